Background: an optimization exercise with open tools, aiming at small area, a short achievable clock period and few clock cycles. Do not read the settings as production practice.
RTL that was checked went through simulation tests only; none was proved equivalent to the original.
Runs are listed by start time; runs that overlapped did not see each other's results, and the first one shown may already differ from the original design.
Some runs may be left out. An edit can pass the tests and still lose a function that they never use.
The RTL of runs 2 to 8 was laid out without a check of its function.
The clock port is modelled as an ideal driver, which makes a skipped or thinned clock tree look cheaper than it is; a real chip needs a root buffer or a tree.

## design/flow/design.v

```verilog
`timescale 1ns / 1ps
module matriscarpici #(parameter M=8)(
    input clk,
    input rst,
    input [M-1:0] matris_veri,
    input matris_gecerli,
    output reg [2*M+1:0] carpim_veri,  
    output reg carpim_gecerli
    );
    reg [M-1:0] A_matrisi [7:0];
    reg [M-1:0] B_matrisi [7:0];
    reg [2*M+1:0] carpim_veri_sonraki;
    reg carpim_gecerli_sonraki;
    reg [4:0] sayac;
    reg [4:0] sayac_sonraki;
    reg [1:0] sayac2;
    reg [1:0] sayac2_sonraki;
    always @* begin
        sayac_sonraki = sayac;
        sayac2_sonraki = sayac2;
        carpim_veri_sonraki = 0;
        carpim_gecerli_sonraki = 0;
        if(matris_gecerli && sayac < 16) begin
            sayac_sonraki = sayac + 1;
        end
        if(sayac == 16) begin  
            sayac2_sonraki = sayac2 + 1;
            case(sayac2)
                2'b00: begin
                    carpim_veri_sonraki = A_matrisi[0]*B_matrisi[0] + A_matrisi[1]*B_matrisi[2] 
                                        + A_matrisi[2]*B_matrisi[4] + A_matrisi[3]*B_matrisi[6];
                    carpim_gecerli_sonraki = 1;
                end
                2'b01: begin
                    carpim_veri_sonraki = A_matrisi[0]*B_matrisi[1] + A_matrisi[1]*B_matrisi[3] 
                                        + A_matrisi[2]*B_matrisi[5] + A_matrisi[3]*B_matrisi[7];
                    carpim_gecerli_sonraki = 1;
                end
                2'b10: begin
                    carpim_veri_sonraki = A_matrisi[4]*B_matrisi[0] + A_matrisi[5]*B_matrisi[2] 
                                        + A_matrisi[6]*B_matrisi[4] + A_matrisi[7]*B_matrisi[6];
                    carpim_gecerli_sonraki = 1;
                end
                2'b11: begin
                    carpim_veri_sonraki = A_matrisi[4]*B_matrisi[1] + A_matrisi[5]*B_matrisi[3] 
                                        + A_matrisi[6]*B_matrisi[5] + A_matrisi[7]*B_matrisi[7];
                    carpim_gecerli_sonraki = 1;
                    sayac_sonraki = 0;
                    sayac2_sonraki = 0;
                end
            endcase
        end
    end
    always @(posedge clk) begin
        if(rst) begin
            sayac <= 0;
            sayac2 <= 0;
            carpim_veri <= 0;
            carpim_gecerli <= 0;
        end
        else begin
            if(matris_gecerli && sayac < 16) begin  
                if(sayac[3] == 0) begin
                    A_matrisi[sayac[2:0]] = matris_veri;
                end
                else begin
                    B_matrisi[sayac[2:0]] = matris_veri;
                end
            end
            sayac <= sayac_sonraki;
            sayac2 <= sayac2_sonraki;
            carpim_veri <= carpim_veri_sonraki;
            carpim_gecerli <= carpim_gecerli_sonraki;
        end
    end
endmodule
```

## design/flow/run.sh

```bash
#!/bin/bash
# synth_recipe.tcl (not shown) runs the flow's synth.tcl, then flattens the netlist and writes it again
# the make line also repeats each setting of config.mk as NAME=value (left out here)
make -C /OpenROAD-flow-scripts/flow DESIGN_CONFIG=/design/flow/config.mk WORK_HOME=/design/flow/orfs CLKGATE_MAP_FILE= SYNTH_SCRIPT=/design/flow/synth_recipe.tcl finish
```

## design/flow/config.mk

```make
export PLATFORM = sky130hd
export DESIGN_NAME = matriscarpici
export DESIGN_NICKNAME = matriscarpici
export VERILOG_FILES = /design/flow/design.v
export SDC_FILE = /design/flow/constraint.sdc
export NUM_CORES = 4
export LEC_CHECK = 0
export CAP_MARGIN = 20
export CORE_MARGIN = 2
export CORE_UTILIZATION = 40
export PLACE_DENSITY = 0.6
export SLEW_MARGIN = 20
```

## design/flow/constraint.sdc

```tcl
create_clock -name core_clock -period 9.0 [get_ports {clk}]
set_input_delay 1.8000 -clock core_clock [delete_from_list [all_inputs] [get_ports {clk}]]
set_output_delay 1.8000 -clock core_clock [all_outputs]
set_load 0.01 [all_outputs]
```

==> results.toml, run 1 <==
[die]
die_area_mm2 = 0.107
core_mm2 = 0.103
ios = 30
dieWidth_um = 327
num_rows = 118
fp.dieH_um = 327
start_util = 0.404

[final_layout]
final_area_mm2 = 0.0440
syn2layout_area_growth_pct = 5.43
nets = 5686
drive_above_1_share = 0.0176
fillCellCount = 10200

[logic_synthesis]
synth_top_area_frac = 0.429
synthFlopType = "edfxtp_1"
synthMuxAreaShare = 0.000240
yosys.area_share.simple = 0.146
synth_edf_count = 128
synth-xor-area-share = 0.0134
synth_common_cells = "inv_1 (1227), fa_1 (896), and2_1 (638)"
synth_compound_area_frac = 0.0266
ys_seq_area_frac = 0.104
synth.most_common_cell = "inv_1"
synth_cell_types = 61
ys_top_cells_by_area = "fa_1 (43%), ha_1 (16%), inv_1 (11%)"
avgSynthCellArea_um2 = 9.66
synth_seq_cells = 154
syn-num-nets = 5752
async_reset_ff_frac = 0
synth_adder_area_share = 0.586
syn_inst = 4323
synth_top_family_by_area = "adder cells"
ys_warn_count = 1
synth_area_mm2 = 0.0418
synth_largest_area_cell = "fa_1"

[drt]
postRouteAntennaNets = 0
first_iter_violations = 1820
routedWlPerCell_um = 21.8
via_count = 28100
viasPerCell = 4.96
drc = 0
drt_wl_total_mm = 123
firstDrtPassIters = 5

[placed_design]
dpl_cell_area_mm2 = 0.0435
dp_hpwl_mm = 103
gp_congestion = 0.927
portBuffers = 29

[clocking]
cts_setup_buffers = 0
holdBufCountCts = 0
cts_made_buffers = 17
clk_path_buf_depth = 2
clk_pin_slew_ns = 0.09
root_buffer = "clkbuf_16"
cts_tree = "done"
cts_resized = 0
h-tree-depth = 4
clkLatencyLatePin_ns = 0.51
cts_sinks = 154

[timing]
finalSetupViolations = 0
tns_ns = 0
holdWs_ns = 0.517
maxSlewHeadroom = 0.300
finalCriticalPeriod_ns = 7.84
slew_violations = 0
tightest_slew_ns = 1.05
timing.final.crit_share = 0.871
hold_viol = 0
finalClockSkew_ns = 0.0214
max_freq_mhz = 128
rsz0062_at_grt = "false"

[worst_setup_path]
cp.required_ns = 9.34
critPathKind = "register to register"
cp.arrival_ns = 8.18
crit_top_cell = "fa_1"
cpMaxStageDelayCell = "edfxtp_1"
cp-end-kind = "register"
max_stage_delay_ns = 0.89
worstPathMaxFanout = 17
crit_chain = "nand2_1 > fa_1 > inv_1 > fa_1 > inv_1 > fa_1 > inv_1 > fa_1 > fa_1 > inv_1 > fa_1 > inv_1 > fa_1 > inv_1 > fa_1 > inv_1 > ha_1 > a21o_1 > a2111oi_1 > o31ai_1 > a21o_1 > a21oi_1 > xor2_1 > a221oi_1"
critPathLaunchType = "register"

[outcome]
outcome = "timing/DRC/antenna clean"

[global_route]
grt_pass1_vias = 30700
antenna_found_initial = 5
grt_max_degree = 37
grt.total_usage = 0.238
grt_overflow_total = 0
grt_first_pass_wirelength_mm = 185

[worst_hold_path]
worst_hold_path_type = "register to register"

[flow_run]
max_cap_viol_count = 0
[cell type report]
class                   count  area [um^2]  share of cell area
diodes                      7         17.5            0.000398
clock inverters            14          136             0.00310
flip-flops and latches    154         4360              0.0991
inverters                1227         4610               0.105
repair buffers             57          480              0.0109
clock buffers              18          429             0.00975
multi-input cells        2800        32300               0.733
well taps                1380         1730              0.0392
[logic make-up (layout without fill, tap and decap cells)]
family	count (synthesis)	in the layout
DFF	154	154
and+or+nand+nor	1166	1166
AOI/OAI and AO/OA	151	151
other	0	7
muxes	1	1
buffers and inverters	1369	1316
xor gates and xnor gates	64	64
adders and majority gates	1418	1418
[final timing paths]
check | from | end | slack (ns) | depth (start not counted)
setup / recovery | B_matrisi[6][2] | carpim_veri[16] | 1.16 | 24
hold reg to reg | sayac[1] | sayac[1] | 0.52 | 2
setup reg to reg | B_matrisi[6][2] | carpim_veri[16] | 1.16 | 24
hold / removal | sayac[1] | sayac[1] | 0.52 | 2
[placed cells by master, fill, tap and decap left out, drive strengths merged, types with 6 or more instances in the layout]
cell type / count
ha: 522
nand2: 413
nor3: 14
dfxtp: 26
fa: 896
nand3: 10
nor2: 57
xnor2: 46
clkbuf: 18
clkdlybuf4s50: 25
inv: 1233
buf: 32
a221oi: 10
and2: 638
o21a: 6
nand2b: 6
o21ai: 13
a211oi: 11
a21o: 18
a222oi: 7
xor2: 18
edfxtp: 128
diode: 7
nor2b: 10
a21oi: 43
[stage by stage]
step	util	cells	worst slack, ns
floorplan	-	4323	2.06
global placement	0.420	5618	1.26
detailed placement	0.420	5618	1.30
CTS	0.425	5650	1.24
global route	0.425	5650	0.784
finish	0.425	5657	1.16
[worst max-delay path, delay by kind of cell (launching register included)]
kind / cells / cell delay (ns)
simple gates: 1 / 0.16
buf+inv: 7 / 0.37
xor+xnor: 1 / 0.37
flops: 1 / 0.89
compound gates: 6 / 1.46
fa+ha+maj: 9 / 4.42
[per-layer routing]
metal  up-vias  GRT usage  part of all wire
li1      12500          -                 -
met1     14700      0.284              0.38
met2       671      0.427              0.52
met3       221     0.0183             0.038
met4         0      0.125             0.058
met5         -          0                 0
Testbench counts, summed over its fixed seeds: cycles 10,248.
Power of run 1 is not shown: the default activity estimate is doubtful for this run.
==> run 2, diff against run 1 <==
==> design/flow/design.v (replaced) <==
`timescale 1ns / 1ps
module matriscarpici #(parameter M=8)(
    input clk,
    input rst,
    input [M-1:0] matris_veri,
    input matris_gecerli,
    output reg [2*M+1:0] carpim_veri,
    output reg carpim_gecerli
    );
    reg [M-1:0] a_zincir [7:0];    
    reg [M-1:0] b_reg;             
    reg         b_gecerli;         
    reg [4:0]   sayac;             
    reg [2*M+1:0] r0a;             
    reg [2*M+1:0] r1a, r1b;        
    wire al = matris_gecerli && !sayac[4];
    wire k0 = (sayac == 5'd9) || (sayac == 5'd10);
    wire k3 = (sayac == 5'd15) || (sayac == 5'd16);
    wire j1 = !sayac[0];
    wire kaydir = (al && !sayac[3]) || (b_gecerli && j1);
    wire [2*M+1:0] mac0 = (k0 ? {(2*M+2){1'b0}} : r0a) + a_zincir[0] * b_reg;
    wire [2*M+1:0] mac1 = (k0 ? {(2*M+2){1'b0}} : r1a) + a_zincir[4] * b_reg;
    wire kuyruk1 = (sayac == 5'd17);
    wire kuyruk2 = (sayac == 5'd18);
    integer i;
    always @(posedge clk) begin
        b_reg <= matris_veri;
        if (kaydir) begin
            for (i = 0; i < 7; i = i + 1) a_zincir[i] <= a_zincir[i+1];
            a_zincir[7] <= matris_veri;
        end
        if (b_gecerli) begin
            carpim_veri <= mac0;
            r0a <= carpim_veri;
            r1b <= mac1;
            r1a <= r1b;
        end else if (kuyruk1) begin
            carpim_veri <= r1a;
            r1a <= r1b;
        end else if (kuyruk2) begin
            carpim_veri <= r1a;
        end
        if (rst) begin
            sayac <= 5'd0;
            b_gecerli <= 1'b0;
            carpim_gecerli <= 1'b0;
        end else begin
            b_gecerli <= al && sayac[3];
            carpim_gecerli <= (b_gecerli && k3) || kuyruk1 || kuyruk2;
            if (kuyruk2)
                sayac <= 5'd0;
            else if (sayac[4] || al)
                sayac <= sayac + 5'd1;
        end
    end
endmodule
==> run 2 against run 1 <==
Compared with the run above: still clean; via count shrank 78%; worst setup slack gained 2.4 ns; design area shrank 74%; clock-buffer cell count shrank 1; synthesized area shrank 75%; hold slack lost 0.10 ns; global-route usage shrank 7.8 points; critical path depth shrank 6; non-clock buffer count shrank 25.
==> results.toml, run 2 <==
[outcome]
outcome = "timing/DRC/antenna clean"

[timing]
maxSlewHeadroom = 0.411
hold_viol = 0
finalCriticalPeriod_ns = 5.45
max_freq_mhz = 184
finalSetupViolations = 0
rsz0062_at_grt = "false"
tightest_slew_ns = 0.881
timing.final.crit_share = 0.605
slew_violations = 0
tns_ns = 0
finalClockSkew_ns = 0.0130

[drt]
drt_wl_total_mm = 19.8
firstDrtPassIters = 4
first_iter_violations = 393
via_count = 6037
viasPerCell = 4.76
drc = 0
routedWlPerCell_um = 15.6
postRouteAntennaNets = 0

[logic_synthesis]
synth_common_cells = "inv_1 (176), edfxtp_1 (136), fa_1 (100), nand2_1 (100), and2_1 (94)"
synth_cell_types = 56
synthFlopType = "edfxtp_1"
ys_warn_count = 2
synth_seq_cells = 151
synth_adder_area_share = 0.296
async_reset_ff_frac = 0
ys_top_cells_by_area = "edfxtp_1 (40%), fa_1 (19%), ha_1 (10%)"
synth_largest_area_cell = "edfxtp_1"
synth_compound_area_frac = 0.0603
syn-num-nets = 1086
synth-xor-area-share = 0.0170
synth.most_common_cell = "inv_1"
synth_top_family_by_area = "adder cells"
synth_edf_count = 136
yosys.area_share.simple = 0.118
synth_area_mm2 = 0.0103
synth_top_area_frac = 0.396
avgSynthCellArea_um2 = 11.6
ys_seq_area_frac = 0.425
syn_inst = 891
synthMuxAreaShare = 0.0108

[worst_setup_path]
cp-end-kind = "register"
critPathKind = "register to register"
crit_chain = "inv_1 > ha_1 > nor2_1 > or4_1 > buf_4 > nand2_1 > fa_1 > inv_1 > fa_1 > fa_1 > inv_1 > fa_1 > inv_1 > ha_1 > nand4_1 > a211o_2 > a211oi_1 > o311ai_0"
worstReg2RegEnd = "carpim_veri[16]"
cp.required_ns = 9.16
rr_worst_depth = 18
cpMaxStageDelayCell = "fa_1"
r2r_setup_slack_ns = 3.55
max_stage_delay_ns = 0.55
critPathBufInv = 5
worstPathMaxFanout = 35
cp.arrival_ns = 5.61
critPathLaunchType = "register"
reg2reg_from = "sayac[0]"
cp.depth = 18
cp_top_family = "adder cells"

[clocking]
clkLatencyLatePin_ns = 0.43
clk_pin_slew_ns = 0.07
h-tree-depth = 4
holdBufCountCts = 0
cts_sinks = 151
root_buffer = "clkbuf_16"
cts_made_buffers = 17
cts_tree = "done"
cts_setup_buffers = 0
clk_path_buf_depth = 2
cts_resized = 0

[placed_design]
gp_congestion = 0.789
portBuffers = 29
dp_hpwl_mm = 14.7

[flow_run]
max_cap_viol_count = 0

[final_layout]
antenna_cells = 0
multi_input_area_mm2 = 0.00519
register_area_mm2 = 0.00439
syn2layout_area_growth_pct = 11.9
final_cell_mix = "inv_1 (176), edfxtp_1 (136), nand2_1 (100), fa_1 (100), and2_1 (94)"
largest_reg_flops = 64
regMostFlops = "a_zincir"
fillCellCount = 2348
nets = 1119
drive_above_1_share = 0.0598
final_common_cell = "inv_1"

[die]
start_util = 0.408
fp.dieH_um = 165
core_mm2 = 0.0253
num_rows = 58
dieWidth_um = 165
ios = 30
die_area_mm2 = 0.0271

[global_route]
grt.total_usage = 0.160
antenna_found_initial = 0
grt_pass1_vias = 6303
grt_max_degree = 65
grt_overflow_total = 0
grt_first_pass_wirelength_mm = 33.2

[worst_hold_path]
hold_end = "a_zincir[6][2]"
hold_depth = 0
worst_hold_path_type = "register to register"
min_from = "a_zincir[7][2]"
-- run 2: how the worst max path moves through the flow --
stage	start	end	slack (ns)
floorplan	matris_gecerli	a_zincir[0][0]	3.46
global placement	sayac[0]	r1b[17]	3.65
detailed placement	sayac[0]	r1b[17]	3.52
CTS	sayac[0]	carpim_veri[16]	3.51
global route	sayac[0]	r1b[17]	3.13
finish	sayac[0]	carpim_veri[16]	3.55
-- run 2: logic make-up after synthesis --
group           count (synthesis)
flops                         151
fa+ha+maj                     184
mux                            10
xor+xnor                       20
compound gates                 90
simple gates                  241
buf+inv                       195
-- run 2: layer usage --
layer / track usage / vias up / routed length [um]
met5: 0 / - / 0
met4: 0.0498 / 0 / 295
met3: 0.0264 / 23 / 674
met2: 0.257 / 101 / 9430
met1: 0.224 / 2969 / 9400
li1: - / 2944 / -
-- run 2: worst reg2reg max path, stage by stage (launching register included) --
cell	delay, ns
dfxtp_1	0.44
inv_1	0.13
ha_1	0.24
nor2_1	0.14
or4_1	0.12
buf_4	0.36
nand2_1	0.15
fa_1	0.54
inv_1	0.06
fa_1	0.48
fa_1	0.55
inv_1	0.05
fa_1	0.53
inv_1	0.05
ha_1	0.35
nand4_1	0.12
a211o_2	0.39
a211oi_1	0.30
o311ai_0	0.17
-- run 2: layout make-up --
type,instances,area share
clock buffers,17,0.0368
clock inverters,15,0.0135
inverters,177,0.0575
multi-input cells,545,0.449
flip-flops and latches,151,0.380
well taps,330,0.0358
repair buffers,32,0.0271
-- run 2: metrics by stage --
step	setup slack, ns	hold slack, ns	utilization	std cells	cell area [um^2]
2_1_floorplan	3.46	0.400	-	891	10300
3_3_place_gp	3.65	0.400	0.434	1235	11000
3_5_place_dp	3.52	0.405	0.434	1235	11000
4_1_cts	3.51	0.415	0.457	1267	11500
5_1_grt	3.13	0.425	0.457	1267	11500
6_report	3.55	0.415	0.457	1267	11500
Power of run 2 is not shown: the default activity estimate is doubtful for this run.
==> run 3, diff against run 2 <==
--- a/design/flow/config.mk
+++ b/design/flow/config.mk
@@ -7,2 +7,3 @@
 export LEC_CHECK = 0
+export ABC_CLOCK_PERIOD_IN_PS = 2000
 export CAP_MARGIN = 20
@@ -11,2 +12,3 @@
 export PLACE_DENSITY = 0.6
+export SETUP_SLACK_MARGIN = 5
 export SLEW_MARGIN = 20
==> run 3 against run 2 <==
Compared with the run above: via count increased by 4.9%; final cell count grew 2.0%; design area increased by 6.0%; clock-buffer cell count rose by 2; synthesized area did not move; routed wire length increased by 11%; critical path depth is 4 higher; die area did not move; first-iteration DRC count rose by 0.25%; global-route usage is 1.3 points higher; non-clock buffer count is 25 higher; hold slack about the same; critical path type unchanged.
==> results.toml, run 3 <==
[outcome]
outcome = "timing/DRC/antenna clean"

[clocking]
clk_pin_slew_ns = 0.07
h-tree-depth = 4
root_buffer = "clkbuf_16"
clkLatencyLatePin_ns = 0.43
cts_sinks = 151
clk_path_buf_depth = 2
cts_tree = "done"
holdBufCountCts = 0
cts_made_buffers = 17

[global_route]
grt.total_usage = 0.173
grt_first_pass_wirelength_mm = 35.5
grt_max_degree = 65
grt_pass1_vias = 6711
grt_overflow_total = 0
antenna_found_initial = 0

[logic_synthesis]
ys_warn_count = 2
synth_common_cells = "inv_1 (176), edfxtp_1 (136), fa_1 (100), nand2_1 (100), and2_1 (94)"
synth_cell_types = 56
synth_area_mm2 = 0.0103
ys_seq_area_frac = 0.425
async_reset_ff_frac = 0
syn-num-nets = 1086
syn_inst = 891
synth_largest_area_cell = "edfxtp_1"
synth_edf_count = 136
synth_top_area_frac = 0.396
avgSynthCellArea_um2 = 11.6
synth_seq_cells = 151
synthFlopType = "edfxtp_1"
synth.most_common_cell = "inv_1"
ys_top_cells_by_area = "edfxtp_1 (40%), fa_1 (19%), ha_1 (10%)"

[worst_setup_path]
crit_chain = "inv_4 > ha_4 > nor2_2 > or4_4 > buf_12 > nand2_2 > fa_1 > inv_1 > ha_4 > ha_1 > inv_2 > fa_1 > inv_1 > ha_2 > inv_1 > fa_2 > nor2b_1 > o21a_1 > o211ai_4 > a211o_4 > a2111oi_2 > nand3b_1"
cp.arrival_ns = 5.23
worstSetupStartpoint = "sayac[1]"
worstReg2RegEnd = "carpim_veri[15]"
critPathLaunchType = "register"
cpMaxStageDelayCell = "or4_4"
rr_worst_depth = 22
cp.required_ns = 9.29
crit_top_cell = "inv_1"
reg2reg_from = "sayac[1]"
critPathKind = "register to register"
max_stage_delay_ns = 0.49
worstPathMaxFanout = 6
r2r_setup_slack_ns = 4.06
cp-end-kind = "register"

[drt]
drc = 0
viasPerCell = 4.90
drt_wl_total_mm = 21.9
routedWlPerCell_um = 16.9
first_iter_violations = 394
firstDrtPassIters = 4
via_count = 6335
postRouteAntennaNets = 0

[flow_run]
max_cap_viol_count = 0

[die]
die_area_mm2 = 0.0271
fp.dieH_um = 165
core_mm2 = 0.0253
dieWidth_um = 165
num_rows = 58
start_util = 0.408
ios = 30

[timing]
finalCriticalPeriod_ns = 4.94
max_freq_mhz = 203
slew_violations = 0
tns_ns = 0
finalClockSkew_ns = 0.0155
hold_viol = 0
maxSlewHeadroom = 0.300
tightest_slew_ns = 1.05
finalSetupViolations = 0
timing.final.crit_share = 0.549
rsz0062_at_grt = "true"

[final_layout]
fillCellCount = 2273
nets = 1144
antenna_cells = 0
largest_reg_flops = 64
final_common_cell = "inv_1"
regMostFlops = "a_zincir"
syn2layout_area_growth_pct = 18.7
drive_above_1_share = 0.167
final_cell_mix = "inv_1 (159), edfxtp_1 (136), fa_1 (96)"

[worst_hold_path]
worst_hold_path_type = "register to register"
hold_end = "a_zincir[5][1]"
min_from = "a_zincir[6][1]"
hold_depth = 0

[placed_design]
dp_hpwl_mm = 15.5
portBuffers = 29
gp_congestion = 0.777
[run 3: cell counts after synthesis]
No cell type changed its count.
[run 3: critical path: cells and delay by family (launching register included)]
family	cells	cell delay (ns)
simple gates	5	0.87
flops	1	0.37
buf+inv	6	0.52
compound gates	4	1.01
fa+ha+maj	7	2.02
[run 3: kinds of logic after synthesis]
| group | count (synthesis) | share of synthesized area |
|---|---|---|
| AO/OA/AOI/OAI | 90 | 0.0603 |
| XOR/XNOR | 20 | 0.0170 |
| adder cells (fa/ha/maj) | 184 | 0.296 |
| buffers and inverters | 195 | 0.0731 |
| flip-flops | 151 | 0.425 |
| multiplexers | 10 | 0.0108 |
| AND/OR/NAND/NOR | 241 | 0.118 |
[run 3: repair_timing]
action | in CTS | in global routing
cloned | 2 | 0
pin swaps | 23 | 27
endpoints found under the setup margin | 27 | 28
resized for setup | 34 | 41
setup buffers | 16 | 7
[run 3: worst max path at each step]
stage | to | slack (ns) | cells past startpoint
2_1_floorplan | carpim_veri[14] | 4.28 | 20
3_3_place_gp | carpim_veri[12] | 3.96 | 19
3_5_place_dp | carpim_veri[12] | 3.85 | 20
4_1_cts | carpim_veri[16] | 4.07 | 19
5_1_grt | carpim_veri[15] | 3.87 | 22
6_report | carpim_veri[15] | 4.06 | 22
[run 3: final cells by class]
| class | count | area (um^2) | area share |
|---|---|---|---|
| Multi-Input combinational cell | 545 | 5600 | 0.457 |
| Clock buffer | 19 | 443 | 0.0362 |
| Timing Repair Buffer | 57 | 589 | 0.0481 |
| Clock inverter | 13 | 136 | 0.0111 |
| Tap cell | 330 | 413 | 0.0337 |
| Inverter | 177 | 669 | 0.0547 |
| Sequential cell | 151 | 4390 | 0.359 |
[run 3: per-stage QoR]
| stage | worst slack, ns | area [um^2] | util | std cells | hold slack (ns) |
|---|---|---|---|---|---|
| after floorplan | 4.28 | 10500 | - | 891 | 0.400 |
| final | 4.06 | 12200 | 0.485 | 1292 | 0.415 |
| after global placement | 3.96 | 11100 | 0.441 | 1235 | 0.401 |
| after detailed placement | 3.85 | 11100 | 0.441 | 1235 | 0.405 |
| after CTS | 4.07 | 12000 | 0.476 | 1285 | 0.417 |
| after global routing | 3.87 | 12200 | 0.485 | 1292 | 0.423 |
[run 3: metal layers]
| metal | vias to the layer above | global-route usage | wire length [um] |
|---|---|---|---|
| li1 | 3009 | - | - |
| met5 | - | 0 | 0 |
| met2 | 83 | 0.285 | 10800 |
| met3 | 25 | 0.0271 | 507 |
| met4 | 0 | 0.0478 | 266 |
| met1 | 3218 | 0.240 | 10300 |
Power of run 3 is not shown: the default activity estimate is doubtful for this run.
==> run 4, diff against run 3 <==
==> design/flow/design.v (replaced) <==
`timescale 1ns / 1ps
module matriscarpici #(parameter M=8)(
    input clk,
    input rst,
    input [M-1:0] matris_veri,
    input matris_gecerli,
    output reg [2*M+1:0] carpim_veri,
    output reg carpim_gecerli
    );
    localparam [17:0] BASLA = 18'd88064;    
    reg [7:0]   a_zincir [7:0];    
    reg [4:0]   sayac;             
    reg [3:0]   b_one, b_two, b_neg;    
    reg         b_b7;
    reg         p_v, p_k0, p_k3, p_j1, p_t1, p_t2;
    reg [17:0]  r0a, r1a, r1b;
    wire al   = matris_gecerli && !sayac[4];
    wire al_b = al && sayac[3];
    wire [9:0] bb = {1'b0, matris_veri, 1'b0};
    wire [3:0] e_one, e_two, e_neg;
    genvar g;
    generate for (g = 0; g < 4; g = g + 1) begin : enc
        assign e_one[g] = bb[2*g+1] ^ bb[2*g];
        assign e_two[g] = (bb[2*g+2] & ~bb[2*g+1] & ~bb[2*g]) | (~bb[2*g+2] & bb[2*g+1] & bb[2*g]);
        assign e_neg[g] = bb[2*g+2];
    end endgenerate
    wire [3:0] nn = {4{p_v}} & ~b_neg;
    wire [17:0] acc0 = p_k0 ? BASLA : p_v ? r0a : (p_t1 || p_t2) ? r1a : carpim_veri;
    wire [17:0] acc1 = p_k0 ? BASLA : p_v ? r1a : r1b;
    wire [17:0] mac0, mac1;
    matriscarpici_mac u0 (.a(a_zincir[0]), .one(b_one), .two(b_two), .neg(b_neg), .nn(nn),
                          .b7(b_b7), .acc(acc0), .y(mac0));
    matriscarpici_mac u1 (.a(a_zincir[4]), .one(b_one), .two(b_two), .neg(b_neg), .nn(nn),
                          .b7(b_b7), .acc(acc1), .y(mac1));
    wire kaydir = (al && !sayac[3]) || (p_v && p_j1);
    integer i;
    always @(posedge clk) begin
        if (kaydir) begin
            for (i = 0; i < 7; i = i + 1) a_zincir[i] <= a_zincir[i+1];
            a_zincir[7] <= matris_veri;
        end
        carpim_veri <= mac0;
        r1b <= mac1;
        if (p_v) r0a <= carpim_veri;
        if (p_v || p_t1) r1a <= r1b;
        if (rst) begin
            sayac <= 5'd0;
            b_one <= 4'd0; b_two <= 4'd0; b_neg <= 4'd0; b_b7 <= 1'b0;
            p_v <= 1'b0; p_k0 <= 1'b0; p_k3 <= 1'b0; p_j1 <= 1'b0;
            p_t1 <= 1'b0; p_t2 <= 1'b0;
            carpim_gecerli <= 1'b0;
        end else begin
            b_one <= al_b ? e_one : 4'd0;
            b_two <= al_b ? e_two : 4'd0;
            b_neg <= al_b ? e_neg : 4'd0;
            b_b7  <= al_b & matris_veri[7];
            p_v  <= al_b;
            p_k0 <= al_b && (sayac[2:1] == 2'd0);
            p_k3 <= al_b && (sayac[2:1] == 2'd3);
            p_j1 <= al_b && sayac[0];
            p_t1 <= (sayac == 5'd16);
            p_t2 <= (sayac == 5'd17);
            carpim_gecerli <= (p_v && p_k3) || p_t1 || p_t2;
            if (sayac == 5'd18)
                sayac <= 5'd0;
            else if (sayac[4] || al)
                sayac <= sayac + 5'd1;
        end
    end
endmodule
module matriscarpici_mac (
    input  [7:0] a,
    input  [3:0] one, two, neg, nn,
    input        b7,
    input  [17:0] acc,
    output [17:0] y
);
    wire x0_0 = ((one[0] & a[0])) ^ neg[0];
    wire x0_1 = ((one[0] & a[1]) | (two[0] & a[0])) ^ neg[0];
    wire x0_2 = ((one[0] & a[2]) | (two[0] & a[1])) ^ neg[0];
    wire x0_3 = ((one[0] & a[3]) | (two[0] & a[2])) ^ neg[0];
    wire x0_4 = ((one[0] & a[4]) | (two[0] & a[3])) ^ neg[0];
    wire x0_5 = ((one[0] & a[5]) | (two[0] & a[4])) ^ neg[0];
    wire x0_6 = ((one[0] & a[6]) | (two[0] & a[5])) ^ neg[0];
    wire x0_7 = ((one[0] & a[7]) | (two[0] & a[6])) ^ neg[0];
    wire x0_8 = ((two[0] & a[7])) ^ neg[0];
    wire x1_0 = ((one[1] & a[0])) ^ neg[1];
    wire x1_1 = ((one[1] & a[1]) | (two[1] & a[0])) ^ neg[1];
    wire x1_2 = ((one[1] & a[2]) | (two[1] & a[1])) ^ neg[1];
    wire x1_3 = ((one[1] & a[3]) | (two[1] & a[2])) ^ neg[1];
    wire x1_4 = ((one[1] & a[4]) | (two[1] & a[3])) ^ neg[1];
    wire x1_5 = ((one[1] & a[5]) | (two[1] & a[4])) ^ neg[1];
    wire x1_6 = ((one[1] & a[6]) | (two[1] & a[5])) ^ neg[1];
    wire x1_7 = ((one[1] & a[7]) | (two[1] & a[6])) ^ neg[1];
    wire x1_8 = ((two[1] & a[7])) ^ neg[1];
    wire x2_0 = ((one[2] & a[0])) ^ neg[2];
    wire x2_1 = ((one[2] & a[1]) | (two[2] & a[0])) ^ neg[2];
    wire x2_2 = ((one[2] & a[2]) | (two[2] & a[1])) ^ neg[2];
    wire x2_3 = ((one[2] & a[3]) | (two[2] & a[2])) ^ neg[2];
    wire x2_4 = ((one[2] & a[4]) | (two[2] & a[3])) ^ neg[2];
    wire x2_5 = ((one[2] & a[5]) | (two[2] & a[4])) ^ neg[2];
    wire x2_6 = ((one[2] & a[6]) | (two[2] & a[5])) ^ neg[2];
    wire x2_7 = ((one[2] & a[7]) | (two[2] & a[6])) ^ neg[2];
    wire x2_8 = ((two[2] & a[7])) ^ neg[2];
    wire x3_0 = ((one[3] & a[0])) ^ neg[3];
    wire x3_1 = ((one[3] & a[1]) | (two[3] & a[0])) ^ neg[3];
    wire x3_2 = ((one[3] & a[2]) | (two[3] & a[1])) ^ neg[3];
    wire x3_3 = ((one[3] & a[3]) | (two[3] & a[2])) ^ neg[3];
    wire x3_4 = ((one[3] & a[4]) | (two[3] & a[3])) ^ neg[3];
    wire x3_5 = ((one[3] & a[5]) | (two[3] & a[4])) ^ neg[3];
    wire x3_6 = ((one[3] & a[6]) | (two[3] & a[5])) ^ neg[3];
    wire x3_7 = ((one[3] & a[7]) | (two[3] & a[6])) ^ neg[3];
    wire x3_8 = ((two[3] & a[7])) ^ neg[3];
    wire y_0 = b7 & a[0];
    wire y_1 = b7 & a[1];
    wire y_2 = b7 & a[2];
    wire y_3 = b7 & a[3];
    wire y_4 = b7 & a[4];
    wire y_5 = b7 & a[5];
    wire y_6 = b7 & a[6];
    wire y_7 = b7 & a[7];
    wire t1 = neg[0] ^ acc[0] ^ x0_0;
    wire t2 = (neg[0] & acc[0]) | (neg[0] & x0_0) | (acc[0] & x0_0);
    wire t3 = neg[1] ^ acc[2] ^ x0_2;
    wire t4 = (neg[1] & acc[2]) | (neg[1] & x0_2) | (acc[2] & x0_2);
    wire t5 = acc[3] ^ x0_3 ^ x1_1;
    wire t6 = (acc[3] & x0_3) | (acc[3] & x1_1) | (x0_3 & x1_1);
    wire t7 = neg[2] ^ acc[4] ^ x0_4;
    wire t8 = (neg[2] & acc[4]) | (neg[2] & x0_4) | (acc[4] & x0_4);
    wire t9 = acc[5] ^ x0_5 ^ x1_3;
    wire t10 = (acc[5] & x0_5) | (acc[5] & x1_3) | (x0_5 & x1_3);
    wire t11 = neg[3] ^ acc[6] ^ x0_6;
    wire t12 = (neg[3] & acc[6]) | (neg[3] & x0_6) | (acc[6] & x0_6);
    wire t13 = x1_4 ^ x2_2 ^ x3_0;
    wire t14 = (x1_4 & x2_2) | (x1_4 & x3_0) | (x2_2 & x3_0);
    wire t15 = acc[7] ^ x0_7 ^ x1_5;
    wire t16 = (acc[7] & x0_7) | (acc[7] & x1_5) | (x0_7 & x1_5);
    wire t17 = y_0 ^ acc[8] ^ x0_8;
    wire t18 = (y_0 & acc[8]) | (y_0 & x0_8) | (acc[8] & x0_8);
    wire t19 = x1_6 ^ x2_4 ^ x3_2;
    wire t20 = (x1_6 & x2_4) | (x1_6 & x3_2) | (x2_4 & x3_2);
    wire t21 = nn[0] ^ y_1 ^ acc[9];
    wire t22 = (nn[0] & y_1) | (nn[0] & acc[9]) | (y_1 & acc[9]);
    wire t23 = x1_7 ^ x2_5 ^ x3_3;
    wire t24 = (x1_7 & x2_5) | (x1_7 & x3_3) | (x2_5 & x3_3);
    wire t25 = y_2 ^ acc[10] ^ x1_8;
    wire t26 = (y_2 & acc[10]) | (y_2 & x1_8) | (acc[10] & x1_8);
    wire t27 = nn[1] ^ y_3 ^ acc[11];
    wire t28 = (nn[1] & y_3) | (nn[1] & acc[11]) | (y_3 & acc[11]);
    wire t29 = y_4 ^ acc[12] ^ x2_8;
    wire t30 = (y_4 & acc[12]) | (y_4 & x2_8) | (acc[12] & x2_8);
    wire t31 = nn[2] ^ y_5 ^ acc[13];
    wire t32 = (nn[2] & y_5) | (nn[2] & acc[13]) | (y_5 & acc[13]);
    wire t33 = y_6 ^ acc[14] ^ x3_8;
    wire t34 = (y_6 & acc[14]) | (y_6 & x3_8) | (acc[14] & x3_8);
    wire t35 = nn[3] ^ y_7 ^ acc[15];
    wire t36 = (nn[3] & y_7) | (nn[3] & acc[15]) | (y_7 & acc[15]);
    wire t37 = acc[1] ^ x0_1 ^ t2;
    wire t38 = (acc[1] & x0_1) | (acc[1] & t2) | (x0_1 & t2);
    wire t39 = x1_2 ^ x2_0 ^ t6;
    wire t40 = (x1_2 & x2_0) | (x1_2 & t6) | (x2_0 & t6);
    wire t41 = x2_1 ^ t8 ^ t9;
    wire t42 = (x2_1 & t8) | (x2_1 & t9) | (t8 & t9);
    wire t43 = t10 ^ t11 ^ t13;
    wire t44 = (t10 & t11) | (t10 & t13) | (t11 & t13);
    wire t45 = x2_3 ^ x3_1 ^ t12;
    wire t46 = (x2_3 & x3_1) | (x2_3 & t12) | (x3_1 & t12);
    wire t47 = t16 ^ t17 ^ t19;
    wire t48 = (t16 & t17) | (t16 & t19) | (t17 & t19);
    wire t49 = t18 ^ t20 ^ t21;
    wire t50 = (t18 & t20) | (t18 & t21) | (t20 & t21);
    wire t51 = x2_6 ^ x3_4 ^ t22;
    wire t52 = (x2_6 & x3_4) | (x2_6 & t22) | (x3_4 & t22);
    wire t53 = x2_7 ^ x3_5 ^ t26;
    wire t54 = (x2_7 & x3_5) | (x2_7 & t26) | (x3_5 & t26);
    wire t55 = x3_6 ^ t28 ^ t29;
    wire t56 = (x3_6 & t28) | (x3_6 & t29) | (t28 & t29);
    wire t57 = x3_7 ^ t30 ^ t31;
    wire t58 = (x3_7 & t30) | (x3_7 & t31) | (t30 & t31);
    wire t59 = x1_0 ^ t3 ^ t38;
    wire t60 = (x1_0 & t3) | (x1_0 & t38) | (t3 & t38);
    wire t61 = t14 ^ t15 ^ t44;
    wire t62 = (t14 & t15) | (t14 & t44) | (t15 & t44);
    wire t63 = t23 ^ t48 ^ t49;
    wire t64 = (t23 & t48) | (t23 & t49) | (t48 & t49);
    wire t65 = t24 ^ t25 ^ t50;
    wire t66 = (t24 & t25) | (t24 & t50) | (t25 & t50);
    wire t67 = t27 ^ t52 ^ t53;
    wire t68 = (t27 & t52) | (t27 & t53) | (t52 & t53);
    wire t69 = t32 ^ t33 ^ t58;
    wire t70 = (t32 & t33) | (t32 & t58) | (t33 & t58);
    wire t71 = t4 ^ t5 ^ t60;
    wire t72 = (t4 & t5) | (t4 & t60) | (t5 & t60);
    wire t73 = t46 ^ t47 ^ t62;
    wire t74 = (t46 & t47) | (t46 & t62) | (t47 & t62);
    wire t75 = t51 ^ t64 ^ t65;
    wire t76 = (t51 & t64) | (t51 & t65) | (t64 & t65);
    wire t77 = t54 ^ t55 ^ t68;
    wire t78 = (t54 & t55) | (t54 & t68) | (t55 & t68);
    wire t79 = t34 ^ t35 ^ t70;
    wire t80 = (t34 & t35) | (t34 & t70) | (t35 & t70);
    wire t81 = t7 ^ t39 ^ t72;
    wire t82 = (t7 & t39) | (t7 & t72) | (t39 & t72);
    wire t83 = t66 ^ t67 ^ t76;
    wire t84 = (t66 & t67) | (t66 & t76) | (t67 & t76);
    wire t85 = t56 ^ t57 ^ t78;
    wire t86 = (t56 & t57) | (t56 & t78) | (t57 & t78);
    wire t87 = acc[16] ^ t36 ^ t80;
    wire t88 = (acc[16] & t36) | (acc[16] & t80) | (t36 & t80);
    wire t89 = t40 ^ t41 ^ t82;
    wire t90 = (t40 & t41) | (t40 & t82) | (t41 & t82);
    wire t91 = t42 ^ t43 ^ t90;
    wire t92 = (t42 & t43) | (t42 & t90) | (t43 & t90);
    wire t93 = t45 ^ t61 ^ t92;
    wire t94 = (t45 & t61) | (t45 & t92) | (t61 & t92);
    wire [17:0] ra = {acc[17], t87, t79, t69, t85, t77, t83, t75, t63, t94, t93, t91, t89, t81, t71, t59, t37, t1};
    wire [17:0] rb = {t88, 1'b0, 1'b0, t86, 1'b0, t84, 1'b0, 1'b0, t74, t73, 1'b0, 1'b0, 1'b0, 1'b0, 1'b0, 1'b0, 1'b0, 1'b0};
    assign y = ra + rb;
endmodule
--- a/design/flow/config.mk
+++ b/design/flow/config.mk
@@ -7,3 +7,2 @@
 export LEC_CHECK = 0
-export ABC_CLOCK_PERIOD_IN_PS = 2000
 export CAP_MARGIN = 20
@@ -12,3 +11,2 @@
 export PLACE_DENSITY = 0.6
-export SETUP_SLACK_MARGIN = 5
 export SLEW_MARGIN = 20
==> run 4 against run 3 <==
Compared with the run above: flip-flop and latch count is 10 higher; utilization is 3.3 points lower; synthesized cell count is 12% lower; synthesized area is 9.1% lower; clock-buffer cell count is 2 lower; design area is 14% lower; sequential share of layout area is 4.3 points higher; critical path type unchanged; highest routed layer unchanged.
==> results.toml, run 4 <==
[outcome]
outcome = "timing/DRC/antenna clean"

[flow_run]
max_cap_viol_count = 0

[die]
fp.dieH_um = 157
num_rows = 56
die_area_mm2 = 0.0247
start_util = 0.403
core_mm2 = 0.0233
ios = 30
dieWidth_um = 157

[logic_synthesis]
synth_common_cells = "edfxtp_1 (100), fa_1 (94), inv_1 (79)"
ys_seq_area_frac = 0.450
synth_cell_types = 44
synthFlopType = "edfxtp_1"
synth_largest_area_cell = "edfxtp_1"
synth.most_common_cell = "edfxtp_1"
synth_area_mm2 = 0.00938
ys_top_cells_by_area = "edfxtp_1 (32%), fa_1 (20%), dfxtp_1 (13%)"
ys_warn_count = 3
syn_inst = 781
synth_top_area_frac = 0.320
synth_edf_count = 100
syn-num-nets = 898
async_reset_ff_frac = 0
synth_seq_cells = 161
avgSynthCellArea_um2 = 12.0

[final_layout]
syn2layout_area_growth_pct = 12.0
nets = 896
largest_reg_flops = 64
final_cell_mix = "edfxtp_1 (100), fa_1 (94), inv_1 (79)"
final_cells = 1111
regMostFlops = "a_zincir"
antenna_cells = 0
drive_above_1_share = 0.0795
final_common_cell = "edfxtp_1"

[drt]
firstDrtPassIters = 5
drt_wl_total_mm = 18.9
first_iter_violations = 314
drc = 0
via_count = 5399
viasPerCell = 4.86
postRouteAntennaNets = 0
routedWlPerCell_um = 17.0

[placed_design]
dp_hpwl_mm = 13.3
portBuffers = 29
dp.cells = 1079
gp_congestion = 0.795

[clocking]
clk_pin_slew_ns = 0.07
clkLatencyLatePin_ns = 0.44
clk_path_buf_depth = 2
cts_setup_buffers = 0
cts_sinks = 161
cts_made_buffers = 17
holdBufCountCts = 0
root_buffer = "clkbuf_16"
cts_resized = 0
cts_tree = "done"
h-tree-depth = 4

[global_route]
antenna_found_initial = 0
grt_overflow_total = 0
grt.total_usage = 0.167
grt_first_pass_wirelength_mm = 31.1
grt_pass1_vias = 5761
grt_max_degree = 65

[worst_setup_path]
r2r_setup_slack_ns = 2.78
cpMaxStageDelayCell = "dfxtp_2"
critPathKind = "register to register"
crit_chain = "inv_2 > nor2_1 > a311oi_1 > mux2_2 > fa_1 > fa_1 > inv_1 > fa_1 > inv_1 > fa_1 > fa_1 > fa_1 > fa_1 > ha_1 > fa_1 > a41oi_1 > o21ai_0 > xnor2_1"
cp.required_ns = 9.33
cp.arrival_ns = 6.55
critPathLaunchType = "register"
max_stage_delay_ns = 0.70
worstPathMaxFanout = 35
cp-end-kind = "register"
crit_top_cell = "fa_1"

[timing]
tns_ns = 0
rsz0062_at_grt = "false"
slew_violations = 0
maxSlewHeadroom = 0.313
timing.final.crit_share = 0.692
finalCriticalPeriod_ns = 6.22
finalClockSkew_ns = 0.0115
max_freq_mhz = 161
hold_viol = 0
tightest_slew_ns = 1.03
finalSetupViolations = 0

[worst_hold_path]
worst_hold_path_type = "register to register"
## run 4: changes by cell type after synthesis, moves of 13 or more
cell      change
ha_1         -72
edfxtp_1     -36
xnor2_1      +62
clkbuf_1     +24
and2_1       -76
xor2_1       +13
inv_1        -97
a21o_1       -16
dfxtp_1      +46
nand2_1      -44
nor2_1       +21
mux2i_1      +17
a22oi_1      +55
## run 4: cell families (layout without fill, tap and decap cells)
| kind of cell | after synthesis | count (layout) | share of synthesized area |
|---|---|---|---|
| XOR/XNOR | 95 | 95 | 0.0887 |
| AO/OA/AOI/OAI | 111 | 111 | 0.0848 |
| buffers and inverters | 136 | 147 | 0.0571 |
| flip-flops | 161 | 161 | 0.450 |
| adder cells (fa/ha/maj) | 106 | 106 | 0.217 |
| AND/OR/NAND/NOR | 147 | 147 | 0.0747 |
| multiplexers | 25 | 25 | 0.0276 |
## run 4: final timing paths
check / cells past startpoint / endpoint / from
worst max-delay path: 18 / carpim_veri[16] / p_v
worst min-delay path: 0 / a_zincir[1][0] / a_zincir[2][0]
worst max register to register: 18 / carpim_veri[16] / p_v
worst min register to register: 0 / a_zincir[1][0] / a_zincir[2][0]
## run 4: cell type report
cell class / instances / area (um^2)
multi-input combinational: 484 / 4630
sequential: 161 / 4230
tap: 319 / 399
fill: 2177 / 12800
clock inverter: 15 / 189
inverter: 81 / 307
timing repair buffer: 34 / 328
clock buffer: 17 / 425
## run 4: critical path: cells and delay by family (launching register included)
| family | cells | cell delay, ns |
|---|---|---|
| buf+inv | 3 | 0.60 |
| xor+xnor | 1 | 0.14 |
| fa+ha+maj | 9 | 3.64 |
| compound gates | 3 | 0.49 |
| simple gates | 1 | 0.19 |
| mux | 1 | 0.34 |
| flops | 1 | 0.70 |
## run 4: per-stage QoR
stage	setup slack, ns	utilization	hold slack, ns	cell area [um^2]
4_1_cts	2.71	0.452	0.420	10500
5_1_grt	2.36	0.452	0.426	10500
3_5_place_dp	2.75	0.425	0.405	9890
6_report	2.78	0.452	0.419	10500
3_3_place_gp	2.80	0.425	0.400	9890
2_1_floorplan	2.07	-	0.400	9380
## run 4: routing by layer
metal / share of wire / global-route usage
met5: 0 / 0
met4: 0.018 / 0.0597
met3: 0.042 / 0.0292
met2: 0.45 / 0.258
met1: 0.49 / 0.238
Power of run 4 is not shown: the default activity estimate is doubtful for this run.
==> run 5, diff against run 4 <==
==> design/flow/design.v (replaced) <==
`timescale 1ns / 1ps
module matriscarpici #(parameter M=8)(
    input clk,
    input rst,
    input [M-1:0] matris_veri,
    input matris_gecerli,
    output reg [2*M+1:0] carpim_veri,
    output reg carpim_gecerli
    );
    localparam [17:0] BASLA = 18'd88064;    
    reg [7:0]   a_zincir [7:0];    
    reg [4:0]   sayac;             
    reg [3:0]   b_one, b_two, b_neg;    
    reg         b_b7;
    reg         p_v, p_k3, p_j1, p_t1, p_t2;
    reg [17:0]  r0a, r1a, r1b;
    wire al   = matris_gecerli && !sayac[4];
    wire al_b = al && sayac[3];
    wire [9:0] bb = {1'b0, matris_veri, 1'b0};
    wire [3:0] e_one, e_two, e_neg;
    genvar g;
    generate for (g = 0; g < 4; g = g + 1) begin : enc
        assign e_one[g] = bb[2*g+1] ^ bb[2*g];
        assign e_two[g] = (bb[2*g+2] & ~bb[2*g+1] & ~bb[2*g]) | (~bb[2*g+2] & bb[2*g+1] & bb[2*g]);
        assign e_neg[g] = bb[2*g+2];
    end endgenerate
    wire [3:0] nn = {4{p_v}} & ~b_neg;
    reg q_c, q_p, q_t, q_h0, q_h1;
    wire [17:0] acc0 = ({18{q_c}} & BASLA) | ({18{q_p}} & r0a) | ({18{q_t}} & r1a) | ({18{q_h0}} & carpim_veri);
    wire [17:0] acc1 = ({18{q_c}} & BASLA) | ({18{q_p}} & r1a) | ({18{q_h1}} & r1b);
    wire [17:0] mac0, mac1;
    matriscarpici_mac u0 (.a(a_zincir[0]), .one(b_one), .two(b_two), .neg(b_neg), .nn(nn),
                          .b7(b_b7), .acc(acc0), .y(mac0));
    matriscarpici_mac u1 (.a(a_zincir[4]), .one(b_one), .two(b_two), .neg(b_neg), .nn(nn),
                          .b7(b_b7), .acc(acc1), .y(mac1));
    wire kaydir = (al && !sayac[3]) || (p_v && p_j1);
    integer i;
    always @(posedge clk) begin
        if (kaydir) begin
            for (i = 0; i < 7; i = i + 1) a_zincir[i] <= a_zincir[i+1];
            a_zincir[7] <= matris_veri;
        end
        carpim_veri <= mac0;
        r1b <= mac1;
        if (p_v) r0a <= carpim_veri;
        if (p_v || p_t1) r1a <= r1b;
        if (rst) begin
            sayac <= 5'd0;
            b_one <= 4'd0; b_two <= 4'd0; b_neg <= 4'd0; b_b7 <= 1'b0;
            p_v <= 1'b0; p_k3 <= 1'b0; p_j1 <= 1'b0;
            p_t1 <= 1'b0; p_t2 <= 1'b0;
            q_c <= 1'b0; q_p <= 1'b0; q_t <= 1'b0; q_h0 <= 1'b0; q_h1 <= 1'b0;
            carpim_gecerli <= 1'b0;
        end else begin
            b_one <= al_b ? e_one : 4'd0;
            b_two <= al_b ? e_two : 4'd0;
            b_neg <= al_b ? e_neg : 4'd0;
            b_b7  <= al_b & matris_veri[7];
            p_v  <= al_b;
            p_k3 <= al_b && (sayac[2:1] == 2'd3);
            p_j1 <= al_b && sayac[0];
            p_t1 <= (sayac == 5'd16);
            p_t2 <= (sayac == 5'd17);
            q_c  <= al_b && (sayac[2:1] == 2'd0);
            q_p  <= al_b && (sayac[2:1] != 2'd0);
            q_t  <= (sayac == 5'd16) || (sayac == 5'd17);
            q_h0 <= !al_b && !((sayac == 5'd16) || (sayac == 5'd17));
            q_h1 <= !al_b;
            carpim_gecerli <= (p_v && p_k3) || p_t1 || p_t2;
            if (sayac == 5'd18)
                sayac <= 5'd0;
            else if (sayac[4] || al)
                sayac <= sayac + 5'd1;
        end
    end
endmodule
module matriscarpici_mac (
    input  [7:0] a,
    input  [3:0] one, two, neg, nn,
    input        b7,
    input  [17:0] acc,
    output [17:0] y
);
    wire x0_0 = ((one[0] & a[0])) ^ neg[0];
    wire x0_1 = ((one[0] & a[1]) | (two[0] & a[0])) ^ neg[0];
    wire x0_2 = ((one[0] & a[2]) | (two[0] & a[1])) ^ neg[0];
    wire x0_3 = ((one[0] & a[3]) | (two[0] & a[2])) ^ neg[0];
    wire x0_4 = ((one[0] & a[4]) | (two[0] & a[3])) ^ neg[0];
    wire x0_5 = ((one[0] & a[5]) | (two[0] & a[4])) ^ neg[0];
    wire x0_6 = ((one[0] & a[6]) | (two[0] & a[5])) ^ neg[0];
    wire x0_7 = ((one[0] & a[7]) | (two[0] & a[6])) ^ neg[0];
    wire x0_8 = ((two[0] & a[7])) ^ neg[0];
    wire x1_0 = ((one[1] & a[0])) ^ neg[1];
    wire x1_1 = ((one[1] & a[1]) | (two[1] & a[0])) ^ neg[1];
    wire x1_2 = ((one[1] & a[2]) | (two[1] & a[1])) ^ neg[1];
    wire x1_3 = ((one[1] & a[3]) | (two[1] & a[2])) ^ neg[1];
    wire x1_4 = ((one[1] & a[4]) | (two[1] & a[3])) ^ neg[1];
    wire x1_5 = ((one[1] & a[5]) | (two[1] & a[4])) ^ neg[1];
    wire x1_6 = ((one[1] & a[6]) | (two[1] & a[5])) ^ neg[1];
    wire x1_7 = ((one[1] & a[7]) | (two[1] & a[6])) ^ neg[1];
    wire x1_8 = ((two[1] & a[7])) ^ neg[1];
    wire x2_0 = ((one[2] & a[0])) ^ neg[2];
    wire x2_1 = ((one[2] & a[1]) | (two[2] & a[0])) ^ neg[2];
    wire x2_2 = ((one[2] & a[2]) | (two[2] & a[1])) ^ neg[2];
    wire x2_3 = ((one[2] & a[3]) | (two[2] & a[2])) ^ neg[2];
    wire x2_4 = ((one[2] & a[4]) | (two[2] & a[3])) ^ neg[2];
    wire x2_5 = ((one[2] & a[5]) | (two[2] & a[4])) ^ neg[2];
    wire x2_6 = ((one[2] & a[6]) | (two[2] & a[5])) ^ neg[2];
    wire x2_7 = ((one[2] & a[7]) | (two[2] & a[6])) ^ neg[2];
    wire x2_8 = ((two[2] & a[7])) ^ neg[2];
    wire x3_0 = ((one[3] & a[0])) ^ neg[3];
    wire x3_1 = ((one[3] & a[1]) | (two[3] & a[0])) ^ neg[3];
    wire x3_2 = ((one[3] & a[2]) | (two[3] & a[1])) ^ neg[3];
    wire x3_3 = ((one[3] & a[3]) | (two[3] & a[2])) ^ neg[3];
    wire x3_4 = ((one[3] & a[4]) | (two[3] & a[3])) ^ neg[3];
    wire x3_5 = ((one[3] & a[5]) | (two[3] & a[4])) ^ neg[3];
    wire x3_6 = ((one[3] & a[6]) | (two[3] & a[5])) ^ neg[3];
    wire x3_7 = ((one[3] & a[7]) | (two[3] & a[6])) ^ neg[3];
    wire x3_8 = ((two[3] & a[7])) ^ neg[3];
    wire y_0 = b7 & a[0];
    wire y_1 = b7 & a[1];
    wire y_2 = b7 & a[2];
    wire y_3 = b7 & a[3];
    wire y_4 = b7 & a[4];
    wire y_5 = b7 & a[5];
    wire y_6 = b7 & a[6];
    wire y_7 = b7 & a[7];
    wire t1 = neg[2] ^ x0_4;
    wire t2 = neg[2] & x0_4;
    wire t3 = x0_5 ^ x1_3;
    wire t4 = x0_5 & x1_3;
    wire t5 = neg[3] ^ x0_6 ^ x1_4;
    wire t6 = (neg[3] & x0_6) | (neg[3] & x1_4) | (x0_6 & x1_4);
    wire t7 = x2_2 ^ x3_0;
    wire t8 = x2_2 & x3_0;
    wire t9 = x0_7 ^ x1_5 ^ x2_3;
    wire t10 = (x0_7 & x1_5) | (x0_7 & x2_3) | (x1_5 & x2_3);
    wire t11 = x3_1 ^ acc[7];
    wire t12 = x3_1 & acc[7];
    wire t13 = y_0 ^ x0_8 ^ x1_6;
    wire t14 = (y_0 & x0_8) | (y_0 & x1_6) | (x0_8 & x1_6);
    wire t15 = x2_4 ^ x3_2 ^ acc[8];
    wire t16 = (x2_4 & x3_2) | (x2_4 & acc[8]) | (x3_2 & acc[8]);
    wire t17 = nn[0] ^ y_1 ^ x1_7;
    wire t18 = (nn[0] & y_1) | (nn[0] & x1_7) | (y_1 & x1_7);
    wire t19 = x2_5 ^ x3_3 ^ acc[9];
    wire t20 = (x2_5 & x3_3) | (x2_5 & acc[9]) | (x3_3 & acc[9]);
    wire t21 = y_2 ^ x1_8 ^ x2_6;
    wire t22 = (y_2 & x1_8) | (y_2 & x2_6) | (x1_8 & x2_6);
    wire t23 = x3_4 ^ acc[10];
    wire t24 = x3_4 & acc[10];
    wire t25 = nn[1] ^ y_3 ^ x2_7;
    wire t26 = (nn[1] & y_3) | (nn[1] & x2_7) | (y_3 & x2_7);
    wire t27 = x3_5 ^ acc[11];
    wire t28 = x3_5 & acc[11];
    wire t29 = y_4 ^ x2_8 ^ x3_6;
    wire t30 = (y_4 & x2_8) | (y_4 & x3_6) | (x2_8 & x3_6);
    wire t31 = nn[2] ^ y_5;
    wire t32 = nn[2] & y_5;
    wire t33 = neg[1] ^ x0_2;
    wire t34 = neg[1] & x0_2;
    wire t35 = x0_3 ^ x1_1;
    wire t36 = x0_3 & x1_1;
    wire t37 = x1_2 ^ x2_0 ^ t1;
    wire t38 = (x1_2 & x2_0) | (x1_2 & t1) | (x2_0 & t1);
    wire t39 = x2_1 ^ t2 ^ t3;
    wire t40 = (x2_1 & t2) | (x2_1 & t3) | (t2 & t3);
    wire t41 = t4 ^ t7 ^ t5;
    wire t42 = (t4 & t7) | (t4 & t5) | (t7 & t5);
    wire t43 = t8 ^ t6 ^ t9;
    wire t44 = (t8 & t6) | (t8 & t9) | (t6 & t9);
    wire t45 = t10 ^ t13 ^ t12;
    wire t46 = (t10 & t13) | (t10 & t12) | (t13 & t12);
    wire t47 = t14 ^ t17 ^ t16;
    wire t48 = (t14 & t17) | (t14 & t16) | (t17 & t16);
    wire t49 = t18 ^ t21 ^ t23;
    wire t50 = (t18 & t21) | (t18 & t23) | (t21 & t23);
    wire t51 = t22 ^ t25 ^ t24;
    wire t52 = (t22 & t25) | (t22 & t24) | (t25 & t24);
    wire t53 = t26 ^ t29 ^ acc[12];
    wire t54 = (t26 & t29) | (t26 & acc[12]) | (t29 & acc[12]);
    wire t55 = x3_7 ^ t31 ^ t30;
    wire t56 = (x3_7 & t31) | (x3_7 & t30) | (t31 & t30);
    wire t57 = y_6 ^ t32 ^ x3_8;
    wire t58 = (y_6 & t32) | (y_6 & x3_8) | (t32 & x3_8);
    wire t59 = nn[3] ^ y_7;
    wire t60 = nn[3] & y_7;
    wire t61 = neg[0] ^ x0_0;
    wire t62 = neg[0] & x0_0;
    wire t63 = x0_1 ^ acc[1];
    wire t64 = x0_1 & acc[1];
    wire t65 = x1_0 ^ t33 ^ acc[2];
    wire t66 = (x1_0 & t33) | (x1_0 & acc[2]) | (t33 & acc[2]);
    wire t67 = t34 ^ t35 ^ acc[3];
    wire t68 = (t34 & t35) | (t34 & acc[3]) | (t35 & acc[3]);
    wire t69 = t36 ^ acc[4] ^ t37;
    wire t70 = (t36 & acc[4]) | (t36 & t37) | (acc[4] & t37);
    wire t71 = acc[5] ^ t38 ^ t39;
    wire t72 = (acc[5] & t38) | (acc[5] & t39) | (t38 & t39);
    wire t73 = acc[6] ^ t40 ^ t41;
    wire t74 = (acc[6] & t40) | (acc[6] & t41) | (t40 & t41);
    wire t75 = t11 ^ t42 ^ t43;
    wire t76 = (t11 & t42) | (t11 & t43) | (t42 & t43);
    wire t77 = t44 ^ t15 ^ t45;
    wire t78 = (t44 & t15) | (t44 & t45) | (t15 & t45);
    wire t79 = t19 ^ t46 ^ t47;
    wire t80 = (t19 & t46) | (t19 & t47) | (t46 & t47);
    wire t81 = t20 ^ t49 ^ t48;
    wire t82 = (t20 & t49) | (t20 & t48) | (t49 & t48);
    wire t83 = t27 ^ t50 ^ t51;
    wire t84 = (t27 & t50) | (t27 & t51) | (t50 & t51);
    wire t85 = t28 ^ t53 ^ t52;
    wire t86 = (t28 & t53) | (t28 & t52) | (t53 & t52);
    wire t87 = acc[13] ^ t54 ^ t55;
    wire t88 = (acc[13] & t54) | (acc[13] & t55) | (t54 & t55);
    wire t89 = t57 ^ acc[14] ^ t56;
    wire t90 = (t57 & acc[14]) | (t57 & t56) | (acc[14] & t56);
    wire t91 = t59 ^ t58 ^ acc[15];
    wire t92 = (t59 & t58) | (t59 & acc[15]) | (t58 & acc[15]);
    wire t93 = t60 ^ acc[16];
    wire t94 = t60 & acc[16];
    wire [17:0] ra = {t94, t92, t90, t88, t86, t84, t82, t80, t78, t76, t74, t72, t70, t68, t66, t64, t62, t61};
    wire [17:0] rb = {acc[17], t93, t91, t89, t87, t85, t83, t81, t79, t77, t75, t73, t71, t69, t67, t65, t63, acc[0]};
    assign y = ra + rb;
endmodule
--- a/design/flow/config.mk
+++ b/design/flow/config.mk
@@ -7,2 +7,3 @@
 export LEC_CHECK = 0
+export ABC_CLOCK_PERIOD_IN_PS = 2000
 export CAP_MARGIN = 20
@@ -11,2 +12,3 @@
 export PLACE_DENSITY = 0.6
+export SETUP_SLACK_MARGIN = 5
 export SLEW_MARGIN = 20
==> run 5 against run 4 <==
Compared with the run above: still clean on timing, DRC and antenna; global-route usage grew 2.5 points; first-iteration DRC count grew 130%; worst setup slack gained 2.2 ns; design area grew 16%; routed wire length grew 31%; register-to-register slack gained 2.2 ns; largest cell class unchanged.
==> results.toml, run 5 <==
[die]
fp.dieH_um = 164
core_mm2 = 0.0251
num_rows = 58
ios = 30
start_util = 0.407
dieWidth_um = 164
die_area_mm2 = 0.0269

[timing]
finalCriticalPeriod_ns = 4.02
finalSetupViolations = 0
max_freq_mhz = 249
timing.final.crit_share = 0.446
maxSlewHeadroom = 0.487
tightest_slew_ns = 0.770
setup_ws_ns = 4.98
finalClockSkew_ns = 0.0219
slew_violations = 0
rsz0062_at_grt = "true"
hold_viol = 0
holdWs_ns = 0.405
tns_ns = 0

[placed_design]
dp_hpwl_mm = 17.4
dpl_cell_area_mm2 = 0.0107
gp_congestion = 0.885
dp_worst_setup_slack_ns = 4.44
portBuffers = 29

[logic_synthesis]
synth.most_common_cell = "edfxtp_1"
synth_edf_count = 100
synth_cell_types = 60
syn-num-nets = 1046
synth_seq_cells = 165
synth_top_area_frac = 0.294
ys_top_cells_by_area = "edfxtp_1 (29%), fa_1 (14%), dfxtp_1 (13%)"
synth_area_mm2 = 0.0102
synth_largest_area_cell = "edfxtp_1"
ys_warn_count = 3
synth_common_cells = "edfxtp_1 (100), inv_1 (82), xnor2_1 (79)"
async_reset_ff_frac = 0
syn_inst = 901
avgSynthCellArea_um2 = 11.3
synthFlopType = "edfxtp_1"
ys_seq_area_frac = 0.421

[final_layout]
drive_above_1_share = 0.195
final_area_mm2 = 0.0122
largest_reg_flops = 64
final_cell_mix = "edfxtp_1 (100), inv_1 (81), xnor2_1 (75)"
final_common_cell = "edfxtp_1"
regMostFlops = "a_zincir"
antenna_cells = 0
nets = 1085
syn2layout_area_growth_pct = 19.5

[drt]
viasPerCell = 5.41
via_count = 6941
wl_met3_mm = 1.64
drc = 0
maxUsedRoutingLayer = "met4"
firstDrtPassIters = 6
met1Wirelength_mm = 10.6
first_iter_violations = 718
postRouteAntennaNets = 0
drt_wl_total_mm = 24.8
wl_met2_mm = 12.0
routedWlPerCell_um = 19.3

[clocking]
holdBufCountCts = 0
h-tree-depth = 4
cts_tree = "done"
clk_path_buf_depth = 2
clkLatencyLatePin_ns = 0.44
cts_made_buffers = 17
clk_pin_slew_ns = 0.09
root_buffer = "clkbuf_16"
cts_sinks = 165

[worst_setup_path]
cp.required_ns = 9.36
cp-end-kind = "register"
critPathLaunchType = "register"
worstPathMaxFanout = 7
critPathKind = "register to register"
cp.arrival_ns = 4.38

[global_route]
grt_max_degree = 65
grt.total_usage = 0.192
grt_pass1_vias = 7079
grt_overflow_total = 0
antenna_found_initial = 0
grt_first_pass_wirelength_mm = 38.8

[flow_run]
max_cap_viol_count = 0

[worst_hold_path]
worst_hold_path_type = "register to register"

[outcome]
outcome = "timing/DRC/antenna clean"
## run 5: what timing repair did
item | 4_1_cts | 5_1_grt
buffers inserted | 26 | 20
cloned | 0 | 0
gates resized for setup | 44 | 72
endpoints found under the setup margin | 19 | 18
pin swaps | 7 | 24
## run 5: layout make-up
class | count | area (um^2)
clock buffer | 17 | 425
clock inverter | 15 | 201
fill | 2258 | 12900
inverter | 85 | 322
multi-input combinational | 591 | 5820
sequential | 165 | 4330
tap | 330 | 413
timing repair buffer | 80 | 703
## run 5: cells by family after synthesis
group,share of synthesized area
AOI/OAI and AO/OA,0.140
DFF,0.421
and+or+nand+nor,0.0745
buffers and inverters,0.0552
adders and majority gates,0.215
xor gates and xnor gates,0.0934
muxes,0.000979
## run 5: worst paths after layout
path	from	end	slack (ns)	cells past startpoint
setup reg to reg	a_zincir[0][5]	carpim_veri[17]	4.98	15
hold reg to reg	a_zincir[2][7]	a_zincir[1][7]	0.41	0
hold / removal	a_zincir[2][7]	a_zincir[1][7]	0.41	0
setup / recovery	a_zincir[0][5]	carpim_veri[17]	4.98	15
## run 5: metrics by stage
| stage | instances | util |
|---|---|---|
| floorplan | 901 | - |
| global placement | 1205 | 0.427 |
| detailed placement | 1205 | 0.427 |
| CTS | 1263 | 0.467 |
| global route | 1283 | 0.486 |
| finish | 1283 | 0.486 |
## run 5: worst max-delay path, stage by stage (launching register included)
cell	delay [ns]
edfxtp_1	0.37
buf_4	0.18
buf_4	0.15
a22oi_2	0.17
xor2_1	0.23
fa_1	0.46
fa_1	0.51
inv_1	0.05
fa_1	0.49
ha_4	0.21
a21oi_4	0.16
o221ai_2	0.11
a21o_1	0.18
a221o_1	0.33
a31oi_1	0.18
xnor2_1	0.14
## run 5: layer usage
| layer | vias up | GRT usage |
|---|---|---|
| met4 | 0 | 0.0738 |
| met3 | 42 | 0.0308 |
| met5 | - | 0 |
| li1 | 3238 | - |
| met2 | 224 | 0.320 |
| met1 | 3437 | 0.251 |
Power of run 5 is not shown: the default activity estimate is doubtful for this run.
==> run 6, diff against run 5 <==
--- a/design/flow/config.mk
+++ b/design/flow/config.mk
@@ -7,3 +7,2 @@
 export LEC_CHECK = 0
-export ABC_CLOCK_PERIOD_IN_PS = 2000
 export CAP_MARGIN = 20
@@ -12,3 +11,2 @@
 export PLACE_DENSITY = 0.6
-export SETUP_SLACK_MARGIN = 5
 export SLEW_MARGIN = 20
==> run 6 against run 5 <==
Compared with the run above: fmax decreased by 15%; die area unchanged; highest routed layer unchanged; largest cell class unchanged; still clean on timing, DRC and antenna; worst setup slack got worse by 0.72 ns.
==> results.toml, run 6 <==
[die]
fp.dieH_um = 164
ios = 30
dieWidth_um = 164
die_area_mm2 = 0.0269
num_rows = 58
start_util = 0.407
core_mm2 = 0.0251

[logic_synthesis]
synthFlopType = "edfxtp_1"
ys_warn_count = 3
ys_top_cells_by_area = "edfxtp_1 (29%), fa_1 (14%), dfxtp_1 (13%)"
synth_cell_types = 60
synth_top_area_frac = 0.294
synth_largest_area_cell = "edfxtp_1"
synth_edf_count = 100
syn-num-nets = 1046
async_reset_ff_frac = 0
syn_inst = 901
avgSynthCellArea_um2 = 11.3
synth.most_common_cell = "edfxtp_1"
ys_seq_area_frac = 0.421
synth_seq_cells = 165
synth_area_mm2 = 0.0102
synth_common_cells = "edfxtp_1 (100), inv_1 (82), xnor2_1 (79)"

[final_layout]
drive_above_1_share = 0.0583
final_cell_mix = "edfxtp_1 (100), inv_1 (82), xnor2_1 (79)"
nets = 1041
antenna_cells = 0
register_area_mm2 = 0.00430
largest_reg_flops = 64
fillCellCount = 2380
syn2layout_area_growth_pct = 10.9
multi_input_area_mm2 = 0.00537
regMostFlops = "a_zincir"
final_common_cell = "edfxtp_1"

[worst_setup_path]
worstPathMaxFanout = 16
critPathKind = "register to register"
crit_chain = "a22oi_1 > xnor2_1 > fa_1 > inv_1 > fa_1 > fa_1 > inv_1 > ha_1 > a211oi_1 > o211ai_1 > a41oi_2 > o21bai_1 > a21o_1 > xor2_1"
cp.required_ns = 9.32
max_stage_delay_ns = 0.82
cpMaxStageDelayCell = "dfxtp_1"
cp.arrival_ns = 5.05
cp-end-kind = "register"
crit_top_cell = "fa_1"
critPathLaunchType = "register"
critPathBufInv = 2
cp_top_family = "adder cells"

[clocking]
cts_setup_buffers = 0
cts_sinks = 165
cts_made_buffers = 17
clk_pin_slew_ns = 0.08
cts_tree = "done"
holdBufCountCts = 0
clk_path_buf_depth = 2
h-tree-depth = 4
root_buffer = "clkbuf_16"
cts_resized = 0
clkLatencyLatePin_ns = 0.44

[timing]
finalCriticalPeriod_ns = 4.74
tightest_slew_ns = 0.868
max_freq_mhz = 211
timing.final.crit_share = 0.526
hold_viol = 0
slew_violations = 0
finalClockSkew_ns = 0.0121
rsz0062_at_grt = "false"
maxSlewHeadroom = 0.420
finalSetupViolations = 0
tns_ns = 0

[global_route]
grt_overflow_total = 0
grt_pass1_vias = 6844
grt_first_pass_wirelength_mm = 38.2
grt_max_degree = 65
grt.total_usage = 0.189
antenna_found_initial = 0

[drt]
postRouteAntennaNets = 0
viasPerCell = 5.42
drt_wl_total_mm = 24.0
drc = 0
via_count = 6715
firstDrtPassIters = 6
routedWlPerCell_um = 19.4
first_iter_violations = 555

[placed_design]
gp_congestion = 0.861
dp_hpwl_mm = 17.3
portBuffers = 29

[worst_hold_path]
worst_hold_path_type = "register to register"

[outcome]
outcome = "timing/DRC/antenna clean"

[flow_run]
max_cap_viol_count = 0
run 6: cell families after synthesis:
family                     count (synthesis)  share of synthesized area
AOI/OAI and AO/OA                        193                      0.140
xor gates and xnor gates                 109                     0.0934
adders and majority gates                134                      0.215
buffers and inverters                    145                     0.0552
DFF                                      165                      0.421
muxes                                      1                   0.000979
and+or+nand+nor                          154                     0.0745
run 6: final timing paths:
path | slack (ns) | cells past startpoint | endpoint | start
worst min register to register | 0.42 | 0 | a_zincir[2][6] | a_zincir[3][6]
worst min-delay path | 0.42 | 0 | a_zincir[2][6] | a_zincir[3][6]
worst max register to register | 4.26 | 14 | carpim_veri[12] | b_two[2]
worst max-delay path | 4.26 | 14 | carpim_veri[12] | b_two[2]
run 6: stage by stage:
step | instance area [um^2] | utilization | worst slack, ns | hold WS, ns | instances
floorplan | 10200 | - | 1.86 | 0.400 | 901
global placement | 10700 | 0.428 | 4.33 | 0.400 | 1207
detailed placement | 10700 | 0.428 | 4.31 | 0.405 | 1207
CTS | 11300 | 0.452 | 4.30 | 0.414 | 1239
global route | 11300 | 0.452 | 4.02 | 0.417 | 1239
finish | 11300 | 0.452 | 4.26 | 0.416 | 1239
run 6: layout make-up:
cell class              instances  area share
multi-input cells             591       0.474
flip-flops and latches        165       0.380
clock buffers                  18      0.0379
well taps                     330      0.0364
repair buffers                 36      0.0302
inverters                      85      0.0281
clock inverters                14      0.0142
run 6: metal layers:
layer / global-route usage / share of wire
met1: 0.257 / 0.44
met4: 0.0606 / 0.016
met5: 0 / 0
met2: 0.308 / 0.48
met3: 0.0323 / 0.057
Power of run 6 is not shown: the default activity estimate is doubtful for this run.
==> run 7, diff against run 6 <==
==> design/flow/design.v (replaced) <==
`timescale 1ns / 1ps
module matriscarpici #(parameter M=8)(
    input clk,
    input rst,
    input [M-1:0] matris_veri,
    input matris_gecerli,
    output reg [2*M+1:0] carpim_veri,
    output reg carpim_gecerli
    );
    localparam [17:0] BASLA = 18'd88064;    
    reg [7:0]   a_zincir [7:0];    
    reg [4:0]   sayac;             
    reg [3:0]   b_one, b_two, b_neg;    
    reg         b_b7;
    reg         p_v, p_k0, p_k3, p_j1;      
    reg         c_k3;                       
    reg         q_c, q_p, q_t, q_h0, q_h1, q_r1a, q_r0a;    
    reg [17:0]  s0a, s0b, s1a, s1b;        
    reg [17:0]  r0a, r1a, r1b;
    wire al   = matris_gecerli && !sayac[4];
    wire al_b = al && sayac[3];
    wire [9:0] bb = {1'b0, matris_veri, 1'b0};
    wire [3:0] e_one, e_two, e_neg;
    genvar g;
    generate for (g = 0; g < 4; g = g + 1) begin : enc
        assign e_one[g] = bb[2*g+1] ^ bb[2*g];
        assign e_two[g] = (bb[2*g+2] & ~bb[2*g+1] & ~bb[2*g]) | (~bb[2*g+2] & bb[2*g+1] & bb[2*g]);
        assign e_neg[g] = bb[2*g+2];
    end endgenerate
    wire [3:0] nn = {4{p_v}} & ~b_neg;
    wire [17:0] t0a, t0b, t1a, t1b;
    matriscarpici_pp u0 (.a(a_zincir[0]), .one(b_one), .two(b_two), .neg(b_neg), .nn(nn),
                         .b7(b_b7), .ra(t0a), .rb(t0b));
    matriscarpici_pp u1 (.a(a_zincir[4]), .one(b_one), .two(b_two), .neg(b_neg), .nn(nn),
                         .b7(b_b7), .ra(t1a), .rb(t1b));
    wire [17:0] acc0 = ({18{q_c}} & BASLA) | ({18{q_p}} & r0a) | ({18{q_t}} & r1a) | ({18{q_h0}} & carpim_veri);
    wire [17:0] acc1 = ({18{q_c}} & BASLA) | ({18{q_p}} & r1a) | ({18{q_h1}} & r1b);
    wire [17:0] mac0, mac1;
    matriscarpici_add3 w0 (.x(acc0), .y(s0a), .z(s0b), .s(mac0));
    matriscarpici_add3 w1 (.x(acc1), .y(s1a), .z(s1b), .s(mac1));
    wire kaydir = (al && !sayac[3]) || (p_v && p_j1);
    integer i;
    always @(posedge clk) begin
        if (kaydir) begin
            for (i = 0; i < 7; i = i + 1) a_zincir[i] <= a_zincir[i+1];
            a_zincir[7] <= matris_veri;
        end
        s0a <= t0a; s0b <= t0b; s1a <= t1a; s1b <= t1b;
        carpim_veri <= mac0;
        r1b <= mac1;
        if (q_r0a) r0a <= carpim_veri;
        if (q_r1a) r1a <= r1b;
        if (rst) begin
            sayac <= 5'd0;
            b_one <= 4'd0; b_two <= 4'd0; b_neg <= 4'd0; b_b7 <= 1'b0;
            p_v <= 1'b0; p_k0 <= 1'b0; p_k3 <= 1'b0; p_j1 <= 1'b0;
            c_k3 <= 1'b0;
            q_c <= 1'b0; q_p <= 1'b0; q_t <= 1'b0; q_h0 <= 1'b0; q_h1 <= 1'b0;
            q_r1a <= 1'b0; q_r0a <= 1'b0;
            carpim_gecerli <= 1'b0;
        end else begin
            b_one <= al_b ? e_one : 4'd0;
            b_two <= al_b ? e_two : 4'd0;
            b_neg <= al_b ? e_neg : 4'd0;
            b_b7  <= al_b & matris_veri[7];
            p_v  <= al_b;
            p_k0 <= al_b && (sayac[2:1] == 2'd0);
            p_k3 <= al_b && (sayac[2:1] == 2'd3);
            p_j1 <= al_b && sayac[0];
            c_k3 <= p_v && p_k3;
            q_c  <= p_v && p_k0;
            q_p  <= p_v && !p_k0;
            q_t  <= (sayac == 5'd17) || (sayac == 5'd18);
            q_h0 <= !p_v && !((sayac == 5'd17) || (sayac == 5'd18));
            q_h1 <= !p_v;
            q_r0a <= p_v;
            q_r1a <= p_v || (sayac == 5'd17);
            carpim_gecerli <= c_k3 || q_t;
            if (sayac == 5'd19)
                sayac <= 5'd0;
            else if (sayac[4] || al)
                sayac <= sayac + 5'd1;
        end
    end
endmodule
module matriscarpici_pp (
    input  [7:0] a,
    input  [3:0] one, two, neg, nn,
    input        b7,
    output [17:0] ra,
    output [17:0] rb
);
    wire x0_0 = ((one[0] & a[0])) ^ neg[0];
    wire x0_1 = ((one[0] & a[1]) | (two[0] & a[0])) ^ neg[0];
    wire x0_2 = ((one[0] & a[2]) | (two[0] & a[1])) ^ neg[0];
    wire x0_3 = ((one[0] & a[3]) | (two[0] & a[2])) ^ neg[0];
    wire x0_4 = ((one[0] & a[4]) | (two[0] & a[3])) ^ neg[0];
    wire x0_5 = ((one[0] & a[5]) | (two[0] & a[4])) ^ neg[0];
    wire x0_6 = ((one[0] & a[6]) | (two[0] & a[5])) ^ neg[0];
    wire x0_7 = ((one[0] & a[7]) | (two[0] & a[6])) ^ neg[0];
    wire x0_8 = ((two[0] & a[7])) ^ neg[0];
    wire x1_0 = ((one[1] & a[0])) ^ neg[1];
    wire x1_1 = ((one[1] & a[1]) | (two[1] & a[0])) ^ neg[1];
    wire x1_2 = ((one[1] & a[2]) | (two[1] & a[1])) ^ neg[1];
    wire x1_3 = ((one[1] & a[3]) | (two[1] & a[2])) ^ neg[1];
    wire x1_4 = ((one[1] & a[4]) | (two[1] & a[3])) ^ neg[1];
    wire x1_5 = ((one[1] & a[5]) | (two[1] & a[4])) ^ neg[1];
    wire x1_6 = ((one[1] & a[6]) | (two[1] & a[5])) ^ neg[1];
    wire x1_7 = ((one[1] & a[7]) | (two[1] & a[6])) ^ neg[1];
    wire x1_8 = ((two[1] & a[7])) ^ neg[1];
    wire x2_0 = ((one[2] & a[0])) ^ neg[2];
    wire x2_1 = ((one[2] & a[1]) | (two[2] & a[0])) ^ neg[2];
    wire x2_2 = ((one[2] & a[2]) | (two[2] & a[1])) ^ neg[2];
    wire x2_3 = ((one[2] & a[3]) | (two[2] & a[2])) ^ neg[2];
    wire x2_4 = ((one[2] & a[4]) | (two[2] & a[3])) ^ neg[2];
    wire x2_5 = ((one[2] & a[5]) | (two[2] & a[4])) ^ neg[2];
    wire x2_6 = ((one[2] & a[6]) | (two[2] & a[5])) ^ neg[2];
    wire x2_7 = ((one[2] & a[7]) | (two[2] & a[6])) ^ neg[2];
    wire x2_8 = ((two[2] & a[7])) ^ neg[2];
    wire x3_0 = ((one[3] & a[0])) ^ neg[3];
    wire x3_1 = ((one[3] & a[1]) | (two[3] & a[0])) ^ neg[3];
    wire x3_2 = ((one[3] & a[2]) | (two[3] & a[1])) ^ neg[3];
    wire x3_3 = ((one[3] & a[3]) | (two[3] & a[2])) ^ neg[3];
    wire x3_4 = ((one[3] & a[4]) | (two[3] & a[3])) ^ neg[3];
    wire x3_5 = ((one[3] & a[5]) | (two[3] & a[4])) ^ neg[3];
    wire x3_6 = ((one[3] & a[6]) | (two[3] & a[5])) ^ neg[3];
    wire x3_7 = ((one[3] & a[7]) | (two[3] & a[6])) ^ neg[3];
    wire x3_8 = ((two[3] & a[7])) ^ neg[3];
    wire y_0 = b7 & a[0];
    wire y_1 = b7 & a[1];
    wire y_2 = b7 & a[2];
    wire y_3 = b7 & a[3];
    wire y_4 = b7 & a[4];
    wire y_5 = b7 & a[5];
    wire y_6 = b7 & a[6];
    wire y_7 = b7 & a[7];
    wire t1 = neg[3] ^ x0_6;
    wire t2 = neg[3] & x0_6;
    wire t3 = x0_7 ^ x1_5;
    wire t4 = x0_7 & x1_5;
    wire t5 = y_0 ^ x0_8 ^ x1_6;
    wire t6 = (y_0 & x0_8) | (y_0 & x1_6) | (x0_8 & x1_6);
    wire t7 = nn[0] ^ y_1 ^ x1_7;
    wire t8 = (nn[0] & y_1) | (nn[0] & x1_7) | (y_1 & x1_7);
    wire t9 = y_2 ^ x1_8;
    wire t10 = y_2 & x1_8;
    wire t11 = nn[1] ^ y_3;
    wire t12 = nn[1] & y_3;
    wire t13 = neg[2] ^ x0_4;
    wire t14 = neg[2] & x0_4;
    wire t15 = x0_5 ^ x1_3;
    wire t16 = x0_5 & x1_3;
    wire t17 = x1_4 ^ x2_2 ^ x3_0;
    wire t18 = (x1_4 & x2_2) | (x1_4 & x3_0) | (x2_2 & x3_0);
    wire t19 = x2_3 ^ x3_1 ^ t2;
    wire t20 = (x2_3 & x3_1) | (x2_3 & t2) | (x3_1 & t2);
    wire t21 = x2_4 ^ x3_2 ^ t4;
    wire t22 = (x2_4 & x3_2) | (x2_4 & t4) | (x3_2 & t4);
    wire t23 = x2_5 ^ x3_3 ^ t6;
    wire t24 = (x2_5 & x3_3) | (x2_5 & t6) | (x3_3 & t6);
    wire t25 = x2_6 ^ x3_4 ^ t9;
    wire t26 = (x2_6 & x3_4) | (x2_6 & t9) | (x3_4 & t9);
    wire t27 = x2_7 ^ x3_5 ^ t11;
    wire t28 = (x2_7 & x3_5) | (x2_7 & t11) | (x3_5 & t11);
    wire t29 = y_4 ^ t12 ^ x2_8;
    wire t30 = (y_4 & t12) | (y_4 & x2_8) | (t12 & x2_8);
    wire t31 = nn[2] ^ y_5;
    wire t32 = nn[2] & y_5;
    wire t33 = neg[1] ^ x0_2;
    wire t34 = neg[1] & x0_2;
    wire t35 = x0_3 ^ x1_1;
    wire t36 = x0_3 & x1_1;
    wire t37 = x1_2 ^ x2_0 ^ t13;
    wire t38 = (x1_2 & x2_0) | (x1_2 & t13) | (x2_0 & t13);
    wire t39 = x2_1 ^ t14 ^ t15;
    wire t40 = (x2_1 & t14) | (x2_1 & t15) | (t14 & t15);
    wire t41 = t16 ^ t1 ^ t17;
    wire t42 = (t16 & t1) | (t16 & t17) | (t1 & t17);
    wire t43 = t3 ^ t18 ^ t19;
    wire t44 = (t3 & t18) | (t3 & t19) | (t18 & t19);
    wire t45 = t5 ^ t20 ^ t21;
    wire t46 = (t5 & t20) | (t5 & t21) | (t20 & t21);
    wire t47 = t7 ^ t22 ^ t23;
    wire t48 = (t7 & t22) | (t7 & t23) | (t22 & t23);
    wire t49 = t8 ^ t25 ^ t24;
    wire t50 = (t8 & t25) | (t8 & t24) | (t25 & t24);
    wire t51 = t10 ^ t27 ^ t26;
    wire t52 = (t10 & t27) | (t10 & t26) | (t27 & t26);
    wire t53 = x3_6 ^ t28 ^ t29;
    wire t54 = (x3_6 & t28) | (x3_6 & t29) | (t28 & t29);
    wire t55 = x3_7 ^ t31 ^ t30;
    wire t56 = (x3_7 & t31) | (x3_7 & t30) | (t31 & t30);
    wire t57 = y_6 ^ t32 ^ x3_8;
    wire t58 = (y_6 & t32) | (y_6 & x3_8) | (t32 & x3_8);
    wire t59 = nn[3] ^ y_7;
    wire t60 = nn[3] & y_7;
    assign ra = {1'b0, t60, t58, t56, t54, t52, t50, t48, t46, t44, t42, t40, t38, t36, t34, t33, x0_1, neg[0]};
    assign rb = {1'b0, 1'b0, t59, t57, t55, t53, t51, t49, t47, t45, t43, t41, t39, t37, t35, x1_0, 1'b0, x0_0};
endmodule
module matriscarpici_add3 (
    input  [17:0] x, y, z,
    output [17:0] s
);
    wire [17:0] u = x ^ y ^ z;
    wire [17:0] v = (x & y) | (x & z) | (y & z);
    assign s = u + {v[16:0], 1'b0};
endmodule
--- a/design/flow/config.mk
+++ b/design/flow/config.mk
@@ -7,2 +7,3 @@
 export LEC_CHECK = 0
+export ABC_CLOCK_PERIOD_IN_PS = 2000
 export CAP_MARGIN = 20
@@ -11,2 +12,3 @@
 export PLACE_DENSITY = 0.6
+export SETUP_SLACK_MARGIN = 5
 export SLEW_MARGIN = 20
==> run 7 against run 6 <==
Compared with the run above: clock skew decreased by 0.0031 ns; global-route usage down 3.9 points; highest routed layer unchanged; worst setup slack gained 1.2 ns; first-iteration DRC count shrank 22%.
==> results.toml, run 7 <==
[die]
die_area_mm2 = 0.0304
ios = 30
start_util = 0.405
fp.dieH_um = 174
num_rows = 62
core_mm2 = 0.0286
dieWidth_um = 174

[logic_synthesis]
syn-num-nets = 1145
synth_area_mm2 = 0.0116
synth.most_common_cell = "inv_1"
synth_adder_area_share = 0.188
ys_top_cells_by_area = "edfxtp_1 (26%), dfxtp_1 (22%), fa_1 (12%)"
syn_inst = 1003
synth_compound_area_frac = 0.126
synth_top_family_by_area = "adder cells"
async_reset_ff_frac = 0
avgSynthCellArea_um2 = 11.6
synth_seq_cells = 230
yosys.area_share.simple = 0.0512
synthFlopType = "dfxtp_1"
ys_warn_count = 3
synth_cell_types = 57
synth-xor-area-share = 0.0793
ys_seq_area_frac = 0.484
synth_largest_area_cell = "edfxtp_1"
synth_top_area_frac = 0.259
synthMuxAreaShare = 0
synth_edf_count = 100
synth_common_cells = "inv_1 (163), dfxtp_1 (130), edfxtp_1 (100)"

[timing]
maxSlewHeadroom = 0.425
finalSetupViolations = 0
tightest_slew_ns = 0.861
hold_viol = 0
slew_violations = 0
timing.final.crit_share = 0.391
finalCriticalPeriod_ns = 3.52
finalClockSkew_ns = 0.00900
max_freq_mhz = 284
tns_ns = 0
rsz0062_at_grt = "false"
holdWs_ns = 0.404

[global_route]
antenna_found_initial = 0
grt_overflow_total = 0
grt.total_usage = 0.150
grt_max_degree = 65
grt_pass1_vias = 7115
grt_first_pass_wirelength_mm = 36.8

[final_layout]
largest_reg_flops = 64
register_area_mm2 = 0.00561
final_cell_mix = "inv_1 (163), dfxtp_1 (130), edfxtp_1 (100)"
fillCellCount = 2547
nets = 1152
drive_above_1_share = 0.0680
multi_input_area_mm2 = 0.00515
final_common_cell = "inv_1"
syn2layout_area_growth_pct = 12.9
utilization = 0.457
antenna_cells = 0
regMostFlops = "a_zincir"

[clocking]
h-tree-depth = 1
cts_resized = 0
clkLatencyLatePin_ns = 0.52
root_buffer = "clkbuf_16"
cts_sinks = 230
cts_setup_buffers = 0
cts_tree = "done"
holdBufCountCts = 0
clk_path_buf_depth = 3
clk_pin_slew_ns = 0.06
cts_made_buffers = 27

[drt]
drc = 0
via_count = 6968
routedWlPerCell_um = 15.8
firstDrtPassIters = 5
first_iter_violations = 434
drt_wl_total_mm = 22.3
viasPerCell = 4.93
postRouteAntennaNets = 0

[worst_setup_path]
crit_chain = "a222oi_1 > inv_1 > fa_1 > ha_1 > fa_1 > a211oi_2 > o21ai_2 > o221a_2 > a31oi_1 > a31oi_1 > xnor2_1"
cp.required_ns = 9.41
worstSetupStartpoint = "q_t"
worstPathMaxFanout = 19
critPathLaunchType = "register"
r2r_setup_slack_ns = 5.48
cp.arrival_ns = 3.93
reg2reg_from = "q_t"
critPathKind = "register to register"
max_stage_delay_ns = 0.54
cpMaxStageDelayCell = "dfxtp_1"
cp-end-kind = "register"

[worst_hold_path]
worst_hold_path_type = "register to register"
min_from = "p_k0"

[placed_design]
dp_hpwl_mm = 15.6
portBuffers = 29
gp_congestion = 0.854

[flow_run]
max_cap_viol_count = 0

[outcome]
outcome = "timing/DRC/antenna clean"
## run 7: layout make-up
type | count | share of cell area
clock inverters | 18 | 0.0141
clock buffers | 31 | 0.0551
well taps | 384 | 0.0367
inverters | 163 | 0.0467
repair buffers | 35 | 0.0256
multi-input cells | 553 | 0.394
flip-flops and latches | 230 | 0.428
## run 7: final timing paths
| kind | endpoint | cells after the start |
|---|---|---|
| setup / recovery | carpim_veri[17] | 11 |
| hold / removal | q_p | 1 |
| setup reg to reg | carpim_veri[17] | 11 |
| hold reg to reg | q_p | 1 |
## run 7: cell families (layout without fill, tap and decap cells)
logic type / count (synthesis) / in the layout
buffers and inverters: 220 / 247
xor gates and xnor gates: 105 / 105
and+or+nand+nor: 122 / 122
adders and majority gates: 131 / 131
AOI/OAI and AO/OA: 195 / 195
DFF: 230 / 230
## run 7: layer usage
| layer | GRT usage | wire length [um] | vias to the layer above |
|---|---|---|---|
| li1 | - | - | 3377 |
| met1 | 0.204 | 10500 | 3374 |
| met2 | 0.246 | 10100 | 170 |
| met3 | 0.0210 | 1110 | 47 |
| met4 | 0.0522 | 580 | 0 |
| met5 | 0 | 0 | - |
## run 7: critical path: cells and delay by family (launching register included)
family / cells / cell delay [ns]
flip-flops: 1 / 0.54
buffers and inverters: 1 / 0.10
AO/OA/AOI/OAI: 6 / 1.49
XOR/XNOR: 1 / 0.15
adder cells (fa/ha/maj): 3 / 1.12
## run 7: per-stage QoR
| step | area (um^2) | instances | worst slack, ns |
|---|---|---|---|
| floorplan | 11600 | 1003 | 5.05 |
| global placement | 12200 | 1365 | 5.28 |
| detailed placement | 12200 | 1365 | 5.22 |
| CTS | 13100 | 1414 | 5.49 |
| global route | 13100 | 1414 | 5.25 |
| finish | 13100 | 1414 | 5.48 |
Power of run 7 is not shown: the default activity estimate is doubtful for this run.
==> run 8, diff against run 7 <==
--- a/design/flow/config.mk
+++ b/design/flow/config.mk
@@ -7,3 +7,2 @@
 export LEC_CHECK = 0
-export ABC_CLOCK_PERIOD_IN_PS = 2000
 export CAP_MARGIN = 20
@@ -12,3 +11,2 @@
 export PLACE_DENSITY = 0.6
-export SETUP_SLACK_MARGIN = 5
 export SLEW_MARGIN = 20
==> run 8 against run 7 <==
Compared with the run above: synthesized cell count is the same; routed wire length is the same; via count unchanged; critical endpoint unchanged; fmax unchanged; clock skew unchanged; global-route usage is the same; hold slack stayed put; non-clock buffer count unchanged; first-iteration DRC count stayed put; worst setup slack is the same; still clean on timing, DRC and antenna; register-to-register slack barely moved; sequential share of layout area did not move.
==> results.toml, run 8 <==
[outcome]
outcome = "timing/DRC/antenna clean"

[logic_synthesis]
ys_warn_count = 3
avgSynthCellArea_um2 = 11.6
syn-num-nets = 1145
synth_common_cells = "inv_1 (163), dfxtp_1 (130), edfxtp_1 (100)"
synth_edf_count = 100
synth_cell_types = 57
synth_seq_cells = 230
ys_seq_area_frac = 0.484
synth_top_area_frac = 0.259
synth_largest_area_cell = "edfxtp_1"
synth_area_mm2 = 0.0116
ys_top_cells_by_area = "edfxtp_1 (26%), dfxtp_1 (22%), fa_1 (12%)"
syn_inst = 1003
synth.most_common_cell = "inv_1"
async_reset_ff_frac = 0
synthFlopType = "dfxtp_1"

[drt]
drc = 0
drt_wl_total_mm = 22.3
via_count = 6968
postRouteAntennaNets = 0
routedWlPerCell_um = 15.8
firstDrtPassIters = 5
viasPerCell = 4.93
first_iter_violations = 434

[final_layout]
syn2layout_area_growth_pct = 12.9
final_cell_mix = "inv_1 (163), dfxtp_1 (130), edfxtp_1 (100)"
fillCellCount = 2547
regMostFlops = "a_zincir"
nets = 1152
final_common_cell = "inv_1"
largest_reg_flops = 64
drive_above_1_share = 0.0680
antenna_cells = 0

[die]
ios = 30
fp.dieH_um = 174
core_mm2 = 0.0286
num_rows = 62
start_util = 0.405
die_area_mm2 = 0.0304
dieWidth_um = 174

[timing]
timing.final.crit_share = 0.391
maxSlewHeadroom = 0.425
tns_ns = 0
rsz0062_at_grt = "false"
finalClockSkew_ns = 0.00900
finalSetupViolations = 0
slew_violations = 0
tightest_slew_ns = 0.861
finalCriticalPeriod_ns = 3.52
max_freq_mhz = 284
hold_viol = 0

[clocking]
cts_resized = 0
h-tree-depth = 1
cts_tree = "done"
clk_path_buf_depth = 3
root_buffer = "clkbuf_16"
cts_made_buffers = 27
clk_pin_slew_ns = 0.06
clkLatencyLatePin_ns = 0.52
holdBufCountCts = 0
cts_sinks = 230
cts_setup_buffers = 0

[worst_setup_path]
cp.required_ns = 9.41
critPathKind = "register to register"
cp-end-kind = "register"
endpoint = "carpim_veri[17]"
cp_top_family = "compound AO/OA/AOI/OAI gates"
worstPathMaxFanout = 19
crit_chain = "a222oi_1 > inv_1 > fa_1 > ha_1 > fa_1 > a211oi_2 > o21ai_2 > o221a_2 > a31oi_1 > a31oi_1 > xnor2_1"
worstSetupStartpoint = "q_t"
r2r_setup_slack_ns = 5.48
rr_worst_depth = 11
cpMaxStageDelayCell = "dfxtp_1"
cp.depth = 11
critPathLaunchType = "register"
max_stage_delay_ns = 0.54
critPathBufInv = 1
cp.arrival_ns = 3.93
reg2reg_from = "q_t"
worstReg2RegEnd = "carpim_veri[17]"

[placed_design]
gp_congestion = 0.854
portBuffers = 29
dp_hpwl_mm = 15.6

[global_route]
grt_pass1_vias = 7115
grt_overflow_total = 0
grt_first_pass_wirelength_mm = 36.8
grt.total_usage = 0.150
grt_max_degree = 65
antenna_found_initial = 0

[worst_hold_path]
worst_hold_path_type = "register to register"

[flow_run]
max_cap_viol_count = 0
[run 8: cell counts in the layout (fill, tap and decap cells not counted)]
Identical to the previous run, type by type.
[run 8: worst register-to-register path, cell delays in order, from the launching register on]
cell and delay (ns):
dfxtp_1 0.54, a222oi_1 0.43, inv_1 0.10, fa_1 0.37, ha_1 0.25, fa_1 0.50, a211oi_2 0.23, o21ai_2 0.11
o221a_2 0.33, a31oi_1 0.26, a31oi_1 0.14, xnor2_1 0.15
[run 8: layout make-up]
cell class | instances | area [um^2] | share of cell area
Sequential cell | 230 | 5610 | 0.428
Multi-Input combinational cell | 553 | 5150 | 0.394
Clock buffer | 31 | 721 | 0.0551
Inverter | 163 | 612 | 0.0467
Tap cell | 384 | 480 | 0.0367
Timing Repair Buffer | 35 | 335 | 0.0256
Clock inverter | 18 | 185 | 0.0141
[run 8: worst min-delay path by stage]
stage / slack [ns] / startpoint / cells past startpoint / to
2_1_floorplan: 0.33 / b_neg[0] / 0 / s1a[0]
3_3_place_gp: 0.39 / p_k0 / 1 / q_p
3_5_place_dp: 0.40 / p_k0 / 1 / q_p
4_1_cts: 0.40 / p_k0 / 1 / q_p
5_1_grt: 0.42 / p_k0 / 1 / q_p
6_report: 0.40 / p_k0 / 1 / q_p
[run 8: per-layer routing]
layer	part of all wire	wire, um	track usage	vias to the layer above
met5	0	0	0	-
met4	0.026	580	0.0522	0
met3	0.050	1110	0.0210	47
met2	0.45	10100	0.246	170
met1	0.47	10500	0.204	3374
li1	-	-	-	3377
[run 8: cells by family (layout without fill, tap and decap cells)]
logic type	count (synthesis)	after routing	share of synthesized area
fa+ha+maj	131	131	0.188
simple gates	122	122	0.0512
compound gates	195	195	0.126
flops	230	230	0.484
buf+inv	220	247	0.0720
xor+xnor	105	105	0.0793
[run 8: metrics by stage]
stage | worst slack (ns) | instances | area [um^2] | hold WS, ns | util
global placement | 5.28 | 1365 | 12200 | 0.394 | 0.426
detailed placement | 5.22 | 1365 | 12200 | 0.397 | 0.426
finish | 5.48 | 1414 | 13100 | 0.404 | 0.457
global route | 5.25 | 1414 | 13100 | 0.418 | 0.457
floorplan | 5.05 | 1003 | 11600 | 0.329 | -
CTS | 5.49 | 1414 | 13100 | 0.404 | 0.457
Power of run 8 is not shown: the default activity estimate is doubtful for this run.
==> run 9, diff against run 8 <==
--- a/design/flow/design.v
+++ b/design/flow/design.v
@@ -13,6 +13,5 @@
     reg [3:0]   b_one, b_two, b_neg;    
-    reg         b_b7;
-    reg         p_v, p_k0, p_k3, p_j1;      
-    reg         c_k3;                       
-    reg         q_c, q_p, q_t, q_h0, q_h1, q_r1a, q_r0a;    
+    reg         p_a, p_v, p_k0, p_k3, p_j1;      
+    reg         c_v, c_ilk, c_k3, c_son;          
+    reg         t1, t2, yukle;
     reg [17:0]  s0a, s0b, s1a, s1b;        
@@ -20,3 +19,2 @@
     wire al   = matris_gecerli && !sayac[4];
-    wire al_b = al && sayac[3];
     wire [9:0] bb = {1'b0, matris_veri, 1'b0};
@@ -29,14 +27,22 @@
     end endgenerate
+    wire [7:0] geri;
+    assign geri[0] = b_one[0];
+    assign geri[1] = b_neg[0];
+    assign geri[2] = b_one[1] ^ b_neg[0];
+    assign geri[3] = b_neg[1];
+    assign geri[4] = b_one[2] ^ b_neg[1];
+    assign geri[5] = b_neg[2];
+    assign geri[6] = b_one[3] ^ b_neg[2];
+    assign geri[7] = b_neg[3];
     wire [3:0] nn = {4{p_v}} & ~b_neg;
+    wire       b7 = p_v & b_neg[3];
     wire [17:0] t0a, t0b, t1a, t1b;
     matriscarpici_pp u0 (.a(a_zincir[0]), .one(b_one), .two(b_two), .neg(b_neg), .nn(nn),
-                         .b7(b_b7), .ra(t0a), .rb(t0b));
+                         .b7(b7), .ra(t0a), .rb(t0b));
     matriscarpici_pp u1 (.a(a_zincir[4]), .one(b_one), .two(b_two), .neg(b_neg), .nn(nn),
-                         .b7(b_b7), .ra(t1a), .rb(t1b));
-    wire [17:0] acc0 = ({18{q_c}} & BASLA) | ({18{q_p}} & r0a) | ({18{q_t}} & r1a) | ({18{q_h0}} & carpim_veri);
-    wire [17:0] acc1 = ({18{q_c}} & BASLA) | ({18{q_p}} & r1a) | ({18{q_h1}} & r1b);
+                         .b7(b7), .ra(t1a), .rb(t1b));
     wire [17:0] mac0, mac1;
-    matriscarpici_add3 w0 (.x(acc0), .y(s0a), .z(s0b), .s(mac0));
-    matriscarpici_add3 w1 (.x(acc1), .y(s1a), .z(s1b), .s(mac1));
-    wire kaydir = (al && !sayac[3]) || (p_v && p_j1);
+    matriscarpici_add3 w0 (.x(r0a), .y(s0a), .z(s0b), .s(mac0));
+    matriscarpici_add3 w1 (.x(r1a), .y(s1a), .z(s1b), .s(mac1));
+    wire kaydir = p_a || (p_v && p_j1);
     integer i;
@@ -45,35 +51,40 @@
             for (i = 0; i < 7; i = i + 1) a_zincir[i] <= a_zincir[i+1];
-            a_zincir[7] <= matris_veri;
+            a_zincir[7] <= geri;
         end
         s0a <= t0a; s0b <= t0b; s1a <= t1a; s1b <= t1b;
-        carpim_veri <= mac0;
-        r1b <= mac1;
-        if (q_r0a) r0a <= carpim_veri;
-        if (q_r1a) r1a <= r1b;
+        if (c_v || t1 || t2) carpim_veri <= mac0;
+        if (c_v) r1b <= mac1;
+        if (c_son || t1)
+            r0a <= r1b;
+        else if (c_v && !c_ilk)
+            r0a <= carpim_veri;
+        else if (c_v || yukle)
+            r0a <= BASLA;
+        if (c_v && !c_ilk)
+            r1a <= r1b;
+        else if (c_v || yukle)
+            r1a <= BASLA;
+        b_one <= al ? e_one : 4'd0;
+        b_two <= al ? e_two : 4'd0;
+        b_neg <= al ? e_neg : 4'd0;
         if (rst) begin
             sayac <= 5'd0;
-            b_one <= 4'd0; b_two <= 4'd0; b_neg <= 4'd0; b_b7 <= 1'b0;
-            p_v <= 1'b0; p_k0 <= 1'b0; p_k3 <= 1'b0; p_j1 <= 1'b0;
-            c_k3 <= 1'b0;
-            q_c <= 1'b0; q_p <= 1'b0; q_t <= 1'b0; q_h0 <= 1'b0; q_h1 <= 1'b0;
-            q_r1a <= 1'b0; q_r0a <= 1'b0;
+            p_a <= 1'b0; p_v <= 1'b0; p_k0 <= 1'b0; p_k3 <= 1'b0; p_j1 <= 1'b0;
+            c_v <= 1'b0; c_ilk <= 1'b0; c_k3 <= 1'b0; c_son <= 1'b0;
+            t1 <= 1'b0; t2 <= 1'b0; yukle <= 1'b0;
             carpim_gecerli <= 1'b0;
         end else begin
-            b_one <= al_b ? e_one : 4'd0;
-            b_two <= al_b ? e_two : 4'd0;
-            b_neg <= al_b ? e_neg : 4'd0;
-            b_b7  <= al_b & matris_veri[7];
-            p_v  <= al_b;
-            p_k0 <= al_b && (sayac[2:1] == 2'd0);
-            p_k3 <= al_b && (sayac[2:1] == 2'd3);
-            p_j1 <= al_b && sayac[0];
-            c_k3 <= p_v && p_k3;
-            q_c  <= p_v && p_k0;
-            q_p  <= p_v && !p_k0;
-            q_t  <= (sayac == 5'd17) || (sayac == 5'd18);
-            q_h0 <= !p_v && !((sayac == 5'd17) || (sayac == 5'd18));
-            q_h1 <= !p_v;
-            q_r0a <= p_v;
-            q_r1a <= p_v || (sayac == 5'd17);
-            carpim_gecerli <= c_k3 || q_t;
+            p_a  <= al && !sayac[3];
+            p_v  <= al && sayac[3];
+            p_k0 <= sayac[2:1] == 2'd0;
+            p_k3 <= sayac[2:1] == 2'd3;
+            p_j1 <= sayac[0];
+            c_v   <= p_v;
+            c_ilk <= p_v && p_k0 && !p_j1;
+            c_k3  <= p_v && p_k3;
+            c_son <= p_v && p_k3 && p_j1;
+            t1 <= (sayac == 5'd17);
+            t2 <= (sayac == 5'd18);
+            yukle <= (sayac[4:3] == 2'd0);
+            carpim_gecerli <= c_k3 || t1 || t2;
             if (sayac == 5'd19)
==> run 9 against run 8 <==
Compared with the run above: fmax is 7.7% higher; routed wire length shrank 0.88%; hold slack improved by 0.0012 ns; final cell count fell by 8.3%; design area shrank 1.9%; via count decreased by 6.3%; synthesized area is 1.1% lower; critical path depth shrank 10; clock skew is 0.0072 ns higher; first-iteration DRC count fell by 24%; synthesized cell count shrank 11%; worst setup slack better by 0.25 ns.
==> results.toml, run 9 <==
[outcome]
outcome = "timing/DRC/antenna clean"

[worst_setup_path]
critPathLaunchType = "register"
worstPathMaxFanout = 2
critPathBufInv = 1
critPathKind = "register to output port"
max_stage_delay_ns = 0.56
cp.arrival_ns = 1.47
cp.required_ns = 7.20
cp-end-kind = "output port"
r2r_setup_slack_ns = 5.89
crit_chain = "clkdlybuf4s50_1"
cpMaxStageDelayCell = "clkdlybuf4s50_1"
rr_worst_depth = 12
reg2reg_from = "s1a[0]"
worstReg2RegEnd = "r1b[15]"
cp_top_family = "buffers and inverters"

[flow_run]
max_cap_viol_count = 0

[drt]
firstDrtPassIters = 5
via_count = 6532
routedWlPerCell_um = 17.1
first_iter_violations = 329
drc = 0
viasPerCell = 5.04
drt_wl_total_mm = 22.1
postRouteAntennaNets = 0

[timing]
hold_viol = 0
finalClockSkew_ns = 0.0161
tightest_slew_ns = 0.945
finalSetupViolations = 0
slew_violations = 0
max_freq_mhz = 306
maxSlewHeadroom = 0.369
tns_ns = 0
finalCriticalPeriod_ns = 3.27
rsz0062_at_grt = "false"
timing.final.crit_share = 0.364

[clocking]
clkLatencyLatePin_ns = 0.52
clk_pin_slew_ns = 0.06
cts_sinks = 229
h-tree-depth = 1
cts_tree = "done"
holdBufCountCts = 0
root_buffer = "clkbuf_16"
cts_setup_buffers = 0
clk_path_buf_depth = 3
cts_made_buffers = 25
cts_resized = 0

[logic_synthesis]
ys_seq_area_frac = 0.519
synth_seq_cells = 229
synth_common_cells = "edfxtp_1 (136), dfxtp_1 (93), fa_1 (72)"
synth_area_mm2 = 0.0115
syn-num-nets = 1031
syn_inst = 889
synth_cell_types = 50
synth.most_common_cell = "edfxtp_1"
ys_top_cells_by_area = "edfxtp_1 (36%), dfxtp_1 (16%), fa_1 (13%)"
async_reset_ff_frac = 0
avgSynthCellArea_um2 = 12.9
synth_top_area_frac = 0.356
ys_warn_count = 3
synth_edf_count = 136
synthFlopType = "edfxtp_1"
synth_largest_area_cell = "edfxtp_1"

[die]
num_rows = 61
ios = 30
start_util = 0.409
fp.dieH_um = 173
die_area_mm2 = 0.0300
core_mm2 = 0.0280
dieWidth_um = 173

[worst_hold_path]
hold_end = "a_zincir[1][7]"
min_from = "a_zincir[2][7]"
worst_hold_path_type = "register to register"
hold_depth = 0

[global_route]
grt_first_pass_wirelength_mm = 36.1
grt.total_usage = 0.150
grt_pass1_vias = 6584
grt_overflow_total = 0
antenna_found_initial = 0
grt_max_degree = 65

[placed_design]
dpl_cell_area_mm2 = 0.0121
gp_congestion = 0.816
portBuffers = 29
dp_hpwl_mm = 15.5

[final_layout]
syn2layout_area_growth_pct = 12.1
final_area_mm2 = 0.0128
fillCellCount = 2545
final_cell_mix = "edfxtp_1 (136), dfxtp_1 (93), fa_1 (72)"
largest_reg_flops = 64
drive_above_1_share = 0.0654
regMostFlops = "a_zincir"
final_common_cell = "edfxtp_1"
antenna_cells = 0
nets = 1042
## run 9: changes by cell type after synthesis, sizes merged, moves of 5 or more
cell    before  now
edfxtp     100  136
a211oi      15    9
nand2b       3    9
inv        163   50
a222oi      14    0
dfxtp      130   93
a22o         6   14
nor2        32   27
and3         2   16
buf          7    1
o21a         8    2
a22oi       71   56
a21oi       25   30
and2        18   24
## run 9: per-stage QoR
step / util / setup WS (ns) / instances / hold WS (ns)
floorplan: - / 6.20 / 889 / 0.359
global placement: 0.431 / 5.91 / 1251 / 0.401
detailed placement: 0.431 / 5.90 / 1251 / 0.405
CTS: 0.459 / 5.69 / 1296 / 0.410
global route: 0.459 / 5.67 / 1296 / 0.422
finish: 0.459 / 5.73 / 1296 / 0.405
## run 9: logic make-up (layout without fill, tap and decap cells)
family | Yosys count | in the layout | synth area share
fa+ha+maj | 131 | 131 | 0.190
mux | 1 | 1 | 0.000874
simple gates | 151 | 151 | 0.0696
buf+inv | 103 | 132 | 0.0339
xor+xnor | 111 | 111 | 0.0848
compound gates | 163 | 163 | 0.102
flops | 229 | 229 | 0.519
## run 9: area by class of cell
cell class / count / area (um^2) / area share
multi-input combinational: 557 / 5130 / 0.399
timing repair buffer: 37 / 350 / 0.0273
inverter: 50 / 188 / 0.0146
sequential: 229 / 5950 / 0.463
clock inverter: 7 / 35.0 / 0.00273
tap: 378 / 473 / 0.0368
clock buffer: 38 / 726 / 0.0565
## run 9: worst max path at each step
stage | start | end | cells past startpoint
after global placement | matris_gecerli | sayac[4] | 5
after CTS | carpim_veri[2] | carpim_veri[2] | 1
after floorplan | s1a[0] | r1b[15] | 12
after detailed placement | matris_gecerli | sayac[4] | 5
final | carpim_veri[15] | carpim_veri[15] | 1
after global routing | s1a[0] | r1b[15] | 12
## run 9: routing by layer
layer,global-route usage,up-vias,part of all wire
li1,-,3142,-
met1,0.221,3239,0.50
met2,0.234,122,0.44
met3,0.0232,29,0.040
met4,0.0318,0,0.017
met5,0,-,0
Testbench counts for the RTL of run 9, summed over its fixed seeds: cycles 10,248.
Power of run 9 is not shown: the default activity estimate is doubtful for this run.
==> run 10, diff against run 9 <==
==> design/flow/flow/run.sh (new file) <==
#!/bin/bash
set -euo pipefail
bash standard.sh SETUP_SLACK_MARGIN=6.3 finish > standard.log 2>&1
==> design/flow/standard.sh (new file) <==
#!/bin/bash
# synth_recipe.tcl (not shown) runs the flow's synth.tcl, then flattens the netlist and writes it again
# the make line also repeats each setting of config.mk as NAME=value (left out here)
make -C /OpenROAD-flow-scripts/flow DESIGN_CONFIG=/design/flow/config.mk WORK_HOME=/design/flow/orfs CLKGATE_MAP_FILE= SYNTH_SCRIPT=/design/flow/synth_recipe.tcl "${@:-finish}"
removed: design/flow/run.sh
==> run 10 against run 9 <==
Compared with the run above: still clean; clock-buffer cell count shrank 1; non-clock buffer count increased by 33; global-route usage up 0.63 points; first-iteration DRC count is 13% higher; synthesized cell count unchanged; critical path depth unchanged; clock skew fell by 0.0045 ns; worst setup slack better by 0.35 ns; hold slack gained 0.012 ns; routed wire length rose by 4.2%; critical path type unchanged; critical endpoint is now carpim_veri[2]; highest routed layer unchanged.
==> results.toml, run 10 <==
[logic_synthesis]
synth_area_mm2 = 0.0115
synthFlopType = "edfxtp_1"
ys_seq_area_frac = 0.519
synth_largest_area_cell = "edfxtp_1"
synth.most_common_cell = "edfxtp_1"
ys_top_cells_by_area = "edfxtp_1 (36%), dfxtp_1 (16%), fa_1 (13%)"
syn_inst = 889
async_reset_ff_frac = 0
avgSynthCellArea_um2 = 12.9
syn-num-nets = 1031
synth_adder_area_share = 0.190
ys_warn_count = 3
synth_top_area_frac = 0.356
synth-xor-area-share = 0.0848
synth_top_family_by_area = "adder cells"
yosys.area_share.simple = 0.0696
synth_compound_area_frac = 0.102
synth_seq_cells = 229
synth_common_cells = "edfxtp_1 (136), dfxtp_1 (93), fa_1 (72)"
synthMuxAreaShare = 0.000874
synth_edf_count = 136
synth_cell_types = 50

[worst_setup_path]
cp.required_ns = 7.20
max_stage_delay_ns = 0.43
worstPathMaxFanout = 2
cp.arrival_ns = 1.12
critPathBufInv = 1
cp_top_family = "flip-flops"
critPathKind = "register to output port"
crit_chain = "buf_2"
critPathLaunchType = "register"
cp-end-kind = "output port"
cpMaxStageDelayCell = "edfxtp_1"

[global_route]
grt_overflow_total = 0
grt_first_pass_wirelength_mm = 37.8
grt.total_usage = 0.156
antenna_found_initial = 0
grt_max_degree = 65
grt_pass1_vias = 7079

[placed_design]
dp.cells = 1251
dp_hpwl_mm = 15.7
dpl_cell_area_mm2 = 0.0121
portBuffers = 29
gp_congestion = 0.820

[timing]
timing.final.crit_share = 0.325
hold_viol = 0
max_freq_mhz = 342
finalSetupViolations = 0
finalCriticalPeriod_ns = 2.92
maxSlewHeadroom = 0.369
holdWs_ns = 0.417
slew_violations = 0
finalClockSkew_ns = 0.0116
tns_ns = 0
rsz0062_at_grt = "true"
tightest_slew_ns = 0.945

[clocking]
cts_tree = "done"
root_buffer = "clkbuf_16"
h-tree-depth = 1
cts_made_buffers = 26
cts_sinks = 229
clkLatencyLatePin_ns = 0.53
clk_path_buf_depth = 3
clk_pin_slew_ns = 0.06
holdBufCountCts = 0

[die]
dieWidth_um = 173
num_rows = 61
start_util = 0.409
die_area_mm2 = 0.0300
ios = 30
fp.dieH_um = 173
core_mm2 = 0.0280

[drt]
routedWlPerCell_um = 17.3
via_count = 6748
drc = 0
postRouteAntennaNets = 0
first_iter_violations = 371
viasPerCell = 5.07
firstDrtPassIters = 4
drt_wl_total_mm = 23.1

[final_layout]
final_cell_mix = "edfxtp_1 (136), dfxtp_1 (90), xnor2_1 (69), fa_1 (69), a22oi_1 (56)"
drive_above_1_share = 0.156
syn2layout_area_growth_pct = 16.0
final_common_cell = "edfxtp_1"
antenna_cells = 0
final_cells = 1332
regMostFlops = "a_zincir"
final_area_mm2 = 0.0133
largest_reg_flops = 64
nets = 1076

[worst_hold_path]
worst_hold_path_type = "register to register"

[outcome]
outcome = "timing/DRC/antenna clean"

[flow_run]
max_cap_viol_count = 0
[run 10: cell types whose count changed in the layout (fill, tap and decap cells not counted), moves of 5 or more]
cell	previous run	this run
a211oi_2	1	6
buf_4	8	40
ha_1	59	52
a211oi_1	8	3
buf_2	0	19
clkdlybuf4s50_1	29	10
[run 10: final timing paths]
kind	from	to	cells after the start	slack [ns]
worst max-delay path	carpim_veri[2]	carpim_veri[2]	1	6.08
worst min-delay path	a_zincir[6][3]	a_zincir[5][3]	0	0.42
worst min register to register	a_zincir[6][3]	a_zincir[5][3]	0	0.42
worst max register to register	r1a[2]	r1b[16]	8	6.28
[run 10: cell type report]
cell class,instances,area (um^2)
Clock buffer,37,763
Clock inverter,11,126
Fill cell,2564,14700
Inverter,50,188
Multi-Input combinational cell,557,5280
Sequential cell,229,5950
Tap cell,378,473
Timing Repair Buffer,70,510
[run 10: layer usage]
metal / up-vias / routed length (um) / global-route usage
li1: 3208 / - / -
met1: 3370 / 11300 / 0.221
met2: 130 / 10400 / 0.253
met3: 40 / 931 / 0.0230
met4: 0 / 518 / 0.0392
met5: - / 0 / 0
[run 10: cells by family (layout without fill, tap and decap cells)]
| family | Yosys count | in the layout |
|---|---|---|
| AOI/OAI and AO/OA | 163 | 163 |
| buffers and inverters | 103 | 168 |
| and+or+nand+nor | 151 | 151 |
| DFF | 229 | 229 |
| muxes | 1 | 1 |
| xor gates and xnor gates | 111 | 111 |
| adders and majority gates | 131 | 131 |
[run 10: what timing repair did]
action                     CTS  global route
buffers inserted            23            10
gates resized for setup     95            23
pin swaps                   11             9
setup endpoints to repair   36            35
[run 10: per-stage QoR]
stage	util	worst slack (ns)
final	0.475	6.08
after global routing	0.475	6.03
after CTS	0.469	6.03
after detailed placement	0.431	5.91
after global placement	0.431	5.91
after floorplan	-	6.29
Power of run 10 is not shown: the default activity estimate is doubtful for this run.
==> run 11, diff against run 10 <==
==> design/flow/flow/run.sh (replaced) <==
#!/bin/bash
set -euo pipefail
bash standard.sh SETUP_SLACK_MARGIN=6.0 "BUFFER_PORTS_ARGS=-buffer_cell sky130_fd_sc_hd__buf_4" finish > standard.log 2>&1
==> run 11 against run 10 <==
Compared with the run above: utilization down 1.5 points; design area shrank 3.1%; synthesized cell count unchanged; synthesized area unchanged; routed wire length fell by 1.4%; first-iteration DRC count shrank 3.2%; critical path depth did not move; hold slack got worse by 0.0012 ns; clock skew decreased by 0.00074 ns.
==> results.toml, run 11 <==
[worst_hold_path]
hold_depth = 0
hold_end = "a_zincir[5][4]"
worst_hold_path_type = "register to register"
min_from = "a_zincir[6][4]"

[final_layout]
syn2layout_area_growth_pct = 12.4
final_common_cell = "edfxtp_1"
fillCellCount = 2532
regMostFlops = "a_zincir"
antenna_cells = 0
largest_reg_flops = 64
drive_above_1_share = 0.104
nets = 1041
final_cell_mix = "edfxtp_1 (136), dfxtp_1 (93), fa_1 (72)"

[drt]
routedWlPerCell_um = 17.5
first_iter_violations = 359
via_count = 6546
postRouteAntennaNets = 0
firstDrtPassIters = 5
drc = 0
drt_wl_total_mm = 22.8
viasPerCell = 5.05

[timing]
max_freq_mhz = 341
finalClockSkew_ns = 0.0109
hold_viol = 0
maxSlewHeadroom = 0.373
tightest_slew_ns = 0.940
finalCriticalPeriod_ns = 2.93
tns_ns = 0
timing.final.crit_share = 0.326
finalSetupViolations = 0
slew_violations = 0
rsz0062_at_grt = "false"

[logic_synthesis]
synth.most_common_cell = "edfxtp_1"
synthFlopType = "edfxtp_1"
synth_area_mm2 = 0.0115
synth_top_area_frac = 0.356
async_reset_ff_frac = 0
synth_largest_area_cell = "edfxtp_1"
synth_cell_types = 50
ys_warn_count = 3
ys_seq_area_frac = 0.519
ys_top_cells_by_area = "edfxtp_1 (36%), dfxtp_1 (16%), fa_1 (13%)"
synth_common_cells = "edfxtp_1 (136), dfxtp_1 (93), fa_1 (72)"
synth_seq_cells = 229
synth_edf_count = 136
syn-num-nets = 1031
avgSynthCellArea_um2 = 12.9
syn_inst = 889

[die]
ios = 30
fp.dieH_um = 173
dieWidth_um = 173
core_mm2 = 0.0280
num_rows = 61
start_util = 0.409
die_area_mm2 = 0.0300

[global_route]
grt_overflow_total = 0
antenna_found_initial = 0
grt_pass1_vias = 6659
grt_first_pass_wirelength_mm = 36.8
grt_max_degree = 65
grt.total_usage = 0.154

[placed_design]
portBuffers = 29
gp_congestion = 0.878
dp_hpwl_mm = 16.0

[worst_setup_path]
critPathBufInv = 1
rr_worst_depth = 8
cpMaxStageDelayCell = "edfxtp_1"
critPathKind = "register to output port"
critPathLaunchType = "register"
cp.required_ns = 7.20
cp-end-kind = "output port"
cp.depth = 1
worstPathMaxFanout = 2
reg2reg_from = "r1a[2]"
max_stage_delay_ns = 0.44
cp.arrival_ns = 1.13
cp_top_family = "flip-flops"
r2r_setup_slack_ns = 6.10
crit_chain = "buf_4"
worstReg2RegEnd = "r1b[16]"

[clocking]
clkLatencyLatePin_ns = 0.53
root_buffer = "clkbuf_16"
holdBufCountCts = 0
clk_path_buf_depth = 3
cts_tree = "done"
cts_made_buffers = 26
cts_sinks = 229
clk_pin_slew_ns = 0.06
h-tree-depth = 1

[flow_run]
max_cap_viol_count = 0

[outcome]
outcome = "timing/DRC/antenna clean"
==> run 11: cell counts after synthesis <==
Identical to the previous run, type by type.
==> run 11: per-layer routing <==
metal	vias to the layer above	share of wire	GRT usage	wire length [um]
met2	156	0.43	0.234	9900
met3	38	0.047	0.0230	1070
met4	0	0.018	0.0374	402
met5	-	0	0	0
li1	3130	-	-	-
met1	3222	0.50	0.231	11400
==> run 11: how the worst max path moves through the flow <==
stage,end,startpoint
6_report,carpim_veri[16],carpim_veri[16]
5_1_grt,r1b[15],s1a[0]
4_1_cts,r1b[15],s1a[0]
3_5_place_dp,r1b[15],s1a[0]
3_3_place_gp,r1b[15],s1a[0]
2_1_floorplan,r1b[15],s1a[0]
==> run 11: layout make-up <==
class,instances,area (um^2),share of cell area
sequential,229,5950,0.462
multi-input combinational,557,5140,0.399
clock buffer,38,778,0.0604
tap,378,473,0.0367
timing repair buffer,35,263,0.0204
inverter,50,188,0.0146
clock inverter,10,90.1,0.00700
==> run 11: per-stage QoR <==
step / cell area [um^2] / util / worst slack (ns) / cells / hold slack [ns]
final: 12900 / 0.460 / 6.07 / 1297 / 0.416
after global routing: 12900 / 0.460 / 6.00 / 1297 / 0.422
after CTS: 12900 / 0.459 / 6.00 / 1297 / 0.415
after detailed placement: 12000 / 0.428 / 5.92 / 1249 / 0.405
after global placement: 12000 / 0.428 / 6.00 / 1249 / 0.400
after floorplan: 11500 / - / 6.20 / 889 / 0.359
==> run 11: cells by family (layout without fill, tap and decap cells) <==
kind of cell | count (synthesis) | count (layout) | share of synthesized area
AO/OA/AOI/OAI | 163 | 163 | 0.102
XOR/XNOR | 111 | 111 | 0.0848
adder cells (fa/ha/maj) | 131 | 131 | 0.190
buffers and inverters | 103 | 133 | 0.0339
flip-flops | 229 | 229 | 0.519
multiplexers | 1 | 1 | 0.000874
AND/OR/NAND/NOR | 151 | 151 | 0.0696
==> run 11: timing repair <==
item,CTS,global route
buffers inserted,0,0
hold endpoints to repair,0,0
setup endpoints to repair,1,3
resized for setup,1,3
Power of run 11 is not shown: the default activity estimate is doubtful for this run.
==> run 12, diff against run 11 <==
==> design/flow/flow/run.sh (replaced) <==
#!/bin/bash
set -euo pipefail
bash standard.sh SETUP_SLACK_MARGIN=6.3 "BUFFER_PORTS_ARGS=-buffer_cell sky130_fd_sc_hd__buf_4" finish > standard.log 2>&1
--- a/design/flow/config.mk
+++ b/design/flow/config.mk
@@ -10,2 +10,4 @@
 export CORE_UTILIZATION = 40
+export CTS_CLUSTER_DIAMETER = 150
+export CTS_CLUSTER_SIZE = 24
 export PLACE_DENSITY = 0.6
==> run 12 against run 11 <==
Compared with the run above: critical endpoint is now carpim_veri[2]; synthesized area unchanged; highest routed layer unchanged; hold slack got worse by 0.0076 ns; global-route usage about the same; design area decreased by 0.47%; flip-flop and latch count unchanged; sequential share of layout area increased by 0.30 points.
==> results.toml, run 12 <==
[outcome]
outcome = "timing/DRC/antenna clean"

[worst_setup_path]
critPathLaunchType = "register"
cp_top_family = "flip-flops"
cp-end-kind = "output port"
crit_chain = "buf_6"
critPathBufInv = 1
cpMaxStageDelayCell = "edfxtp_1"
cp.arrival_ns = 1.10
worstPathMaxFanout = 2
critPathKind = "register to output port"
max_stage_delay_ns = 0.45
cp.required_ns = 7.20

[flow_run]
max_cap_viol_count = 0

[placed_design]
dp.cells = 1249
portBuffers = 29
gp_congestion = 0.857
dp_hpwl_mm = 16.1

[drt]
postRouteAntennaNets = 0
routedWlPerCell_um = 17.6
viasPerCell = 5.04
via_count = 6577
drt_wl_total_mm = 22.9
first_iter_violations = 423
firstDrtPassIters = 5
drc = 0

[logic_synthesis]
avgSynthCellArea_um2 = 12.9
synthFlopType = "edfxtp_1"
synth_area_mm2 = 0.0115
synth_cell_types = 50
synth_seq_cells = 229
async_reset_ff_frac = 0
syn_inst = 889
syn-num-nets = 1031
synth_edf_count = 136
ys_seq_area_frac = 0.519
ys_top_cells_by_area = "edfxtp_1 (36%), dfxtp_1 (16%), fa_1 (13%)"
synth_largest_area_cell = "edfxtp_1"
ys_warn_count = 3
synth_top_area_frac = 0.356
synth_common_cells = "edfxtp_1 (136), dfxtp_1 (93), fa_1 (72)"
synth.most_common_cell = "edfxtp_1"

[final_layout]
largest_reg_flops = 64
final_cells = 1305
syn2layout_area_growth_pct = 11.9
drive_above_1_share = 0.138
nets = 1062
utilization = 0.458
final_cell_mix = "edfxtp_1 (136), dfxtp_1 (86), fa_1 (70)"
antenna_cells = 0
regMostFlops = "a_zincir"
final_common_cell = "edfxtp_1"

[die]
start_util = 0.409
die_area_mm2 = 0.0300
num_rows = 61
core_mm2 = 0.0280
ios = 30
fp.dieH_um = 173
dieWidth_um = 173

[global_route]
grt_first_pass_wirelength_mm = 36.7
grt.total_usage = 0.154
grt_max_degree = 65
grt_overflow_total = 0
antenna_found_initial = 0
grt_pass1_vias = 6693

[timing]
slew_violations = 0
maxSlewHeadroom = 0.364
hold_viol = 0
max_freq_mhz = 345
finalClockSkew_ns = 0.0245
rsz0062_at_grt = "true"
tightest_slew_ns = 0.952
tns_ns = 0
finalCriticalPeriod_ns = 2.90
timing.final.crit_share = 0.322
finalSetupViolations = 0

[clocking]
clk_pin_slew_ns = 0.10
root_buffer = "clkbuf_16"
cts_made_buffers = 13
cts_sinks = 229
clk_path_buf_depth = 3
h-tree-depth = 1
cts_tree = "done"
clkLatencyLatePin_ns = 0.49

[worst_hold_path]
worst_hold_path_type = "register to register"
## run 12: metal layers
metal / up-vias / routed length [um] / GRT usage
met4: 0 / 314 / 0.0321
met1: 3260 / 11600 / 0.233
met2: 127 / 10000 / 0.234
met3: 30 / 970 / 0.0254
met5: - / 0 / 0
li1: 3160 / - / -
## run 12: cell type report
type / instances / area [um^2]
clock buffers: 20 / 352
clock inverters: 2 / 25.0
fillers: 2592 / 15200
inverters: 50 / 188
multi-input cells: 557 / 5250
flip-flops and latches: 229 / 5960
well taps: 378 / 473
repair buffers: 69 / 574
## run 12: through the flow
step | setup slack, ns | instance area [um^2] | hold slack [ns]
after floorplan | 6.29 | 11500 | 0.359
after global placement | 6.09 | 12000 | 0.400
after detailed placement | 6.03 | 12000 | 0.405
after CTS | 6.09 | 12600 | 0.408
after global routing | 6.06 | 12800 | 0.416
final | 6.10 | 12800 | 0.408
## run 12: final timing paths
path | startpoint | endpoint | slack, ns | cells after the start
max reg2reg | r1a[2] | r1b[16] | 6.26 | 8
max | carpim_veri[2] | carpim_veri[2] | 6.10 | 1
min reg2reg | a_zincir[2][4] | a_zincir[1][4] | 0.41 | 0
min | a_zincir[2][4] | a_zincir[1][4] | 0.41 | 0
## run 12: kinds of logic (layout without fill, tap and decap cells)
kind of cell | after synthesis | count (layout) | share of synthesized area
flops | 229 | 229 | 0.519
compound gates | 163 | 163 | 0.102
simple gates | 151 | 151 | 0.0696
fa+ha+maj | 131 | 131 | 0.190
xor+xnor | 111 | 111 | 0.0848
buf+inv | 103 | 141 | 0.0339
mux | 1 | 1 | 0.000874
## run 12: what timing repair did
item,in CTS,in global routing
buffers inserted,18,16
hold buffers,0,0
pin swaps,4,12
gates resized for setup,24,29
setup endpoints to repair,33,39
Power of run 12 is not shown: the default activity estimate is doubtful for this run.
==> run 13, diff against run 12 <==
--- a/design/flow/config.mk
+++ b/design/flow/config.mk
@@ -9,6 +9,6 @@
 export CORE_MARGIN = 2
-export CORE_UTILIZATION = 40
+export CORE_UTILIZATION = 55
 export CTS_CLUSTER_DIAMETER = 150
 export CTS_CLUSTER_SIZE = 24
-export PLACE_DENSITY = 0.6
+export PLACE_DENSITY = 0.7
 export SLEW_MARGIN = 20
==> run 13 against run 12 <==
Compared with the run above: hold slack improved by 0.0073 ns; synthesized cell count did not move; largest cell class unchanged; synthesized area did not move; die area fell by 27%.
==> results.toml, run 13 <==
[outcome]
outcome = "timing/DRC/antenna clean"

[die]
num_rows = 52
ios = 30
dieWidth_um = 148
die_area_mm2 = 0.0220
core_mm2 = 0.0204
start_util = 0.563
fp.dieH_um = 148

[timing]
rsz0062_at_grt = "true"
slew_violations = 0
finalClockSkew_ns = 0.0280
setup_ws_ns = 6.07
max_freq_mhz = 341
tns_ns = 0
hold_viol = 0
maxSlewHeadroom = 0.342
finalSetupViolations = 0
tightest_slew_ns = 0.987
timing.final.crit_share = 0.326
finalCriticalPeriod_ns = 2.93

[drt]
first_iter_violations = 579
postRouteAntennaNets = 0
drt_wl_total_mm = 22.3
routedWlPerCell_um = 18.7
via_count = 6668
firstDrtPassIters = 5
viasPerCell = 5.60
drc = 0

[clocking]
clk_pin_slew_ns = 0.10
clk_path_buf_depth = 3
cts_sinks = 229
clkLatencyLatePin_ns = 0.48
cts_made_buffers = 13
root_buffer = "clkbuf_16"
cts_tree = "done"
h-tree-depth = 1

[final_layout]
syn2layout_area_growth_pct = 11.3
largest_reg_flops = 64
antenna_cells = 0
final_cell_mix = "edfxtp_1 (136), dfxtp_1 (86), xnor2_1 (69)"
final_cells = 1190
drive_above_1_share = 0.145
nets = 1056
final_area_mm2 = 0.0128
final_common_cell = "edfxtp_1"
regMostFlops = "a_zincir"

[placed_design]
portBuffers = 29
gp_congestion = 0.889
dpl_cell_area_mm2 = 0.0119
dp.cells = 1142
dp_worst_setup_slack_ns = 6.04
dp_hpwl_mm = 15.5

[logic_synthesis]
synth_cell_types = 50
ys_top_cells_by_area = "edfxtp_1 (36%), dfxtp_1 (16%), fa_1 (13%)"
ys_warn_count = 3
syn-num-nets = 1031
ys_seq_area_frac = 0.519
synth_edf_count = 136
synth_area_mm2 = 0.0115
synthFlopType = "edfxtp_1"
syn_inst = 889
synth_seq_cells = 229
synth_largest_area_cell = "edfxtp_1"
synth.most_common_cell = "edfxtp_1"
synth_top_area_frac = 0.356
synth_common_cells = "edfxtp_1 (136), dfxtp_1 (93), fa_1 (72)"
async_reset_ff_frac = 0
avgSynthCellArea_um2 = 12.9

[worst_setup_path]
cp.arrival_ns = 1.13
cp.required_ns = 7.20
worstPathMaxFanout = 2
cp_top_family = "flip-flops"
crit_chain = "buf_6"
critPathLaunchType = "register"
cpMaxStageDelayCell = "edfxtp_1"
critPathKind = "register to output port"
cp-end-kind = "output port"
max_stage_delay_ns = 0.49
critPathBufInv = 1

[global_route]
antenna_found_initial = 0
grt_overflow_total = 0
grt_first_pass_wirelength_mm = 36.4
grt_pass1_vias = 6929
grt.total_usage = 0.209
grt_max_degree = 56

[flow_run]
max_cap_viol_count = 0

[worst_hold_path]
worst_hold_path_type = "register to register"
run 13: cell count changes in the layout (fill, tap and decap cells not counted), sizes merged:
cell | previous run | this run
buf | 69 | 63
inv | 51 | 50
run 13: final cells by class:
class	instances	area [um^2]
repair buffers	63	552
clock inverters	1	16.3
clock buffers	20	352
flip-flops and latches	229	5950
inverters	50	188
fillers	1584	7610
multi-input cells	557	5350
well taps	270	338
run 13: path summary, 6_finish.rpt:
path	from	endpoint	slack, ns	cells past startpoint
setup reg to reg	r1a[10]	r1b[16]	6.31	8
setup / recovery	carpim_veri[12]	carpim_veri[12]	6.07	1
hold reg to reg	a_zincir[2][1]	a_zincir[1][1]	0.42	0
hold / removal	a_zincir[2][1]	a_zincir[1][1]	0.42	0
run 13: logic make-up (layout without fill, tap and decap cells):
group | after synthesis | after routing | share of synthesized area
flops | 229 | 229 | 0.519
compound gates | 163 | 163 | 0.102
simple gates | 151 | 151 | 0.0696
fa+ha+maj | 131 | 131 | 0.190
xor+xnor | 111 | 111 | 0.0848
buf+inv | 103 | 134 | 0.0339
mux | 1 | 1 | 0.000874
run 13: what timing repair did:
item                       CTS  global route
pin swaps                    8            13
gates resized for setup     43            30
buffers inserted            15            12
hold buffers                 0             0
setup endpoints to repair   33            36
run 13: worst register-to-register path: cells and delay by family, from the launching register on:
| family | cells | cell delay, ns |
|---|---|---|
| adders and majority gates | 2 | 0.83 |
| AOI/OAI and AO/OA | 4 | 0.95 |
| DFF | 1 | 0.44 |
| and+or+nand+nor | 1 | 0.10 |
| xor gates and xnor gates | 1 | 0.14 |
run 13: metrics by stage:
stage	util	hold slack [ns]
detailed placement	0.583	0.405
CTS	0.615	0.421
finish	0.626	0.415
global placement	0.583	0.400
floorplan	-	0.359
global route	0.626	0.417
run 13: routing by layer:
layer	GRT usage	vias up	routed length, um
met4	0.0557	0	386
met3	0.0224	33	1130
met2	0.343	174	10600
met5	0	-	0
met1	0.301	3311	10200
li1	-	3150	-
Power of run 13 is not shown: the default activity estimate is doubtful for this run.
==> run 14, diff against run 13 <==
==> design/flow/flow/run.sh (replaced) <==
#!/bin/bash
set -euo pipefail
bash standard.sh SETUP_SLACK_MARGIN=5.8 "BUFFER_PORTS_ARGS=-buffer_cell sky130_fd_sc_hd__buf_4" finish > standard.log 2>&1
--- a/design/flow/config.mk
+++ b/design/flow/config.mk
@@ -9,6 +9,6 @@
 export CORE_MARGIN = 2
-export CORE_UTILIZATION = 55
+export CORE_UTILIZATION = 40
 export CTS_CLUSTER_DIAMETER = 150
 export CTS_CLUSTER_SIZE = 24
-export PLACE_DENSITY = 0.7
+export PLACE_DENSITY = 0.6
 export SLEW_MARGIN = 20
==> run 14 against run 13 <==
Compared with the run above: sequential share of layout area up 1.3 points; still clean on timing, DRC and antenna; utilization fell by 18 points; clock skew shrank 0.0097 ns; die area grew 36%; global-route usage shrank 5.9 points; highest routed layer unchanged; design area down 2.9%; hold slack worse by 0.0060 ns.
==> results.toml, run 14 <==
[outcome]
outcome = "timing/DRC/antenna clean"

[clocking]
clk_pin_slew_ns = 0.10
cts_made_buffers = 13
h-tree-depth = 1
cts_setup_buffers = 0
clkLatencyLatePin_ns = 0.49
cts_tree = "done"
clk_path_buf_depth = 3
root_buffer = "clkbuf_16"
cts_sinks = 229

[placed_design]
dp.cells = 1249
gp_congestion = 0.878
portBuffers = 29
dp_hpwl_mm = 16.0

[global_route]
grt_first_pass_wirelength_mm = 36.0
grt_pass1_vias = 6503
grt_max_degree = 65
grt.total_usage = 0.150
antenna_found_initial = 0
grt_overflow_total = 0

[logic_synthesis]
synth.most_common_cell = "edfxtp_1"
synth_cell_types = 50
ys_warn_count = 3
synth_edf_count = 136
synth_area_mm2 = 0.0115
synthFlopType = "edfxtp_1"
synth_common_cells = "edfxtp_1 (136), dfxtp_1 (93), fa_1 (72)"
synth_seq_cells = 229
syn_inst = 889
ys_seq_area_frac = 0.519
syn-num-nets = 1031
synth_top_area_frac = 0.356
ys_top_cells_by_area = "edfxtp_1 (36%), dfxtp_1 (16%), fa_1 (13%)"
synth_largest_area_cell = "edfxtp_1"
avgSynthCellArea_um2 = 12.9
async_reset_ff_frac = 0

[worst_setup_path]
crit_chain = "inv_1 > fa_1 > inv_1 > ha_1 > inv_1 > fa_1 > nand2b_1 > a21oi_2 > a21oi_2 > o21ai_1 > nand4_1 > o311a_1"
cp-end-kind = "register"
cp_top_family = "adder cells"
cp.arrival_ns = 3.16
critPathLaunchType = "register"
cpMaxStageDelayCell = "fa_1"
critPathBufInv = 3
worstPathMaxFanout = 4
crit_top_cell = "inv_1"
cp.required_ns = 9.25
critPathKind = "register to register"
max_stage_delay_ns = 0.46

[final_layout]
final_common_cell = "edfxtp_1"
final_cell_mix = "edfxtp_1 (136), dfxtp_1 (93), fa_1 (72)"
syn2layout_area_growth_pct = 8.00
multi_input_area_mm2 = 0.00513
drive_above_1_share = 0.0761
register_area_mm2 = 0.00595
antenna_cells = 0
utilization = 0.442
final_cells = 1271
nets = 1028
fillCellCount = 2585
regMostFlops = "a_zincir"
largest_reg_flops = 64

[timing]
rsz0062_at_grt = "false"
hold_viol = 0
finalClockSkew_ns = 0.0183
holdWs_ns = 0.409
finalCriticalPeriod_ns = 2.91
tns_ns = 0
timing.final.crit_share = 0.324
tightest_slew_ns = 0.943
maxSlewHeadroom = 0.372
slew_violations = 0
finalSetupViolations = 0
max_freq_mhz = 343

[worst_hold_path]
worst_hold_path_type = "register to register"

[drt]
postRouteAntennaNets = 0
routedWlPerCell_um = 17.5
drt_wl_total_mm = 22.2
drc = 0
firstDrtPassIters = 6
via_count = 6419
viasPerCell = 5.05
first_iter_violations = 418

[die]
core_mm2 = 0.0280
ios = 30
die_area_mm2 = 0.0300
fp.dieH_um = 173
num_rows = 61
start_util = 0.409
dieWidth_um = 173

[flow_run]
max_cap_viol_count = 0
==> run 14: routing by layer <==
metal,GRT usage,vias to the layer above,share of wire
met3,0.0202,23,0.038
met2,0.231,125,0.44
met1,0.227,3185,0.51
met5,0,-,0
li1,-,3086,-
met4,0.0286,0,0.013
==> run 14: metrics by stage <==
step	cell area [um^2]	setup WS, ns
after global routing	12400	5.87
after global placement	12000	6.00
after floorplan	11500	6.20
after CTS	12400	5.88
after detailed placement	12000	5.92
final	12400	6.09
==> run 14: layout make-up <==
| class | instances | share of cell area |
|---|---|---|
| inverters | 50 | 0.0152 |
| well taps | 378 | 0.0382 |
| clock buffers | 20 | 0.0284 |
| clock inverters | 2 | 0.00202 |
| multi-input cells | 557 | 0.415 |
| flip-flops and latches | 229 | 0.480 |
| repair buffers | 35 | 0.0212 |
==> run 14: worst paths after layout <==
| kind | slack [ns] | end | from | depth (start not counted) |
|---|---|---|---|---|
| worst max-delay path | 6.09 | r1b[15] | s1a[0] | 12 |
| worst min-delay path | 0.41 | a_zincir[5][2] | a_zincir[6][2] | 0 |
| worst max register to register | 6.09 | r1b[15] | s1a[0] | 12 |
| worst min register to register | 0.41 | a_zincir[5][2] | a_zincir[6][2] | 0 |
==> run 14: repair_timing <==
action	4_1_cts	5_1_grt
hold buffers	0	0
setup endpoints to repair	0	1
resized for setup	0	2
==> run 14: logic make-up (layout without fill, tap and decap cells) <==
kind of cell / after synthesis / in the layout / synth area share
XOR/XNOR: 111 / 111 / 0.0848
AND/OR/NAND/NOR: 151 / 151 / 0.0696
multiplexers: 1 / 1 / 0.000874
adder cells (fa/ha/maj): 131 / 131 / 0.190
flip-flops: 229 / 229 / 0.519
AO/OA/AOI/OAI: 163 / 163 / 0.102
buffers and inverters: 103 / 107 / 0.0339
Power of run 14 is not shown: the default activity estimate is doubtful for this run.
==> run 15, diff against run 14 <==
==> design/flow/flow/run.sh (replaced) <==
#!/bin/bash
set -euo pipefail
bash standard.sh SETUP_SLACK_MARGIN=6.0 "BUFFER_PORTS_ARGS=-buffer_cell sky130_fd_sc_hd__buf_4" finish > standard.log 2>&1
--- a/design/flow/config.mk
+++ b/design/flow/config.mk
@@ -11,3 +11,3 @@
 export CTS_CLUSTER_DIAMETER = 150
-export CTS_CLUSTER_SIZE = 24
+export CTS_CLUSTER_SIZE = 30
 export PLACE_DENSITY = 0.6
==> run 15 against run 14 <==
Compared with the run above: routed wire length is 0.36% lower; worst setup slack lost 0.0070 ns; die area stayed put; register-to-register slack about the same; critical path depth is 11 lower; non-clock buffer count unchanged; critical endpoint is now carpim_veri[11]; largest cell class unchanged.
==> results.toml, run 15 <==
[drt]
drc = 0
met1Wirelength_mm = 11.3
via_count = 6420
wl_met3_um = 827
drt_wl_total_mm = 22.2
wl_met2_mm = 9.75
first_iter_violations = 372
routedWlPerCell_um = 17.5
firstDrtPassIters = 5
maxUsedRoutingLayer = "met4"
viasPerCell = 5.07
postRouteAntennaNets = 0

[timing]
finalCriticalPeriod_ns = 2.92
hold_viol = 0
holdWs_ns = 0.412
finalSetupViolations = 0
timing.final.crit_share = 0.325
tightest_slew_ns = 0.950
tns_ns = 0
rsz0062_at_grt = "false"
finalClockSkew_ns = 0.0303
slew_violations = 0
max_freq_mhz = 342
maxSlewHeadroom = 0.366

[placed_design]
gp_congestion = 0.878
dp_hpwl_mm = 16.0
dp.cells = 1249
dpl_cell_area_mm2 = 0.0120
portBuffers = 29

[logic_synthesis]
synthFlopType = "edfxtp_1"
synth_common_cells = "edfxtp_1 (136), dfxtp_1 (93), fa_1 (72)"
synth_top_area_frac = 0.356
avgSynthCellArea_um2 = 12.9
synth_area_mm2 = 0.0115
synth_largest_area_cell = "edfxtp_1"
syn_inst = 889
synth.most_common_cell = "edfxtp_1"
synth_seq_cells = 229
syn-num-nets = 1031
ys_seq_area_frac = 0.519
synth_cell_types = 50
ys_top_cells_by_area = "edfxtp_1 (36%), dfxtp_1 (16%), fa_1 (13%)"
synth_edf_count = 136
ys_warn_count = 3
async_reset_ff_frac = 0

[die]
ios = 30
start_util = 0.409
die_area_mm2 = 0.0300
core_mm2 = 0.0280
dieWidth_um = 173
num_rows = 61
fp.dieH_um = 173

[worst_setup_path]
critPathLaunchType = "register"
cpMaxStageDelayCell = "edfxtp_1"
critPathKind = "register to output port"
cp.required_ns = 7.20
cp_top_family = "flip-flops"
worstPathMaxFanout = 2
cp.arrival_ns = 1.12
max_stage_delay_ns = 0.46
crit_chain = "buf_4"
cp-end-kind = "output port"
critPathBufInv = 1

[flow_run]
max_cap_viol_count = 0

[final_layout]
regMostFlops = "a_zincir"
drive_above_1_share = 0.0743
final_cell_mix = "edfxtp_1 (136), dfxtp_1 (93), fa_1 (72)"
final_area_mm2 = 0.0123
nets = 1026
antenna_cells = 0
fillCellCount = 2588
final_cells = 1266
largest_reg_flops = 64
final_common_cell = "edfxtp_1"
syn2layout_area_growth_pct = 7.52

[global_route]
grt_overflow_total = 0
antenna_found_initial = 0
grt_max_degree = 65
grt_pass1_vias = 6447
grt.total_usage = 0.150
grt_first_pass_wirelength_mm = 35.9

[clocking]
cts_sinks = 229
clk_pin_slew_ns = 0.12
root_buffer = "clkbuf_16"
holdBufCountCts = 0
cts_setup_buffers = 0
cts_tree = "done"
clkLatencyLatePin_ns = 0.49
h-tree-depth = 1
cts_made_buffers = 11
clk_path_buf_depth = 3

[worst_hold_path]
worst_hold_path_type = "register to register"

[outcome]
outcome = "timing/DRC/antenna clean"
## run 15: cell counts after synthesis
Identical to the previous run, type by type.
## run 15: area by class of cell
cell class	instances	area (um^2)	share of cell area
multi-input combinational	557	5140	0.417
inverter	50	188	0.0152
clock buffer	16	294	0.0239
tap	378	473	0.0384
sequential	229	5950	0.483
timing repair buffer	35	263	0.0213
clock inverter	1	16.3	0.00132
## run 15: kinds of logic (layout without fill, tap and decap cells)
family,count (synthesis),in the layout,synth area share
adders and majority gates,131,131,0.190
xor gates and xnor gates,111,111,0.0848
muxes,1,1,0.000874
and+or+nand+nor,151,151,0.0696
buffers and inverters,103,102,0.0339
DFF,229,229,0.519
AOI/OAI and AO/OA,163,163,0.102
## run 15: repair_timing
action                     4_1_cts  5_1_grt
resized for setup                1        3
pin swaps                        0        0
setup endpoints to repair        1        3
## run 15: path summary, 6_finish.rpt
path / start / endpoint / slack (ns) / cells after the start
worst max register to register: b_two[1] / s0b[9] / 6.10 / 6
worst min-delay path: a_zincir[6][2] / a_zincir[5][2] / 0.41 / 0
worst max-delay path: carpim_veri[11] / carpim_veri[11] / 6.08 / 1
worst min register to register: a_zincir[6][2] / a_zincir[5][2] / 0.41 / 0
## run 15: through the flow
stage	utilization	worst slack, ns
5_1_grt	0.440	6.01
4_1_cts	0.439	6.01
2_1_floorplan	-	6.20
3_5_place_dp	0.428	5.92
3_3_place_gp	0.428	6.00
6_report	0.440	6.08
## run 15: layer usage
metal	up-vias	global-route usage
met5	-	0
met4	0	0.0311
met3	21	0.0164
met2	131	0.231
met1	3190	0.229
li1	3078	-
Power of run 15 is not shown: the default activity estimate is doubtful for this run.
==> run 16, diff against run 15 <==
==> design/flow/flow/run.sh (replaced) <==
#!/bin/bash
set -euo pipefail
bash standard.sh SETUP_SLACK_MARGIN=6.15 "BUFFER_PORTS_ARGS=-buffer_cell sky130_fd_sc_hd__buf_4" finish > standard.log 2>&1
==> run 16 against run 15 <==
Compared with the run above: routed wire length rose by 0.97%; sequential share of layout area down 1.1 points; critical endpoint is now carpim_veri[2]; synthesized cell count did not move; still clean on timing, DRC and antenna; highest routed layer unchanged; die area is the same.
==> results.toml, run 16 <==
[clocking]
clk_path_buf_depth = 3
h-tree-depth = 1
root_buffer = "clkbuf_16"
holdBufCountCts = 0
cts_tree = "done"
clkLatencyLatePin_ns = 0.49
clk_pin_slew_ns = 0.11
cts_made_buffers = 11
cts_sinks = 229

[timing]
tns_ns = 0
finalCriticalPeriod_ns = 2.87
tightest_slew_ns = 0.946
hold_viol = 0
timing.final.crit_share = 0.319
rsz0062_at_grt = "true"
maxSlewHeadroom = 0.369
finalClockSkew_ns = 0.0303
slew_violations = 0
finalSetupViolations = 0
max_freq_mhz = 348

[logic_synthesis]
synth.most_common_cell = "edfxtp_1"
synth_largest_area_cell = "edfxtp_1"
async_reset_ff_frac = 0
ys_top_cells_by_area = "edfxtp_1 (36%), dfxtp_1 (16%), fa_1 (13%)"
avgSynthCellArea_um2 = 12.9
synth_cell_types = 50
syn_inst = 889
synth_common_cells = "edfxtp_1 (136), dfxtp_1 (93), fa_1 (72)"
synth_area_mm2 = 0.0115
synthFlopType = "edfxtp_1"
syn-num-nets = 1031
ys_seq_area_frac = 0.519
synth_top_area_frac = 0.356
synth_edf_count = 136
ys_warn_count = 3
synth_seq_cells = 229

[drt]
viasPerCell = 5.04
first_iter_violations = 471
postRouteAntennaNets = 0
drt_wl_total_mm = 22.4
firstDrtPassIters = 5
via_count = 6511
drc = 0
routedWlPerCell_um = 17.3

[final_layout]
nets = 1051
utilization = 0.450
drive_above_1_share = 0.114
final_common_cell = "edfxtp_1"
largest_reg_flops = 64
regMostFlops = "a_zincir"
final_cell_mix = "edfxtp_1 (136), dfxtp_1 (89), fa_1 (72)"
syn2layout_area_growth_pct = 10.1
antenna_cells = 0
fillCellCount = 2577
final_cells = 1291

[die]
ios = 30
num_rows = 61
fp.dieH_um = 173
die_area_mm2 = 0.0300
dieWidth_um = 173
start_util = 0.409
core_mm2 = 0.0280

[worst_setup_path]
cp.depth = 1
reg2reg_from = "s1a[0]"
cp-end-kind = "output port"
cp_top_family = "flip-flops"
critPathKind = "register to output port"
r2r_setup_slack_ns = 6.18
endpoint = "carpim_veri[2]"
cp.arrival_ns = 1.07
rr_worst_depth = 12
worstSetupStartpoint = "carpim_veri[2]"
worstReg2RegEnd = "r1b[15]"
critPathBufInv = 1
cp.required_ns = 7.20
max_stage_delay_ns = 0.45
crit_chain = "buf_6"
critPathLaunchType = "register"
cpMaxStageDelayCell = "edfxtp_1"
worstPathMaxFanout = 2

[flow_run]
max_cap_viol_count = 0

[global_route]
grt_first_pass_wirelength_mm = 36.2
grt_overflow_total = 0
grt_max_degree = 65
grt.total_usage = 0.151
grt_pass1_vias = 6529
antenna_found_initial = 0

[placed_design]
dp.cells = 1249
portBuffers = 29
dp_hpwl_mm = 16.0
gp_congestion = 0.878

[outcome]
outcome = "timing/DRC/antenna clean"

[worst_hold_path]
worst_hold_path_type = "register to register"
run 16: cell types whose count changed in the layout (fill, tap and decap cells not counted), moves of 3 or more:
cell / change
a211oi_2: +3
buf_6: +12
dfxtp_2: +4
dfxtp_1: -4
buf_4: +13
a211oi_1: -3
ha_2: +3
ha_1: -3
run 16: worst min path at each step:
stage | start | end | cells after the start
global route | a_zincir[7][1] | a_zincir[6][1] | 0
detailed placement | a_zincir[3][4] | a_zincir[2][4] | 0
CTS | a_zincir[6][2] | a_zincir[5][2] | 0
floorplan | b_neg[0] | s1a[0] | 0
global placement | a_zincir[1][2] | a_zincir[0][2] | 0
finish | a_zincir[6][2] | a_zincir[5][2] | 0
run 16: kinds of logic (layout without fill, tap and decap cells):
logic type               count (synthesis)  count (layout)  synth area share
adder cells (fa/ha/maj)                131             131             0.190
flip-flops                             229             229             0.519
multiplexers                             1               1          0.000874
buffers and inverters                  103             127            0.0339
AO/OA/AOI/OAI                          163             163             0.102
XOR/XNOR                               111             111            0.0848
AND/OR/NAND/NOR                        151             151            0.0696
run 16: final cells by class:
type | instances | area [um^2] | area share
clock inverters | 1 | 16.3 | 0.00129
repair buffers | 60 | 495 | 0.0393
multi-input cells | 557 | 5200 | 0.412
clock buffers | 16 | 294 | 0.0233
inverters | 50 | 188 | 0.0149
flip-flops and latches | 229 | 5950 | 0.472
well taps | 378 | 473 | 0.0375
run 16: metal layers:
metal  GRT usage  up-vias  wire length, um  part of all wire
li1            -     3126                -                 -
met1       0.230     3237            11300              0.51
met2       0.233      127             9830              0.44
met3      0.0164       21              894             0.040
met4      0.0311        0              299             0.013
met5           0        -                0                 0
run 16: timing repair:
item                                   4_1_cts  5_1_grt
endpoints found under the hold margin        0        0
resized for setup                            6       26
pin swaps                                    0        6
setup endpoints to repair                   23       30
setup buffers                               18        7
run 16: per-stage QoR:
step | cell area, um^2 | hold WS [ns] | worst slack (ns)
floorplan | 11500 | 0.359 | 6.20
global placement | 12000 | 0.400 | 6.00
detailed placement | 12000 | 0.405 | 5.92
CTS | 12500 | 0.413 | 6.11
global route | 12600 | 0.413 | 6.07
finish | 12600 | 0.409 | 6.13
Power of run 16 is not shown: the default activity estimate is doubtful for this run.
==> run 17, diff against run 16 <==
==> design/flow/flow/run.sh (replaced) <==
#!/bin/bash
set -euo pipefail
bash standard.sh SETUP_SLACK_MARGIN=6.0 "BUFFER_PORTS_ARGS=-buffer_cell sky130_fd_sc_hd__buf_2" finish > standard.log 2>&1
==> run 17 against run 16 <==
Compared with the run above: still clean on timing, DRC and antenna; hold slack improved by 0.0029 ns; critical path type unchanged; utilization fell by 1.4 points; design area fell by 3.0%; first-iteration DRC count fell by 14%; synthesized area did not move; die area did not move; worst setup slack got worse by 0.033 ns; largest cell class unchanged; flip-flop and latch count did not move.
==> results.toml, run 17 <==
[outcome]
outcome = "timing/DRC/antenna clean"

[worst_setup_path]
max_stage_delay_ns = 0.46
worstPathMaxFanout = 2
cp.required_ns = 7.20
crit_chain = "buf_2"
critPathLaunchType = "register"
cp_top_family = "flip-flops"
cp.arrival_ns = 1.11
critPathKind = "register to output port"
cp-end-kind = "output port"
critPathBufInv = 1
cpMaxStageDelayCell = "edfxtp_1"

[timing]
slew_violations = 0
rsz0062_at_grt = "false"
tightest_slew_ns = 0.972
finalClockSkew_ns = 0.0221
hold_viol = 0
tns_ns = 0
finalSetupViolations = 0
finalCriticalPeriod_ns = 2.91
max_freq_mhz = 344
maxSlewHeadroom = 0.352
timing.final.crit_share = 0.323

[global_route]
grt_overflow_total = 0
grt_max_degree = 65
grt_first_pass_wirelength_mm = 35.9
antenna_found_initial = 0
grt_pass1_vias = 6600
grt.total_usage = 0.149

[drt]
first_iter_violations = 407
postRouteAntennaNets = 0
via_count = 6368
firstDrtPassIters = 5
routedWlPerCell_um = 17.4
viasPerCell = 5.03
drt_wl_total_mm = 22.0
drc = 0

[clocking]
cts_sinks = 229
cts_made_buffers = 11
h-tree-depth = 1
clkLatencyLatePin_ns = 0.48
root_buffer = "clkbuf_16"
clk_pin_slew_ns = 0.12
clk_path_buf_depth = 3
cts_tree = "done"
cts_setup_buffers = 0

[placed_design]
dp_hpwl_mm = 15.9
portBuffers = 29
gp_congestion = 0.831

[final_layout]
regMostFlops = "a_zincir"
syn2layout_area_growth_pct = 6.77
final_common_cell = "edfxtp_1"
largest_reg_flops = 64
final_cell_mix = "edfxtp_1 (136), dfxtp_1 (92), fa_1 (72)"
drive_above_1_share = 0.0744
nets = 1026
antenna_cells = 0

[logic_synthesis]
synth_common_cells = "edfxtp_1 (136), dfxtp_1 (93), fa_1 (72)"
ys_top_cells_by_area = "edfxtp_1 (36%), dfxtp_1 (16%), fa_1 (13%)"
synth_area_mm2 = 0.0115
synth_cell_types = 50
async_reset_ff_frac = 0
avgSynthCellArea_um2 = 12.9
synth_seq_cells = 229
synth.most_common_cell = "edfxtp_1"
synth_top_area_frac = 0.356
syn_inst = 889
syn-num-nets = 1031
synth_edf_count = 136
synth_largest_area_cell = "edfxtp_1"
ys_warn_count = 3
ys_seq_area_frac = 0.519
synthFlopType = "edfxtp_1"

[die]
fp.dieH_um = 173
core_mm2 = 0.0280
start_util = 0.409
num_rows = 61
dieWidth_um = 173
die_area_mm2 = 0.0300
ios = 30

[flow_run]
max_cap_viol_count = 0

[worst_hold_path]
worst_hold_path_type = "register to register"
==> run 17: final cells by class <==
type | instances | area (um^2)
clock buffer | 15 | 290
clock inverter | 1 | 16.3
fill | 2608 | 15800
inverter | 50 | 188
multi-input combinational | 557 | 5130
sequential | 229 | 5950
tap | 378 | 473
timing repair buffer | 35 | 190
==> run 17: metrics by stage <==
step	area (um^2)	util	worst slack, ns	hold slack, ns	instances
after CTS	12200	0.437	6.05	0.416	1265
after detailed placement	11900	0.426	5.94	0.405	1249
after global placement	11900	0.426	6.00	0.401	1249
final	12200	0.437	6.09	0.412	1265
after global routing	12200	0.437	6.00	0.419	1265
after floorplan	11500	-	6.20	0.359	889
==> run 17: what timing repair did <==
action | in CTS | in global routing
hold buffers | 0 | 0
gates resized for setup | 1 | 2
setup endpoints to repair | 1 | 2
==> run 17: path summary, 6_finish.rpt <==
check	from	cells after the start	slack, ns	end
worst max-delay path	carpim_veri[14]	1	6.09	carpim_veri[14]
worst max register to register	r1a[2]	8	6.15	r1b[16]
worst min register to register	a_zincir[1][5]	0	0.41	a_zincir[0][5]
worst min-delay path	a_zincir[1][5]	0	0.41	a_zincir[0][5]
==> run 17: cells by family after synthesis <==
kind of cell	after synthesis	synth area share
DFF	229	0.519
xor gates and xnor gates	111	0.0848
and+or+nand+nor	151	0.0696
muxes	1	0.000874
buffers and inverters	103	0.0339
adders and majority gates	131	0.190
AOI/OAI and AO/OA	163	0.102
==> run 17: routing by layer <==
metal,up-vias,wire (um),GRT usage
met1,3139,11300,0.226
met2,127,9590,0.233
met3,15,893,0.0164
met4,0,215,0.0265
met5,-,0,0
li1,3087,-,-
Power of run 17 is not shown: the default activity estimate is doubtful for this run.
==> run 18, diff against run 17 <==
==> design/flow/flow/run.sh (replaced) <==
#!/bin/bash
set -euo pipefail
bash standard.sh SETUP_SLACK_MARGIN=6.0 "BUFFER_PORTS_ARGS=-buffer_cell sky130_fd_sc_hd__buf_4" \
  "CTS_ARGS=-sink_clustering_enable -repair_clock_nets -sink_clustering_size 30 -sink_clustering_max_diameter 150 -num_static_layers 0 -sink_clustering_levels 1 -balance_levels" \
  finish > standard.log 2>&1
==> run 18 against run 17 <==
Compared with the run above: critical path depth stayed put; critical path type unchanged; flip-flop and latch count stayed put; hold slack hardly changed; synthesized cell count stayed put; utilization is 0.31 points higher; register-to-register slack worse by 0.05 ns; design area is 0.71% higher; global-route usage is 0.10 points higher; die area stayed put; clock skew is 0.0082 ns higher; worst setup slack worse by 0.015 ns; clock-buffer cell count is 1 higher.
==> results.toml, run 18 <==
[logic_synthesis]
synth_top_area_frac = 0.356
synth_common_cells = "edfxtp_1 (136), dfxtp_1 (93), fa_1 (72)"
syn-num-nets = 1031
ys_top_cells_by_area = "edfxtp_1 (36%), dfxtp_1 (16%), fa_1 (13%)"
ys_warn_count = 3
synth.most_common_cell = "edfxtp_1"
synth_largest_area_cell = "edfxtp_1"
synth_edf_count = 136
async_reset_ff_frac = 0
syn_inst = 889
avgSynthCellArea_um2 = 12.9
synth_area_mm2 = 0.0115
ys_seq_area_frac = 0.519
synth_seq_cells = 229
synth_cell_types = 50
synthFlopType = "edfxtp_1"

[timing]
tns_ns = 0
tightest_slew_ns = 0.950
slew_violations = 0
max_freq_mhz = 342
finalClockSkew_ns = 0.0303
timing.final.crit_share = 0.325
maxSlewHeadroom = 0.366
finalSetupViolations = 0
finalCriticalPeriod_ns = 2.92
rsz0062_at_grt = "false"
hold_viol = 0

[drt]
firstDrtPassIters = 5
via_count = 6420
met1Wirelength_mm = 11.3
postRouteAntennaNets = 0
routedWlPerCell_um = 17.5
drt_wl_total_mm = 22.2
viasPerCell = 5.07
wl_met3_um = 827
wl_met2_mm = 9.75
first_iter_violations = 372
drc = 0
maxUsedRoutingLayer = "met4"

[final_layout]
nets = 1026
regMostFlops = "a_zincir"
drive_above_1_share = 0.0743
largest_reg_flops = 64
fillCellCount = 2588
antenna_cells = 0
syn2layout_area_growth_pct = 7.52
final_common_cell = "edfxtp_1"
final_cell_mix = "edfxtp_1 (136), dfxtp_1 (93), fa_1 (72)"

[clocking]
clk_path_buf_depth = 3
root_buffer = "clkbuf_16"
cts_made_buffers = 11
cts_tree = "done"
h-tree-depth = 1
cts_sinks = 229
clkLatencyLatePin_ns = 0.49
clk_pin_slew_ns = 0.12
holdBufCountCts = 0

[worst_setup_path]
worstReg2RegEnd = "s0b[9]"
r2r_setup_slack_ns = 6.10
cpMaxStageDelayCell = "edfxtp_1"
rr_worst_depth = 6
cp_top_family = "flip-flops"
cp-end-kind = "output port"
reg2reg_from = "b_two[1]"
critPathBufInv = 1
critPathKind = "register to output port"
cp.required_ns = 7.20
max_stage_delay_ns = 0.46
cp.arrival_ns = 1.12
critPathLaunchType = "register"
worstPathMaxFanout = 2
crit_chain = "buf_4"

[die]
core_mm2 = 0.0280
fp.dieH_um = 173
start_util = 0.409
die_area_mm2 = 0.0300
dieWidth_um = 173
num_rows = 61
ios = 30

[global_route]
antenna_found_initial = 0
grt_first_pass_wirelength_mm = 35.9
grt_overflow_total = 0
grt.total_usage = 0.150
grt_pass1_vias = 6447
grt_max_degree = 65

[placed_design]
gp_congestion = 0.878
portBuffers = 29
dp_hpwl_mm = 16.0

[worst_hold_path]
hold_depth = 0
min_from = "a_zincir[6][2]"
worst_hold_path_type = "register to register"
hold_end = "a_zincir[5][2]"

[outcome]
outcome = "timing/DRC/antenna clean"

[flow_run]
max_cap_viol_count = 0
## run 18: cell counts after synthesis
No cell type changed its count.
## run 18: cell type report
cell class	count	area, um^2	share of cell area
inverter	50	188	0.0152
multi-input combinational	557	5140	0.417
clock buffer	16	294	0.0239
clock inverter	1	16.3	0.00132
timing repair buffer	35	263	0.0213
sequential	229	5950	0.483
tap	378	473	0.0384
## run 18: how the worst max path moves through the flow
stage                          from               to  slack, ns  cells past startpoint
finish              carpim_veri[11]  carpim_veri[11]       6.08                      1
CTS                          s1a[0]          r1b[15]       6.01                     12
floorplan                    s1a[0]          r1b[15]       6.20                     12
global route                 s1a[0]          r1b[15]       6.01                     12
detailed placement           s1a[0]          r1b[15]       5.92                     12
global placement             s1a[0]          r1b[15]       6.00                     12
## run 18: stage by stage
step / instance area (um^2) / setup slack, ns / utilization / hold slack, ns / std cells
after global routing: 12300 / 6.01 / 0.440 / 0.413 / 1266
after CTS: 12300 / 6.01 / 0.439 / 0.413 / 1266
final: 12300 / 6.08 / 0.440 / 0.412 / 1266
after detailed placement: 12000 / 5.92 / 0.428 / 0.405 / 1249
after floorplan: 11500 / 6.20 / - / 0.359 / 889
after global placement: 12000 / 6.00 / 0.428 / 0.400 / 1249
## run 18: routing by layer
metal	vias up	global-route usage
li1	3078	-
met1	3190	0.229
met2	131	0.231
met3	21	0.0164
met4	0	0.0311
met5	-	0
## run 18: kinds of logic (layout without fill, tap and decap cells)
| kind of cell | after synthesis | in the layout | share of synthesized area |
|---|---|---|---|
| fa+ha+maj | 131 | 131 | 0.190 |
| simple gates | 151 | 151 | 0.0696 |
| flops | 229 | 229 | 0.519 |
| compound gates | 163 | 163 | 0.102 |
| buf+inv | 103 | 102 | 0.0339 |
| mux | 1 | 1 | 0.000874 |
| xor+xnor | 111 | 111 | 0.0848 |
## run 18: timing repair
| item | CTS | global route |
|---|---|---|
| gates resized for setup | 1 | 3 |
| pin swaps | 0 | 0 |
| endpoints found under the setup margin | 1 | 3 |
| setup buffers | 0 | 0 |
Power of run 18 is not shown: the default activity estimate is doubtful for this run.
==> run 19, diff against run 18 <==
==> design/flow/flow/run.sh (replaced) <==
#!/bin/bash
set -euo pipefail
bash standard.sh SETUP_SLACK_MARGIN=5.9 "BUFFER_PORTS_ARGS=-buffer_cell sky130_fd_sc_hd__buf_2" finish > standard.log 2>&1
--- a/design/flow/config.mk
+++ b/design/flow/config.mk
@@ -11,4 +11,4 @@
 export CTS_CLUSTER_DIAMETER = 150
-export CTS_CLUSTER_SIZE = 30
-export PLACE_DENSITY = 0.6
+export CTS_CLUSTER_SIZE = 26
+export PLACE_DENSITY = 0.65
 export SLEW_MARGIN = 20
==> run 19 against run 18 <==
Compared with the run above: first-iteration DRC count grew 8.3%; clock-buffer cell count grew 3; synthesized area is the same; still clean; fmax grew 0.54%; via count shrank 0.51%.
==> results.toml, run 19 <==
[worst_setup_path]
max_stage_delay_ns = 0.45
critPathBufInv = 1
cp.required_ns = 7.20
worstPathMaxFanout = 2
cp_top_family = "flip-flops"
cp.arrival_ns = 1.11
cp-end-kind = "output port"
critPathKind = "register to output port"
critPathLaunchType = "register"
crit_chain = "buf_2"
cpMaxStageDelayCell = "edfxtp_1"

[drt]
routedWlPerCell_um = 17.2
viasPerCell = 5.03
drc = 0
via_count = 6387
drt_wl_total_mm = 21.9
firstDrtPassIters = 5
first_iter_violations = 403
postRouteAntennaNets = 0

[placed_design]
dp_hpwl_mm = 15.9
gp_congestion = 0.844
portBuffers = 29

[timing]
tns_ns = 0
tightest_slew_ns = 0.942
timing.final.crit_share = 0.323
slew_violations = 0
finalClockSkew_ns = 0.0219
hold_viol = 0
rsz0062_at_grt = "false"
finalSetupViolations = 0
finalCriticalPeriod_ns = 2.91
holdWs_ns = 0.413
maxSlewHeadroom = 0.371
max_freq_mhz = 344

[final_layout]
antenna_cells = 0
final_cell_mix = "edfxtp_1 (136), dfxtp_1 (93), fa_1 (72)"
syn2layout_area_growth_pct = 7.17
final_common_cell = "edfxtp_1"
largest_reg_flops = 64
fillCellCount = 2550
register_area_mm2 = 0.00595
nets = 1027
drive_above_1_share = 0.0752
multi_input_area_mm2 = 0.00513
regMostFlops = "a_zincir"

[logic_synthesis]
avgSynthCellArea_um2 = 12.9
async_reset_ff_frac = 0
syn-num-nets = 1031
synth_edf_count = 136
ys_top_cells_by_area = "edfxtp_1 (36%), dfxtp_1 (16%), fa_1 (13%)"
synth_area_mm2 = 0.0115
synthFlopType = "edfxtp_1"
synth_cell_types = 50
synth_common_cells = "edfxtp_1 (136), dfxtp_1 (93), fa_1 (72)"
synth_top_area_frac = 0.356
synth_seq_cells = 229
ys_warn_count = 3
synth_largest_area_cell = "edfxtp_1"
ys_seq_area_frac = 0.519
syn_inst = 889
synth.most_common_cell = "edfxtp_1"

[die]
dieWidth_um = 173
start_util = 0.409
core_mm2 = 0.0280
num_rows = 61
die_area_mm2 = 0.0300
fp.dieH_um = 173
ios = 30

[clocking]
clk_pin_slew_ns = 0.10
cts_made_buffers = 12
clk_path_buf_depth = 3
cts_tree = "done"
h-tree-depth = 1
cts_sinks = 229
clkLatencyLatePin_ns = 0.49
holdBufCountCts = 0
root_buffer = "clkbuf_16"

[global_route]
antenna_found_initial = 0
grt_pass1_vias = 6637
grt_first_pass_wirelength_mm = 35.7
grt_overflow_total = 0
grt.total_usage = 0.147
grt_max_degree = 65

[outcome]
outcome = "timing/DRC/antenna clean"

[worst_hold_path]
worst_hold_path_type = "register to register"

[flow_run]
max_cap_viol_count = 0
-- run 19: repair_timing --
| item | 4_1_cts | 5_1_grt |
|---|---|---|
| buffers inserted | 0 | 0 |
| gates resized for setup | 0 | 2 |
| endpoints found under the setup margin | 0 | 1 |
-- run 19: cell families after synthesis --
| kind of cell | Yosys count | synth area share |
|---|---|---|
| mux | 1 | 0.000874 |
| xor+xnor | 111 | 0.0848 |
| buf+inv | 103 | 0.0339 |
| flops | 229 | 0.519 |
| compound gates | 163 | 0.102 |
| simple gates | 151 | 0.0696 |
| fa+ha+maj | 131 | 0.190 |
-- run 19: final timing paths --
path | start | to | slack, ns | cells past startpoint
worst max-delay path | carpim_veri[7] | carpim_veri[7] | 6.09 | 1
worst min-delay path | a_zincir[2][4] | a_zincir[1][4] | 0.41 | 0
worst min register to register | a_zincir[2][4] | a_zincir[1][4] | 0.41 | 0
worst max register to register | r1a[2] | r1b[16] | 6.12 | 8
-- run 19: area by class of cell --
type | count | area share
inverters | 50 | 0.0153
repair buffers | 35 | 0.0155
flip-flops and latches | 229 | 0.484
multi-input cells | 557 | 0.418
well taps | 378 | 0.0385
clock inverters | 1 | 0.000509
clock buffers | 19 | 0.0283
-- run 19: per-layer routing --
metal / up-vias / track usage / share of wire
met5: - / 0 / 0
met4: 0 / 0.0261 / 0.0089
met3: 12 / 0.0191 / 0.040
met2: 119 / 0.234 / 0.45
met1: 3160 / 0.219 / 0.50
li1: 3096 / - / -
-- run 19: through the flow --
stage	instances	utilization	cell area, um^2	setup WS (ns)
after floorplan	889	-	11500	6.20
after global placement	1249	0.426	11900	6.00
after detailed placement	1249	0.426	11900	5.95
after CTS	1269	0.438	12300	5.92
after global routing	1269	0.438	12300	5.97
final	1269	0.438	12300	6.09
Power of run 19 is not shown: the default activity estimate is doubtful for this run.
==> run 20, diff against run 19 <==
==> design/flow/flow/run.sh (replaced) <==
#!/bin/bash
set -euo pipefail
bash standard.sh SETUP_SLACK_MARGIN=6.0 "BUFFER_PORTS_ARGS=-buffer_cell sky130_fd_sc_hd__buf_2" finish > standard.log 2>&1
--- a/design/flow/config.mk
+++ b/design/flow/config.mk
@@ -12,3 +12,3 @@
 export CTS_CLUSTER_SIZE = 26
-export PLACE_DENSITY = 0.65
+export PLACE_DENSITY = 0.6
 export SLEW_MARGIN = 20
==> run 20 against run 19 <==
Compared with the run above: still clean; design area about the same; worst setup slack improved by 0.0036 ns; die area unchanged; final cell count did not move; largest cell class unchanged; highest routed layer unchanged.
==> results.toml, run 20 <==
[outcome]
outcome = "timing/DRC/antenna clean"

[drt]
routedWlPerCell_um = 17.5
wl_met2_mm = 9.63
postRouteAntennaNets = 0
met1Wirelength_mm = 11.4
first_iter_violations = 468
firstDrtPassIters = 4
via_count = 6411
drc = 0
maxUsedRoutingLayer = "met4"
wl_met3_um = 918
drt_wl_total_mm = 22.2
viasPerCell = 5.05

[logic_synthesis]
ys_warn_count = 3
synth_top_area_frac = 0.356
synth_seq_cells = 229
syn_inst = 889
synth_area_mm2 = 0.0115
ys_seq_area_frac = 0.519
synth_cell_types = 50
ys_top_cells_by_area = "edfxtp_1 (36%), dfxtp_1 (16%), fa_1 (13%)"
synth.most_common_cell = "edfxtp_1"
synth_edf_count = 136
async_reset_ff_frac = 0
syn-num-nets = 1031
synth_common_cells = "edfxtp_1 (136), dfxtp_1 (93), fa_1 (72)"
synth_largest_area_cell = "edfxtp_1"
avgSynthCellArea_um2 = 12.9
synthFlopType = "edfxtp_1"

[worst_setup_path]
cp-end-kind = "output port"
cp.arrival_ns = 1.10
max_stage_delay_ns = 0.45
cp.required_ns = 7.20
rr_worst_depth = 8
cpMaxStageDelayCell = "edfxtp_1"
crit_chain = "buf_2"
cp_top_family = "flip-flops"
critPathBufInv = 1
cp.depth = 1
critPathLaunchType = "register"
worstPathMaxFanout = 2
critPathKind = "register to output port"

[die]
num_rows = 61
die_area_mm2 = 0.0300
core_mm2 = 0.0280
start_util = 0.409
fp.dieH_um = 173
ios = 30
dieWidth_um = 173

[placed_design]
gp_congestion = 0.831
portBuffers = 29
dp_hpwl_mm = 15.9

[worst_hold_path]
worst_hold_path_type = "register to register"
hold_depth = 0

[timing]
slew_violations = 0
rsz0062_at_grt = "true"
tns_ns = 0
finalClockSkew_ns = 0.0276
finalCriticalPeriod_ns = 2.90
hold_viol = 0
timing.final.crit_share = 0.322
tightest_slew_ns = 0.957
finalSetupViolations = 0
max_freq_mhz = 345
maxSlewHeadroom = 0.362

[clocking]
cts_tree = "done"
clkLatencyLatePin_ns = 0.49
clk_path_buf_depth = 3
cts_made_buffers = 12
clk_pin_slew_ns = 0.11
root_buffer = "clkbuf_16"
h-tree-depth = 1
cts_setup_buffers = 0
cts_sinks = 229

[global_route]
grt_overflow_total = 0
grt.total_usage = 0.150
grt_first_pass_wirelength_mm = 36.0
antenna_found_initial = 0
grt_pass1_vias = 6641
grt_max_degree = 65

[flow_run]
max_cap_viol_count = 0

[final_layout]
final_common_cell = "edfxtp_1"
nets = 1027
drive_above_1_share = 0.0763
syn2layout_area_growth_pct = 7.19
largest_reg_flops = 64
final_cell_mix = "edfxtp_1 (136), dfxtp_1 (92), fa_1 (72)"
antenna_cells = 0
regMostFlops = "a_zincir"
==> run 20: cell type report <==
class,count,area [um^2]
inverters,50,188
well taps,378,473
multi-input cells,557,5130
repair buffers,35,190
fillers,2600,15700
flip-flops and latches,229,5950
clock buffers,19,348
clock inverters,1,6.26
==> run 20: stage by stage <==
stage                     utilization  setup slack, ns  cells  cell area [um^2]  hold WS (ns)
after detailed placement        0.426             5.94   1249             11900         0.405
final                           0.438             6.10   1269             12300         0.413
after floorplan                     -             6.20    889             11500         0.359
after global placement          0.426             6.00   1249             11900         0.401
after CTS                       0.438             6.03   1269             12300         0.416
after global routing            0.438             5.98   1269             12300         0.423
==> run 20: cell families after synthesis <==
| kind of cell | count (synthesis) | synth area share |
|---|---|---|
| simple gates | 151 | 0.0696 |
| xor+xnor | 111 | 0.0848 |
| compound gates | 163 | 0.102 |
| mux | 1 | 0.000874 |
| buf+inv | 103 | 0.0339 |
| fa+ha+maj | 131 | 0.190 |
| flops | 229 | 0.519 |
==> run 20: worst paths after layout <==
check                                     from        endpoint  slack, ns
worst min register to register  a_zincir[1][5]  a_zincir[0][5]       0.41
worst max register to register          r1a[2]         r1b[16]       6.15
worst min-delay path            a_zincir[1][5]  a_zincir[0][5]       0.41
worst max-delay path            carpim_veri[2]  carpim_veri[2]       6.10
==> run 20: layer usage <==
| metal | up-vias | global-route usage |
|---|---|---|
| met3 | 16 | 0.0215 |
| li1 | 3088 | - |
| met5 | - | 0 |
| met1 | 3178 | 0.225 |
| met2 | 129 | 0.233 |
| met4 | 0 | 0.0293 |
==> run 20: what timing repair did <==
action | in CTS | in global routing
resized for setup | 1 | 3
hold buffers | 0 | 0
endpoints found under the setup margin | 1 | 4
Power of run 20 is not shown: the default activity estimate is doubtful for this run.
==> run 21, diff against run 20 <==
==> design/flow/flow/run.sh (replaced) <==
#!/bin/bash
set -euo pipefail
ARGS=(SETUP_SLACK_MARGIN=6.0 "BUFFER_PORTS_ARGS=-buffer_cell sky130_fd_sc_hd__buf_2")
bash standard.sh "${ARGS[@]}" cts > standard_cts.log 2>&1
RES=orfs/results/sky130hd/matriscarpici/base openroad -no_init -exit flow/flatten_clock.tcl > flatten_clock.log 2>&1
bash standard.sh "${ARGS[@]}" finish > standard.log 2>&1
==> design/flow/flow/flatten_clock.tcl (new file) <==
# Take out the clock tree's middle level: the leaf clock buffers are driven
# straight from the root buffer, which shortens the clock path of every
# register alike. The dummy clock loads CTS added for balancing go too.
set res $::env(RES)
read_db $res/4_cts.odb
set block [ord::get_db_block]
set root_net [$block findNet clknet_0_clk]
if {$root_net eq "NULL" || $root_net eq ""} { error "no clknet_0_clk" }
set mids {}
foreach inst [$block getInsts] {
  set n [$inst getName]
  if {[string match "clkbuf_1_*" $n]} { lappend mids $inst }
}
foreach inst $mids {
  set name [$inst getName]
  set out [[$inst findITerm X] getNet]
  set loads {}
  foreach it [$out getITerms] {
    if {[$it getInst] ne $inst} { lappend loads $it }
  }
  odb::dbInst_destroy $inst
  foreach it $loads {
    set li [$it getInst]
    if {[string match "clkload*" [$li getName]]} {
      odb::dbInst_destroy $li
    } else {
      $it connect $root_net
    }
  }
  odb::dbNet_destroy $out
  puts "removed $name -> [llength $loads] loads moved"
}
# leaf-level dummy loads
foreach inst [$block getInsts] {
  set name [$inst getName]
  if {[string match "clkload*" $name]} {
    puts "removed dummy load $name"
    odb::dbInst_destroy $inst
  }
}
write_db $res/4_cts.odb
==> run 21 against run 20 <==
Compared with the run above: still clean; clock-buffer cell count shrank 9; hold slack lost 0.0087 ns; worst setup slack gained 0.057 ns; via count shrank 0.75%; critical path depth grew 7; design area shrank 0.85%; flip-flop and latch count is the same; register-to-register slack is essentially flat; fmax grew 2.0%; final cell count shrank 0.79%; critical endpoint is now r1b[16].
==> results.toml, run 21 <==
[logic_synthesis]
yosys.area_share.simple = 0.0696
synthFlopType = "edfxtp_1"
async_reset_ff_frac = 0
synth_top_family_by_area = "adder cells"
synthMuxAreaShare = 0.000874
synth_compound_area_frac = 0.102
synth-xor-area-share = 0.0848
ys_warn_count = 3
syn-num-nets = 1031
synth_adder_area_share = 0.190
synth_seq_cells = 229
ys_top_cells_by_area = "edfxtp_1 (36%), dfxtp_1 (16%), fa_1 (13%)"
ys_seq_area_frac = 0.519
synth_area_mm2 = 0.0115
synth_cell_types = 50
synth_common_cells = "edfxtp_1 (136), dfxtp_1 (93), fa_1 (72)"
synth_largest_area_cell = "edfxtp_1"
synth_edf_count = 136
synth_top_area_frac = 0.356
syn_inst = 889
synth.most_common_cell = "edfxtp_1"
avgSynthCellArea_um2 = 12.9

[clocking]
cts_setup_buffers = 0
cts_sinks = 229
clkLatencyLatePin_ns = 0.41
clk_pin_slew_ns = 0.11

[timing]
hold_viol = 0
timing.final.crit_share = 0.316
max_freq_mhz = 352
maxSlewHeadroom = 0.370
slew_violations = 0
tns_ns = 0
finalSetupViolations = 0
finalCriticalPeriod_ns = 2.84
tightest_slew_ns = 0.945
finalClockSkew_ns = 0.0192
rsz0062_at_grt = "false"

[die]
ios = 30
start_util = 0.409
die_area_mm2 = 0.0300
core_mm2 = 0.0280
dieWidth_um = 173
num_rows = 61
fp.dieH_um = 173

[drt]
maxUsedRoutingLayer = "met4"
drt_wl_total_mm = 22.0
met1Wirelength_mm = 11.2
routedWlPerCell_um = 17.5
viasPerCell = 5.05
wl_met2_mm = 9.59
wl_met3_um = 955
drc = 0
via_count = 6363
first_iter_violations = 461
postRouteAntennaNets = 0
firstDrtPassIters = 5

[global_route]
antenna_found_initial = 0
grt_first_pass_wirelength_mm = 36.0
grt_overflow_total = 0
grt.total_usage = 0.155
grt_pass1_vias = 6583
grt_max_degree = 65

[placed_design]
gp_congestion = 0.831
dp_hpwl_mm = 15.9
portBuffers = 29

[worst_setup_path]
r2r_setup_slack_ns = 6.16
worstReg2RegEnd = "r1b[16]"
worstPathMaxFanout = 3
critPathLaunchType = "register"
cp-end-kind = "register"
cp.arrival_ns = 3.03
reg2reg_from = "r1a[2]"
cp.required_ns = 9.18
rr_worst_depth = 8
critPathKind = "register to register"

[flow_run]
max_cap_viol_count = 0

[final_layout]
final_common_cell = "edfxtp_1"
nets = 1025
fillCellCount = 2607
regMostFlops = "a_zincir"
antenna_cells = 0
syn2layout_area_growth_pct = 6.28
drive_above_1_share = 0.0726
final_cell_mix = "edfxtp_1 (136), dfxtp_1 (92), fa_1 (72)"
multi_input_area_mm2 = 0.00513
register_area_mm2 = 0.00595
largest_reg_flops = 64

[worst_hold_path]
hold_end = "a_zincir[0][4]"
min_from = "a_zincir[1][4]"
hold_depth = 0
worst_hold_path_type = "register to register"

[outcome]
outcome = "timing/DRC/antenna clean"
run 21: cell counts after synthesis:
Identical to the previous run, type by type.
run 21: cell type report:
cell class	instances	share of cell area
flip-flops and latches	229	0.488
multi-input cells	557	0.421
well taps	378	0.0388
clock buffers	10	0.0205
repair buffers	35	0.0156
inverters	50	0.0154
run 21: cells by family after synthesis:
family | after synthesis
compound gates | 163
xor+xnor | 111
fa+ha+maj | 131
buf+inv | 103
flops | 229
mux | 1
simple gates | 151
run 21: worst max path at each step:
stage / start / endpoint / slack, ns / depth (start not counted)
after floorplan: s1a[0] / r1b[15] / 6.20 / 12
after global placement: s1a[0] / r1b[15] / 6.00 / 12
after detailed placement: s1a[0] / r1b[15] / 5.94 / 12
after CTS: s1a[0] / r1b[15] / 6.03 / 12
after global routing: s1a[0] / r1b[15] / 6.01 / 12
final: r1a[2] / r1b[16] / 6.16 / 8
run 21: through the flow:
step / instances / worst slack, ns / hold slack (ns) / utilization / instance area (um^2)
floorplan: 889 / 6.20 / 0.359 / - / 11500
global placement: 1249 / 6.00 / 0.401 / 0.426 / 11900
detailed placement: 1249 / 5.94 / 0.405 / 0.426 / 11900
CTS: 1269 / 6.03 / 0.416 / 0.438 / 12300
global route: 1259 / 6.01 / 0.420 / 0.435 / 12200
finish: 1259 / 6.16 / 0.404 / 0.435 / 12200
run 21: worst max-delay path, stage by stage (launching register included):
cell and delay, ns:
edfxtp_1 0.39, fa_1 0.47, ha_1 0.33, a211oi_1 0.33, o21ai_2 0.14, a211oi_2 0.27, o41ai_2 0.16, a311o_2 0.39
xor2_1 0.14
run 21: layer usage:
| metal | vias up | track usage |
|---|---|---|
| met5 | - | 0 |
| met2 | 123 | 0.232 |
| li1 | 3077 | - |
| met4 | 0 | 0.0441 |
| met3 | 13 | 0.0340 |
| met1 | 3150 | 0.226 |
run 21: timing repair:
| action | CTS | global route |
|---|---|---|
| endpoints found under the setup margin | 1 | 2 |
| hold buffers | 0 | 0 |
| gates resized for setup | 1 | 2 |
Power of run 21 is not shown: the default activity estimate is doubtful for this run.
==> run 22, diff against run 21 <==
--- a/design/flow/flow/run.sh
+++ b/design/flow/flow/run.sh
@@ -2,3 +2,3 @@
 set -euo pipefail
-ARGS=(SETUP_SLACK_MARGIN=6.0 "BUFFER_PORTS_ARGS=-buffer_cell sky130_fd_sc_hd__buf_2")
+ARGS=(SETUP_SLACK_MARGIN=6.2 "BUFFER_PORTS_ARGS=-buffer_cell sky130_fd_sc_hd__buf_2")
 bash standard.sh "${ARGS[@]}" cts > standard_cts.log 2>&1
==> run 22 against run 21 <==
Compared with the run above: still clean on timing, DRC and antenna; clock skew increased by 0.0016 ns; die area unchanged; via count increased by 1.3%; final cell count increased by 1.8%; flip-flop and latch count unchanged; routed wire length increased by 1.7%; first-iteration DRC count decreased by 13%; critical path type is now register to output port; critical endpoint is now carpim_veri[2].
==> results.toml, run 22 <==
[die]
die_area_mm2 = 0.0300
num_rows = 61
fp.dieH_um = 173
dieWidth_um = 173
core_mm2 = 0.0280
start_util = 0.409
ios = 30

[worst_setup_path]
cp-end-kind = "output port"
cp.arrival_ns = 1.03
cpMaxStageDelayCell = "edfxtp_1"
critPathBufInv = 1
worstPathMaxFanout = 2
critPathLaunchType = "register"
critPathKind = "register to output port"
crit_chain = "buf_2"
cp.required_ns = 7.20
max_stage_delay_ns = 0.44
cp_top_family = "flip-flops"

[clocking]
clkLatencyLatePin_ns = 0.42
cts_sinks = 229
clk_pin_slew_ns = 0.10
holdBufCountCts = 0

[drt]
first_iter_violations = 402
firstDrtPassIters = 5
drt_wl_total_mm = 22.4
via_count = 6448
routedWlPerCell_um = 17.5
viasPerCell = 5.03
postRouteAntennaNets = 0
drc = 0

[global_route]
antenna_found_initial = 0
grt_overflow_total = 0
grt_first_pass_wirelength_mm = 36.2
grt.total_usage = 0.156
grt_pass1_vias = 6649
grt_max_degree = 65

[logic_synthesis]
syn-num-nets = 1031
ys_warn_count = 3
synth_top_area_frac = 0.356
synth.most_common_cell = "edfxtp_1"
synth_common_cells = "edfxtp_1 (136), dfxtp_1 (93), fa_1 (72)"
synth_edf_count = 136
ys_top_cells_by_area = "edfxtp_1 (36%), dfxtp_1 (16%), fa_1 (13%)"
syn_inst = 889
synth_area_mm2 = 0.0115
avgSynthCellArea_um2 = 12.9
synthFlopType = "edfxtp_1"
synth_largest_area_cell = "edfxtp_1"
synth_seq_cells = 229
async_reset_ff_frac = 0
synth_cell_types = 50
ys_seq_area_frac = 0.519

[placed_design]
dp_worst_setup_slack_ns = 5.94
portBuffers = 29
gp_congestion = 0.831
dp_hpwl_mm = 15.9

[timing]
tightest_slew_ns = 0.957
holdWs_ns = 0.401
maxSlewHeadroom = 0.362
tns_ns = 0
finalClockSkew_ns = 0.0208
rsz0062_at_grt = "true"
timing.final.crit_share = 0.314
hold_viol = 0
finalCriticalPeriod_ns = 2.83
max_freq_mhz = 354
slew_violations = 0
finalSetupViolations = 0
setup_ws_ns = 6.17

[final_layout]
final_common_cell = "edfxtp_1"
fillCellCount = 2585
antenna_cells = 0
syn2layout_area_growth_pct = 8.86
utilization = 0.445
drive_above_1_share = 0.116
regMostFlops = "a_zincir"
nets = 1048
largest_reg_flops = 64
register_area_mm2 = 0.00595
final_cell_mix = "edfxtp_1 (136), dfxtp_1 (88), fa_1 (72)"
multi_input_area_mm2 = 0.00525

[worst_hold_path]
worst_hold_path_type = "register to register"

[outcome]
outcome = "timing/DRC/antenna clean"

[flow_run]
max_cap_viol_count = 0
run 22: cell count changes in the layout (fill, tap and decap cells not counted), sizes merged:
cell  delta
buf     +23
run 22: kinds of logic after synthesis:
family          after synthesis  synth area share
xor+xnor                    111            0.0848
compound gates              163             0.102
simple gates                151            0.0696
flops                       229             0.519
mux                           1          0.000874
fa+ha+maj                   131             0.190
buf+inv                     103            0.0339
run 22: per-layer routing:
| layer | global-route usage | wire length [um] | vias to the layer above |
|---|---|---|---|
| met5 | 0 | 0 | - |
| met4 | 0.0441 | 257 | 0 |
| met3 | 0.0340 | 888 | 13 |
| met2 | 0.234 | 9790 | 125 |
| met1 | 0.227 | 11500 | 3185 |
| li1 | - | - | 3125 |
run 22: layout make-up:
class / instances / area share
clock buffers: 10 / 0.0201
inverters: 50 / 0.0150
multi-input cells: 557 / 0.421
flip-flops and latches: 229 / 0.477
well taps: 378 / 0.0379
repair buffers: 58 / 0.0291
run 22: path summary, 6_finish.rpt:
check,end,slack (ns),startpoint,cells past startpoint
setup reg to reg,r1b[16],6.20,r1a[10],8
hold / removal,a_zincir[0][4],0.40,a_zincir[1][4],0
setup / recovery,carpim_veri[2],6.17,carpim_veri[2],1
hold reg to reg,a_zincir[0][4],0.40,a_zincir[1][4],0
run 22: worst reg2reg max path: cells and delay by family, from the launching register on:
family	cells	cell delay [ns]
xor+xnor	1	0.14
flops	1	0.46
simple gates	1	0.08
compound gates	4	1.02
fa+ha+maj	2	0.88
run 22: repair_timing:
action | in CTS | in global routing
gates resized for setup | 7 | 21
pin swaps | 3 | 11
buffers inserted | 19 | 4
endpoints found under the setup margin | 27 | 29
run 22: through the flow:
step / cell area, um^2 / instances
after floorplan: 11500 / 889
after global placement: 11900 / 1249
after detailed placement: 11900 / 1249
after CTS: 12400 / 1288
after global routing: 12500 / 1282
final: 12500 / 1282
Power of run 22 is not shown: the default activity estimate is doubtful for this run.

## what the ideal ports hide
How much do the figures lean on ideal ports? The routed layouts below were timed once more, with nothing changed but the port constraints. Step 1, drivers: a clkbuf_16 drives clk and a buf_2 each remaining input, both assumed. Step 2 also shifts input and output timing later by t, the mid clock arrival at the registers, as if the neighbouring blocks saw the same clock. Slacks: ideal / step 1 / step 2; pairs: ideal / step 1.
| run | t, ns | slack for setup (ns) | worst slew at a driven data input, ns |
|---|---|---|---|
| run 1 | 0.553 | 1.163 / 1.163 / 1.163 | 0.05 |
| run 2 | 0.473 | 3.551 / 3.551 / 3.551 | 0.03 |
| run 3 | 0.468 | 4.063 / 4.063 / 4.063 | 0.03 |
| run 4 | 0.476 | 2.776 / 2.776 / 2.776 | 0.03 |
| run 5 | 0.473 | 4.982 / 4.982 / 4.982 | 0.03 |
| run 6 | 0.477 | 4.264 / 4.264 / 4.264 | 0.03 |
| run 7 | 0.558 | 5.477 / 5.477 / 5.232 | 0.03 |
| run 8 | 0.558 | 5.477 / 5.477 / 5.232 | 0.03 |
| run 9 | 0.556 | 5.727 / 5.681 / 5.888 | 0.04 |
| run 10 | 0.573 | 6.076 / 6.029 / 5.928 | 0.05 |
| run 11 | 0.567 | 6.066 / 6.019 / 6.101 | 0.04 |
| run 12 | 0.528 | 6.100 / 6.053 / 6.236 | 0.04 |
| run 13 | 0.508 | 6.068 / 6.024 / 6.305 | 0.03 |
| run 14 | 0.526 | 6.086 / 6.046 / 6.086 | 0.04 |
| run 15 | 0.517 | 6.079 / 6.034 / 6.103 | 0.04 |
| run 16 | 0.516 | 6.127 / 6.082 / 6.183 | 0.04 |
| run 17 | 0.518 | 6.094 / 6.045 / 6.150 | 0.04 |
| run 18 | 0.517 | 6.079 / 6.034 / 6.103 | 0.04 |
| run 19 | 0.526 | 6.094 / 6.045 / 6.118 | 0.05 |
| run 20 | 0.522 | 6.098 / 6.049 / 6.148 | 0.04 |
| run 21 | 0.458 | 6.155 / 6.122 / 6.155 | 0.04 |
| run 22 | 0.457 | 6.172 / 6.124 / 6.202 | 0.04 |
After both steps every run listed still meets setup and hold.
